Background: an optimization exercise with open tools, aiming at small area. Do not read the settings as production practice. RTL that was checked went through simulation tests only; none was proved equivalent to the original. The runs stand in the order in which they began. Some may have run side by side, so a run need not build on the results above it, and the first need not be the original design. The series may have gaps, and a smaller design here may also do less where the tests do not look. Function not checked in run 8: the RTL went through the layout flow alone. Power is estimated from default activity; no workload was simulated.

**design.v**
```verilog
module peripheral_gpio_apb4 #(
  PDATA_SIZE = 32,   
  PADDR_SIZE = 8
) (
  input                         PRESETn,
  input                         PCLK,
  input                         PSEL,
  input                         PENABLE,
  input      [PADDR_SIZE  -1:0] PADDR,
  input                         PWRITE,
  input      [PDATA_SIZE/8-1:0] PSTRB,
  input      [PDATA_SIZE  -1:0] PWDATA,
  output reg [PDATA_SIZE  -1:0] PRDATA,
  output                        PREADY,
  output                        PSLVERR,
  output reg irq_o,
  input      [PDATA_SIZE  -1:0] gpio_i,
  output reg [PDATA_SIZE  -1:0] gpio_o,
  output reg [PDATA_SIZE  -1:0] gpio_oe
);
  localparam MODE = 0;
  localparam DIRECTION = 1;
  localparam OUTPUT = 2;
  localparam INPUT = 3;
  localparam TR_TYPE = 4;
  localparam TR_LVL0 = 5;
  localparam TR_LVL1 = 6;
  localparam TR_STAT = 7;
  localparam IRQ_ENA = 8;
  localparam INPUT_STAGES = 2;
  logic [PDATA_SIZE-1:0] mode_reg;
  logic [PDATA_SIZE-1:0] dir_reg;
  logic [PDATA_SIZE-1:0] out_reg;
  logic [PDATA_SIZE-1:0] in_reg;
  logic [PDATA_SIZE-1:0] tr_type_reg;
  logic [PDATA_SIZE-1:0] tr_lvl0_reg;
  logic [PDATA_SIZE-1:0] tr_lvl1_reg;
  logic [PDATA_SIZE-1:0] tr_stat_reg;
  logic [PDATA_SIZE-1:0] irq_ena_reg;
  logic [PDATA_SIZE-1:0] tr_in_dly_reg;
  logic [PDATA_SIZE-1:0] tr_rising_edge_reg;
  logic [PDATA_SIZE-1:0] tr_falling_edge_reg;
  logic [PDATA_SIZE-1:0] tr_status;
  logic [PDATA_SIZE-1:0] input_regs          [INPUT_STAGES];
  wire is_read = PSEL & PENABLE & ~PWRITE;
  wire is_write = PSEL & PENABLE & PWRITE;
  function automatic [PDATA_SIZE-1:0] get_write_value(input [PDATA_SIZE-1:0] orig_val);
    for (int n = 0; n < PDATA_SIZE / 8; n++) begin
      get_write_value[n*8+:8] = PSTRB[n] ? PWDATA[n*8+:8] : orig_val[n*8+:8];
    end
  endfunction
  function automatic [PDATA_SIZE-1:0] get_clearonwrite_value(input [PDATA_SIZE-1:0] orig_val);
    for (int n = 0; n < PDATA_SIZE / 8; n++) begin
      get_clearonwrite_value[n*8 +: 8] = PSTRB[n] ? orig_val[n*8 +: 8] & ~PWDATA[n*8 +: 8] : orig_val[n*8 +: 8];
    end
  endfunction
  assign PREADY  = 1'b1;   
  assign PSLVERR = 1'b0;   
  always @(posedge PCLK, negedge PRESETn) begin
    if (!PRESETn) begin
      mode_reg <= {PDATA_SIZE{1'b0}};
    end else if ((is_write & (PADDR == MODE))) begin
      mode_reg <= get_write_value(mode_reg);
    end
  end
  always @(posedge PCLK, negedge PRESETn) begin
    if (!PRESETn) begin
      dir_reg <= {PDATA_SIZE{1'b0}};
    end else if ((is_write & (PADDR == DIRECTION))) begin
      dir_reg <= get_write_value(dir_reg);
    end
  end
  always @(posedge PCLK, negedge PRESETn) begin
    if (!PRESETn) begin
      out_reg <= {PDATA_SIZE{1'b0}};
    end else if ((is_write & (PADDR == OUTPUT)) || (is_write & (PADDR == INPUT))) begin
      out_reg <= get_write_value(out_reg);
    end
  end
  always @(posedge PCLK, negedge PRESETn) begin
    if (!PRESETn) begin
      tr_type_reg <= {PDATA_SIZE{1'b0}};
    end else if ((is_write & (PADDR == TR_TYPE))) begin
      tr_type_reg <= get_write_value(tr_type_reg);
    end
  end
  always @(posedge PCLK, negedge PRESETn) begin
    if (!PRESETn) begin
      tr_lvl0_reg <= {PDATA_SIZE{1'b0}};
    end else if ((is_write & (PADDR == TR_LVL0))) begin
      tr_lvl0_reg <= get_write_value(tr_lvl0_reg);
    end
  end
  always @(posedge PCLK, negedge PRESETn) begin
    if (!PRESETn) begin
      tr_lvl1_reg <= {PDATA_SIZE{1'b0}};
    end else if ((is_write & (PADDR == TR_LVL1))) begin
      tr_lvl1_reg <= get_write_value(tr_lvl1_reg);
    end
  end
  always @(posedge PCLK, negedge PRESETn) begin
    if (!PRESETn) begin
      tr_stat_reg <= {PDATA_SIZE{1'b0}};
    end else if ((is_write & (PADDR == TR_STAT))) begin
      tr_stat_reg <= get_clearonwrite_value(tr_stat_reg) | tr_status;
    end else begin
      tr_stat_reg <= tr_stat_reg | tr_status;
    end
  end
  always @(posedge PCLK, negedge PRESETn) begin
    if (!PRESETn) begin
      irq_ena_reg <= {PDATA_SIZE{1'b0}};
    end else if ((is_write & (PADDR == IRQ_ENA))) begin
      irq_ena_reg <= get_write_value(irq_ena_reg);
    end
  end
  always @(posedge PCLK) begin
    case (PADDR)
      MODE:      PRDATA <= mode_reg;
      DIRECTION: PRDATA <= dir_reg;
      OUTPUT:    PRDATA <= out_reg;
      INPUT:     PRDATA <= in_reg;
      TR_TYPE:   PRDATA <= tr_type_reg;
      TR_LVL0:   PRDATA <= tr_lvl0_reg;
      TR_LVL1:   PRDATA <= tr_lvl1_reg;
      TR_STAT:   PRDATA <= tr_stat_reg;
      IRQ_ENA:   PRDATA <= irq_ena_reg;
      default:   PRDATA <= {PDATA_SIZE{1'b0}};
    endcase
  end
  always @(posedge PCLK) begin
    for (int n = 0; n < INPUT_STAGES; n++) begin
      if (n == 0) begin
        input_regs[n] <= gpio_i;
      end else begin
        input_regs[n] <= input_regs[n-1];
      end
    end
  end
  always @(posedge PCLK) begin
    in_reg <= input_regs[INPUT_STAGES-1];
  end
  always @(posedge PCLK) begin
    for (int n = 0; n < PDATA_SIZE; n++) begin
      gpio_o[n] <= mode_reg[n] ? 1'b0 : out_reg[n];
    end
  end
  always @(posedge PCLK) begin
    for (int n = 0; n < PDATA_SIZE; n++) begin
      gpio_oe[n] <= dir_reg[n] & ~(mode_reg[n] ? out_reg[n] : 1'b0);
    end
  end
  always @(posedge PCLK) begin
    tr_in_dly_reg <= in_reg;
  end
  always @(posedge PCLK, negedge PRESETn) begin
    if (!PRESETn) begin
      tr_rising_edge_reg <= {PDATA_SIZE{1'b0}};
    end else begin
      tr_rising_edge_reg <= in_reg & ~tr_in_dly_reg;
    end
  end
  always @(posedge PCLK, negedge PRESETn) begin
    if (!PRESETn) begin
      tr_falling_edge_reg <= {PDATA_SIZE{1'b0}};
    end else begin
      tr_falling_edge_reg <= tr_in_dly_reg & ~in_reg;
    end
  end
  always_comb begin
    for (int n = 0; n < PDATA_SIZE; n++) begin
      case (tr_type_reg[n])
        0: tr_status[n] = (tr_lvl0_reg[n] & ~in_reg[n]) | (tr_lvl1_reg[n] & in_reg[n]);
        1: tr_status[n] = (tr_lvl0_reg[n] & tr_falling_edge_reg[n]) | (tr_lvl1_reg[n] & tr_rising_edge_reg[n]);
      endcase
    end
  end
  always @(posedge PCLK, negedge PRESETn) begin
    if (!PRESETn) begin
      irq_o <= 1'b0;
    end else begin
      irq_o <= |(irq_ena_reg & tr_stat_reg);
    end
  end
endmodule
```
**run.sh**
```bash
#!/bin/bash
# synth_recipe.tcl (not shown) runs the flow's synth.tcl, then flattens the netlist and writes it again
# the make line also repeats each setting of config.mk as NAME=value (left out here)
make -C /OpenROAD-flow-scripts/flow DESIGN_CONFIG=/design/flow/config.mk WORK_HOME=/design/flow/orfs CLKGATE_MAP_FILE= SYNTH_SCRIPT=/design/flow/synth_recipe.tcl finish
```
**config.mk**
```make
export PLATFORM = sky130hd
export DESIGN_NAME = peripheral_gpio_apb4
export DESIGN_NICKNAME = peripheral_gpio_apb4
export VERILOG_FILES = /design/flow/design.v
export SDC_FILE = /design/flow/constraint.sdc
export NUM_CORES = 4
export LEC_CHECK = 0
export CAP_MARGIN = 20
export CORE_MARGIN = 2
export CORE_UTILIZATION = 40
export SLEW_MARGIN = 20
```
**constraint.sdc**
```tcl
create_clock -name core_clock -period 5.0 [get_ports {PCLK}]
set_input_delay 1.0000 -clock core_clock [delete_from_list [all_inputs] [get_ports {PCLK}]]
set_output_delay 1.0000 -clock core_clock [all_outputs]
set_load 0.01 [all_outputs]
```
==> run_results.csv, run 1 <==
group,metric,value,unit
outcome,status,"timing/DRC/antenna clean",
synth,yosysMostFrequentCell,"dfrtp_1",
grt,busiest_layer,"met2",
synth,synth_nets,1456,
layout,area.sequential,0.01252,mm²
worst_setup_path,crit_arrival,3.74,ns
sta,finalCriticalPeriod,3.267,ns
worst_setup_path,critPathKind,"in -> reg",
clocking,cts_buffer_depth,3,
layout,layout.nets,1669,
synth,yosys_warnings,2,
place,pre_cts_ws,1.194,ns
worst_setup_path,crit_path_start_kind,"input port",
job,cap_violations,0,
place,io_buffers,177,
min_path,holdCritPathClass,"reg -> reg",
detailed_routing,drt_iter0_drc,929,
clocking,ctsHoldBuffers,0,
sta,setup_violations,0,
grt,grt_pass1_wl,79.24,mm
sta,max_freq,306.1,MHz
detailed_routing,drcViolationCount,0,
synth,async_flop_share,58.90,%
grt,first_global_vias,12730,
sta,finalSetupTns,0,ns
floorplan,ios,180,
place,gp_congestion,0.8288,
sta,clock_skew,0.01544,ns
synth,synth_seq_cells,545,
grt,use_met1,28.32,%
clocking,cts.clk_slew.worst_paths,0.06,ns
sta,slew_violations,0,
detailed_routing,vias,12240,
detailed_routing,antenna_left,0,
synth,yosys-top-cells-area,"dfrtp_1, dfxtp_1, mux2_2",
worst_setup_path,end_kind,"flip-flop",
worst_setup_path,cp.required,5.47,ns
layout,areaGrowthSynthToFinish,22.85,%
grt,antenna_found_initial,6,
sta,rsz0062_at_grt,"no",
synth,ys.flop_type,"dfrtp_1",
synth,ys_seq_area_share,62.64,%
pwr,powerDensity,382.5,mW/mm²
pwr,combPwrFrac,4.6,%
detailed_routing,wl,52.20,mm
pwr,seqPwrFrac,49.6,%
detailed_routing,vias_per_cell,5.312,
worst_setup_path,ff2ff_path_depth,3,
layout,largest-register,"input_regs",
place,dp_hpwl,34.94,mm
synth,synth_top_area_share,40.20,%
clocking,cts.root.buffer_cell,"clkbuf_16",
clocking,cts_resized,0,
pwr,pwr-share-clk,45.8,%
clocking,cts_sinks,545,
pwr,swShare,21.98,%
floorplan,die-area,0.05176,mm²
grt,grt_overflow_total,0,
clocking,clock_latency,0.60,ns
sta,tightest_slew,1.002,ns
grt,gr-usage-met3,4.220,%
floorplan,die_h,227.5,µm
floorplan,core,0.04915,mm²
clocking,cts_buffers,56,
min_path,hp-start,"input_regs[1][15]$_DFF_P_",
pwr,internal_power,7325,µW
grt,grt_usage,20.63,%
pwr,p_total,9389,µW
layout,largest_reg_flops,64,
sta,fin_crit_sh,65.35,%
clocking,cts_tree,"done",
synth,synth_edf_count,0,
worst_setup_path,r2r-end,"irq_o$_DFF_PN0_",
layout,multi_input_area,0.007253,mm²
worst_setup_path,worstPathMaxFanout,29,
detailed_routing,firstDrtPassIters,8,
pwr,leakagePower,0.01077,µW
pwr,ir_worst_vdd,224.7,µV
sta,slew-limit-headroom,33.11,%
floorplan,fp-row-count,81,
min_path,holdPathEnd,"in_reg[15]$_DFF_P_",
sta,hold_violations,0,
grt,grt_util_met2,31.56,%
floorplan,die_w,227.5,µm
synth,synth_commonest_cells,"dfrtp_1, mux2_2, dfxtp_1, nor2b_1, a21boi_0",
worst_setup_path,r2r-start,"tr_stat_reg[2]$_DFF_PN0_",
layout,layout-drive-gt1-share,28.09,%
pwr,switching_power,2064,µW
synth,synth_top_area_cell,"dfrtp_1",
worst_setup_path,r2r_setup_slack,3.31,ns
min_path,hold_path_depth,0,
sta,setup_ws,1.733,ns
detailed_routing,wl_per_cell,22.66,µm
grt,grt_start_max_net_pins,111,
synth,synthDistinctLibCells,59,
floorplan,start_util,40.65,%
clocking,cts-htree-levels,2,
synth,synth.avg_cell_area,14.53,µm²
clocking,post_cts_buffers,0,
synth,synthesis.instances,1375,
layout,num-fill-cells,4230,
synth,syn_area,0.01998,mm²
final cells by class:
cell class | instances | area share, %
antenna | 6 | 0.06116
clock buffer | 85 | 7.324
clock inverter | 19 | 0.6422
inverter | 1 | 0.01529
multi-input combinational | 782 | 29.54
sequential | 545 | 50.99
tap | 664 | 3.384
timing repair buffer | 202 | 8.042
layer usage:
layer	part of all wire, %	vias to the layer above
met5	0.025	-
met4	3.5	2
met3	6.8	93
met2	46	399
met1	44	6206
li1	-	5539
worst max-delay path by stage:
stage                        start                          end  slack (ns)  cells past startpoint
after floorplan           PADDR[7]  tr_lvl0_reg[16]$_DFFE_PN0P_        2.18                      6
final                     PADDR[7]      dir_reg[30]$_DFFE_PN0P_        1.73                      5
after global routing      PADDR[7]      dir_reg[26]$_DFFE_PN0P_        1.69                      5
after CTS                 PADDR[7]      dir_reg[31]$_DFFE_PN0P_        1.83                      5
after global placement    PADDR[7]      dir_reg[28]$_DFFE_PN0P_        1.22                      5
after detailed placement  PADDR[7]      dir_reg[28]$_DFFE_PN0P_        1.19                      5
cells by family (layout without fill, tap and decap cells):
logic type / Yosys count / in the layout / share of synthesized area, %
flip-flops: 545 / 545 / 62.64
AND/OR/NAND/NOR: 215 / 215 / 7.013
multiplexers: 305 / 305 / 19.16
other: 2 / 8 / 0.03758
buffers and inverters: 48 / 307 / 1.077
AO/OA/AOI/OAI: 260 / 260 / 10.07
cell usage in the layout (no fill, tap or decap), types with 3 or more instances in the layout:
cell type        count
a222oi_1            16
inv_4                3
clkdlybuf4s50_1    175
diode_2              6
a221oi_1             3
buf_4               25
o21ai_0             49
mux4_2              30
a21boi_0            65
clkbuf_1             7
nand2_2              4
or2_2                3
mux2i_1              3
nand3_2              4
o2bb2ai_1           11
nand2b_1             5
clkbuf_16           62
nor2_4               4
nand2_1             45
nand4_1              4
nor2b_1             98
mux2_4              16
dfxtp_1            224
nor2_8               4
nor2_1               6
dfrtp_1            321
a22oi_1             46
clkbuf_8            16
nor3_4               4
a221o_1             43
a22o_1              17
nand3_1              3
nor2_2               6
mux2_2             255
and3_1               6
and4_1               4
clkinv_2            11
power groups by stage:
| stage | combinational (µW) | clock (µW) | sequential (µW) |
|---|---|---|---|
| finish | 432 | 4300 | 4660 |
| global route | 471 | 4590 | 4670 |
| CTS | 437 | 4410 | 4660 |
| detailed placement | 436 | 0 | 4740 |
| global placement | 428 | 0 | 4740 |
| floorplan | 207 | 0 | 4690 |
critical path, stage by stage:
cell             delay [ns]
clkdlybuf4s50_1        0.42
or4_4                  0.78
nor3_2                 0.58
nand2_1                0.51
mux2_2                 0.42
through the flow:
stage          hold slack (ns)  cell area, µm²  utilization, %  std cells
6_report                0.3206           24550           49.95       2304
5_1_grt                 0.3224           24540           49.94       2302
4_1_cts                 0.3217           24530           49.91       2298
3_5_place_dp            0.3121           22580           45.94       2194
3_3_place_gp            0.3104           22580           45.94       2194
2_1_floorplan           0.3096           19980               -       1375
==> inputs of run 2 (changes only) <==
==> design.v (replaced) <==
module peripheral_gpio_apb4 #(
  PDATA_SIZE = 32,   
  PADDR_SIZE = 8
) (
  input                         PRESETn,
  input                         PCLK,
  input                         PSEL,
  input                         PENABLE,
  input      [PADDR_SIZE  -1:0] PADDR,
  input                         PWRITE,
  input      [PDATA_SIZE/8-1:0] PSTRB,
  input      [PDATA_SIZE  -1:0] PWDATA,
  output reg [PDATA_SIZE  -1:0] PRDATA,
  output                        PREADY,
  output                        PSLVERR,
  output reg irq_o,
  input      [PDATA_SIZE  -1:0] gpio_i,
  output reg [PDATA_SIZE  -1:0] gpio_o,
  output reg [PDATA_SIZE  -1:0] gpio_oe
);
  localparam W  = PDATA_SIZE;
  localparam NB = PDATA_SIZE / 8;
  assign PREADY  = 1'b1;
  assign PSLVERR = 1'b0;
  wire rst = ~PRESETn;
  wire wr  = PSEL & PENABLE & PWRITE;
  wire a_mode = (PADDR == 0);
  wire a_dir  = (PADDR == 1);
  wire a_out  = (PADDR == 2) | (PADDR == 3);
  wire a_type = (PADDR == 4);
  wire a_lvl0 = (PADDR == 5);
  wire a_lvl1 = (PADDR == 6);
  wire a_stat = (PADDR == 7);
  wire a_ena  = (PADDR == 8);
  wire [W-1:0] wdat = PWDATA & {W{PRESETn}};
  reg  [W-1:0] rd_q;
  wire [W-1:0] rdat = rd_q & {W{PRESETn}};
  reg          pw_mode, pw_dir, pw_out;
  reg [NB-1:0] pw_strb;
  reg [W-1:0] mode_q, dir_q, out_q;   
  reg [W-1:0] type_q, lvl0_q, lvl1_q, stat_q, ena_q;
  reg [W-1:0] s1, s2, in_q, dly1, dly2;
  wire [W-1:0] mode_d, dir_d, out_d, type_d, lvl0_d, lvl1_d, ena_d;
  genvar b;
  generate
    for (b = 0; b < NB; b = b + 1) begin : g_byte
      wire e_mode = rst | (pw_mode & pw_strb[b]);
      wire e_dir  = rst | (pw_dir  & pw_strb[b]);
      wire e_out  = rst | (pw_out  & pw_strb[b]);
      wire e_type = rst | (wr & a_type & PSTRB[b]);
      wire e_lvl0 = rst | (wr & a_lvl0 & PSTRB[b]);
      wire e_lvl1 = rst | (wr & a_lvl1 & PSTRB[b]);
      wire e_ena  = rst | (wr & a_ena  & PSTRB[b]);
      assign mode_d[b*8+:8] = e_mode ? rdat[b*8+:8] : mode_q[b*8+:8];
      assign dir_d [b*8+:8] = e_dir  ? rdat[b*8+:8] : dir_q [b*8+:8];
      assign out_d [b*8+:8] = e_out  ? rdat[b*8+:8] : out_q [b*8+:8];
      assign type_d[b*8+:8] = e_type ? wdat[b*8+:8] : type_q[b*8+:8];
      assign lvl0_d[b*8+:8] = e_lvl0 ? wdat[b*8+:8] : lvl0_q[b*8+:8];
      assign lvl1_d[b*8+:8] = e_lvl1 ? wdat[b*8+:8] : lvl1_q[b*8+:8];
      assign ena_d [b*8+:8] = e_ena  ? wdat[b*8+:8] : ena_q [b*8+:8];
    end
  endgenerate
  wire [W-1:0] clr;
  generate
    for (b = 0; b < NB; b = b + 1) begin : g_clr
      assign clr[b*8+:8] = PWDATA[b*8+:8] & {8{wr & a_stat & PSTRB[b]}};
    end
  endgenerate
  wire [W-1:0] lvl_val = (type_q & dly1) | (~type_q & in_q);
  wire [W-1:0] hit     = (lvl1_q & lvl_val) | (lvl0_q & ~lvl_val);
  wire [W-1:0] tr      = hit & (~type_q | (dly1 ^ dly2));
  wire [W-1:0] stat_d  = ((stat_q & ~clr) | tr) & {W{PRESETn}};
  reg [W-1:0] rsel;
  always @(*) begin
    case (PADDR)
      0:       rsel = mode_d;
      1:       rsel = dir_d;
      2:       rsel = out_d;
      3:       rsel = in_q;
      4:       rsel = type_q;
      5:       rsel = lvl0_q;
      6:       rsel = lvl1_q;
      7:       rsel = stat_q;
      8:       rsel = ena_q;
      default: rsel = {W{1'b0}};
    endcase
  end
  always @(posedge PCLK) begin
    rd_q    <= wr ? PWDATA : rsel;
    pw_mode <= wr & a_mode;
    pw_dir  <= wr & a_dir;
    pw_out  <= wr & a_out;
    pw_strb <= PSTRB;
    mode_q <= mode_d;
    dir_q  <= dir_d;
    out_q  <= out_d;
    type_q <= type_d;
    lvl0_q <= lvl0_d;
    lvl1_q <= lvl1_d;
    ena_q  <= ena_d;
    stat_q <= stat_d;
    s1   <= gpio_i;
    s2   <= s1;
    in_q <= s2;
    dly1 <= in_q;
    dly2 <= dly1;
  end
  always @(*) begin
    PRDATA  = rd_q;
    gpio_o  = out_q & ~mode_q;
    gpio_oe = dir_q & ~(mode_q & out_q);
  end
  always @(posedge PCLK, negedge PRESETn) begin
    if (!PRESETn) irq_o <= 1'b0;
    else          irq_o <= |(ena_q & stat_q);
  end
endmodule
==> run 2 against run 1 <==
Net effect:
- worst setup slack got worse by 0.20 ns
- first-iteration DRC count rose by 100%
- flip-flop and latch count fell by 89
- sequential power fell by about 10%
- total power fell by 11%
- via count rose by 17%
- core utilization rose by 0.48 points
- critical path type unchanged
- largest power group unchanged
- highest routed layer unchanged
==> run_results.csv, run 2 <==
group,metric,value,unit
outcome,status,"timing/DRC/antenna clean",
sta,rsz0062_at_grt,"no",
layout,layout-drive-gt1-share,9.349,%
place,dpl_cell_area,0.01959,mm²
grt,grt_start_max_net_pins,83,
synth,synthesis.instances,1604,
min_path,holdCritPathClass,"reg -> reg",
synth,synthAdderAreaFrac,0,%
sta,hold_violations,0,
place,pre_cts_ws,1.025,ns
floorplan,die_h,210.9,µm
layout,mostFrequentLayoutCell,"dfxtp_1",
place,io_buffers,177,
clocking,cts_buffer_depth,3,
worst_setup_path,crit_chain,"clkdlybuf4s50_1 -> inv_2 -> nor3_4 -> nand2_1 -> o21ai_0 -> buf_4",
sta,finalCriticalPeriod,3.463,ns
sta,slew_violations,0,
grt,grt_usage,27.49,%
detailed_routing,vias_per_cell,6.070,
floorplan,die-area,0.04450,mm²
synth,synth_commonest_cells,"dfxtp_1, nand2_1, edfxtp_1, nor2_1, o21ai_0",
grt,first_global_vias,13710,
worst_setup_path,crit_path_start,"PADDR[2]",
sta,whs,0.3254,ns
synth,yosys-top-cells-area,"dfxtp_1, edfxtp_1, nand2_1",
synth,synthDistinctLibCells,64,
clocking,cts.clk_slew.worst_paths,0.06,ns
synth,synth-compound-area-share,17.52,%
floorplan,start_util,40.66,%
synth,synth_edf_count,128,
synth,synth_top_area_cell,"dfxtp_1",
synth,ys_seq_area_share,60.80,%
clocking,post_cts_buffers,0,
synth,ys.flop_type,"dfxtp_1",
layout,fin_area,0.02125,mm²
clocking,ctsHoldBuffers,0,
min_path,hp-start,"s1[31]$_DFF_P_",
detailed_routing,drcViolationCount,0,
worst_setup_path,critPathKind,"in -> reg",
layout,layout.nets,1872,
sta,slew-limit-headroom,36.50,%
synth,yosys.area_share.xor_xnor,0,%
floorplan,ios,180,
detailed_routing,drt_iter0_drc,1896,
worst_setup_path,r2r-start,"pw_mode$_DFF_P_",
worst_setup_path,crit_path_start_kind,"input port",
detailed_routing,antenna_left,0,
detailed_routing,wl_per_cell,26.09,µm
sta,finalSetupTns,0,ns
synth,synth_nets,1685,
worst_setup_path,worstPathMaxFanout,15,
detailed_routing,wl,61.82,mm
sta,setup_ws,1.537,ns
clocking,cts-htree-levels,2,
sta,max_freq,288.8,MHz
floorplan,die_w,210.9,µm
synth,synth_seq_cells,456,
layout,mostFrequentLayoutCells,"dfxtp_1, nand2_1, clkdlybuf4s50_1, edfxtp_1, nor2_1",
clocking,clock_latency,0.59,ns
floorplan,fp-row-count,75,
sta,tightest_slew,0.9490,ns
synth,syn_area,0.01713,mm²
job,cap_violations,0,
place,gp_congestion,0.9625,
grt,grt_overflow_total,0,
pwr,leakagePower,0.007722,µW
worst_setup_path,cpPeakStageDelay,0.94,ns
grt,antenna_found_initial,3,
synth,synth.avg_cell_area,10.68,µm²
synth,synth_top_area_share,38.21,%
synth,synthMuxAreaShare,3.491,%
worst_setup_path,r2r_setup_slack,2.16,ns
sta,fin_crit_sh,69.26,%
place,dp_hpwl,44.62,mm
detailed_routing,vias,14380,
synth,synthSimpleGateAreaFrac,14.83,%
detailed_routing,firstDrtPassIters,9,
grt,grt_pass1_wl,89.70,mm
clocking,cts_tree,"done",
clocking,cts_buffers,48,
sta,setup_violations,0,
worst_setup_path,crit_arrival,3.74,ns
clocking,cts_sinks,456,
sta,clock_skew,0.01337,ns
layout,areaGrowthSynthToFinish,24.02,%
worst_setup_path,cp_slowest_cell,"clkdlybuf4s50_1",
worst_setup_path,end_kind,"flip-flop",
synth,async_flop_share,0.2193,%
pwr,powerDensity,393.2,mW/mm²
synth,yosys_warnings,1,
synth,synth_top_family_by_area,"compound AO/OA/AOI/OAI gates",
synth,yosysMostFrequentCell,"dfxtp_1",
clocking,cts.root.buffer_cell,"clkbuf_16",
clocking,cts_resized,0,
pwr,ir_worst_vdd,247.4,µV
worst_setup_path,cp.required,5.28,ns
floorplan,core,0.04213,mm²
==> run 2: cell types whose count changed after synthesis, sizes merged, moves of 75 or more <==
cell    before  now
dfrtp      321    1
mux2       272   10
nand2       49  179
edfxtp       0  128
dfxtp      224  327
a21oi        1   85
nor2        20   95
==> run 2: per-stage QoR <==
step | total power (µW) | instances | utilization, %
6_report | 8354 | 2369 | 50.42
2_1_floorplan | 4446 | 1604 | -
4_1_cts | 8379 | 2368 | 50.42
3_5_place_dp | 4751 | 2280 | 46.49
3_3_place_gp | 4743 | 2280 | 46.49
5_1_grt | 8597 | 2368 | 50.42
==> run 2: critical path, delay by kind of cell <==
| family | cells | cell delay, ns |
|---|---|---|
| AND/OR/NAND/NOR | 2 | 0.98 |
| buffers and inverters | 3 | 1.49 |
| AO/OA/AOI/OAI | 1 | 0.26 |
==> run 2: path summary, 6_finish.rpt <==
path,to,cells past startpoint
hold / removal,s2[31]$_DFF_P_,0
max in group asynchronous,irq_o$_DFF_PN0_,2
setup / recovery,lvl0_q[27]$_DFFE_PP_,6
min in group asynchronous,irq_o$_DFF_PN0_,2
setup reg to reg,rd_q[24]$_DFF_P_,7
hold reg to reg,s2[31]$_DFF_P_,0
==> run 2: power breakdown <==
part | switching (µW) | internal (µW) | leakage, µW
clock | 1490 | 2170 | 0.000832
sequential | 187 | 4000 | 0.00395
combinational | 292 | 216 | 0.00294
==> run 2: routing by layer <==
metal  routed length, µm  GRT usage (%)  vias up
li1                    -              -     6338
met1               25380          37.20     6892
met2               27040          41.85      972
met3                6730          6.467      176
met4                2649          12.60        2
met5                  12              0        -
==> run 2: cell families (layout without fill, tap and decap cells) <==
logic type	count (synthesis)	in the layout
AO/OA/AOI/OAI	441	441
buffers and inverters	133	358
flip-flops	456	456
multiplexers	56	56
other	2	3
AND/OR/NAND/NOR	516	516
==> run 2: area by class of cell <==
class	count	area (µm²)
well taps	539	674.4
fillers	3788	20890
clock inverters	17	95.09
repair buffers	235	2217
clock buffers	71	1559
diodes	1	2.502
inverters	35	132.6
multi-input cells	1015	6150
flip-flops and latches	456	10420
==> inputs of run 3 (changes only) <==
--- a/config.mk
+++ b/config.mk
@@ -5,7 +5,9 @@
 export SDC_FILE = /design/flow/constraint.sdc
 export NUM_CORES = 4
 export LEC_CHECK = 0
+export ABC_AREA = 1
 export CAP_MARGIN = 20
 export CORE_MARGIN = 2
 export CORE_UTILIZATION = 40
+export CTS_BUF_LIST = sky130_fd_sc_hd__clkbuf_4
 export SLEW_MARGIN = 20
==> run 3 against run 2 <==
Net effect:
- largest cell class unchanged
- synthesized cell count is 35% higher
- still clean on timing, DRC and antenna
- clock power is 9.0% lower
- flip-flop and latch count stayed put
- die area is 5.2% higher
- final area is 3.5% higher
==> run_results.csv, run 3 <==
group,metric,value,unit
clocking,ctsHoldBuffers,0,
worst_setup_path,worstPathMaxFanout,2,
synth,yosys_warnings,1,
layout,mostFrequentLayoutCell,"nand2_1",
sta,rsz0062_at_grt,"no",
floorplan,core,0.04432,mm²
synth,synthDistinctLibCells,39,
grt,grt_usage,23.51,%
worst_setup_path,end_kind,"output port",
layout,num-fill-cells,4305,
clocking,clock_latency,0.83,ns
pwr,ir_worst_vdd,178.9,µV
synth,yosysMostFrequentCell,"nand2_1",
layout,mostFrequentLayoutCells,"nand2_1, nand3_1, dfxtp_1, inv_1, nor2_1",
pwr,leakagePower,0.01012,µW
clocking,cts.root.buffer_cell,"clkbuf_4",
layout,area.sequential,0.01042,mm²
detailed_routing,antenna_left,0,
synth,synth_nets,2242,
detailed_routing,vias_per_cell,4.978,
place,io_buffers,177,
clocking,cts_tree,"done",
floorplan,die_w,216.4,µm
clocking,cts.clk_slew.worst_paths,0.06,ns
worst_setup_path,crit_path_start_kind,"flip-flop",
detailed_routing,firstDrtPassIters,6,
synth,ys.flop_type,"dfxtp_1",
job,cap_violations,0,
synth,synth_top_area_share,36.29,%
synth,synth.avg_cell_area,8.347,µm²
grt,first_global_vias,14450,
clocking,cts_buffer_depth,3,
sta,slew-limit-headroom,39.85,%
synth,synth_top_area_cell,"dfxtp_1",
detailed_routing,drt_iter0_drc,1599,
floorplan,start_util,40.70,%
worst_setup_path,critPathKind,"reg -> out",
synth,synth_seq_cells,456,
layout,layout.nets,2492,
layout,fin_area,0.02200,mm²
floorplan,ios,180,
sta,fin_crit_sh,64.01,%
sta,clock_skew,0.03181,ns
layout,areaGrowthSynthToFinish,21.95,%
sta,setup_violations,0,
floorplan,fp-row-count,77,
clocking,cts_buffers,115,
synth,synth_commonest_cells,"nand2_1, nand3_1, dfxtp_1, inv_1, nor2_1",
floorplan,die-area,0.04681,mm²
synth,synth_edf_count,128,
grt,grt_start_max_net_pins,93,
detailed_routing,drcViolationCount,0,
sta,tightest_slew,0.9002,ns
synth,async_flop_share,0.2193,%
synth,yosys-top-cells-area,"dfxtp_1, edfxtp_1, nand2_1",
sta,max_freq,312.5,MHz
outcome,status,"timing/DRC/antenna clean",
detailed_routing,vias,15430,
synth,synthesis.instances,2161,
place,gp_congestion,0.8979,
worst_setup_path,crit_arrival,2.20,ns
detailed_routing,wl,55.38,mm
sta,hold_violations,0,
min_path,holdCritPathClass,"reg -> reg",
sta,slew_violations,0,
floorplan,die_h,216.4,µm
layout,layout-drive-gt1-share,10.73,%
layout,multi_input_area,0.006307,mm²
layout,fin_cells,3100,
worst_setup_path,cp.required,4.00,ns
clocking,cts_resized,0,
sta,finalSetupTns,0,ns
pwr,powerDensity,359.8,mW/mm²
grt,grt_overflow_total,0,
place,dp_hpwl,38.39,mm
clocking,cts_sinks,456,
synth,syn_area,0.01804,mm²
grt,antenna_found_initial,1,
place,dp.cells,2886,
grt,grt_pass1_wl,84.10,mm
pwr,p_total,7914,µW
layout,final_util,49.63,%
clocking,post_cts_buffers,0,
clocking,cts-htree-levels,3,
synth,ys_seq_area_share,57.74,%
detailed_routing,wl_per_cell,17.87,µm
sta,finalCriticalPeriod,3.200,ns
place,dpl_cell_area,0.02040,mm²
-- run 3: cell type report --
| cell class | instances | area share, % |
|---|---|---|
| Sequential cell | 456 | 47.35 |
| Timing Repair Buffer | 217 | 9.465 |
| Antenna cell | 1 | 0.01138 |
| Clock buffer | 189 | 6.451 |
| Multi-Input combinational cell | 1393 | 28.67 |
| Clock inverter | 24 | 0.7793 |
| Tap cell | 592 | 3.367 |
| Inverter | 228 | 3.902 |
-- run 3: metal layers --
layer,GRT usage (%),share of wire (%)
met1,34.41,46
met3,5.895,10
met4,10.32,3.2
met2,32.55,40
met5,0,0
-- run 3: cell families (layout without fill, tap and decap cells) --
family / Yosys count / after routing / share of synthesized area [%]
xor+xnor: 7 / 7 / 0.3399
flops: 456 / 456 / 57.74
mux: 2 / 2 / 0.1110
simple gates: 1185 / 1185 / 27.65
compound gates: 197 / 197 / 6.770
buf+inv: 312 / 658 / 7.346
other cells: 2 / 3 / 0.04164
-- run 3: path summary, 6_finish.rpt --
check,endpoint,depth (start not counted),slack (ns),startpoint
setup / recovery,gpio_oe[15],2,1.80,dir_q[15]$_DFF_P_
hold reg to reg,in_q[17]$_DFF_P_,0,0.32,s2[17]$_DFF_P_
hold / removal,in_q[17]$_DFF_P_,0,0.32,s2[17]$_DFF_P_
setup reg to reg,rd_q[29]$_DFF_P_,9,3.00,pw_mode$_DFF_P_
min in group asynchronous,irq_o$_DFF_PN0_,2,0.55,PRESETn
max in group asynchronous,irq_o$_DFF_PN0_,2,4.21,PRESETn
-- run 3: worst max-delay path: stages (launching register included) --
cell	delay (ns)
dfxtp_1	0.33
a21boi_0	0.42
clkdlybuf4s50_1	0.63
-- run 3: power breakdown --
part	internal, µW	switching [µW]	total [µW]
logic	183	277	460
clock network	1850	1480	3330
registers	4000	127	4130
-- run 3: per-stage QoR --
| stage | setup WS [ns] | hold slack (ns) |
|---|---|---|
| 6_report | 1.800 | 0.3154 |
| 5_1_grt | 1.703 | 0.3200 |
| 4_1_cts | 1.722 | 0.3212 |
| 3_5_place_dp | 1.452 | 0.3121 |
| 3_3_place_gp | 1.459 | 0.3096 |
| 2_1_floorplan | 2.258 | 0.3096 |
==> inputs of run 4 (changes only) <==
--- a/design.v
+++ b/design.v
@@ -32,13 +32,12 @@
   wire a_lvl1 = (PADDR == 6);
   wire a_stat = (PADDR == 7);
   wire a_ena  = (PADDR == 8);
-  wire [W-1:0] wdat = PWDATA & {W{PRESETn}};
   reg  [W-1:0] rd_q;
-  wire [W-1:0] rdat = rd_q & {W{PRESETn}};
-  reg          pw_mode, pw_dir, pw_out;
+  wire [W-1:0] rdat = rd_q & {W{PRESETn}};   
+  reg          pw_mode, pw_dir, pw_out, pw_type, pw_lvl0, pw_lvl1, pw_ena;
   reg [NB-1:0] pw_strb;
-  reg [W-1:0] mode_q, dir_q, out_q;   
-  reg [W-1:0] type_q, lvl0_q, lvl1_q, stat_q, ena_q;
+  reg [W-1:0] mode_q, dir_q, out_q, type_q, lvl0_q, lvl1_q, ena_q;
+  reg [W-1:0] stat_q;
   reg [W-1:0] s1, s2, in_q, dly1, dly2;
   wire [W-1:0] mode_d, dir_d, out_d, type_d, lvl0_d, lvl1_d, ena_d;
   genvar b;
@@ -47,17 +46,17 @@
       wire e_mode = rst | (pw_mode & pw_strb[b]);
       wire e_dir  = rst | (pw_dir  & pw_strb[b]);
       wire e_out  = rst | (pw_out  & pw_strb[b]);
-      wire e_type = rst | (wr & a_type & PSTRB[b]);
-      wire e_lvl0 = rst | (wr & a_lvl0 & PSTRB[b]);
-      wire e_lvl1 = rst | (wr & a_lvl1 & PSTRB[b]);
-      wire e_ena  = rst | (wr & a_ena  & PSTRB[b]);
+      wire e_type = rst | (pw_type & pw_strb[b]);
+      wire e_lvl0 = rst | (pw_lvl0 & pw_strb[b]);
+      wire e_lvl1 = rst | (pw_lvl1 & pw_strb[b]);
+      wire e_ena  = rst | (pw_ena  & pw_strb[b]);
       assign mode_d[b*8+:8] = e_mode ? rdat[b*8+:8] : mode_q[b*8+:8];
       assign dir_d [b*8+:8] = e_dir  ? rdat[b*8+:8] : dir_q [b*8+:8];
       assign out_d [b*8+:8] = e_out  ? rdat[b*8+:8] : out_q [b*8+:8];
-      assign type_d[b*8+:8] = e_type ? wdat[b*8+:8] : type_q[b*8+:8];
-      assign lvl0_d[b*8+:8] = e_lvl0 ? wdat[b*8+:8] : lvl0_q[b*8+:8];
-      assign lvl1_d[b*8+:8] = e_lvl1 ? wdat[b*8+:8] : lvl1_q[b*8+:8];
-      assign ena_d [b*8+:8] = e_ena  ? wdat[b*8+:8] : ena_q [b*8+:8];
+      assign type_d[b*8+:8] = e_type ? rdat[b*8+:8] : type_q[b*8+:8];
+      assign lvl0_d[b*8+:8] = e_lvl0 ? rdat[b*8+:8] : lvl0_q[b*8+:8];
+      assign lvl1_d[b*8+:8] = e_lvl1 ? rdat[b*8+:8] : lvl1_q[b*8+:8];
+      assign ena_d [b*8+:8] = e_ena  ? rdat[b*8+:8] : ena_q [b*8+:8];
     end
   endgenerate
   wire [W-1:0] clr;
@@ -66,10 +65,10 @@
       assign clr[b*8+:8] = PWDATA[b*8+:8] & {8{wr & a_stat & PSTRB[b]}};
     end
   endgenerate
-  wire [W-1:0] lvl_val = (type_q & dly1) | (~type_q & in_q);
-  wire [W-1:0] hit     = (lvl1_q & lvl_val) | (lvl0_q & ~lvl_val);
-  wire [W-1:0] tr      = hit & (~type_q | (dly1 ^ dly2));
-  wire [W-1:0] stat_d  = ((stat_q & ~clr) | tr) & {W{PRESETn}};
+  wire [W-1:0] lvl_val = (type_d & dly1) | (~type_d & in_q);
+  wire [W-1:0] hit     = (lvl1_d & lvl_val) | (lvl0_d & ~lvl_val);
+  wire [W-1:0] tr      = hit & (~type_d | (dly1 ^ dly2));
+  wire [W-1:0] stat_d  = (stat_q & ~(clr | {W{rst}})) | tr;
   reg [W-1:0] rsel;
   always @(*) begin
     case (PADDR)
@@ -77,11 +76,11 @@
       1:       rsel = dir_d;
       2:       rsel = out_d;
       3:       rsel = in_q;
-      4:       rsel = type_q;
-      5:       rsel = lvl0_q;
-      6:       rsel = lvl1_q;
+      4:       rsel = type_d;
+      5:       rsel = lvl0_d;
+      6:       rsel = lvl1_d;
       7:       rsel = stat_q;
-      8:       rsel = ena_q;
+      8:       rsel = ena_d;
       default: rsel = {W{1'b0}};
     endcase
   end
@@ -90,6 +89,10 @@
     pw_mode <= wr & a_mode;
     pw_dir  <= wr & a_dir;
     pw_out  <= wr & a_out;
+    pw_type <= wr & a_type;
+    pw_lvl0 <= wr & a_lvl0;
+    pw_lvl1 <= wr & a_lvl1;
+    pw_ena  <= wr & a_ena;
     pw_strb <= PSTRB;
     mode_q <= mode_d;
     dir_q  <= dir_d;
@@ -112,6 +115,6 @@
   end
   always @(posedge PCLK, negedge PRESETn) begin
     if (!PRESETn) irq_o <= 1'b0;
-    else          irq_o <= |(ena_q & stat_q);
+    else          irq_o <= |(ena_d & stat_q);
   end
 endmodule
==> flow/run.sh (new file) <==
#!/bin/bash
set -euo pipefail
export BUFFER_PORTS_ARGS="-buffer_cell sky130_fd_sc_hd__buf_1"
export CTS_ARGS="-sink_clustering_enable -repair_clock_nets -buf_list sky130_fd_sc_hd__clkbuf_4 -dont_use_dummy_load"
bash standard.sh finish > flow_make.log 2>&1
==> standard.sh (new file) <==
#!/bin/bash
# synth_recipe.tcl (not shown) runs the flow's synth.tcl, then flattens the netlist and writes it again
# the make line also repeats each setting of config.mk as NAME=value (left out here)
make -C /OpenROAD-flow-scripts/flow DESIGN_CONFIG=/design/flow/config.mk WORK_HOME=/design/flow/orfs CLKGATE_MAP_FILE= SYNTH_SCRIPT=/design/flow/synth_recipe.tcl "${@:-finish}"
--- a/config.mk
+++ b/config.mk
@@ -5,9 +5,7 @@
 export SDC_FILE = /design/flow/constraint.sdc
 export NUM_CORES = 4
 export LEC_CHECK = 0
-export ABC_AREA = 1
 export CAP_MARGIN = 20
 export CORE_MARGIN = 2
 export CORE_UTILIZATION = 40
-export CTS_BUF_LIST = sky130_fd_sc_hd__clkbuf_4
 export SLEW_MARGIN = 20
removed: run.sh
==> run 4 against run 3 <==
Net effect:
- worst setup slack gained 0.16 ns
- wire length grew 21%
- sequential power shrank 8.2%
- still clean on timing, DRC and antenna
- highest routed layer is now met5
- non-clock buffer count shrank 9
- fmax grew 5.4%
- synthesized cell count shrank 7.0%
- clock power shrank 27%
- critical path depth grew 4
==> run_results.csv, run 4 <==
group,metric,value,unit
outcome,status,"timing/DRC/antenna clean",
sta,slew-limit-headroom,21.38,%
synth,synth.avg_cell_area,9.178,µm²
detailed_routing,wl_per_cell,23.82,µm
grt,grt_usage,27.64,%
pwr,seqPwrFrac,58.3,%
detailed_routing,vias,16590,
layout,fin_cells,2820,
sta,hold_violations,0,
worst_setup_path,worstPathMaxFanout,10,
pwr,powerDensity,317.4,mW/mm²
job,cap_violations,0,
worst_setup_path,crit_path_start,"pw_ena$_DFF_P_",
detailed_routing,firstDrtPassIters,6,
clocking,ctsHoldBuffers,0,
place,pre_cts_ws,1.254,ns
clocking,clock_latency,0.87,ns
floorplan,ios,180,
synth,synth_top_area_cell,"dfxtp_1",
worst_setup_path,crit_chain,"nand2_1 -> mux2i_1 -> o22ai_1 -> nor4_1 -> a41o_1 -> nand4_1",
synth,synthesis.instances,2009,
place,dp.cells,2700,
pwr,ir_worst_vdd,148.2,µV
detailed_routing,wl,67.17,mm
sta,fin_crit_sh,60.76,%
grt,first_global_vias,15860,
sta,slew_violations,0,
clocking,cts_tree,"done",
worst_setup_path,cpPeakStageDelay,0.76,ns
worst_setup_path,end_kind,"flip-flop",
layout,layout.nets,2301,
clocking,cts_sinks,460,
synth,synth_top_area_share,49.83,%
synth,synth_seq_cells,460,
synth,yosys-top-cells-area,"dfxtp_1, mux2i_1, nand2_1",
pwr,internal_power,4874,µW
pwr,leakagePower,0.008232,µW
clocking,cts_buffers,118,
floorplan,start_util,40.54,%
sta,finalCriticalPeriod,3.038,ns
pwr,swShare,25.03,%
pwr,combPwrFrac,4.2,%
floorplan,fp-row-count,78,
floorplan,die_w,218.7,µm
clocking,cts_resized,0,
sta,tightest_slew,1.175,ns
worst_setup_path,r2r-start,"pw_ena$_DFF_P_",
layout,areaGrowthSynthToFinish,11.09,%
detailed_routing,drcViolationCount,0,
detailed_routing,antenna_left,0,
worst_setup_path,critPathKind,"reg -> reg",
sta,rsz0062_at_grt,"no",
synth,yosys_warnings,1,
grt,grt_pass1_wl,98.82,mm
clocking,cts-htree-levels,3,
pwr,pwr-share-clk,37.5,%
worst_setup_path,cp.required,5.73,ns
worst_setup_path,ff2ff_path_depth,6,
place,gp_congestion,0.9344,
floorplan,die_h,218.7,µm
layout,layout-drive-gt1-share,11.77,%
synth,synth_nets,2090,
synth,synth_edf_count,0,
synth,yosysMostFrequentCell,"dfxtp_1",
layout,final_util,45.04,%
grt,grt_overflow_total,0,
sta,whs,0.1274,ns
synth,ys_seq_area_share,49.97,%
floorplan,core,0.04548,mm²
sta,clock_skew,0.02947,ns
synth,async_flop_share,0.2174,%
place,io_buffers,177,
place,dp_hpwl,46.56,mm
synth,synthDistinctLibCells,72,
grt,grt_start_max_net_pins,116,
clocking,post_cts_buffers,0,
synth,synth_commonest_cells,"dfxtp_1, nand2_1, a21oi_1, nor2_1, nand3_1",
worst_setup_path,crit_arrival,3.76,ns
sta,finalSetupTns,0,ns
min_path,holdCritPathClass,"in -> async",
detailed_routing,vias_per_cell,5.881,
layout,mostFrequentLayoutCell,"dfxtp_1",
worst_setup_path,cp_slowest_cell,"dfxtp_1",
clocking,cts_buffer_depth,3,
synth,syn_area,0.01844,mm²
sta,setup_violations,0,
clocking,cts.root.buffer_cell,"clkbuf_4",
sta,setup_ws,1.962,ns
synth,ys.flop_type,"dfxtp_1",
sta,max_freq,329.2,MHz
layout,mostFrequentLayoutCells,"dfxtp_1, nand2_1, buf_1, a21oi_1, nor2_1",
detailed_routing,drt_iter0_drc,1863,
floorplan,die-area,0.04783,mm²
grt,antenna_found_initial,5,
pwr,switching_power,1628,µW
worst_setup_path,crit_path_start_kind,"flip-flop",
clocking,cts.clk_slew.worst_paths,0.06,ns
[run 4: metal layers]
metal	wire length, µm	part of all wire, %	GRT usage, %
met2	29340	44	42.27
met1	28680	43	36.83
met3	6269	9.3	6.166
met5	41	0.061	0
met4	2848	4.2	13.33
[run 4: final cells by class]
type                    count  area [µm²]
diodes                      2       5.005
clock buffers             118       885.9
fillers                  4549       25000
inverters                  77       294.0
multi-input cells        1355        8404
flip-flops and latches    460        9214
well taps                 600       750.7
repair buffers            208       929.6
[run 4: worst paths after layout]
| kind | to | slack (ns) |
|---|---|---|
| hold / removal | irq_o$_DFF_PN0_ | 0.13 |
| max in group asynchronous | irq_o$_DFF_PN0_ | 4.55 |
| hold reg to reg | s2[31]$_DFF_P_ | 0.31 |
| setup / recovery | irq_o$_DFF_PN0_ | 1.96 |
| setup reg to reg | irq_o$_DFF_PN0_ | 1.96 |
| min in group core_clock | s1[26]$_DFF_P_ | 0.22 |
[run 4: metrics by stage]
stage	total power [µW]	instance area, µm²
final	6502	20480
after global routing	6755	20480
after CTS	6558	20480
after detailed placement	4135	19590
after global placement	4126	19590
after floorplan	4006	18440
[run 4: cells by family (layout without fill, tap and decap cells)]
group	Yosys count	after routing	share of synthesized area, %
and+or+nand+nor	689	689	17.97
AOI/OAI and AO/OA	494	494	17.86
muxes	170	170	9.670
other	2	4	0.04073
buffers and inverters	194	403	4.492
DFF	460	460	49.97
[run 4: power by group through the flow]
| stage | logic, µW | registers, µW | clock network [µW] |
|---|---|---|---|
| final | 274 | 3790 | 2440 |
| after global routing | 285 | 3800 | 2670 |
| after CTS | 266 | 3790 | 2500 |
| after floorplan | 157 | 3850 | 0 |
| after global placement | 260 | 3870 | 0 |
| after detailed placement | 265 | 3870 | 0 |
[run 4: worst max-delay path, delay by kind of cell (launching register included)]
family | cells | cell delay (ns)
flip-flops | 1 | 0.76
AND/OR/NAND/NOR | 3 | 1.12
AO/OA/AOI/OAI | 2 | 0.42
multiplexers | 1 | 0.59
==> inputs of run 5 (changes only) <==
==> flow/run.sh (replaced) <==
#!/bin/bash
# The standard layout (standard.sh), with these changes to how it is made:
# - synthesis: the same script, but ABC maps the logic with flow/area.abc
#   (Yosys's own ABC script) instead of the flow's speed script;
# - port buffers are buf_1 cells instead of the cell buffer_ports picks;
# - the clock tree uses one buffer type, set clustering, and no dummy loads.
# Each tool's output is in the ORFS logs under orfs/logs; make's own output
# is in flow_make.log.
set -euo pipefail
W=$(pwd)
CTS_BUF=${CTS_BUF:-sky130_fd_sc_hd__clkbuf_4}
CTS_SIZE=${CTS_SIZE:-10}
CTS_DIAM=${CTS_DIAM:-60}

cat > "$W/area_synth.tcl" <<EOT
# ABC with another script; everything else as in synth_recipe.tcl
proc abc {args} {
  set i [lsearch -exact \$args -script]
  if { \$i >= 0 } { set args [lreplace \$args \$i [expr { \$i + 1 }]] }
  yosys abc -script $W/flow/area.abc {*}\$args
}
source $W/synth_recipe.tcl
EOT
sed "s#SYNTH_SCRIPT=[^ ]*#SYNTH_SCRIPT=$W/area_synth.tcl#" standard.sh > area_standard.sh
grep -q "SYNTH_SCRIPT=$W/area_synth.tcl" area_standard.sh

export BUFFER_PORTS_ARGS="-buffer_cell sky130_fd_sc_hd__buf_1"
export CTS_ARGS="-sink_clustering_enable -repair_clock_nets -sink_clustering_size $CTS_SIZE -sink_clustering_max_diameter $CTS_DIAM -buf_list $CTS_BUF -dont_use_dummy_load"
bash area_standard.sh finish > flow_make.log 2>&1
==> flow/area.abc (new file) <==
strash
&get -n
&fraig -x
&put
scorr
dc2
dretime
strash
&get -n
&dch -f
&nf -R 1000
&put
==> run 5 against run 4 <==
Net effect:
- first-iteration DRC count is 31% lower
- synthesized cell count decreased by 19%
- wire length fell by 25%
- clock skew is 0.0025 ns higher
- final cell count shrank 15%
- fmax decreased by 0.35%
- sequential power is essentially flat
- total power fell by 13%
- synthesized area is 17% lower
- clock-buffer cell count fell by 66
- critical path type is now in -> reg
- largest cell class unchanged
- largest power group unchanged
- highest routed layer is now met4
==> run_results.csv, run 5 <==
group,metric,value,unit
floorplan,ios,180,
worst_setup_path,end_kind,"flip-flop",
place,pre_cts_ws,1.214,ns
layout,fin_area,0.01729,mm²
clocking,cts_resized,0,
layout,fin_cells,2396,
grt,use_met1,31.45,%
detailed_routing,wl_per_cell,20.91,µm
synth,synth_edf_count,0,
clocking,cts_buffer_depth,3,
place,gp_congestion,0.8752,
layout,areaGrowthSynthToFinish,12.31,%
floorplan,die_h,200.2,µm
clocking,post_cts_buffers,0,
worst_setup_path,crit_arrival,3.69,ns
worst_setup_path,cp.required,5.64,ns
detailed_routing,drcViolationCount,0,
grt,busiest_layer,"met2",
pwr,powerDensity,326.0,mW/mm²
worst_setup_path,critPathKind,"in -> reg",
grt,grt_pass1_wl,75.78,mm
worst_setup_path,crit_path_start_kind,"input port",
clocking,cts_sinks,460,
sta,setup_ws,1.952,ns
synth,synth_commonest_cells,"dfxtp_1, nand2_1, o21ai_0, nand3_1, nor2_1",
detailed_routing,wl,50.09,mm
layout,mostFrequentLayoutCells,"dfxtp_1, nand2_1, o21ai_0, buf_1, nand3_1",
grt,first_global_vias,12980,
synth,synth_nets,1715,
synth,synth_top_area_cell,"dfxtp_1",
synth,syn_area,0.01539,mm²
floorplan,start_util,40.78,%
synth,synthDistinctLibCells,35,
worst_setup_path,ff2ff_path_depth,8,
worst_setup_path,cp_slowest_cell,"and2_0",
worst_setup_path,r2r_setup_slack,2.22,ns
synth,ys.flop_type,"dfxtp_1",
sta,clock_skew,0.03195,ns
pwr,ir_worst_vdd,181.5,µV
place,dpl_cell_area,0.01690,mm²
worst_setup_path,r2r-end,"irq_o$_DFF_PN0_",
synth,synth.avg_cell_area,9.422,µm²
worst_setup_path,cpPeakStageDelay,0.66,ns
sta,rsz0062_at_grt,"no",
sta,slew_violations,0,
worst_setup_path,path_delay_family,"simple AND/OR/NAND/NOR gates",
place,io_buffers,177,
clocking,cts-htree-levels,2,
floorplan,core,0.03776,mm²
grt,gr-usage-met3,4.263,%
sta,finalCriticalPeriod,3.048,ns
sta,max_freq,328.0,MHz
sta,tightest_slew,0.9025,ns
sta,slew-limit-headroom,39.83,%
layout,layout.nets,1967,
clocking,ctsHoldBuffers,0,
sta,setup_violations,0,
grt,grt_overflow_total,0,
outcome,status,"timing/DRC/antenna clean",
synth,yosysMostFrequentCell,"dfxtp_1",
clocking,cts_buffers,52,
clocking,cts.clk_slew.worst_paths,0.11,ns
min_path,hold_path_depth,0,
floorplan,die-area,0.04007,mm²
floorplan,die_w,200.2,µm
detailed_routing,drt_iter0_drc,1291,
synth,yosys_warnings,1,
detailed_routing,firstDrtPassIters,8,
synth,synth_seq_cells,460,
place,dp.cells,2343,
clocking,cts_tree,"done",
job,cap_violations,0,
layout,mostFrequentLayoutCell,"dfxtp_1",
worst_setup_path,crit_chain,"clkbuf_4 -> and2_0 -> o21ai_0 -> a222oi_1 -> nand2_1 -> a221oi_1 -> nand4_1 -> or3_1",
place,dp_hpwl,33.43,mm
clocking,clock_latency,0.76,ns
sta,fin_crit_sh,60.97,%
clocking,cts.root.buffer_cell,"clkbuf_4",
worst_setup_path,cp_num_buf_inv,1,
detailed_routing,vias,13470,
sta,whs,0.3126,ns
grt,grt_usage,24.24,%
synth,synth_top_area_share,59.69,%
sta,hold_violations,0,
min_path,hp-start,"s2[18]$_DFF_P_",
pwr,leakagePower,0.006029,µW
worst_setup_path,worstPathMaxFanout,35,
grt,grt_start_max_net_pins,37,
worst_setup_path,r2r-start,"pw_ena$_DFF_P_",
floorplan,fp-row-count,71,
grt,grt_util_met2,39.82,%
synth,synthesis.instances,1634,
synth,async_flop_share,0.2174,%
grt,antenna_found_initial,2,
min_path,holdPathEnd,"in_q[18]$_DFF_P_",
synth,ys_seq_area_share,59.85,%
detailed_routing,antenna_left,0,
min_path,holdCritPathClass,"reg -> reg",
layout,layout-drive-gt1-share,4.246,%
sta,finalSetupTns,0,ns
synth,yosys-top-cells-area,"dfxtp_1, o21ai_0, nand2_1",
detailed_routing,vias_per_cell,5.623,
-- run 5: power breakdown --
group          internal, µW  total [µW]  leakage [µW]  switching (µW)
combinational          54.7         206       0.00201             151
sequential             3750        3800       0.00378            49.0
clock                   477        1630      0.000239            1150
total                  4280        5640       0.00603            1350
-- run 5: layout make-up --
cell class / instances / area, µm²
fill: 3757 / 20460
tap: 511 / 639.4
sequential: 460 / 9214
antenna: 1 / 2.502
clock buffer: 52 / 390.4
multi-input combinational: 1123 / 6007
inverter: 49 / 183.9
timing repair buffer: 200 / 853.3
-- run 5: worst max path at each step --
stage | slack (ns) | from | cells after the start | to
global route | 1.72 | PRESETn | 8 | irq_o$_DFF_PN0_
floorplan | 0.31 | PADDR[5] | 5 | rd_q[23]$_DFF_P_
global placement | 1.28 | PADDR[5] | 8 | rd_q[4]$_DFF_P_
detailed placement | 1.21 | PRESETn | 8 | irq_o$_DFF_PN0_
finish | 1.95 | PRESETn | 8 | irq_o$_DFF_PN0_
CTS | 2.02 | PADDR[5] | 8 | rd_q[4]$_DFF_P_
-- run 5: cells by family after synthesis --
group,share of synthesized area (%)
compound gates,22.84
simple gates,15.97
buf+inv,1.292
flops,59.85
other cells,0.04878
-- run 5: per-layer routing --
metal	routed length, µm	share of wire, %
met2	23290	46
met4	1904	3.8
met3	3931	7.8
met1	20960	42
met5	0	0
-- run 5: per-stage QoR --
step           utilization [%]  power [µW]
2_1_floorplan                -        3960
3_3_place_gp             44.76        4086
3_5_place_dp             44.76        4088
4_1_cts                  45.79        5690
5_1_grt                  45.80        5870
6_report                 45.80        5637
==> inputs of run 6 (changes only) <==
--- a/flow/run.sh
+++ b/flow/run.sh
@@ -8,9 +8,9 @@
 # is in flow_make.log.
 set -euo pipefail
 W=$(pwd)
-CTS_BUF=${CTS_BUF:-sky130_fd_sc_hd__clkbuf_4}
-CTS_SIZE=${CTS_SIZE:-10}
-CTS_DIAM=${CTS_DIAM:-60}
+CTS_BUF=${CTS_BUF:-sky130_fd_sc_hd__clkbuf_8}
+CTS_SIZE=${CTS_SIZE:-16}
+CTS_DIAM=${CTS_DIAM:-80}
 
 cat > "$W/area_synth.tcl" <<EOT
 # ABC with another script; everything else as in synth_recipe.tcl
==> run 6 against run 5 <==
Net effect:
- synthesized area unchanged
- sequential power about the same
- synthesized cell count unchanged
- largest power group unchanged
- global-route usage down 0.14 points
- clock power up 8%
- largest cell class unchanged
- critical endpoint is now stat_q[22]$_DFF_P_
- register-to-register slack about the same
- core utilization up 0.20 points
==> run_results.csv, run 6 <==
group,metric,value,unit
synth,synth_commonest_cells,"dfxtp_1, nand2_1, o21ai_0, nand3_1, nor2_1",
pwr,ir_worst_vdd,200.9,µV
worst_setup_path,r2r-start,"pw_ena$_DFF_P_",
detailed_routing,antenna_left,0,
pwr,leakagePower,0.006034,µW
detailed_routing,top_layer,"met4",
floorplan,fp-row-count,71,
sta,hold_violations,0,
clocking,cts_tree,"done",
clocking,cts.root.buffer_cell,"clkbuf_8",
synth,yosys-top-cells-area,"dfxtp_1, o21ai_0, nand2_1",
floorplan,core,0.03776,mm²
detailed_routing,drcViolationCount,0,
synth,synthesis.instances,1634,
grt,grt_pass1_wl,75.18,mm
clocking,clock_latency,0.58,ns
floorplan,start_util,40.78,%
layout,fin_cells,2377,
grt,grt_start_max_net_pins,37,
grt,grt_overflow_total,0,
synth,synth_top_area_cell,"dfxtp_1",
worst_setup_path,critPathKind,"in -> reg",
sta,tightest_slew,0.9027,ns
sta,slew_violations,0,
detailed_routing,firstDrtPassIters,9,
detailed_routing,wl_per_cell,20.98,µm
clocking,cts_resized,0,
layout,mostFrequentLayoutCells,"dfxtp_1, nand2_1, o21ai_0, buf_1, nand3_1",
sta,slew-limit-headroom,39.82,%
clocking,cts.clk_slew.worst_paths,0.11,ns
worst_setup_path,worstPathMaxFanout,36,
detailed_routing,drt_iter0_drc,1258,
sta,rsz0062_at_grt,"no",
synth,yosysMostFrequentCell,"dfxtp_1",
sta,finalSetupTns,0,ns
floorplan,ios,180,
floorplan,die_w,200.2,µm
pwr,powerDensity,332.0,mW/mm²
sta,max_freq,310.9,MHz
detailed_routing,vias,13390,
job,cap_violations,0,
detailed_routing,met2_length,23.35,mm
place,gp_congestion,0.8752,
worst_setup_path,crit_arrival,3.68,ns
layout,layout-drive-gt1-share,3.323,%
layout,mostFrequentLayoutCell,"dfxtp_1",
layout,areaGrowthSynthToFinish,12.80,%
min_path,hp-start,"s2[5]$_DFF_P_",
sta,finalCriticalPeriod,3.216,ns
clocking,ctsHoldBuffers,0,
synth,synth_edf_count,0,
sta,fin_crit_sh,64.33,%
place,dp_hpwl,33.43,mm
synth,async_flop_share,0.2174,%
worst_setup_path,crit_path_start_kind,"input port",
synth,ys.flop_type,"dfxtp_1",
sta,setup_violations,0,
floorplan,die_h,200.2,µm
clocking,cts_sinks,460,
worst_setup_path,crit_path_start,"PADDR[5]",
min_path,holdCritPathClass,"reg -> reg",
detailed_routing,wl,49.87,mm
place,dp.cells,2343,
synth,synth_seq_cells,460,
worst_setup_path,cp.required,5.46,ns
grt,antenna_found_initial,1,
clocking,cts-htree-levels,2,
detailed_routing,wl_met1,21.34,mm
grt,first_global_vias,12790,
detailed_routing,vias_per_cell,5.631,
synth,synth.avg_cell_area,9.422,µm²
layout,final_util,46.00,%
clocking,post_cts_buffers,0,
place,io_buffers,177,
synth,yosys_warnings,1,
sta,clock_skew,0.02505,ns
clocking,cts_buffers,34,
synth,synth_nets,1715,
synth,syn_area,0.01539,mm²
floorplan,die-area,0.04007,mm²
synth,synthDistinctLibCells,35,
clocking,cts_buffer_depth,3,
synth,synth_top_area_share,59.69,%
worst_setup_path,end_kind,"flip-flop",
layout,layout.nets,1949,
layout,num-fill-cells,3747,
grt,grt_usage,24.10,%
outcome,status,"timing/DRC/antenna clean",
layout,diodes,0,
detailed_routing,wl_met3,3.480,mm
synth,ys_seq_area_share,59.85,%
[run 6: critical path, cell delays in order]
cell and delay, ns:
buf_1 0.06, or4_1 0.62, nor3b_1 0.49, and3_1 0.28
buf_12 0.26, and3_1 0.49, nand2_1 0.11, nand3_1 0.10
o21ai_0 0.08, a21o_1 0.17
[run 6: area by class of cell]
type | instances | area [µm²] | area share (%)
clock buffers | 34 | 467.9 | 2.695
multi-input cells | 1123 | 6007 | 34.59
well taps | 511 | 639.4 | 3.682
flip-flops and latches | 460 | 9214 | 53.06
inverters | 49 | 183.9 | 1.059
repair buffers | 200 | 853.3 | 4.914
[run 6: worst paths after layout]
check / end / slack [ns] / cells after the start
min in group asynchronous: irq_o$_DFF_PN0_ / 0.88 / 2
max: stat_q[22]$_DFF_P_ / 1.78 / 10
min reg2reg: in_q[5]$_DFF_P_ / 0.32 / 0
max reg2reg: irq_o$_DFF_PN0_ / 2.23 / 8
max in group asynchronous: irq_o$_DFF_PN0_ / 3.89 / 2
min: in_q[5]$_DFF_P_ / 0.32 / 0
[run 6: kinds of logic after synthesis]
group | synth area share [%]
AO/OA/AOI/OAI | 22.84
flip-flops | 59.85
AND/OR/NAND/NOR | 15.97
buffers and inverters | 1.292
other | 0.04878
[run 6: power breakdown]
part	internal [µW]	switching, µW
logic	54.7	151
clock network	616	1140
registers	3750	48.7
[run 6: metrics by stage]
stage,total power (µW),cell area (µm²),hold WS [ns],worst slack (ns)
global route,5980,17370,0.3309,1.522
finish,5765,17370,0.3176,1.784
detailed placement,4088,16900,0.3121,1.214
CTS,5819,17370,0.3213,1.828
global placement,4086,16900,0.3098,1.280
floorplan,3960,15390,0.3096,0.3117
[run 6: layer usage]
metal,global-route usage [%],vias to the layer above
li1,-,6339
met1,31.54,6379
met2,39.89,560
met3,3.889,107
met4,9.328,0
met5,0,-
==> inputs of run 7 (changes only) <==
--- a/flow/run.sh
+++ b/flow/run.sh
@@ -8,9 +8,9 @@
 # is in flow_make.log.
 set -euo pipefail
 W=$(pwd)
-CTS_BUF=${CTS_BUF:-sky130_fd_sc_hd__clkbuf_8}
-CTS_SIZE=${CTS_SIZE:-16}
-CTS_DIAM=${CTS_DIAM:-80}
+CTS_BUF=${CTS_BUF:-sky130_fd_sc_hd__clkbuf_16}
+CTS_SIZE=${CTS_SIZE:-30}
+CTS_DIAM=${CTS_DIAM:-100}
 
 cat > "$W/area_synth.tcl" <<EOT
 # ABC with another script; everything else as in synth_recipe.tcl
==> run 7 against run 6 <==
Net effect:
- clock skew rose by 0.021 ns
- clock power barely moved
- core utilization barely moved
- combinational power barely moved
- sequential power barely moved
- die area did not move
- synthesized area did not move
- register-to-register slack improved by 0.03 ns
- via count fell by 0.49%
- non-clock buffer count did not move
- total power rose by 0.42%
- sequential share of layout area barely moved
==> run_results.csv, run 7 <==
group,metric,value,unit
outcome,status,"timing/DRC/antenna clean",
sta,setup_ws,1.725,ns
floorplan,fp-row-count,71,
sta,fin_crit_sh,65.50,%
worst_setup_path,cp.required,5.45,ns
worst_setup_path,crit_arrival,3.72,ns
worst_setup_path,critPathCapture,"stat_q[22]$_DFF_P_",
sta,clock_skew,0.04597,ns
clocking,cts.root.buffer_cell,"clkbuf_16",
sta,max_freq,305.4,MHz
worst_setup_path,cpPeakStageDelay,0.63,ns
grt,grt_pass1_wl,74.55,mm
synth,ys.flop_type,"dfxtp_1",
synth,syn_area,0.01539,mm²
synth,yosys-top-cells-area,"dfxtp_1, o21ai_0, nand2_1",
worst_setup_path,cp_slowest_cell,"or4_1",
sta,slew_violations,0,
grt,first_global_vias,12650,
layout,layout.nets,1934,
pwr,p_total,5789,µW
job,cap_violations,0,
clocking,cts_buffer_depth,3,
place,dpl_cell_area,0.01690,mm²
detailed_routing,vias,13320,
synth,yosys_warnings,1,
grt,antenna_found_initial,1,
synth,ys_seq_area_share,59.85,%
detailed_routing,met2_length,23.16,mm
floorplan,die_h,200.2,µm
min_path,holdCritPathClass,"reg -> reg",
synth,synth_top_area_cell,"dfxtp_1",
detailed_routing,antenna_left,0,
synth,synth_top_area_share,59.69,%
clocking,cts_buffers,19,
clocking,cts_sinks,460,
floorplan,ios,180,
detailed_routing,drcViolationCount,0,
detailed_routing,wl_met1,21.27,mm
clocking,cts_tree,"done",
place,gp_congestion,0.8752,
detailed_routing,vias_per_cell,5.639,
grt,grt_start_max_net_pins,37,
worst_setup_path,critPathKind,"in -> reg",
synth,synth.avg_cell_area,9.422,µm²
clocking,cts.clk_slew.worst_paths,0.11,ns
layout,areaGrowthSynthToFinish,12.85,%
sta,tightest_slew,0.9093,ns
clocking,clock_latency,0.54,ns
detailed_routing,wl_per_cell,20.91,µm
clocking,ctsHoldBuffers,0,
sta,slew-limit-headroom,39.38,%
place,dp_hpwl,33.43,mm
layout,mostFrequentLayoutCells,"dfxtp_1, nand2_1, o21ai_0, buf_1, nand3_1",
worst_setup_path,r2r-end,"rd_q[21]$_DFF_P_",
worst_setup_path,crit_top_cell,"and3_1",
layout,mostFrequentLayoutCell,"dfxtp_1",
floorplan,die_w,200.2,µm
grt,grt_usage,23.72,%
worst_setup_path,ff2ff_path_depth,9,
floorplan,die-area,0.04007,mm²
worst_setup_path,end_kind,"flip-flop",
place,pre_cts_ws,1.214,ns
clocking,post_cts_buffers,0,
synth,synth_commonest_cells,"dfxtp_1, nand2_1, o21ai_0, nand3_1, nor2_1",
detailed_routing,top_layer,"met4",
worst_setup_path,crit_path_start_kind,"input port",
floorplan,start_util,40.78,%
layout,diodes,0,
clocking,cts_resized,0,
worst_setup_path,crit_path_start,"PADDR[5]",
pwr,powerDensity,333.2,mW/mm²
floorplan,core,0.03776,mm²
detailed_routing,wl,49.39,mm
detailed_routing,drt_iter0_drc,1215,
pwr,ir_worst_vdd,232.9,µV
pwr,leakagePower,0.006024,µW
worst_setup_path,crit_chain,"buf_1 -> or4_1 -> nor3b_1 -> and3_1 -> buf_12 -> and3_1 -> nand2_1 -> nand3_1 -> o21ai_0 -> a21o_1",
synth,synthesis.instances,1634,
sta,hold_violations,0,
synth,synthDistinctLibCells,35,
sta,setup_violations,0,
synth,synth_nets,1715,
worst_setup_path,worstPathMaxFanout,36,
worst_setup_path,r2r_setup_slack,2.26,ns
sta,finalCriticalPeriod,3.275,ns
detailed_routing,firstDrtPassIters,8,
layout,layout-drive-gt1-share,2.539,%
synth,synth_edf_count,0,
detailed_routing,wl_met3,3.128,mm
clocking,cts-htree-levels,1,
grt,grt_overflow_total,0,
sta,finalSetupTns,0,ns
layout,fin_area,0.01737,mm²
worst_setup_path,r2r-start,"pw_strb[2]$_DFF_P_",
synth,async_flop_share,0.2174,%
synth,yosysMostFrequentCell,"dfxtp_1",
place,io_buffers,177,
sta,rsz0062_at_grt,"no",
synth,synth_seq_cells,460,
==> run 7: cell types whose count changed in the layout (fill, tap and decap cells not counted), sizes merged <==
| cell | delta |
|---|---|
| clkbuf | -15 |
==> run 7: worst min path at each step <==
stage | startpoint | endpoint | slack (ns) | cells after the start
floorplan | s2[0]$_DFF_P_ | in_q[0]$_DFF_P_ | 0.31 | 0
global placement | s1[19]$_DFF_P_ | s2[19]$_DFF_P_ | 0.31 | 0
detailed placement | s2[10]$_DFF_P_ | in_q[10]$_DFF_P_ | 0.31 | 0
CTS | in_q[23]$_DFF_P_ | dly1[23]$_DFF_P_ | 0.33 | 0
global route | in_q[23]$_DFF_P_ | dly1[23]$_DFF_P_ | 0.34 | 0
finish | s1[11]$_DFF_P_ | s2[11]$_DFF_P_ | 0.33 | 0
==> run 7: cells by family (layout without fill, tap and decap cells) <==
group,count (synthesis),in the layout,share of synthesized area (%)
buf+inv,51,268,1.292
compound gates,554,554,22.84
other cells,2,2,0.04878
flops,460,460,59.85
simple gates,567,567,15.97
==> run 7: layout make-up <==
| type | count | area, µm² |
|---|---|---|
| clock buffers | 19 | 475.5 |
| fillers | 3722 | 20380 |
| inverters | 49 | 183.9 |
| multi-input cells | 1123 | 6007 |
| flip-flops and latches | 460 | 9214 |
| well taps | 511 | 639.4 |
| repair buffers | 200 | 853.3 |
==> run 7: worst max-delay path, delay by kind of cell <==
kind	cells	cell delay, ns
simple gates	6	2.13
buf+inv	2	0.32
compound gates	2	0.25
==> run 7: stage by stage <==
stage | hold slack, ns | std cells | utilization [%]
floorplan | 0.3096 | 1634 | -
global placement | 0.3098 | 2343 | 44.76
detailed placement | 0.3121 | 2343 | 44.76
CTS | 0.3336 | 2362 | 46.01
global route | 0.3383 | 2362 | 46.01
finish | 0.3347 | 2362 | 46.01
==> run 7: power by group <==
part           internal [µW]  switching [µW]
logic                   54.7             151
clock network            690            1090
registers               3750            48.8
==> run 7: routing by layer <==
metal  vias to the layer above  track usage (%)
met1                      6361            31.35
met2                       532            39.83
met5                         -                0
met3                       110            3.026
li1                       6316                -
met4                         0            8.502
==> inputs of run 8 (changes only) <==
==> design.v (replaced) <==
module peripheral_gpio_apb4 #(
  PDATA_SIZE = 32,   
  PADDR_SIZE = 8
) (
  input                         PRESETn,
  input                         PCLK,
  input                         PSEL,
  input                         PENABLE,
  input      [PADDR_SIZE  -1:0] PADDR,
  input                         PWRITE,
  input      [PDATA_SIZE/8-1:0] PSTRB,
  input      [PDATA_SIZE  -1:0] PWDATA,
  output reg [PDATA_SIZE  -1:0] PRDATA,
  output                        PREADY,
  output                        PSLVERR,
  output reg irq_o,
  input      [PDATA_SIZE  -1:0] gpio_i,
  output reg [PDATA_SIZE  -1:0] gpio_o,
  output reg [PDATA_SIZE  -1:0] gpio_oe
);
  localparam W  = PDATA_SIZE;
  localparam NB = PDATA_SIZE / 8;
  assign PREADY  = 1'b1;
  assign PSLVERR = 1'b0;
  wire rst = ~PRESETn;
  wire wr  = PSEL & PENABLE & PWRITE;
  wire a_mode = (PADDR == 0);
  wire a_dir  = (PADDR == 1);
  wire a_out  = (PADDR == 2);
  wire a_in   = (PADDR == 3);   
  wire a_type = (PADDR == 4);
  wire a_lvl0 = (PADDR == 5);
  wire a_lvl1 = (PADDR == 6);
  wire a_stat = (PADDR == 7);
  wire a_ena  = (PADDR == 8);
  reg  [W-1:0] rd_q;
  wire [W-1:0] rdat = rd_q & {W{PRESETn}};   
  reg pw_mode, pw_dir, pw_out, pw_type, pw_lvl0, pw_lvl1, pw_ena;
  reg [W-1:0] mode_q, dir_q, out_q, type_q, lvl0_q, lvl1_q, ena_q;
  reg [W-1:0] stat_q;
  reg [W-1:0] s1, s2, in_q, dly1, dly2;
  wire [W-1:0] mode_d = (rst | pw_mode) ? rdat : mode_q;
  wire [W-1:0] dir_d  = (rst | pw_dir ) ? rdat : dir_q;
  wire [W-1:0] out_d  = (rst | pw_out ) ? rdat : out_q;
  wire [W-1:0] type_d = (rst | pw_type) ? rdat : type_q;
  wire [W-1:0] lvl0_d = (rst | pw_lvl0) ? rdat : lvl0_q;
  wire [W-1:0] lvl1_d = (rst | pw_lvl1) ? rdat : lvl1_q;
  wire [W-1:0] ena_d  = (rst | pw_ena ) ? rdat : ena_q;
  wire [W-1:0] rd_d;
  wire [W-1:0] clr;
  genvar b;
  generate
    for (b = 0; b < NB; b = b + 1) begin : g_byte
      wire pw  = wr & PSTRB[b];
      wire rd  = ~pw;
      wire rdr = ~wr;
      assign rd_d[b*8+:8] =
          ({8{rd  & a_mode}}                        & mode_d[b*8+:8]) |
          ({8{rd  & a_dir }}                        & dir_d [b*8+:8]) |
          ({8{rd  & (a_out | (wr & a_in))}}         & out_d [b*8+:8]) |
          ({8{rdr & a_in  }}                        & in_q  [b*8+:8]) |
          ({8{rd  & a_type}}                        & type_d[b*8+:8]) |
          ({8{rd  & a_lvl0}}                        & lvl0_d[b*8+:8]) |
          ({8{rd  & a_lvl1}}                        & lvl1_d[b*8+:8]) |
          ({8{rdr & a_stat}}                        & stat_q[b*8+:8]) |
          ({8{rd  & a_ena }}                        & ena_d [b*8+:8]) |
          ({8{pw}}                                  & PWDATA[b*8+:8]);
      assign clr[b*8+:8] = PWDATA[b*8+:8] & {8{pw & a_stat}};
    end
  endgenerate
  wire [W-1:0] chg = dly1 ^ dly2;
  wire [W-1:0] val = (type_d & dly1) | (~type_d & in_q);
  wire [W-1:0] tr  = ((val & lvl1_d) | (~val & lvl0_d)) & (chg | ~type_d);
  wire [W-1:0] stat_d = (stat_q & ~(clr | {W{rst}})) | tr;
  always @(posedge PCLK) begin
    rd_q    <= rd_d;
    pw_mode <= wr & a_mode;
    pw_dir  <= wr & a_dir;
    pw_out  <= wr & (a_out | a_in);
    pw_type <= wr & a_type;
    pw_lvl0 <= wr & a_lvl0;
    pw_lvl1 <= wr & a_lvl1;
    pw_ena  <= wr & a_ena;
    mode_q <= mode_d;
    dir_q  <= dir_d;
    out_q  <= out_d;
    type_q <= type_d;
    lvl0_q <= lvl0_d;
    lvl1_q <= lvl1_d;
    ena_q  <= ena_d;
    stat_q <= stat_d;
    s1   <= gpio_i;
    s2   <= s1;
    in_q <= s2;
    dly1 <= in_q;
    dly2 <= dly1;
  end
  always @(*) begin
    PRDATA  = rd_q;
    gpio_o  = out_q & ~mode_q;
    gpio_oe = dir_q & ~(mode_q & out_q);
  end
  always @(posedge PCLK, negedge PRESETn) begin
    if (!PRESETn) irq_o <= 1'b0;
    else          irq_o <= |(ena_d & stat_q);
  end
endmodule
--- a/flow/run.sh
+++ b/flow/run.sh
@@ -8,9 +8,9 @@
 # is in flow_make.log.
 set -euo pipefail
 W=$(pwd)
-CTS_BUF=${CTS_BUF:-sky130_fd_sc_hd__clkbuf_16}
-CTS_SIZE=${CTS_SIZE:-30}
-CTS_DIAM=${CTS_DIAM:-100}
+CTS_BUF=${CTS_BUF:-sky130_fd_sc_hd__clkbuf_8}
+CTS_SIZE=${CTS_SIZE:-16}
+CTS_DIAM=${CTS_DIAM:-80}
 
 cat > "$W/area_synth.tcl" <<EOT
 # ABC with another script; everything else as in synth_recipe.tcl
==> run 8 against run 7 <==
Net effect:
- worst setup slack worse by 0.11 ns
- register-to-register slack worse by 0.54 ns
- worst hold slack worse by 0.034 ns
- first-iteration DRC count up 11%
- total power down 1.0%
- fmax down 3.2%
- via count down 2.5%
- combinational power about the same
- flip-flop and latch count down 4
- critical path depth down 1
- largest cell class unchanged
- wire length down 2.5%
- sequential power down 1%
- still clean on timing, DRC and antenna
==> run_results.csv, run 8 <==
group,metric,value,unit
synth,yosysMostFrequentCell,"dfxtp_1",
layout,layout.nets,1827,
clocking,cts_resized,0,
job,cap_violations,0,
pwr,ir_worst_vdd,213.0,µV
floorplan,fp-row-count,71,
detailed_routing,firstDrtPassIters,6,
detailed_routing,antenna_left,0,
synth,yosys-top-cells-area,"dfxtp_1, a22o_1, nand2_1",
clocking,cts_sinks,456,
clocking,ctsHoldBuffers,0,
sta,rsz0062_at_grt,"no",
synth,ys_seq_area_share,59.63,%
grt,grt_overflow_total,0,
pwr,leakagePower,0.006247,µW
clocking,clock_latency,0.60,ns
outcome,status,"timing/DRC/antenna clean",
sta,tightest_slew,1.023,ns
place,io_buffers,177,
grt,grt_start_max_net_pins,35,
floorplan,die_w,199.7,µm
sta,clock_skew,0.04917,ns
sta,slew_violations,0,
detailed_routing,vias_per_cell,5.751,
place,dp_hpwl,31.74,mm
synth,synth_top_area_cell,"dfxtp_1",
layout,layout-drive-gt1-share,4.186,%
synth,synthesis.instances,1508,
synth,syn_area,0.01532,mm²
floorplan,ios,180,
synth,synth_top_area_share,59.47,%
clocking,cts_buffers,34,
grt,first_global_vias,12310,
synth,synth_nets,1589,
clocking,cts-htree-levels,2,
sta,hold_violations,0,
worst_setup_path,crit_arrival,3.91,ns
worst_setup_path,worstPathMaxFanout,13,
synth,synthDistinctLibCells,36,
layout,mostFrequentLayoutCells,"dfxtp_1, nand2_1, buf_1, o21ai_0, a22o_1",
clocking,cts_tree,"done",
sta,max_freq,295.6,MHz
sta,finalSetupTns,0,ns
detailed_routing,wl,48.15,mm
worst_setup_path,end_kind,"flip-flop",
synth,ys.flop_type,"dfxtp_1",
pwr,p_total,5731,µW
sta,slew-limit-headroom,31.78,%
synth,synth_seq_cells,456,
detailed_routing,drcViolationCount,0,
synth,synth_edf_count,0,
min_path,holdCritPathClass,"reg -> reg",
synth,synth_commonest_cells,"dfxtp_1, nand2_1, o21ai_0, a22o_1, nand3_1",
floorplan,die_h,199.7,µm
worst_setup_path,critPathKind,"in -> reg",
detailed_routing,wl_per_cell,21.33,µm
pwr,powerDensity,330.5,mW/mm²
clocking,cts.root.buffer_cell,"clkbuf_8",
clocking,post_cts_buffers,0,
synth,yosys_warnings,1,
sta,fin_crit_sh,67.65,%
floorplan,die-area,0.03987,mm²
grt,grt_pass1_wl,72.59,mm
worst_setup_path,crit_path_start_kind,"input port",
grt,antenna_found_initial,2,
sta,finalCriticalPeriod,3.383,ns
layout,mostFrequentLayoutCell,"dfxtp_1",
sta,setup_violations,0,
layout,areaGrowthSynthToFinish,13.19,%
place,gp_congestion,0.8985,
detailed_routing,drt_iter0_drc,1346,
floorplan,start_util,40.67,%
worst_setup_path,cp.required,5.52,ns
floorplan,core,0.03767,mm²
clocking,cts.clk_slew.worst_paths,0.10,ns
layout,num-fill-cells,3720,
grt,grt_usage,23.81,%
synth,synth.avg_cell_area,10.16,µm²
synth,async_flop_share,0.2193,%
detailed_routing,vias,12980,
clocking,cts_buffer_depth,3,
[run 8: area by class of cell]
| cell class | count | area (µm²) | area share [%] |
|---|---|---|---|
| repair buffers | 204 | 883.3 | 5.095 |
| flip-flops and latches | 456 | 9136 | 52.70 |
| multi-input cells | 998 | 6011 | 34.67 |
| inverters | 52 | 195.2 | 1.126 |
| diodes | 2 | 5.005 | 0.02887 |
| well taps | 511 | 639.4 | 3.688 |
| clock buffers | 34 | 467.9 | 2.699 |
[run 8: worst paths after layout]
path	from	end	slack, ns	depth (start not counted)
worst max register to register	pw_ena$_DFF_P_	irq_o$_DFF_PN0_	1.72	8
max in group asynchronous	PRESETn	irq_o$_DFF_PN0_	4.01	2
min in group asynchronous	PRESETn	irq_o$_DFF_PN0_	0.77	2
worst min-delay path	s2[14]$_DFF_P_	in_q[14]$_DFF_P_	0.30	0
worst min register to register	s2[14]$_DFF_P_	in_q[14]$_DFF_P_	0.30	0
worst max-delay path	PADDR[5]	rd_q[20]$_DFF_P_	1.62	9
[run 8: where the power goes]
| group | internal [µW] | switching, µW | leakage [µW] | total, µW |
|---|---|---|---|---|
| clock network | 616 | 1150 | 0.000244 | 1760 |
| logic | 57.6 | 148 | 0.00226 | 205 |
| registers | 3710 | 46.3 | 0.00374 | 3760 |
| total | 4390 | 1340 | 0.00625 | 5730 |
[run 8: cells by family after synthesis]
kind of cell	Yosys count	share of synthesized area [%]
AO/OA/AOI/OAI	513	24.52
buffers and inverters	54	1.372
flip-flops	456	59.63
other	2	0.04903
AND/OR/NAND/NOR	483	14.43
[run 8: per-layer routing]
layer,vias to the layer above,GRT usage (%),wire [µm]
met5,-,0,0
met2,626,37.19,21040
met1,6181,32.79,21400
li1,6078,-,-
met3,95,4.135,4215
met4,0,9.218,1495
[run 8: stage by stage]
step	std cells	setup slack, ns	utilization [%]	hold WS (ns)	area (µm²)
floorplan	1508	0.9606	-	0.3096	15320
global placement	2221	1.257	44.77	0.3097	16860
detailed placement	2221	1.190	44.77	0.3121	16860
global route	2257	1.532	46.03	0.3151	17340
finish	2257	1.617	46.03	0.3012	17340
CTS	2255	1.715	46.02	0.3027	17330
[run 8: critical path: stages]
cell	delay (ns)
buf_1	0.07
nor4_1	0.85
nor3b_1	0.48
nand2_1	0.18
nor2_2	0.55
buf_4	0.37
a222oi_1	0.13
and3_1	0.21
nand2_1	0.06
==> inputs of run 9 (changes only) <==
==> design.v (replaced) <==
module peripheral_gpio_apb4 #(
  PDATA_SIZE = 32,   
  PADDR_SIZE = 8
) (
  input                         PRESETn,
  input                         PCLK,
  input                         PSEL,
  input                         PENABLE,
  input      [PADDR_SIZE  -1:0] PADDR,
  input                         PWRITE,
  input      [PDATA_SIZE/8-1:0] PSTRB,
  input      [PDATA_SIZE  -1:0] PWDATA,
  output reg [PDATA_SIZE  -1:0] PRDATA,
  output                        PREADY,
  output                        PSLVERR,
  output reg irq_o,
  input      [PDATA_SIZE  -1:0] gpio_i,
  output reg [PDATA_SIZE  -1:0] gpio_o,
  output reg [PDATA_SIZE  -1:0] gpio_oe
);
  localparam W  = PDATA_SIZE;
  localparam NB = PDATA_SIZE / 8;
  assign PREADY  = 1'b1;
  assign PSLVERR = 1'b0;
  wire rst = ~PRESETn;
  wire wr  = PSEL & PENABLE & PWRITE;
  wire a_mode = (PADDR == 0);
  wire a_dir  = (PADDR == 1);
  wire a_out  = (PADDR == 2) | (PADDR == 3);
  wire a_type = (PADDR == 4);
  wire a_lvl0 = (PADDR == 5);
  wire a_lvl1 = (PADDR == 6);
  wire a_stat = (PADDR == 7);
  wire a_ena  = (PADDR == 8);
  reg  [W-1:0] rd_q;
  wire [W-1:0] rdat = rd_q & {W{PRESETn}};   
  reg          pw_mode, pw_dir, pw_out, pw_type, pw_lvl0, pw_lvl1, pw_ena;
  reg [NB-1:0] pw_strb;
  reg [W-1:0] mode_q, dir_q, out_q, type_q, lvl0_q, lvl1_q, ena_q;
  reg [W-1:0] stat_q;
  reg [W-1:0] s1, s2, in_q, dly1, dly2;
  wire [W-1:0] mode_d, dir_d, out_d, type_d, lvl0_d, lvl1_d, ena_d;
  genvar b;
  generate
    for (b = 0; b < NB; b = b + 1) begin : g_byte
      wire e_mode = rst | (pw_mode & pw_strb[b]);
      wire e_dir  = rst | (pw_dir  & pw_strb[b]);
      wire e_out  = rst | (pw_out  & pw_strb[b]);
      wire e_type = rst | (pw_type & pw_strb[b]);
      wire e_lvl0 = rst | (pw_lvl0 & pw_strb[b]);
      wire e_lvl1 = rst | (pw_lvl1 & pw_strb[b]);
      wire e_ena  = rst | (pw_ena  & pw_strb[b]);
      assign mode_d[b*8+:8] = e_mode ? rdat[b*8+:8] : mode_q[b*8+:8];
      assign dir_d [b*8+:8] = e_dir  ? rdat[b*8+:8] : dir_q [b*8+:8];
      assign out_d [b*8+:8] = e_out  ? rdat[b*8+:8] : out_q [b*8+:8];
      assign type_d[b*8+:8] = e_type ? rdat[b*8+:8] : type_q[b*8+:8];
      assign lvl0_d[b*8+:8] = e_lvl0 ? rdat[b*8+:8] : lvl0_q[b*8+:8];
      assign lvl1_d[b*8+:8] = e_lvl1 ? rdat[b*8+:8] : lvl1_q[b*8+:8];
      assign ena_d [b*8+:8] = e_ena  ? rdat[b*8+:8] : ena_q [b*8+:8];
    end
  endgenerate
  wire [W-1:0] clr;
  generate
    for (b = 0; b < NB; b = b + 1) begin : g_clr
      assign clr[b*8+:8] = PWDATA[b*8+:8] & {8{wr & a_stat & PSTRB[b]}};
    end
  endgenerate
  wire [W-1:0] lvl_val = (type_d & dly1) | (~type_d & in_q);
  wire [W-1:0] hit     = (lvl1_d & lvl_val) | (lvl0_d & ~lvl_val);
  wire [W-1:0] tr      = hit & (~type_d | (dly1 ^ dly2));
  wire [W-1:0] stat_d  = (stat_q & ~(clr | {W{rst}})) | tr;
  wire        wsel = wr;
  wire        rdok = ~wr;
  wire [W-1:0] rsel =
      ({W{rdok & (PADDR == 0)}} & mode_d) |
      ({W{rdok & (PADDR == 1)}} & dir_d) |
      ({W{rdok & (PADDR == 2)}} & out_d) |
      ({W{rdok & (PADDR == 3)}} & in_q) |
      ({W{rdok & (PADDR == 4)}} & type_d) |
      ({W{rdok & (PADDR == 5)}} & lvl0_d) |
      ({W{rdok & (PADDR == 6)}} & lvl1_d) |
      ({W{rdok & (PADDR == 7)}} & stat_q) |
      ({W{rdok & (PADDR == 8)}} & ena_d) |
      ({W{wsel}} & PWDATA);
  always @(posedge PCLK) begin
    rd_q    <= rsel;
    pw_mode <= wr & a_mode;
    pw_dir  <= wr & a_dir;
    pw_out  <= wr & a_out;
    pw_type <= wr & a_type;
    pw_lvl0 <= wr & a_lvl0;
    pw_lvl1 <= wr & a_lvl1;
    pw_ena  <= wr & a_ena;
    pw_strb <= PSTRB;
    mode_q <= mode_d;
    dir_q  <= dir_d;
    out_q  <= out_d;
    type_q <= type_d;
    lvl0_q <= lvl0_d;
    lvl1_q <= lvl1_d;
    ena_q  <= ena_d;
    stat_q <= stat_d;
    s1   <= gpio_i;
    s2   <= s1;
    in_q <= s2;
    dly1 <= in_q;
    dly2 <= dly1;
  end
  always @(*) begin
    PRDATA  = rd_q;
    gpio_o  = out_q & ~mode_q;
    gpio_oe = dir_q & ~(mode_q & out_q);
  end
  always @(posedge PCLK, negedge PRESETn) begin
    if (!PRESETn) irq_o <= 1'b0;
    else          irq_o <= |(ena_d & stat_q);
  end
endmodule
--- a/config.mk
+++ b/config.mk
@@ -5,7 +5,8 @@
 export SDC_FILE = /design/flow/constraint.sdc
 export NUM_CORES = 4
 export LEC_CHECK = 0
-export CAP_MARGIN = 20
+export CAP_MARGIN = 10
 export CORE_MARGIN = 2
-export CORE_UTILIZATION = 40
-export SLEW_MARGIN = 20
+export CORE_UTILIZATION = 60
+export GPL_TIMING_DRIVEN = 0
+export SLEW_MARGIN = 10
==> run 9 against run 8 <==
Net effect:
- flip-flop and latch count up 4
- still clean
- highest routed layer unchanged
- critical endpoint is now rd_q[2]$_DFF_P_
- wire length shrank 5.0%
- fmax shrank 0.40%
- largest cell class unchanged
- global-route usage up 9.9 points
==> run_results.csv, run 9 <==
group,metric,value,unit
sta,setup_ws,1.604,ns
worst_setup_path,crit_path_start_kind,"input port",
sta,slew-limit-headroom,31.95,%
layout,areaGrowthSynthToFinish,12.53,%
sta,clock_skew,0.03601,ns
detailed_routing,vias,13410,
grt,grt_pass1_wl,69.45,mm
layout,layout-drive-gt1-share,3.593,%
sta,fin_crit_sh,67.93,%
clocking,post_cts_buffers,0,
pwr,ir_worst_vdd,237.6,µV
worst_setup_path,cpPeakStageDelay,0.90,ns
synth,ys_seq_area_share,60.37,%
floorplan,start_util,60.78,%
detailed_routing,drt_iter0_drc,1854,
sta,rsz0062_at_grt,"no",
layout,mostFrequentLayoutCells,"dfxtp_1, nand2_1, o21ai_0, buf_1, a222oi_1",
sta,setup_violations,0,
clocking,cts_resized,0,
synth,synth.avg_cell_area,9.497,µm²
detailed_routing,wl,45.76,mm
sta,slew_violations,0,
layout,layout.nets,1920,
layout,mostFrequentLayoutCell,"dfxtp_1",
clocking,cts.root.buffer_cell,"clkbuf_8",
place,dp_hpwl,29.92,mm
synth,synth_top_area_cell,"dfxtp_1",
synth,synthesis.instances,1607,
synth,synth_edf_count,0,
worst_setup_path,critPathKind,"in -> reg",
layout,final_util,68.40,%
synth,synth_nets,1688,
min_path,holdCritPathClass,"reg -> reg",
floorplan,ios,180,
synth,async_flop_share,0.2174,%
sta,tightest_slew,1.016,ns
detailed_routing,drcViolationCount,0,
synth,yosys_warnings,1,
pwr,pwr-share-clk,30.4,%
clocking,cts_buffer_depth,3,
layout,fin_cells,2171,
outcome,status,"timing/DRC/antenna clean",
sta,max_freq,294.4,MHz
pwr,swShare,22.45,%
clocking,clock_latency,0.57,ns
grt,grt_usage,33.72,%
grt,grt_start_max_net_pins,36,
worst_setup_path,crit_arrival,3.89,ns
detailed_routing,wl_per_cell,21.08,µm
place,dp.cells,2133,
worst_setup_path,cp_slowest_cell,"nor3b_2",
pwr,seqPwrFrac,66.6,%
pwr,internal_power,4404,µW
clocking,cts_tree,"done",
clocking,ctsHoldBuffers,0,
clocking,cts_buffers,34,
synth,ys.flop_type,"dfxtp_1",
detailed_routing,firstDrtPassIters,7,
grt,antenna_found_initial,4,
clocking,cts.clk_slew.worst_paths,0.10,ns
synth,synth_top_area_share,60.21,%
synth,yosys-top-cells-area,"dfxtp_1, o21ai_0, nand2_1",
floorplan,die_h,163.5,µm
synth,syn_area,0.01526,mm²
floorplan,fp-row-count,58,
floorplan,die_w,163.5,µm
job,cap_violations,0,
sta,hold_violations,0,
synth,yosysMostFrequentCell,"dfxtp_1",
layout,num-fill-cells,2157,
pwr,combPwrFrac,3.0,%
clocking,cts_sinks,460,
worst_setup_path,worstPathMaxFanout,9,
detailed_routing,vias_per_cell,6.175,
grt,grt_overflow_total,0,
detailed_routing,antenna_left,0,
pwr,switching_power,1275,µW
pwr,leakagePower,0.005999,µW
worst_setup_path,cp.required,5.49,ns
sta,finalCriticalPeriod,3.396,ns
pwr,powerDensity,330.7,mW/mm²
floorplan,core,0.02511,mm²
worst_setup_path,crit_chain,"buf_1 -> or4_1 -> nor3_1 -> nor3b_2 -> buf_8 -> buf_4 -> a222oi_1 -> clkinv_1 -> a221oi_1 -> nand3_1",
clocking,cts-htree-levels,2,
synth,synth_commonest_cells,"dfxtp_1, nand2_1, o21ai_0, a222oi_1, nand3_1",
place,gp_congestion,0.8473,
place,io_buffers,177,
synth,synthDistinctLibCells,34,
grt,first_global_vias,12840,
floorplan,die-area,0.02673,mm²
worst_setup_path,end_kind,"flip-flop",
synth,synth_seq_cells,460,
place,pre_cts_ws,1.137,ns
[run 9: worst paths after layout]
| check | from | endpoint | slack [ns] | cells after the start |
|---|---|---|---|---|
| hold reg to reg | s2[11]$_DFF_P_ | in_q[11]$_DFF_P_ | 0.31 | 0 |
| setup reg to reg | pw_ena$_DFF_P_ | irq_o$_DFF_PN0_ | 2.02 | 9 |
| max in group asynchronous | PRESETn | irq_o$_DFF_PN0_ | 3.95 | 2 |
| setup / recovery | PADDR[5] | rd_q[2]$_DFF_P_ | 1.60 | 10 |
| min in group asynchronous | PRESETn | irq_o$_DFF_PN0_ | 0.88 | 2 |
| hold / removal | s2[11]$_DFF_P_ | in_q[11]$_DFF_P_ | 0.31 | 0 |
[run 9: through the flow]
step,instance area (µm²),power [µW],hold slack [ns],TNS [ns]
final,17180,5680,0.3092,0
after global routing,17170,5836,0.3177,0
after detailed placement,16700,4031,0.3121,0
after CTS,17170,5695,0.3166,0
after floorplan,15260,3923,0.3096,0
after global placement,16340,4020,0.3096,-354.36
[run 9: power by group through the flow]
stage | Clock, µW | Combinational [µW] | Sequential (µW)
5_1_grt | 1860 | 182 | 3790
3_3_place_gp | 0 | 157 | 3860
2_1_floorplan | 0 | 67.7 | 3860
6_report | 1730 | 170 | 3780
4_1_cts | 1750 | 166 | 3780
3_5_place_dp | 0 | 165 | 3870
[run 9: area by class of cell]
class / count / area (µm²) / area share (%)
inverters: 47 / 176.4 / 1.027
flip-flops and latches: 460 / 9214 / 53.65
plain buffers: 2 / 15.01 / 0.08742
multi-input cells: 1098 / 5906 / 34.38
diodes: 4 / 10.01 / 0.05828
repair buffers: 196 / 973.4 / 5.668
well taps: 330 / 412.9 / 2.404
clock buffers: 34 / 467.9 / 2.725
[run 9: routing by layer]
layer	part of all wire (%)	GRT usage (%)	up-vias
met1	40	44.77	6268
met5	0	0	-
met2	45	53.95	753
li1	-	-	6260
met4	3.5	14.11	0
met3	11	6.805	126
[run 9: kinds of logic (layout without fill, tap and decap cells)]
logic type,after synthesis,count (layout),share of synthesized area [%]
compound gates,526,526,22.06
flops,460,460,60.37
other cells,2,6,0.04921
simple gates,570,570,16.26
buf+inv,49,279,1.254
[run 9: critical path, delay by kind of cell]
family                 cells  cell delay [ns]
AND/OR/NAND/NOR            4             2.06
buffers and inverters      4             0.63
AO/OA/AOI/OAI              2             0.18
==> inputs of run 10 (changes only) <==
--- a/config.mk
+++ b/config.mk
@@ -5,8 +5,8 @@
 export SDC_FILE = /design/flow/constraint.sdc
 export NUM_CORES = 4
 export LEC_CHECK = 0
-export CAP_MARGIN = 10
+export CAP_MARGIN = 20
 export CORE_MARGIN = 2
-export CORE_UTILIZATION = 60
+export CORE_UTILIZATION = 70
 export GPL_TIMING_DRIVEN = 0
-export SLEW_MARGIN = 10
+export SLEW_MARGIN = 20
==> run 10 against run 9 <==
Net effect:
- critical path depth grew 2
- combinational power is essentially flat
- synthesized cell count is the same
- worst setup slack lost 0.054 ns
- first-iteration DRC count grew 4.9%
- largest power group unchanged
- flip-flop and latch count is the same
- synthesized area is the same
- non-clock buffer count is the same
- register-to-register slack gained 0.02 ns
- clock skew shrank 0.012 ns
- die area shrank 14%
- still clean
- via count grew 2.4%
==> run_results.csv, run 10 <==
group,metric,value,unit
clocking,cts_buffers,34,
detailed_routing,antenna_left,0,
pwr,swShare,22.17,%
layout,layout-drive-gt1-share,3.593,%
sta,clock_skew,0.02378,ns
min_path,holdCritPathClass,"reg -> reg",
grt,first_global_vias,12720,
detailed_routing,vias,13730,
synth,synth_top_area_share,60.21,%
synth,syn_area,0.01526,mm²
synth,async_flop_share,0.2174,%
pwr,powerDensity,330.8,mW/mm²
grt,busiest_layer,"met2",
synth,ys.flop_type,"dfxtp_1",
detailed_routing,drcViolationCount,0,
floorplan,start_util,70.59,%
detailed_routing,vias_per_cell,6.483,
sta,hold_violations,0,
min_path,hold_path_depth,0,
clocking,cts.root.buffer_cell,"clkbuf_8",
sta,slew-limit-headroom,39.96,%
grt,use_met1,50.46,%
pwr,switching_power,1255,µW
layout,layout.nets,1920,
clocking,cts_buffer_depth,3,
grt,grt_start_max_net_pins,43,
synth,synth_edf_count,0,
sta,finalCriticalPeriod,3.450,ns
worst_setup_path,end_kind,"flip-flop",
detailed_routing,wl_per_cell,21.15,µm
worst_setup_path,critPathKind,"in -> reg",
worst_setup_path,cpPeakStageDelay,0.43,ns
worst_setup_path,worstPathMaxFanout,36,
synth,synthDistinctLibCells,34,
sta,fin_crit_sh,69.00,%
pwr,pwr-share-clk,30.2,%
sta,whs,0.3239,ns
place,dp_hpwl,29.78,mm
floorplan,core,0.02162,mm²
pwr,leakagePower,0.006005,µW
grt,grt_pass1_wl,66.93,mm
clocking,cts_resized,0,
synth,synth_seq_cells,460,
layout,areaGrowthSynthToFinish,12.15,%
layout,mostFrequentLayoutCells,"dfxtp_1, nand2_1, o21ai_0, buf_1, a222oi_1",
clocking,cts_tree,"done",
worst_setup_path,cp_slowest_cell,"a222oi_1",
synth,yosys_warnings,1,
floorplan,fp-row-count,54,
pwr,seqPwrFrac,66.8,%
layout,mostFrequentLayoutCell,"dfxtp_1",
clocking,cts.clk_slew.worst_paths,0.10,ns
sta,tightest_slew,0.8957,ns
synth,yosys-top-cells-area,"dfxtp_1, o21ai_0, nand2_1",
worst_setup_path,crit_chain,"buf_2 -> buf_16 -> buf_16 -> buf_12 -> and2_0 -> nand2_1 -> o21ai_0 -> a222oi_1 -> nand2_1 -> a221oi_1 -> nand4_1 -> or3_1",
job,cap_violations,0,
clocking,cts_sinks,460,
sta,setup_ws,1.550,ns
pwr,ir_worst_vdd,291.3,µV
clocking,post_cts_buffers,0,
synth,synth_commonest_cells,"dfxtp_1, nand2_1, o21ai_0, a222oi_1, nand3_1",
sta,rsz0062_at_grt,"no",
grt,grt_overflow_total,0,
outcome,status,"timing/DRC/antenna clean",
worst_setup_path,crit_path_start_kind,"input port",
place,gp_congestion,0.9161,
worst_setup_path,cp_num_buf_inv,4,
floorplan,die_h,151.7,µm
place,pre_cts_ws,1.024,ns
grt,antenna_found_initial,3,
detailed_routing,drt_iter0_drc,1944,
grt,grt_util_met2,59.21,%
worst_setup_path,ff2ff_path_depth,9,
worst_setup_path,crit_arrival,3.89,ns
worst_setup_path,r2r_setup_slack,2.04,ns
synth,synth_top_area_cell,"dfxtp_1",
synth,synth.avg_cell_area,9.497,µm²
place,io_buffers,177,
worst_setup_path,cp.depth,12,
floorplan,ios,180,
synth,yosysMostFrequentCell,"dfxtp_1",
sta,slew_violations,0,
pwr,combPwrFrac,3.0,%
floorplan,die-area,0.02300,mm²
clocking,cts-htree-levels,2,
grt,gr-usage-met3,7.455,%
sta,setup_violations,0,
sta,finalSetupTns,0,ns
synth,ys_seq_area_share,60.37,%
detailed_routing,wl,44.80,mm
synth,synthesis.instances,1607,
worst_setup_path,cp.required,5.44,ns
grt,grt_usage,37.71,%
floorplan,die_w,151.7,µm
clocking,ctsHoldBuffers,0,
clocking,clock_latency,0.56,ns
synth,synth_nets,1688,
worst_setup_path,path_delay_family,"simple AND/OR/NAND/NOR gates",
pwr,p_total,5661,µW
sta,max_freq,289.8,MHz
detailed_routing,firstDrtPassIters,11,
pwr,internal_power,4406,µW
-- run 10: routing by layer --
metal	part of all wire, %	routed length (µm)
met5	0.054	24
met4	3.7	1662
met3	13	5931
met2	45	20190
met1	38	16990
-- run 10: worst paths after layout --
check                                from              end
setup reg to reg           pw_ena$_DFF_P_  irq_o$_DFF_PN0_
min in group asynchronous         PRESETn  irq_o$_DFF_PN0_
max in group asynchronous         PRESETn  irq_o$_DFF_PN0_
hold / removal              s2[5]$_DFF_P_  in_q[5]$_DFF_P_
setup / recovery                  PRESETn  irq_o$_DFF_PN0_
hold reg to reg             s2[5]$_DFF_P_  in_q[5]$_DFF_P_
-- run 10: metrics by stage --
| step | cell area, µm² | cells | utilization (%) |
|---|---|---|---|
| final | 17120 | 2118 | 79.17 |
| after global routing | 17110 | 2117 | 79.16 |
| after CTS | 17110 | 2117 | 79.16 |
| after detailed placement | 16650 | 2083 | 76.99 |
| after global placement | 16280 | 2064 | 75.28 |
| after floorplan | 15260 | 1607 | - |
-- run 10: cells by family after synthesis --
kind of cell	synth area share, %
and+or+nand+nor	16.26
DFF	60.37
AOI/OAI and AO/OA	22.06
buffers and inverters	1.254
other	0.04921
-- run 10: final cells by class --
cell class / count / area (µm²)
Buffer: 2 / 15.01
Antenna cell: 1 / 2.502
Tap cell: 280 / 350.3
Fill cell: 1537 / 4504
Sequential cell: 460 / 9214
Clock buffer: 34 / 467.9
Timing Repair Buffer: 196 / 980.9
Inverter: 47 / 176.4
Multi-Input combinational cell: 1098 / 5909
-- run 10: power groups by stage --
stage	registers [µW]	clock network, µW	logic (µW)
after floorplan	3860	0	67.7
after global placement	3860	0	153
after detailed placement	3870	0	164
after CTS	3780	1710	165
after global routing	3790	1830	181
final	3780	1710	171
==> inputs of run 11 (changes only) <==
--- a/config.mk
+++ b/config.mk
@@ -7,6 +7,5 @@
 export LEC_CHECK = 0
 export CAP_MARGIN = 20
 export CORE_MARGIN = 2
-export CORE_UTILIZATION = 70
-export GPL_TIMING_DRIVEN = 0
+export CORE_UTILIZATION = 40
 export SLEW_MARGIN = 20
==> run 11 against run 10 <==
Net effect:
- largest power group unchanged
- core utilization shrank 33 points
- total power grew 1.0%
- highest routed layer unchanged
- synthesized area stayed put
- clock power rose by 4%
- via count down 2.9%
- still clean
==> run_results.csv, run 11 <==
group,metric,value,unit
detailed_routing,wl_per_cell,21.02,µm
worst_setup_path,critPathKind,"in -> reg",
synth,synth_commonest_cells,"dfxtp_1, nand2_1, o21ai_0, a222oi_1, nand3_1",
grt,grt_start_max_net_pins,33,
sta,tightest_slew,1.114,ns
clocking,cts-htree-levels,2,
place,dp_hpwl,32.91,mm
clocking,cts_tree,"done",
worst_setup_path,r2r-start,"pw_ena$_DFF_P_",
clocking,cts.clk_slew.worst_paths,0.10,ns
synth,ys.flop_type,"dfxtp_1",
layout,num-fill-cells,3666,
sta,finalCriticalPeriod,3.206,ns
worst_setup_path,crit_arrival,3.68,ns
layout,mostFrequentLayoutCell,"dfxtp_1",
detailed_routing,drcViolationCount,0,
sta,slew_violations,0,
place,gp_congestion,0.8789,
sta,rsz0062_at_grt,"no",
sta,clock_skew,0.02467,ns
worst_setup_path,cp.required,5.47,ns
pwr,leakagePower,0.005962,µW
place,io_buffers,177,
grt,grt_pass1_wl,73.94,mm
synth,synth_seq_cells,460,
place,dpl_cell_area,0.01676,mm²
grt,antenna_found_initial,2,
sta,setup_violations,0,
synth,ys_seq_area_share,60.37,%
detailed_routing,antenna_left,0,
clocking,cts_buffers,34,
detailed_routing,firstDrtPassIters,6,
clocking,cts_buffer_depth,3,
grt,first_global_vias,12590,
synth,synthDistinctLibCells,34,
synth,synthesis.instances,1607,
worst_setup_path,crit_path_start,"PADDR[5]",
outcome,status,"timing/DRC/antenna clean",
detailed_routing,vias,13330,
layout,mostFrequentLayoutCells,"dfxtp_1, nand2_1, o21ai_0, buf_1, a222oi_1",
synth,syn_area,0.01526,mm²
floorplan,start_util,40.62,%
pwr,ir_worst_vdd,156.9,µV
worst_setup_path,worstPathMaxFanout,8,
floorplan,die_h,199.3,µm
layout,layout.nets,1921,
floorplan,core,0.03758,mm²
detailed_routing,wl,49.39,mm
clocking,clock_latency,0.58,ns
sta,fin_crit_sh,64.12,%
place,dp.cells,2315,
layout,fin_area,0.01723,mm²
clocking,cts.root.buffer_cell,"clkbuf_8",
floorplan,ios,180,
floorplan,die_w,199.3,µm
sta,max_freq,311.9,MHz
min_path,hp-start,"s2[16]$_DFF_P_",
detailed_routing,vias_per_cell,5.672,
clocking,cts_resized,0,
layout,layout-drive-gt1-share,3.536,%
min_path,hold_path_depth,0,
worst_setup_path,crit_path_start_kind,"input port",
floorplan,fp-row-count,71,
place,pre_cts_ws,1.280,ns
sta,setup_ws,1.794,ns
worst_setup_path,critPathCapture,"stat_q[12]$_DFF_P_",
clocking,post_cts_buffers,0,
floorplan,die-area,0.03973,mm²
layout,fin_cells,2350,
job,cap_violations,0,
grt,grt_usage,24.55,%
synth,async_flop_share,0.2174,%
sta,slew-limit-headroom,25.55,%
clocking,cts_sinks,460,
synth,synth_top_area_cell,"dfxtp_1",
worst_setup_path,r2r_setup_slack,2.20,ns
synth,yosys_warnings,1,
synth,yosys-top-cells-area,"dfxtp_1, o21ai_0, nand2_1",
synth,yosysMostFrequentCell,"dfxtp_1",
detailed_routing,drt_iter0_drc,1880,
synth,synth_edf_count,0,
worst_setup_path,ff2ff_path_depth,9,
sta,finalSetupTns,0,ns
clocking,ctsHoldBuffers,0,
min_path,holdCritPathClass,"reg -> reg",
synth,synth_nets,1688,
worst_setup_path,r2r-end,"irq_o$_DFF_PN0_",
sta,hold_violations,0,
synth,synth.avg_cell_area,9.497,µm²
layout,final_util,45.86,%
worst_setup_path,end_kind,"flip-flop",
pwr,powerDensity,331.8,mW/mm²
synth,synth_top_area_share,60.21,%
grt,grt_overflow_total,0,
layout,areaGrowthSynthToFinish,12.92,%
## run 11: cell counts after synthesis
No cell type changed its count.
## run 11: cells by family after synthesis
kind of cell / Yosys count / synth area share, %
and+or+nand+nor: 570 / 16.26
other: 2 / 0.04921
buffers and inverters: 49 / 1.254
DFF: 460 / 60.37
AOI/OAI and AO/OA: 526 / 22.06
## run 11: area by class of cell
cell class                      instances  area (µm²)  share of cell area (%)
Timing Repair Buffer                  199       845.8                   4.908
Antenna cell                            1       2.502                 0.01452
Sequential cell                       460        9214                   53.46
Multi-Input combinational cell       1098        5888                   34.17
Tap cell                              511       639.4                   3.710
Inverter                               47       176.4                   1.024
Clock buffer                           34       467.9                   2.715
## run 11: how the worst min path moves through the flow
stage / end / slack [ns]
after detailed placement: in_q[20]$_DFF_P_ / 0.31
after floorplan: in_q[0]$_DFF_P_ / 0.31
after CTS: in_q[16]$_DFF_P_ / 0.33
after global routing: in_q[16]$_DFF_P_ / 0.33
after global placement: s2[9]$_DFF_P_ / 0.31
final: in_q[16]$_DFF_P_ / 0.33
## run 11: per-stage QoR
| stage | hold slack, ns | total power [µW] |
|---|---|---|
| 5_1_grt | 0.3342 | 5923 |
| 4_1_cts | 0.3326 | 5758 |
| 3_5_place_dp | 0.3121 | 4035 |
| 2_1_floorplan | 0.3096 | 3923 |
| 3_3_place_gp | 0.3103 | 4034 |
| 6_report | 0.3262 | 5719 |
## run 11: power by group
part           switching, µW  internal [µW]
combinational            125           45.7
clock                   1150            616
sequential              42.6           3740
## run 11: layer usage
metal,part of all wire [%],track usage [%]
met5,0.032,0
met3,10,5.603
met4,3.9,10.56
met2,43,37.00
met1,43,33.74
## run 11: critical path: stages
cell and delay [ns]:
buf_1 0.06, or4_1 0.65, nor2_1 0.17, nand2_1 0.14, nor3_1 0.53, and2_0 0.68
nand2_1 0.13, a32oi_1 0.24, nand2_1 0.07
==> inputs of run 12 (changes only) <==
--- a/flow/run.sh
+++ b/flow/run.sh
@@ -8,9 +8,9 @@
 # is in flow_make.log.
 set -euo pipefail
 W=$(pwd)
-CTS_BUF=${CTS_BUF:-sky130_fd_sc_hd__clkbuf_8}
-CTS_SIZE=${CTS_SIZE:-16}
-CTS_DIAM=${CTS_DIAM:-80}
+CTS_BUF=${CTS_BUF:-sky130_fd_sc_hd__clkbuf_4}
+CTS_SIZE=${CTS_SIZE:-12}
+CTS_DIAM=${CTS_DIAM:-40}
 
 cat > "$W/area_synth.tcl" <<EOT
 # ABC with another script; everything else as in synth_recipe.tcl
==> flow/area.abc (replaced) <==
strash
&get -n
&fraig -x
&put
scorr
dc2
dretime
strash
&get -n
&dch -f
&nf -R 1000 -p -F 8 -A 4 -C 32
&put
==> run 12 against run 11 <==
Net effect:
- worst hold slack worse by 0.066 ns
- core utilization fell by 0.34 points
- via count up 0.83%
- fmax rose by 5.3%
- global-route usage grew 0.38 points
- combinational power is essentially flat
- synthesized cell count shrank 2.0%
- largest power group unchanged
==> run_results.csv, run 12 <==
group,metric,value,unit
outcome,status,"timing/DRC/antenna clean",
worst_setup_path,critPathKind,"in -> reg",
synth,synth_commonest_cells,"dfxtp_1, nand2_1, o21ai_0, a222oi_1",
synth,ys.flop_type,"dfxtp_1",
worst_setup_path,cpPeakStageDelay,0.83,ns
detailed_routing,wl_per_cell,21.25,µm
synth,async_flop_share,0.2174,%
sta,tightest_slew,1.063,ns
sta,setup_violations,0,
worst_setup_path,end_kind,"flip-flop",
grt,grt_start_max_net_pins,44,
layout,mostFrequentLayoutCells,"dfxtp_1, nand2_1, o21ai_0, buf_1, a222oi_1",
detailed_routing,wl,49.75,mm
job,cap_violations,0,
synth,synth_seq_cells,460,
clocking,cts-htree-levels,2,
layout,layout-drive-gt1-share,4.866,%
floorplan,core,0.03749,mm²
place,gp_congestion,0.8636,
synth,syn_area,0.01515,mm²
pwr,ir_worst_vdd,216.4,µV
worst_setup_path,path_delay_family,"simple AND/OR/NAND/NOR gates",
clocking,post_cts_buffers,0,
sta,whs,0.2603,ns
worst_setup_path,cp_num_buf_inv,2,
grt,grt_usage,24.93,%
detailed_routing,vias,13440,
synth,synth.avg_cell_area,9.620,µm²
sta,max_freq,328.6,MHz
worst_setup_path,worstPathMaxFanout,23,
synth,yosys-top-cells-area,"dfxtp_1, o21ai_0, nand2_1",
clocking,cts_buffers,61,
synth,synthesis.instances,1575,
pwr,leakagePower,0.005883,µW
place,io_buffers,177,
sta,hold_violations,0,
worst_setup_path,cp.required,5.72,ns
sta,fin_crit_sh,60.87,%
floorplan,die_w,198.6,µm
grt,first_global_vias,12940,
worst_setup_path,crit_arrival,3.77,ns
synth,synth_top_area_cell,"dfxtp_1",
synth,ys_seq_area_share,60.81,%
clocking,cts_resized,0,
layout,areaGrowthSynthToFinish,12.64,%
layout,fin_area,0.01707,mm²
clocking,cts_tree,"done",
clocking,cts.clk_slew.worst_paths,0.09,ns
detailed_routing,firstDrtPassIters,10,
floorplan,die-area,0.03945,mm²
synth,synthDistinctLibCells,28,
sta,setup_ws,1.957,ns
clocking,clock_latency,0.81,ns
synth,synth_top_area_share,60.65,%
worst_setup_path,cp_slowest_cell,"nor3_2",
clocking,cts_sinks,460,
clocking,cts_buffer_depth,3,
layout,mostFrequentLayoutCell,"dfxtp_1",
floorplan,fp-row-count,71,
synth,yosys_warnings,1,
worst_setup_path,crit_chain,"buf_1 -> or4_1 -> nor2_1 -> nand2_1 -> nor3_2 -> buf_4 -> a22oi_1 -> o21ai_0 -> a21oi_1 -> nand3_1",
sta,slew-limit-headroom,29.10,%
grt,grt_overflow_total,0,
synth,yosysMostFrequentCell,"dfxtp_1",
sta,finalCriticalPeriod,3.043,ns
synth,synth_nets,1656,
detailed_routing,vias_per_cell,5.741,
grt,antenna_found_initial,1,
sta,finalSetupTns,0,ns
detailed_routing,drcViolationCount,0,
place,pre_cts_ws,1.229,ns
floorplan,start_util,40.41,%
layout,layout.nets,1912,
sta,clock_skew,0.06237,ns
place,dp_hpwl,32.67,mm
sta,rsz0062_at_grt,"no",
detailed_routing,antenna_left,0,
clocking,ctsHoldBuffers,0,
pwr,powerDensity,334.1,mW/mm²
place,dpl_cell_area,0.01661,mm²
synth,synth_edf_count,0,
worst_setup_path,crit_path_start_kind,"input port",
grt,grt_pass1_wl,74.51,mm
min_path,holdCritPathClass,"in -> reg",
floorplan,ios,180,
clocking,cts.root.buffer_cell,"clkbuf_4",
floorplan,die_h,198.6,µm
sta,slew_violations,0,
detailed_routing,drt_iter0_drc,1553,
==> run 12: final cells by class <==
class | count | area (µm²)
Tap cell | 511 | 639.4
Multi-Input combinational cell | 1072 | 5796
Timing Repair Buffer | 195 | 803.3
Clock buffer | 61 | 457.9
Fill cell | 3767 | 20420
Sequential cell | 460 | 9214
Antenna cell | 1 | 2.502
Inverter | 41 | 153.9
==> run 12: path summary, 6_finish.rpt <==
path	start	endpoint	slack, ns	depth (start not counted)
max	PADDR[5]	rd_q[25]$_DFF_P_	1.96	10
min	gpio_i[23]	s1[23]$_DFF_P_	0.26	1
max reg2reg	pw_ena$_DFF_P_	irq_o$_DFF_PN0_	2.08	7
min reg2reg	s2[26]$_DFF_P_	in_q[26]$_DFF_P_	0.29	0
max in group asynchronous	PRESETn	irq_o$_DFF_PN0_	4.18	2
min in group asynchronous	PRESETn	irq_o$_DFF_PN0_	0.67	2
==> run 12: stage by stage <==
step,power (µW),util (%),instances
3_5_place_dp,4033,44.30,2279
2_1_floorplan,3922,-,1575
3_3_place_gp,4032,44.30,2279
6_report,5701,45.52,2341
5_1_grt,5920,45.52,2341
4_1_cts,5762,45.52,2340
==> run 12: worst reg2reg max path: stages (launching register included) <==
cell and delay (ns):
dfxtp_1 0.47, nand2_1 0.29, and2_0 0.43, nand2_1 0.15, o21ai_0 0.19, a222oi_1 0.60
nand3_1 0.12, or4_1 0.54
==> run 12: power by group <==
| part | switching, µW | leakage, µW | internal (µW) |
|---|---|---|---|
| combinational | 124 | 0.00183 | 45.2 |
| clock | 1190 | 0.000281 | 554 |
| sequential | 43.5 | 0.00378 | 3740 |
==> run 12: metal layers <==
layer / routed length, µm / global-route usage, % / share of wire (%)
met4: 1848 / 11.44 / 3.7
met5: 0 / 0 / 0
met3: 4777 / 5.205 / 9.6
met2: 22190 / 39.29 / 45
met1: 20940 / 32.82 / 42
==> run 12: cell families (layout without fill, tap and decap cells) <==
kind of cell           count (synthesis)  count (layout)  synth area share, %
AND/OR/NAND/NOR                      557             557                16.32
AO/OA/AOI/OAI                        513             513                21.70
flip-flops                           460             460                60.81
buffers and inverters                 43             297                1.115
other                                  2               3              0.04957
==> inputs of run 13 (changes only) <==
--- a/flow/run.sh
+++ b/flow/run.sh
@@ -8,9 +8,9 @@
 # is in flow_make.log.
 set -euo pipefail
 W=$(pwd)
-CTS_BUF=${CTS_BUF:-sky130_fd_sc_hd__clkbuf_4}
-CTS_SIZE=${CTS_SIZE:-12}
-CTS_DIAM=${CTS_DIAM:-40}
+CTS_BUF=${CTS_BUF:-sky130_fd_sc_hd__clkbuf_8}
+CTS_SIZE=${CTS_SIZE:-16}
+CTS_DIAM=${CTS_DIAM:-80}
 
 cat > "$W/area_synth.tcl" <<EOT
 # ABC with another script; everything else as in synth_recipe.tcl
==> run 13 against run 12 <==
Net effect:
- register-to-register slack lost 0.02 ns
- fmax shrank 6.5%
- final area is essentially flat
- critical endpoint unchanged
- still clean
- global-route usage shrank 0.36 points
- non-clock buffer count is the same
- clock-buffer cell count shrank 27
- worst setup slack lost 0.21 ns
- via count shrank 1.2%
- die area is the same
- critical path depth is the same
- worst hold slack gained 0.058 ns
==> run_results.csv, run 13 <==
group,metric,value,unit
clocking,cts_tree,"done",
clocking,cts_resized,0,
floorplan,fp-row-count,71,
synth,synthAdderAreaFrac,0,%
layout,layout-drive-gt1-share,3.441,%
worst_setup_path,r2r-start,"pw_ena$_DFF_P_",
min_path,hold_path_depth,0,
clocking,cts_buffer_depth,3,
synth,async_flop_share,0.2174,%
sta,max_freq,307.2,MHz
floorplan,die_h,198.6,µm
synth,syn_area,0.01515,mm²
layout,fin_cells,2313,
sta,finalCriticalPeriod,3.255,ns
worst_setup_path,worstPathMaxFanout,23,
synth,synthMuxAreaShare,0,%
outcome,status,"timing/DRC/antenna clean",
synth,synth-compound-area-share,21.70,%
detailed_routing,wl_per_cell,21.38,µm
synth,synth_top_area_cell,"dfxtp_1",
synth,synth_commonest_cells,"dfxtp_1, nand2_1, o21ai_0, a222oi_1",
grt,grt_usage,24.57,%
clocking,clock_latency,0.59,ns
clocking,cts.root.buffer_cell,"clkbuf_8",
synth,synthDistinctLibCells,28,
synth,synthesis.instances,1575,
min_path,holdPathEnd,"dly2[12]$_DFF_P_",
worst_setup_path,end_kind,"flip-flop",
clocking,cts_buffers,34,
sta,finalSetupTns,0,ns
synth,ys.flop_type,"dfxtp_1",
min_path,holdCritPathClass,"reg -> reg",
sta,slew_violations,0,
detailed_routing,wl,49.45,mm
layout,layout.nets,1885,
sta,fin_crit_sh,65.10,%
worst_setup_path,ff2ff_path_depth,7,
detailed_routing,firstDrtPassIters,9,
place,dp_hpwl,32.67,mm
worst_setup_path,crit_arrival,3.78,ns
detailed_routing,vias_per_cell,5.742,
place,pre_cts_ws,1.229,ns
worst_setup_path,cp_num_buf_inv,2,
place,io_buffers,177,
sta,hold_violations,0,
synth,yosys.area_share.xor_xnor,0,%
pwr,leakagePower,0.005846,µW
synth,ys_seq_area_share,60.81,%
synth,yosysMostFrequentCell,"dfxtp_1",
place,gp_congestion,0.8636,
floorplan,ios,180,
synth,synth_edf_count,0,
worst_setup_path,crit_chain,"buf_1 -> or4_1 -> nor2_1 -> nand2_1 -> nor3_2 -> buf_4 -> a22oi_1 -> o21ai_0 -> a21oi_1 -> nand3_1",
synth,synth_top_family_by_area,"compound AO/OA/AOI/OAI gates",
worst_setup_path,critPathKind,"in -> reg",
clocking,cts-htree-levels,2,
worst_setup_path,path_delay_family,"simple AND/OR/NAND/NOR gates",
grt,grt_start_max_net_pins,44,
job,cap_violations,0,
grt,grt_pass1_wl,73.74,mm
worst_setup_path,crit_path_start_kind,"input port",
pwr,ir_worst_vdd,187.0,µV
pwr,p_total,5711,µW
synth,synthSimpleGateAreaFrac,16.32,%
pwr,powerDensity,334.5,mW/mm²
sta,setup_violations,0,
grt,first_global_vias,12680,
detailed_routing,vias,13280,
synth,synth_nets,1656,
worst_setup_path,r2r_setup_slack,2.06,ns
synth,synth.avg_cell_area,9.620,µm²
sta,rsz0062_at_grt,"no",
sta,clock_skew,0.04873,ns
sta,slew-limit-headroom,28.57,%
layout,num-fill-cells,3745,
grt,antenna_found_initial,0,
layout,mostFrequentLayoutCell,"dfxtp_1",
worst_setup_path,cp.required,5.52,ns
synth,synth_top_area_share,60.65,%
worst_setup_path,r2r-end,"irq_o$_DFF_PN0_",
floorplan,core,0.03749,mm²
floorplan,die_w,198.6,µm
detailed_routing,drt_iter0_drc,1654,
floorplan,die-area,0.03945,mm²
synth,yosys_warnings,1,
clocking,ctsHoldBuffers,0,
layout,diodes,0,
detailed_routing,drcViolationCount,0,
floorplan,start_util,40.41,%
clocking,cts.clk_slew.worst_paths,0.11,ns
worst_setup_path,cp_slowest_cell,"nor3_2",
synth,yosys-top-cells-area,"dfxtp_1, o21ai_0, nand2_1",
sta,tightest_slew,1.071,ns
clocking,post_cts_buffers,0,
clocking,cts_sinks,460,
worst_setup_path,cpPeakStageDelay,0.86,ns
place,dp.cells,2279,
min_path,hp-start,"dly1[12]$_DFF_P_",
sta,setup_ws,1.745,ns
synth,synth_seq_cells,460,
grt,grt_overflow_total,0,
detailed_routing,antenna_left,0,
layout,mostFrequentLayoutCells,"dfxtp_1, nand2_1, o21ai_0, buf_1, a222oi_1",
layout,areaGrowthSynthToFinish,12.69,%
[run 13: layout make-up]
| class | instances | area, µm² | share of cell area (%) |
|---|---|---|---|
| Inverter | 41 | 153.9 | 0.9014 |
| Multi-Input combinational cell | 1072 | 5796 | 33.94 |
| Sequential cell | 460 | 9214 | 53.96 |
| Timing Repair Buffer | 195 | 803.3 | 4.705 |
| Tap cell | 511 | 639.4 | 3.745 |
| Clock buffer | 34 | 467.9 | 2.741 |
[run 13: worst max path at each step]
stage | cells past startpoint | to | from
2_1_floorplan | 5 | rd_q[7]$_DFF_P_ | PADDR[5]
3_3_place_gp | 10 | rd_q[25]$_DFF_P_ | PADDR[5]
3_5_place_dp | 10 | rd_q[25]$_DFF_P_ | PADDR[5]
4_1_cts | 10 | rd_q[25]$_DFF_P_ | PADDR[5]
5_1_grt | 10 | rd_q[31]$_DFF_P_ | PADDR[5]
6_report | 10 | rd_q[25]$_DFF_P_ | PADDR[5]
[run 13: through the flow]
step | area [µm²] | utilization (%) | hold slack (ns)
floorplan | 15150 | - | 0.3096
global placement | 16610 | 44.30 | 0.3107
detailed placement | 16610 | 44.30 | 0.3121
CTS | 17070 | 45.54 | 0.3147
global route | 17070 | 45.54 | 0.3155
finish | 17070 | 45.54 | 0.3188
[run 13: report_power, final]
part           total, µW  internal, µW  switching [µW]
clock network       1760           616            1140
logic                170          45.1             125
registers           3780          3740            43.7
total               5710          4400            1310
[run 13: cells by family after synthesis]
family,count (synthesis)
DFF,460
AOI/OAI and AO/OA,513
and+or+nand+nor,557
other,2
buffers and inverters,43
[run 13: routing by layer]
layer	vias to the layer above	wire length [µm]	track usage, %
met3	139	4833	4.323
met2	734	22010	39.25
li1	6187	-	-
met5	-	0	0
met1	6221	20710	32.65
met4	0	1892	10.70
==> inputs of run 14 (changes only) <==
--- a/design.v
+++ b/design.v
@@ -23,7 +23,7 @@
   assign PREADY  = 1'b1;
   assign PSLVERR = 1'b0;
   wire rst = ~PRESETn;
-  wire wr  = PSEL & PENABLE & PWRITE;
+  wire wr  = PSEL & PENABLE & PWRITE & PRESETn;   
   wire a_mode = (PADDR == 0);
   wire a_dir  = (PADDR == 1);
   wire a_out  = (PADDR == 2) | (PADDR == 3);
--- a/flow/run.sh
+++ b/flow/run.sh
@@ -25,5 +25,5 @@
 grep -q "SYNTH_SCRIPT=$W/area_synth.tcl" area_standard.sh
 
 export BUFFER_PORTS_ARGS="-buffer_cell sky130_fd_sc_hd__buf_1"
-export CTS_ARGS="-sink_clustering_enable -repair_clock_nets -sink_clustering_size $CTS_SIZE -sink_clustering_max_diameter $CTS_DIAM -buf_list $CTS_BUF -dont_use_dummy_load"
+export CTS_ARGS="-sink_clustering_enable -repair_clock_nets -buf_list \"sky130_fd_sc_hd__clkbuf_4 sky130_fd_sc_hd__clkbuf_8\" -dont_use_dummy_load"
 bash area_standard.sh finish > flow_make.log 2>&1
==> run 14 against run 13 <==
Net effect:
- still clean on timing, DRC and antenna
- combinational power down 11%
- die area fell by 0.52%
- flip-flop and latch count unchanged
- largest cell class unchanged
- highest routed layer is now met5
- fmax decreased by 3.1%
- critical path type unchanged
- largest power group unchanged
- clock power is 49% higher
- critical path depth down 3
==> run_results.csv, run 14 <==
group,metric,value,unit
synth,syn_area,0.01507,mm²
layout,layout-drive-gt1-share,5.843,%
detailed_routing,vias_per_cell,5.783,
clocking,cts_buffer_depth,3,
sta,finalSetupTns,0,ns
sta,clock_skew,0.03447,ns
worst_setup_path,cp.required,5.52,ns
layout,areaGrowthSynthToFinish,16.97,%
worst_setup_path,crit_path_start_kind,"input port",
layout,mostFrequentLayoutCells,"dfxtp_1, nand2_1, o21ai_0, buf_1, a222oi_1",
worst_setup_path,crit_arrival,3.87,ns
sta,setup_violations,0,
synth,synth_top_family_by_area,"compound AO/OA/AOI/OAI gates",
floorplan,die_w,198.1,µm
sta,hold_violations,0,
sta,tightest_slew,0.9769,ns
grt,first_global_vias,12870,
synth,yosys_warnings,1,
place,dp_hpwl,32.74,mm
sta,finalCriticalPeriod,3.359,ns
synth,synthDistinctLibCells,30,
detailed_routing,firstDrtPassIters,9,
detailed_routing,drt_iter0_drc,1790,
synth,synth_edf_count,0,
clocking,cts_sinks,460,
detailed_routing,drcViolationCount,0,
clocking,cts_resized,0,
place,gp_congestion,0.8641,
clocking,cts_buffers,75,
layout,final_util,47.13,%
floorplan,die_h,198.1,µm
synth,synthesis.instances,1544,
synth,synth-compound-area-share,21.53,%
synth,synth_top_area_cell,"dfxtp_1",
synth,synthAdderAreaFrac,0,%
synth,async_flop_share,0.2174,%
min_path,holdCritPathClass,"reg -> reg",
clocking,cts.clk_slew.worst_paths,0.05,ns
grt,antenna_found_initial,2,
sta,slew-limit-headroom,34.80,%
synth,yosysMostFrequentCell,"dfxtp_1",
floorplan,core,0.03740,mm²
clocking,ctsHoldBuffers,0,
pwr,ir_worst_vdd,169.5,µV
layout,fin_cells,2326,
pwr,leakagePower,0.006105,µW
worst_setup_path,critPathKind,"in -> reg",
synth,synthSimpleGateAreaFrac,16.69,%
synth,synth_top_area_share,60.97,%
floorplan,fp-row-count,71,
clocking,clock_latency,0.60,ns
job,cap_violations,0,
synth,synth_commonest_cells,"dfxtp_1, nand2_1, o21ai_0, a222oi_1, nand4_1",
floorplan,die-area,0.03925,mm²
pwr,powerDensity,371.9,mW/mm²
synth,ys.flop_type,"dfxtp_1",
pwr,p_total,6557,µW
outcome,status,"timing/DRC/antenna clean",
synth,synth_nets,1625,
detailed_routing,vias,13450,
synth,yosys-top-cells-area,"dfxtp_1, o21ai_0, nand2_1",
clocking,cts-htree-levels,3,
sta,slew_violations,0,
grt,grt_usage,24.97,%
clocking,post_cts_buffers,0,
clocking,cts.root.buffer_cell,"clkbuf_8",
synth,yosys.area_share.xor_xnor,0,%
synth,synth.avg_cell_area,9.761,µm²
layout,mostFrequentLayoutCell,"dfxtp_1",
sta,fin_crit_sh,67.19,%
sta,rsz0062_at_grt,"no",
floorplan,ios,180,
grt,grt_pass1_wl,74.44,mm
synth,ys_seq_area_share,61.14,%
detailed_routing,wl,49.45,mm
place,dp.cells,2249,
detailed_routing,wl_per_cell,21.26,µm
sta,max_freq,297.7,MHz
worst_setup_path,worstPathMaxFanout,19,
layout,layout.nets,1897,
place,io_buffers,177,
worst_setup_path,end_kind,"flip-flop",
grt,grt_overflow_total,0,
floorplan,start_util,40.30,%
detailed_routing,antenna_left,0,
synth,synthMuxAreaShare,0,%
clocking,cts_tree,"done",
grt,grt_start_max_net_pins,36,
synth,synth_seq_cells,460,
[run 14: changes by cell type after synthesis, sizes merged, moves of 8 or more]
cell / previous run / this run
nor2: 44 / 16
nand2: 345 / 370
clkinv: 41 / 20
nand4: 22 / 34
a222oi: 80 / 90
o211ai: 10 / 18
a221oi: 9 / 0
a21oi: 40 / 24
nand3: 44 / 33
[run 14: layout make-up]
cell class | instances | area [µm²]
multi-input cells | 1062 | 5822
repair buffers | 197 | 843.3
clock buffers | 75 | 1032
inverters | 20 | 75.07
well taps | 511 | 639.4
diodes | 1 | 2.502
fillers | 3651 | 19770
flip-flops and latches | 460 | 9214
[run 14: worst max-delay path, cell delays in order]
cell	delay (ns)
buf_1	0.06
or4_1	0.63
nor3_1	0.45
nor3b_4	0.90
buf_4	0.49
a222oi_1	0.18
nand4_1	0.14
[run 14: logic make-up after synthesis]
family,count (synthesis)
compound gates,501
buf+inv,22
flops,460
other cells,2
simple gates,559
[run 14: worst paths after layout]
kind                                     start               end  slack [ns]  cells after the start
worst max-delay path                  PADDR[5]  rd_q[10]$_DFF_P_        1.64                      7
worst min-delay path             s2[5]$_DFF_P_   in_q[5]$_DFF_P_        0.32                      0
worst max register to register  pw_ena$_DFF_P_   irq_o$_DFF_PN0_        1.99                      7
worst min register to register   s2[5]$_DFF_P_   in_q[5]$_DFF_P_        0.32                      0
max in group asynchronous              PRESETn   irq_o$_DFF_PN0_        3.78                      2
min in group asynchronous              PRESETn   irq_o$_DFF_PN0_        0.92                      2
[run 14: metal layers]
metal  track usage (%)  up-vias  wire length [µm]
met2             37.50      757             21650
met3             5.944      137              4795
met1             33.17     6336             20970
met5                 0        -                18
met4             13.42        2              2019
li1                  -     6219                 -
[run 14: power by group]
| part | switching, µW | internal, µW | total [µW] | leakage, µW |
|---|---|---|---|---|
| registers | 41.0 | 3750 | 3790 | 0.00377 |
| clock network | 1300 | 1320 | 2620 | 0.000539 |
| logic | 111 | 39.5 | 151 | 0.00179 |
| total | 1450 | 5110 | 6560 | 0.00611 |
[run 14: stage by stage]
| step | cell area [µm²] | hold slack, ns | worst slack, ns |
|---|---|---|---|
| final | 17630 | 0.3164 | 1.641 |
| after global routing | 17630 | 0.3269 | 1.688 |
| after CTS | 17610 | 0.3204 | 1.828 |
| after detailed placement | 16570 | 0.3121 | 1.204 |
| after global placement | 16570 | 0.3101 | 1.270 |
| after floorplan | 15070 | 0.3096 | 0.3222 |
==> inputs of run 15 (changes only) <==
--- a/flow/run.sh
+++ b/flow/run.sh
@@ -25,5 +25,5 @@
 grep -q "SYNTH_SCRIPT=$W/area_synth.tcl" area_standard.sh
 
 export BUFFER_PORTS_ARGS="-buffer_cell sky130_fd_sc_hd__buf_1"
-export CTS_ARGS="-sink_clustering_enable -repair_clock_nets -buf_list \"sky130_fd_sc_hd__clkbuf_4 sky130_fd_sc_hd__clkbuf_8\" -dont_use_dummy_load"
+export CTS_ARGS="-sink_clustering_enable -repair_clock_nets -sink_clustering_size $CTS_SIZE -sink_clustering_max_diameter $CTS_DIAM -buf_list $CTS_BUF -dont_use_dummy_load"
 bash area_standard.sh finish > flow_make.log 2>&1
==> run 15 against run 14 <==
Net effect:
- critical path depth stayed put
- clock-buffer cell count is 41 lower
- worst setup slack better by 0.060 ns
- critical path type unchanged
- first-iteration DRC count is 6.3% lower
- global-route usage is 0.55 points lower
- combinational power hardly changed
- via count is 1.6% lower
- sequential power hardly changed
- fmax is 1.8% higher
- sequential share of layout area is 1.7 points higher
- synthesized cell count stayed put
- still clean
- clock skew is 0.0053 ns higher
==> run_results.csv, run 15 <==
group,metric,value,unit
worst_setup_path,crit_path_start_kind,"input port",
grt,grt_usage,24.42,%
detailed_routing,antenna_left,0,
place,dpl_cell_area,0.01657,mm²
synth,synth_commonest_cells,"dfxtp_1, nand2_1, o21ai_0, a222oi_1, nand4_1",
sta,max_freq,303.1,MHz
synth,synth_seq_cells,460,
worst_setup_path,worstPathMaxFanout,19,
floorplan,die_h,198.1,µm
pwr,powerDensity,332.9,mW/mm²
grt,grt_pass1_wl,73.18,mm
layout,mostFrequentLayoutCell,"dfxtp_1",
layout,mostFrequentLayoutCells,"dfxtp_1, nand2_1, o21ai_0, buf_1, a222oi_1",
synth,synthesis.instances,1544,
detailed_routing,vias,13230,
clocking,post_cts_buffers,0,
synth,synth_top_area_cell,"dfxtp_1",
clocking,cts.root.buffer_cell,"clkbuf_8",
detailed_routing,vias_per_cell,5.790,
sta,clock_skew,0.03972,ns
floorplan,die_w,198.1,µm
clocking,clock_latency,0.58,ns
detailed_routing,wl,48.76,mm
grt,antenna_found_initial,2,
sta,setup_violations,0,
synth,synth_edf_count,0,
clocking,cts.clk_slew.worst_paths,0.10,ns
clocking,ctsHoldBuffers,0,
sta,slew_violations,0,
detailed_routing,drt_iter0_drc,1677,
clocking,cts-htree-levels,2,
synth,synth_nets,1625,
clocking,cts_sinks,460,
floorplan,start_util,40.30,%
sta,finalCriticalPeriod,3.299,ns
grt,grt_overflow_total,0,
place,gp_congestion,0.8641,
synth,ys.flop_type,"dfxtp_1",
layout,final_util,45.63,%
clocking,cts_resized,0,
sta,rsz0062_at_grt,"no",
sta,hold_violations,0,
floorplan,die-area,0.03925,mm²
synth,yosysMostFrequentCell,"dfxtp_1",
synth,yosys-top-cells-area,"dfxtp_1, o21ai_0, nand2_1",
synth,syn_area,0.01507,mm²
floorplan,core,0.03740,mm²
sta,whs,0.3176,ns
synth,yosys_warnings,1,
clocking,cts_buffers,34,
floorplan,fp-row-count,71,
synth,ys_seq_area_share,61.14,%
sta,finalSetupTns,0,ns
synth,synthDistinctLibCells,30,
pwr,ir_worst_vdd,178.5,µV
sta,slew-limit-headroom,36.06,%
outcome,status,"timing/DRC/antenna clean",
worst_setup_path,end_kind,"flip-flop",
worst_setup_path,cp.required,5.49,ns
worst_setup_path,crit_arrival,3.79,ns
detailed_routing,firstDrtPassIters,10,
synth,synth.avg_cell_area,9.761,µm²
clocking,cts_tree,"done",
layout,num-fill-cells,3679,
layout,areaGrowthSynthToFinish,13.23,%
place,dp_hpwl,32.74,mm
layout,fin_area,0.01706,mm²
place,io_buffers,177,
detailed_routing,wl_per_cell,21.34,µm
sta,tightest_slew,0.9591,ns
min_path,holdCritPathClass,"reg -> reg",
worst_setup_path,critPathKind,"in -> reg",
synth,async_flop_share,0.2174,%
synth,synth_top_area_share,60.97,%
grt,grt_start_max_net_pins,36,
grt,first_global_vias,12480,
job,cap_violations,0,
layout,layout.nets,1856,
detailed_routing,drcViolationCount,0,
layout,layout-drive-gt1-share,3.666,%
clocking,cts_buffer_depth,3,
pwr,leakagePower,0.005811,µW
sta,fin_crit_sh,65.99,%
floorplan,ios,180,
-- run 15: cell counts after synthesis --
No cell type changed its count.
-- run 15: logic make-up (layout without fill, tap and decap cells) --
kind of cell / Yosys count / in the layout / synth area share (%)
AND/OR/NAND/NOR: 559 / 559 / 16.69
AO/OA/AOI/OAI: 501 / 501 / 21.53
flip-flops: 460 / 460 / 61.14
buffers and inverters: 22 / 251 / 0.5977
other: 2 / 3 / 0.04983
-- run 15: worst paths after layout --
path | from | to | slack (ns) | cells past startpoint
worst max-delay path | PADDR[5] | rd_q[10]$_DFF_P_ | 1.70 | 7
min in group asynchronous | PRESETn | irq_o$_DFF_PN0_ | 0.90 | 2
max in group asynchronous | PRESETn | irq_o$_DFF_PN0_ | 3.81 | 2
worst max register to register | pw_ena$_DFF_P_ | irq_o$_DFF_PN0_ | 1.92 | 7
worst min register to register | s2[13]$_DFF_P_ | in_q[13]$_DFF_P_ | 0.32 | 0
worst min-delay path | s2[13]$_DFF_P_ | in_q[13]$_DFF_P_ | 0.32 | 0
-- run 15: layer usage --
metal  global-route usage (%)  wire length [µm]  vias up
met5                        0                13        -
met4                    10.61              1691        2
met3                    4.803              4730      104
met2                    37.37             21630      728
met1                    33.49             20690     6257
li1                         -                 -     6139
-- run 15: final cells by class --
type                            instances  area, µm²  area share [%]
Antenna cell                            1      2.502         0.01466
Clock buffer                           34      467.9           2.742
Inverter                               20      75.07          0.4399
Multi-Input combinational cell       1062       5822           34.12
Sequential cell                       460       9214           54.00
Tap cell                              511      639.4           3.747
Timing Repair Buffer                  197      843.3           4.942
-- run 15: report_power, final --
group	internal, µW	switching [µW]	total (µW)	leakage, µW
sequential	3740	40.7	3780	0.00377
clock	616	1140	1750	0.000244
combinational	39.5	111	151	0.00179
total	4390	1290	5680	0.00581
-- run 15: through the flow --
| stage | cells | worst slack [ns] | power [µW] |
|---|---|---|---|
| finish | 2285 | 1.701 | 5680 |
| global route | 2284 | 1.668 | 5893 |
| CTS | 2283 | 1.817 | 5733 |
| detailed placement | 2249 | 1.204 | 4011 |
| global placement | 2249 | 1.270 | 4008 |
| floorplan | 1544 | 0.3222 | 3907 |
-- run 15: worst max-delay path: stages --
cell and delay, ns:
buf_1 0.06, or4_1 0.62, nor3_1 0.43, nor3b_4 0.87, buf_4 0.48, a222oi_1 0.17, nand4_1 0.14
==> inputs of run 16 (changes only) <==
--- a/config.mk
+++ b/config.mk
@@ -7,5 +7,5 @@
 export LEC_CHECK = 0
 export CAP_MARGIN = 20
 export CORE_MARGIN = 2
-export CORE_UTILIZATION = 40
+export CORE_UTILIZATION = 55
 export SLEW_MARGIN = 20
==> run 16 against run 15 <==
Net effect:
- still clean
- core utilization increased by 17 points
- first-iteration DRC count increased by 17%
- wire length decreased by 5.8%
- combinational power about the same
- final cell count decreased by 7.4%
- flip-flop and latch count unchanged
- sequential share of layout area increased by 0.75 points
- fmax increased by 3.2%
- synthesized area unchanged
- register-to-register slack improved by 0.04 ns
- critical path type unchanged
==> run_results.csv, run 16 <==
group,metric,value,unit
synth,synth_seq_cells,460,
layout,mostFrequentLayoutCells,"dfxtp_1, nand2_1, o21ai_0, buf_1, a222oi_1",
synth,yosys_warnings,1,
synth,async_flop_share,0.2174,%
detailed_routing,wl,45.93,mm
sta,hold_violations,0,
sta,setup_violations,0,
grt,grt_overflow_total,0,
clocking,ctsHoldBuffers,0,
clocking,cts-htree-levels,2,
clocking,cts_sinks,460,
clocking,clock_latency,0.57,ns
clocking,cts.root.buffer_cell,"clkbuf_8",
detailed_routing,drt_iter0_drc,1970,
synth,ys_seq_area_share,61.14,%
pwr,pwr-share-clk,30.5,%
pwr,internal_power,4393,µW
sta,fin_crit_sh,63.95,%
detailed_routing,drcViolationCount,0,
grt,grt_pass1_wl,68.48,mm
sta,finalCriticalPeriod,3.198,ns
pwr,powerDensity,335.7,mW/mm²
grt,grt_usage,30.95,%
sta,rsz0062_at_grt,"no",
worst_setup_path,end_kind,"flip-flop",
synth,synth_top_area_cell,"dfxtp_1",
worst_setup_path,crit_path_start_kind,"input port",
layout,layout.nets,1859,
clocking,cts_tree,"done",
worst_setup_path,path_delay_family,"simple AND/OR/NAND/NOR gates",
place,gp_congestion,0.8633,
worst_setup_path,crit_top_cell,"nand2_1",
worst_setup_path,r2r-end,"irq_o$_DFF_PN0_",
synth,synth_commonest_cells,"dfxtp_1, nand2_1, o21ai_0, a222oi_1, nand4_1",
place,io_buffers,177,
synth,synthesis.instances,1544,
synth,synth.avg_cell_area,9.761,µm²
pwr,combPwrFrac,2.7,%
sta,slew-limit-headroom,36.94,%
worst_setup_path,cp.depth,9,
worst_setup_path,r2r-start,"pw_ena$_DFF_P_",
clocking,cts_buffers,34,
sta,clock_skew,0.02951,ns
pwr,p_total,5649,µW
detailed_routing,vias,13170,
detailed_routing,vias_per_cell,6.220,
synth,yosysMostFrequentCell,"dfxtp_1",
pwr,seqPwrFrac,66.9,%
synth,synth_nets,1625,
floorplan,fp-row-count,60,
floorplan,die_w,169.5,µm
clocking,cts_resized,0,
sta,slew_violations,0,
worst_setup_path,cp_slowest_cell,"and2_0",
synth,syn_area,0.01507,mm²
sta,whs,0.3307,ns
worst_setup_path,crit_chain,"buf_1 -> or4_1 -> nor2_1 -> nand2_1 -> nor3_1 -> and2_0 -> nand2_1 -> a32oi_1 -> nand2_1",
clocking,cts_buffer_depth,3,
layout,layout-drive-gt1-share,3.829,%
worst_setup_path,critPathKind,"in -> reg",
layout,areaGrowthSynthToFinish,11.66,%
floorplan,ios,180,
place,dp_hpwl,30.09,mm
worst_setup_path,crit_arrival,3.65,ns
worst_setup_path,cp_num_buf_inv,1,
worst_setup_path,r2r_setup_slack,1.96,ns
layout,diodes,0,
worst_setup_path,worstPathMaxFanout,8,
outcome,status,"timing/DRC/antenna clean",
floorplan,core,0.02695,mm²
sta,setup_ws,1.803,ns
synth,synth_top_area_share,60.97,%
layout,num-fill-cells,2430,
sta,finalSetupTns,0,ns
floorplan,start_util,55.92,%
pwr,swShare,22.24,%
pwr,leakagePower,0.005819,µW
job,cap_violations,0,
sta,tightest_slew,0.9449,ns
pwr,switching_power,1256,µW
worst_setup_path,cp.required,5.45,ns
min_path,holdCritPathClass,"reg -> reg",
clocking,cts.clk_slew.worst_paths,0.10,ns
synth,ys.flop_type,"dfxtp_1",
floorplan,die-area,0.02874,mm²
synth,yosys-top-cells-area,"dfxtp_1, o21ai_0, nand2_1",
floorplan,die_h,169.5,µm
worst_setup_path,crit_path_start,"PADDR[5]",
sta,max_freq,312.7,MHz
grt,antenna_found_initial,0,
layout,mostFrequentLayoutCell,"dfxtp_1",
synth,synth_edf_count,0,
worst_setup_path,ff2ff_path_depth,7,
worst_setup_path,cpPeakStageDelay,0.65,ns
grt,grt_start_max_net_pins,34,
detailed_routing,wl_per_cell,21.69,µm
pwr,ir_worst_vdd,247.9,µV
grt,first_global_vias,12160,
clocking,post_cts_buffers,0,
detailed_routing,firstDrtPassIters,10,
synth,synthDistinctLibCells,30,
worst_setup_path,critPathCapture,"stat_q[8]$_DFF_P_",
detailed_routing,antenna_left,0,
place,pre_cts_ws,1.263,ns
## run 16: routing by layer
layer  vias up  track usage [%]  routed length [µm]
met1      6145            42.87               18820
met5         -                0                   0
met2       779            48.32               20540
li1       6140                -                   -
met3       103            6.763                5256
met4         0            10.37                1319
## run 16: cells by family (layout without fill, tap and decap cells)
kind of cell / count (synthesis) / count (layout) / share of synthesized area [%]
and+or+nand+nor: 559 / 559 / 16.69
AOI/OAI and AO/OA: 501 / 501 / 21.53
DFF: 460 / 460 / 61.14
buffers and inverters: 22 / 254 / 0.5977
other: 2 / 2 / 0.04983
## run 16: power by group through the flow
| stage | Sequential (µW) | Clock, µW | Combinational [µW] |
|---|---|---|---|
| after detailed placement | 3860 | 0 | 145 |
| after global routing | 3790 | 1880 | 158 |
| after CTS | 3780 | 1750 | 145 |
| after global placement | 3860 | 0 | 144 |
| after floorplan | 3850 | 0 | 56.6 |
| final | 3780 | 1720 | 150 |
## run 16: worst min path at each step
stage	from	endpoint	slack, ns	cells past startpoint
finish	s1[15]$_DFF_P_	s2[15]$_DFF_P_	0.33	0
CTS	s1[15]$_DFF_P_	s2[15]$_DFF_P_	0.33	0
global route	s1[15]$_DFF_P_	s2[15]$_DFF_P_	0.34	0
detailed placement	s2[22]$_DFF_P_	in_q[22]$_DFF_P_	0.31	0
floorplan	s2[0]$_DFF_P_	in_q[0]$_DFF_P_	0.31	0
global placement	s1[10]$_DFF_P_	s2[10]$_DFF_P_	0.31	0
## run 16: final cells by class
cell class                 count  area (µm²)  share of cell area [%]
sequential                   460        9214                   54.75
clock buffer                  34       467.9                   2.781
tap                          341       426.7                   2.535
inverter                      20       75.07                  0.4461
timing repair buffer         200       840.8                   4.996
multi-input combinational   1062        5804                   34.49
## run 16: stage by stage
| stage | area [µm²] | instances | utilization (%) |
|---|---|---|---|
| final | 16830 | 2117 | 62.44 |
| after global routing | 16830 | 2117 | 62.44 |
| after CTS | 16830 | 2117 | 62.44 |
| after detailed placement | 16360 | 2083 | 60.71 |
| after global placement | 16360 | 2083 | 60.71 |
| after floorplan | 15070 | 1544 | - |
## run 16: worst register-to-register path, stage by stage (launching register included)
cell      delay (ns)
dfxtp_1         0.47
nand2_1         0.29
and2_0          0.45
nand2_1         0.15
o21ai_0         0.14
a222oi_1        0.71
nand3_1         0.17
or4_1           0.54
==> inputs of run 17 (changes only) <==
--- a/flow/run.sh
+++ b/flow/run.sh
@@ -9,8 +9,8 @@
 set -euo pipefail
 W=$(pwd)
 CTS_BUF=${CTS_BUF:-sky130_fd_sc_hd__clkbuf_8}
-CTS_SIZE=${CTS_SIZE:-16}
-CTS_DIAM=${CTS_DIAM:-80}
+CTS_SIZE=${CTS_SIZE:-20}
+CTS_DIAM=${CTS_DIAM:-50}
 
 cat > "$W/area_synth.tcl" <<EOT
 # ABC with another script; everything else as in synth_recipe.tcl
==> run 17 against run 16 <==
Net effect:
- still clean on timing, DRC and antenna
- worst hold slack got worse by 0.015 ns
- worst setup slack worse by 0.026 ns
- fmax shrank 0.80%
- non-clock buffer count is the same
- final area rose by 0.25%
- largest power group unchanged
- highest routed layer unchanged
==> run_results.csv, run 17 <==
group,metric,value,unit
outcome,status,"timing/DRC/antenna clean",
clocking,ctsHoldBuffers,0,
sta,finalCriticalPeriod,3.223,ns
place,gp_congestion,0.8633,
clocking,post_cts_buffers,0,
synth,yosys-top-cells-area,"dfxtp_1, o21ai_0, nand2_1",
worst_setup_path,r2r-start,"pw_ena$_DFF_P_",
layout,final_util,62.60,%
floorplan,fp-row-count,60,
min_path,hp-start,"dly1[9]$_DFF_P_",
min_path,hold_path_depth,0,
worst_setup_path,ff2ff_path_depth,7,
detailed_routing,firstDrtPassIters,9,
sta,finalSetupTns,0,ns
sta,slew_violations,0,
synth,synth_top_area_share,60.97,%
synth,synth_commonest_cells,"dfxtp_1, nand2_1, o21ai_0, a222oi_1, nand4_1",
detailed_routing,vias,13140,
pwr,powerDensity,338.4,mW/mm²
sta,slew-limit-headroom,37.91,%
sta,setup_violations,0,
floorplan,die_w,169.5,µm
synth,synthDistinctLibCells,30,
floorplan,core,0.02695,mm²
worst_setup_path,crit_chain,"buf_1 -> or4_1 -> nor2_1 -> nand2_1 -> nor3_1 -> and2_0 -> nand2_1 -> a32oi_1 -> nand2_1",
synth,synth_top_area_cell,"dfxtp_1",
detailed_routing,wl_per_cell,21.70,µm
sta,clock_skew,0.05799,ns
worst_setup_path,end_kind,"flip-flop",
grt,grt_overflow_total,0,
synth,ys_seq_area_share,61.14,%
synth,async_flop_share,0.2174,%
job,cap_violations,0,
layout,diodes,0,
synth,synth_edf_count,0,
clocking,clock_latency,0.57,ns
worst_setup_path,crit_top_cell,"nand2_1",
clocking,cts_tree,"done",
detailed_routing,wl,46.01,mm
min_path,holdPathEnd,"dly2[9]$_DFF_P_",
floorplan,start_util,55.92,%
synth,syn_area,0.01507,mm²
layout,layout.nets,1862,
pwr,leakagePower,0.005841,µW
layout,mostFrequentLayoutCell,"dfxtp_1",
sta,tightest_slew,0.9304,ns
layout,mostFrequentLayoutCells,"dfxtp_1, nand2_1, o21ai_0, buf_1, a222oi_1",
place,dp_hpwl,30.09,mm
worst_setup_path,worstPathMaxFanout,8,
worst_setup_path,cp_slowest_cell,"or4_1",
layout,layout-drive-gt1-share,3.991,%
floorplan,die_h,169.5,µm
clocking,cts.clk_slew.worst_paths,0.10,ns
sta,max_freq,310.2,MHz
synth,synth.avg_cell_area,9.761,µm²
synth,yosysMostFrequentCell,"dfxtp_1",
worst_setup_path,cpPeakStageDelay,0.65,ns
detailed_routing,drcViolationCount,0,
detailed_routing,drt_iter0_drc,1845,
pwr,ir_worst_vdd,246.2,µV
clocking,cts.root.buffer_cell,"clkbuf_8",
clocking,cts_buffers,37,
sta,rsz0062_at_grt,"no",
clocking,cts_buffer_depth,3,
clocking,cts-htree-levels,2,
floorplan,ios,180,
grt,grt_pass1_wl,68.62,mm
synth,synth_seq_cells,460,
floorplan,die-area,0.02874,mm²
synth,ys.flop_type,"dfxtp_1",
worst_setup_path,r2r_setup_slack,1.98,ns
worst_setup_path,cp.required,5.43,ns
grt,first_global_vias,12180,
worst_setup_path,r2r-end,"irq_o$_DFF_PN0_",
grt,grt_usage,31.03,%
layout,areaGrowthSynthToFinish,11.94,%
min_path,holdCritPathClass,"reg -> reg",
clocking,cts_sinks,460,
detailed_routing,vias_per_cell,6.200,
grt,grt_start_max_net_pins,34,
synth,synthesis.instances,1544,
synth,synth_nets,1625,
synth,yosys_warnings,1,
clocking,cts_resized,0,
sta,hold_violations,0,
place,io_buffers,177,
worst_setup_path,crit_path_start_kind,"input port",
worst_setup_path,critPathKind,"in -> reg",
worst_setup_path,crit_arrival,3.66,ns
detailed_routing,antenna_left,0,
grt,antenna_found_initial,0,
sta,fin_crit_sh,64.47,%
## run 17: cell type report
cell class              count  area, µm²
fillers                  2430      10080
flip-flops and latches    460       9214
multi-input cells        1062       5804
repair buffers            200      840.8
clock buffers              37      509.2
well taps                 341      426.7
inverters                  20      75.07
## run 17: cell families after synthesis
logic type | after synthesis | share of synthesized area (%)
buffers and inverters | 22 | 0.5977
other | 2 | 0.04983
AND/OR/NAND/NOR | 559 | 16.69
flip-flops | 460 | 61.14
AO/OA/AOI/OAI | 501 | 21.53
## run 17: stage by stage
stage          std cells  worst slack, ns  cell area [µm²]  power, µW  hold WS, ns
2_1_floorplan       1544           0.3222            15070       3907       0.3096
3_3_place_gp        2083            1.372            16360       4004       0.3095
3_5_place_dp        2083            1.263            16360       4007       0.3121
4_1_cts             2120            1.862            16870       5726       0.3163
5_1_grt             2120            1.624            16870       5883       0.3187
6_report            2120            1.777            16870       5709       0.3158
## run 17: critical path, delay by kind of cell
kind / cells / cell delay (ns)
compound gates: 1 / 0.23
simple gates: 7 / 2.35
buf+inv: 1 / 0.06
## run 17: worst max-delay path by stage
stage | from | to | slack, ns | depth (start not counted)
2_1_floorplan | PADDR[5] | rd_q[31]$_DFF_P_ | 0.32 | 6
3_3_place_gp | PRESETn | irq_o$_DFF_PN0_ | 1.37 | 7
3_5_place_dp | PADDR[5] | stat_q[31]$_DFF_P_ | 1.26 | 9
4_1_cts | PADDR[5] | stat_q[31]$_DFF_P_ | 1.86 | 9
5_1_grt | PADDR[5] | stat_q[18]$_DFF_P_ | 1.62 | 9
6_report | PADDR[5] | stat_q[8]$_DFF_P_ | 1.78 | 9
## run 17: metal layers
| metal | global-route usage [%] | part of all wire [%] |
|---|---|---|
| met5 | 0 | 0 |
| met4 | 10.74 | 2.8 |
| met3 | 5.924 | 11 |
| met2 | 48.61 | 45 |
| met1 | 43.24 | 42 |
## run 17: power breakdown
group	total [µW]	leakage [µW]	internal [µW]	switching [µW]
clock	1780	0.000266	667	1120
sequential	3780	0.00377	3740	40.2
combinational	150	0.00180	40.3	110
==> inputs of run 18 (changes only) <==
--- a/flow/run.sh
+++ b/flow/run.sh
@@ -8,9 +8,9 @@
 # is in flow_make.log.
 set -euo pipefail
 W=$(pwd)
-CTS_BUF=${CTS_BUF:-sky130_fd_sc_hd__clkbuf_8}
-CTS_SIZE=${CTS_SIZE:-20}
-CTS_DIAM=${CTS_DIAM:-50}
+CTS_BUF=${CTS_BUF:-sky130_fd_sc_hd__clkbuf_4}
+CTS_SIZE=${CTS_SIZE:-10}
+CTS_DIAM=${CTS_DIAM:-40}
 
 cat > "$W/area_synth.tcl" <<EOT
 # ABC with another script; everything else as in synth_recipe.tcl
==> run 18 against run 17 <==
Net effect:
- still clean
- sequential power is essentially flat
- via count grew 1.2%
- die area is the same
- register-to-register slack lost 0.02 ns
- first-iteration DRC count grew 6.3%
- total power shrank 2.9%
- global-route usage grew 0.14 points
- worst setup slack gained 0.15 ns
- highest routed layer unchanged
==> run_results.csv, run 18 <==
group,metric,value,unit
floorplan,ios,180,
layout,mostFrequentLayoutCell,"dfxtp_1",
pwr,ir_worst_vdd,216.5,µV
grt,grt_overflow_total,0,
worst_setup_path,critPathCapture,"stat_q[13]$_DFF_P_",
synth,synth_seq_cells,460,
worst_setup_path,critPathKind,"in -> reg",
worst_setup_path,crit_arrival,3.70,ns
pwr,combPwrFrac,2.7,%
synth,synth_commonest_cells,"dfxtp_1, nand2_1, o21ai_0, a222oi_1, nand4_1",
clocking,post_cts_buffers,0,
place,io_buffers,177,
synth,yosysMostFrequentCell,"dfxtp_1",
job,cap_violations,0,
layout,layout.nets,1880,
layout,num-fill-cells,2430,
clocking,cts-htree-levels,2,
synth,synth_top_area_share,60.97,%
sta,clock_skew,0.06055,ns
clocking,clock_latency,0.73,ns
worst_setup_path,end_kind,"flip-flop",
sta,tightest_slew,0.9334,ns
place,dp.cells,2083,
synth,synth_edf_count,0,
grt,grt_usage,31.17,%
worst_setup_path,ff2ff_path_depth,7,
worst_setup_path,crit_path_start,"PADDR[5]",
detailed_routing,antenna_left,0,
layout,mostFrequentLayoutCells,"dfxtp_1, nand2_1, o21ai_0, buf_1, a222oi_1",
detailed_routing,drt_iter0_drc,1962,
sta,setup_violations,0,
pwr,powerDensity,330.6,mW/mm²
synth,async_flop_share,0.2174,%
floorplan,die-area,0.02874,mm²
worst_setup_path,worstPathMaxFanout,8,
layout,layout-drive-gt1-share,4.953,%
worst_setup_path,r2r-end,"irq_o$_DFF_PN0_",
clocking,cts_resized,0,
detailed_routing,drcViolationCount,0,
detailed_routing,vias_per_cell,6.220,
grt,antenna_found_initial,1,
floorplan,fp-row-count,60,
sta,fin_crit_sh,61.52,%
sta,hold_violations,0,
clocking,cts_sinks,460,
worst_setup_path,crit_path_start_kind,"input port",
outcome,status,"timing/DRC/antenna clean",
clocking,cts.clk_slew.worst_paths,0.10,ns
clocking,cts.root.buffer_cell,"clkbuf_4",
layout,fin_cells,2139,
synth,synthDistinctLibCells,30,
detailed_routing,wl_per_cell,21.51,µm
min_path,hold_path_depth,0,
clocking,cts_tree,"done",
pwr,seqPwrFrac,68.1,%
clocking,cts_buffer_depth,3,
synth,ys.flop_type,"dfxtp_1",
worst_setup_path,r2r_setup_slack,1.96,ns
clocking,ctsHoldBuffers,0,
min_path,holdCritPathClass,"reg -> reg",
worst_setup_path,cp.required,5.63,ns
sta,slew_violations,0,
detailed_routing,wl,46.02,mm
pwr,internal_power,4281,µW
floorplan,die_h,169.5,µm
layout,areaGrowthSynthToFinish,11.32,%
floorplan,core,0.02695,mm²
grt,first_global_vias,12330,
synth,synth_nets,1625,
synth,ys_seq_area_share,61.14,%
pwr,pwr-share-clk,29.2,%
synth,synthesis.instances,1544,
pwr,swShare,22.80,%
floorplan,die_w,169.5,µm
clocking,cts_buffers,55,
synth,yosys_warnings,1,
place,gp_congestion,0.8633,
place,dp_hpwl,30.09,mm
sta,finalSetupTns,0,ns
sta,slew-limit-headroom,37.71,%
pwr,switching_power,1265,µW
floorplan,start_util,55.92,%
detailed_routing,vias,13310,
sta,finalCriticalPeriod,3.076,ns
detailed_routing,firstDrtPassIters,12,
worst_setup_path,r2r-start,"pw_ena$_DFF_P_",
synth,synth.avg_cell_area,9.761,µm²
synth,yosys-top-cells-area,"dfxtp_1, o21ai_0, nand2_1",
grt,grt_start_max_net_pins,34,
sta,rsz0062_at_grt,"no",
sta,max_freq,325.1,MHz
synth,syn_area,0.01507,mm²
synth,synth_top_area_cell,"dfxtp_1",
pwr,leakagePower,0.005828,µW
grt,grt_pass1_wl,69.01,mm
[run 18: area by class of cell]
type / count / area, µm² / share of cell area [%]
Clock buffer: 55 / 412.9 / 2.461
Sequential cell: 460 / 9214 / 54.92
Inverter: 20 / 75.07 / 0.4475
Antenna cell: 1 / 2.502 / 0.01492
Multi-Input combinational cell: 1062 / 5804 / 34.60
Tap cell: 341 / 426.7 / 2.543
Timing Repair Buffer: 200 / 840.8 / 5.012
[run 18: worst max-delay path, cell delays in order]
cell and delay [ns]:
buf_1 0.06, or4_1 0.64, nor2_1 0.21, nand2_1 0.20, nor3_1 0.49, and2_0 0.67, nand2_1 0.13, a32oi_1 0.23
nand2_1 0.07
[run 18: power groups by stage]
stage | registers [µW] | clock network (µW) | logic [µW]
finish | 3780 | 1620 | 150
global route | 3790 | 1800 | 158
CTS | 3780 | 1650 | 145
detailed placement | 3860 | 0 | 145
global placement | 3860 | 0 | 144
floorplan | 3850 | 0 | 56.6
[run 18: per-stage QoR]
stage | total power (µW) | utilization, % | cell area, µm² | hold WS, ns | setup WS (ns)
2_1_floorplan | 3907 | - | 15070 | 0.3096 | 0.3222
3_3_place_gp | 4004 | 60.71 | 16360 | 0.3095 | 1.372
3_5_place_dp | 4007 | 60.71 | 16360 | 0.3121 | 1.263
4_1_cts | 5577 | 62.24 | 16770 | 0.2709 | 2.013
5_1_grt | 5745 | 62.25 | 16780 | 0.2761 | 1.825
6_report | 5546 | 62.25 | 16780 | 0.2705 | 1.924
[run 18: how the worst min path moves through the flow]
stage                         startpoint               end  slack (ns)
final                     s1[11]$_DFF_P_    s2[11]$_DFF_P_        0.27
after global routing      s1[11]$_DFF_P_    s2[11]$_DFF_P_        0.28
after CTS                 s1[11]$_DFF_P_    s2[11]$_DFF_P_        0.27
after detailed placement  s2[22]$_DFF_P_  in_q[22]$_DFF_P_        0.31
after global placement    s1[10]$_DFF_P_    s2[10]$_DFF_P_        0.31
after floorplan            s2[0]$_DFF_P_   in_q[0]$_DFF_P_        0.31
[run 18: per-layer routing]
metal	global-route usage, %	routed length [µm]
met1	43.50	19090
met3	5.947	5063
met4	11.41	1325
met5	0	0
met2	48.46	20540
[run 18: cells by family (layout without fill, tap and decap cells)]
| kind of cell | count (synthesis) | after routing | share of synthesized area, % |
|---|---|---|---|
| buffers and inverters | 22 | 275 | 0.5977 |
| flip-flops | 460 | 460 | 61.14 |
| AO/OA/AOI/OAI | 501 | 501 | 21.53 |
| other | 2 | 3 | 0.04983 |
| AND/OR/NAND/NOR | 559 | 559 | 16.69 |
==> inputs of run 19 (changes only) <==
--- a/config.mk
+++ b/config.mk
@@ -7,5 +7,5 @@
 export LEC_CHECK = 0
 export CAP_MARGIN = 20
 export CORE_MARGIN = 2
-export CORE_UTILIZATION = 55
+export CORE_UTILIZATION = 65
 export SLEW_MARGIN = 20
==> run 19 against run 18 <==
Net effect:
- still clean on timing, DRC and antenna
- register-to-register slack got worse by 0.09 ns
- core utilization rose by 11 points
- via count is 1.5% higher
- worst hold slack gained 0.037 ns
- synthesized area unchanged
- sequential power is essentially flat
- first-iteration DRC count increased by 8.7%
- non-clock buffer count grew 2
- critical path depth fell by 2
- final area fell by 0.31%
- critical path type is now reg -> reg
- critical endpoint is now irq_o$_DFF_PN0_
- largest cell class unchanged
- highest routed layer unchanged
==> run_results.csv, run 19 <==
group,metric,value,unit
worst_setup_path,crit_arrival,3.73,ns
place,dp.cells,2029,
sta,hold_violations,0,
synth,ys.flop_type,"dfxtp_1",
sta,slew-limit-headroom,28.20,%
worst_setup_path,crit_path_start_kind,"flip-flop",
place,gp_congestion,0.9088,
layout,multi_input_area,0.005813,mm²
clocking,cts.clk_slew.worst_paths,0.11,ns
synth,synthDistinctLibCells,30,
pwr,powerDensity,330.0,mW/mm²
worst_setup_path,ff2ff_path_depth,7,
sta,setup_violations,0,
synth,synthesis.instances,1544,
clocking,clock_latency,0.73,ns
min_path,hold_path_depth,0,
layout,mostFrequentLayoutCells,"dfxtp_1, nand2_1, o21ai_0, buf_1, a222oi_1",
layout,area.sequential,0.009214,mm²
place,dpl_cell_area,0.01632,mm²
synth,synth_top_area_share,60.97,%
clocking,cts_buffers,53,
clocking,cts-htree-levels,2,
detailed_routing,wl,44.45,mm
layout,layout-drive-gt1-share,4.953,%
synth,synth_edf_count,0,
sta,finalCriticalPeriod,3.128,ns
floorplan,core,0.02271,mm²
synth,synth_nets,1625,
grt,grt_overflow_total,0,
job,cap_violations,0,
layout,layout.nets,1880,
clocking,ctsHoldBuffers,0,
clocking,cts_sinks,460,
detailed_routing,firstDrtPassIters,11,
worst_setup_path,cp_num_buf_inv,0,
layout,num-fill-cells,1822,
floorplan,die_w,156.3,µm
worst_setup_path,worstPathMaxFanout,9,
min_path,holdCritPathClass,"reg -> reg",
place,dp_hpwl,29.33,mm
worst_setup_path,crit_top_cell,"nand2_1",
sta,fin_crit_sh,62.56,%
sta,finalSetupTns,0,ns
floorplan,die-area,0.02442,mm²
grt,grt_start_max_net_pins,24,
clocking,cts.root.buffer_cell,"clkbuf_4",
grt,grt_usage,35.60,%
grt,first_global_vias,12840,
synth,ys_seq_area_share,61.14,%
sta,max_freq,319.7,MHz
grt,antenna_found_initial,1,
synth,syn_area,0.01507,mm²
synth,synth.avg_cell_area,9.761,µm²
detailed_routing,drcViolationCount,0,
layout,mostFrequentLayoutCell,"dfxtp_1",
worst_setup_path,crit_chain,"nand2_1 -> and2_0 -> nand2_1 -> o21ai_0 -> a222oi_1 -> nand3_1 -> or4_1",
synth,yosys_warnings,1,
worst_setup_path,cpPeakStageDelay,0.74,ns
synth,async_flop_share,0.2174,%
layout,fin_area,0.01672,mm²
sta,rsz0062_at_grt,"no",
worst_setup_path,end_kind,"flip-flop",
worst_setup_path,cp_slowest_cell,"a222oi_1",
synth,synth_top_area_cell,"dfxtp_1",
floorplan,start_util,66.36,%
pwr,p_total,5520,µW
clocking,post_cts_buffers,0,
pwr,leakagePower,0.005832,µW
sta,clock_skew,0.06282,ns
synth,synth_commonest_cells,"dfxtp_1, nand2_1, o21ai_0, a222oi_1, nand4_1",
clocking,cts_tree,"done",
synth,synth_seq_cells,460,
synth,yosysMostFrequentCell,"dfxtp_1",
clocking,cts_resized,0,
worst_setup_path,cp.depth,7,
layout,areaGrowthSynthToFinish,10.98,%
sta,slew_violations,0,
detailed_routing,antenna_left,0,
sta,tightest_slew,1.072,ns
grt,grt_pass1_wl,67.79,mm
worst_setup_path,critPathKind,"reg -> reg",
floorplan,ios,180,
floorplan,die_h,156.3,µm
layout,final_util,73.65,%
detailed_routing,wl_per_cell,21.34,µm
floorplan,fp-row-count,55,
detailed_routing,vias_per_cell,6.483,
outcome,status,"timing/DRC/antenna clean",
detailed_routing,vias,13510,
clocking,cts_buffer_depth,3,
pwr,ir_worst_vdd,233.6,µV
worst_setup_path,cp.required,5.60,ns
detailed_routing,drt_iter0_drc,2133,
synth,yosys-top-cells-area,"dfxtp_1, o21ai_0, nand2_1",
place,io_buffers,177,
worst_setup_path,r2r_setup_slack,1.87,ns
layout,fin_cells,2083,
worst_setup_path,path_delay_family,"simple AND/OR/NAND/NOR gates",
## run 19: path summary, 6_finish.rpt
check	from	end
worst max-delay path	pw_ena$_DFF_P_	irq_o$_DFF_PN0_
worst min-delay path	s1[29]$_DFF_P_	s2[29]$_DFF_P_
worst max register to register	pw_ena$_DFF_P_	irq_o$_DFF_PN0_
worst min register to register	s1[29]$_DFF_P_	s2[29]$_DFF_P_
max in group asynchronous	PRESETn	irq_o$_DFF_PN0_
min in group asynchronous	PRESETn	irq_o$_DFF_PN0_
## run 19: per-stage QoR
step,worst slack [ns],hold slack (ns)
after floorplan,0.3222,0.3096
after CTS,2.006,0.3129
final,1.872,0.3075
after global routing,1.681,0.3050
after global placement,1.357,0.3096
after detailed placement,1.307,0.3121
## run 19: area by class of cell
| cell class | count | share of cell area [%] |
|---|---|---|
| tap | 285 | 2.132 |
| timing repair buffer | 202 | 5.177 |
| inverter | 20 | 0.4489 |
| antenna | 1 | 0.01496 |
| sequential | 460 | 55.09 |
| multi-input combinational | 1062 | 34.76 |
| clock buffer | 53 | 2.379 |
## run 19: layer usage
metal  vias to the layer above  routed length, µm  track usage, %
li1                       6194                  -               -
met1                      6241              16880           46.87
met2                       922              20020           55.80
met3                       148               5952           9.083
met4                         0               1598           15.64
met5                         -                  0               0
## run 19: logic make-up after synthesis
kind of cell	count (synthesis)	synth area share [%]
compound gates	501	21.53
buf+inv	22	0.5977
flops	460	61.14
other cells	2	0.04983
simple gates	559	16.69
## run 19: report_power, final
group	total [µW]	switching, µW	internal [µW]	leakage (µW)
sequential	3780	41.1	3740	0.00377
combinational	151	109	42.3	0.00181
clock	1590	1100	486	0.000244
==> inputs of run 20 (changes only) <==
--- a/config.mk
+++ b/config.mk
@@ -7,5 +7,5 @@
 export LEC_CHECK = 0
 export CAP_MARGIN = 20
 export CORE_MARGIN = 2
-export CORE_UTILIZATION = 65
+export CORE_UTILIZATION = 50
 export SLEW_MARGIN = 20
==> run 20 against run 19 <==
Net effect:
- worst hold slack gained 0.0016 ns
- first-iteration DRC count shrank 15%
- sequential share of layout area shrank 0.36 points
- die area grew 29%
- final area grew 0.66%
- core utilization shrank 17 points
- combinational power is essentially flat
- clock skew shrank 0.012 ns
- largest cell class unchanged
==> run_results.csv, run 20 <==
group,metric,value,unit
outcome,status,"timing/DRC/antenna clean",
clocking,cts-htree-levels,2,
synth,ys.flop_type,"dfxtp_1",
synth,synth_seq_cells,460,
clocking,cts.clk_slew.worst_paths,0.11,ns
layout,areaGrowthSynthToFinish,11.71,%
pwr,ir_worst_vdd,189.7,µV
clocking,cts_buffers,56,
detailed_routing,antenna_left,0,
pwr,powerDensity,332.8,mW/mm²
clocking,ctsHoldBuffers,0,
synth,synth_top_area_cell,"dfxtp_1",
clocking,cts_sinks,460,
pwr,leakagePower,0.005821,µW
worst_setup_path,end_kind,"flip-flop",
min_path,holdCritPathClass,"reg -> reg",
detailed_routing,wl,47.71,mm
synth,yosys-top-cells-area,"dfxtp_1, o21ai_0, nand2_1",
synth,synth_edf_count,0,
detailed_routing,wl_per_cell,21.79,µm
sta,setup_violations,0,
sta,finalCriticalPeriod,2.990,ns
worst_setup_path,critPathKind,"in -> reg",
floorplan,die-area,0.03155,mm²
synth,synth_top_area_share,60.97,%
layout,layout-drive-gt1-share,4.900,%
detailed_routing,vias,13240,
layout,area.sequential,0.009214,mm²
detailed_routing,drcViolationCount,0,
worst_setup_path,worstPathMaxFanout,8,
sta,tightest_slew,0.8959,ns
synth,synth_commonest_cells,"dfxtp_1, nand2_1, o21ai_0, a222oi_1, nand4_1",
sta,rsz0062_at_grt,"no",
sta,hold_violations,0,
synth,synth.avg_cell_area,9.761,µm²
floorplan,die_w,177.6,µm
layout,layout.nets,1879,
synth,syn_area,0.01507,mm²
layout,mostFrequentLayoutCell,"dfxtp_1",
grt,grt_usage,29.70,%
worst_setup_path,crit_path_start_kind,"input port",
synth,synthDistinctLibCells,30,
synth,async_flop_share,0.2174,%
place,dp_hpwl,31.04,mm
detailed_routing,vias_per_cell,6.048,
floorplan,ios,180,
place,io_buffers,177,
floorplan,die_h,177.6,µm
clocking,cts_buffer_depth,3,
grt,antenna_found_initial,3,
sta,slew_violations,0,
layout,multi_input_area,0.005804,mm²
detailed_routing,firstDrtPassIters,8,
sta,max_freq,334.4,MHz
layout,num-fill-cells,2779,
synth,ys_seq_area_share,61.14,%
pwr,p_total,5603,µW
place,gp_congestion,0.8642,
sta,slew-limit-headroom,39.95,%
synth,synthesis.instances,1544,
clocking,cts_resized,0,
clocking,cts.root.buffer_cell,"clkbuf_4",
detailed_routing,drt_iter0_drc,1822,
min_path,hold_path_depth,0,
layout,mostFrequentLayoutCells,"dfxtp_1, nand2_1, o21ai_0, buf_1, a222oi_1",
synth,yosys_warnings,1,
job,cap_violations,0,
grt,grt_overflow_total,0,
grt,grt_pass1_wl,71.42,mm
synth,yosysMostFrequentCell,"dfxtp_1",
worst_setup_path,ff2ff_path_depth,7,
worst_setup_path,crit_arrival,3.63,ns
floorplan,start_util,50.85,%
floorplan,fp-row-count,63,
sta,fin_crit_sh,59.81,%
sta,clock_skew,0.05041,ns
worst_setup_path,cp.required,5.64,ns
clocking,cts_tree,"done",
synth,synth_nets,1625,
clocking,post_cts_buffers,0,
floorplan,core,0.02964,mm²
clocking,clock_latency,0.77,ns
sta,finalSetupTns,0,ns
grt,grt_start_max_net_pins,29,
grt,first_global_vias,12420,
[run 20: cell type report]
cell class	count	share of cell area, %
Clock buffer	56	2.497
Timing Repair Buffer	198	4.905
Antenna cell	3	0.04459
Inverter	20	0.4459
Sequential cell	460	54.73
Multi-Input combinational cell	1062	34.48
Tap cell	390	2.899
[run 20: stage by stage]
step | hold slack, ns | util (%) | std cells | instance area, µm² | setup WS [ns]
finish | 0.3091 | 56.80 | 2189 | 16830 | 2.010
global route | 0.3091 | 56.80 | 2189 | 16830 | 1.848
CTS | 0.2979 | 56.78 | 2186 | 16830 | 2.109
detailed placement | 0.3121 | 55.36 | 2130 | 16410 | 1.340
global placement | 0.3098 | 55.36 | 2130 | 16410 | 1.386
floorplan | 0.3096 | - | 1544 | 15070 | 0.3222
[run 20: metal layers]
metal | track usage (%) | part of all wire (%)
met3 | 5.591 | 8.9
met2 | 46.58 | 44
met5 | 0 | 0
met1 | 40.80 | 44
met4 | 11.00 | 3.2
[run 20: cells by family (layout without fill, tap and decap cells)]
| group | count (synthesis) | count (layout) | synth area share, % |
|---|---|---|---|
| other | 2 | 5 | 0.04983 |
| buffers and inverters | 22 | 274 | 0.5977 |
| and+or+nand+nor | 559 | 559 | 16.69 |
| DFF | 460 | 460 | 61.14 |
| AOI/OAI and AO/OA | 501 | 501 | 21.53 |
[run 20: worst max-delay path, cell delays in order]
cell and delay (ns):
buf_1 0.06, or4_1 0.64, nor2_1 0.17, nand2_1 0.19, nor3_1 0.45, and2_0 0.68
nand2_1 0.14, a32oi_1 0.22, nand2_1 0.07
[run 20: final timing paths]
check,end,start,slack (ns)
worst max-delay path,stat_q[3]$_DFF_P_,PADDR[5],2.01
worst max register to register,irq_o$_DFF_PN0_,pw_ena$_DFF_P_,2.07
min in group asynchronous,irq_o$_DFF_PN0_,PRESETn,0.54
worst min-delay path,in_q[18]$_DFF_P_,s2[18]$_DFF_P_,0.31
max in group asynchronous,irq_o$_DFF_PN0_,PRESETn,4.24
worst min register to register,in_q[18]$_DFF_P_,s2[18]$_DFF_P_,0.31
[run 20: power breakdown]
part	internal [µW]	switching, µW	total (µW)
Combinational	40.3	110	150
Sequential	3740	40.3	3780
Clock	511	1160	1670

## port drivers added, routing unchanged
How much do the figures lean on ideal ports? The routed layouts below were timed once more, with nothing changed but the port constraints. Step 1 (the two cells are an assumption about what drives the block):
set clk [get_ports {PCLK}]
set_driving_cell -lib_cell sky130_fd_sc_hd__clkbuf_16 $clk
set_driving_cell -lib_cell sky130_fd_sc_hd__buf_2 [delete_from_list [all_inputs] $clk]
Step 2 times the ports against the registers' clock, not the clock port: input delays grow and output delays shrink by t, the midpoint of the rising clock arrivals with the driver on. Three values: ideal ports, drivers, drivers and shift; two values: the first two.
run	shift t [ns]	setup WS [ns]	worst register clock-pin slew, ns	worst data-port slew with drivers (ns)
run 1	0.649	1.733 / 1.755 / 1.106	0.07 / 0.07	0.12
run 2	0.638	1.537 / 1.559 / 0.921	0.07 / 0.07	0.07
run 3	0.859	1.800 / 1.754 / 1.422	0.07 / 0.07	0.07
run 4	0.911	1.962 / 1.962 / 1.140	0.07 / 0.07	0.09
run 5	0.784	1.952 / 1.970 / 1.186	0.12 / 0.12	0.05
run 6	0.621	1.784 / 1.812 / 1.191	0.11 / 0.11	0.05
run 7	0.573	1.725 / 1.756 / 1.184	0.12 / 0.12	0.05
run 8	0.613	1.617 / 1.645 / 1.032	0.11 / 0.11	0.09
run 9	0.602	1.604 / 1.631 / 1.029	0.10 / 0.10	0.07
run 10	0.593	1.550 / 1.572 / 0.979	0.10 / 0.10	0.08
run 11	0.619	1.794 / 1.819 / 1.201	0.11 / 0.11	0.07
run 12	0.842	1.957 / 1.983 / 1.141	0.12 / 0.12	0.07
run 13	0.609	1.745 / 1.770 / 1.160	0.11 / 0.11	0.07
run 14	0.640	1.641 / 1.671 / 1.031	0.06 / 0.06	0.09
run 15	0.607	1.701 / 1.730 / 1.122	0.11 / 0.11	0.08
run 16	0.598	1.803 / 1.828 / 1.230	0.10 / 0.10	0.08
run 17	0.590	1.777 / 1.804 / 1.214	0.11 / 0.11	0.08
run 18	0.742	1.924 / 1.949 / 1.207	0.11 / 0.11	0.08
run 19	0.744	1.872 / 1.872 / 1.167	0.11 / 0.11	0.06
run 20	0.789	2.010 / 2.039 / 1.250	0.11 / 0.11	0.08
After both steps setup and hold are still met in every run listed. For run 4, which loses most, drivers alone change the setup slack by 0.000 ns; drivers and shift together by -0.822 ns.
